What follows belongs to an exercise in optimizing a design on an open flow for a short achievable clock period and few clock cycles per item; a production flow would make more cautious choices.
Where RTL was checked, it was by simulation tests only, not by an equivalence proof against the original.
Runs are listed by start time; runs that overlapped did not see each other's results, and the first one shown may already differ from the original design.
The series may have gaps, and a smaller design here may also do less where the tests do not look.
No functional check of the RTL was part of runs 1 to 5 and 7.
No driver is modelled on the clock port, so clocking that relies on it looks cheaper here than on a real chip.
Power figures rest on the tool's default switching activity, not on a simulated workload.

==> config.mk <==
export PLATFORM = sky130hd
export DESIGN_NAME = hart
export DESIGN_NICKNAME = hart
export VERILOG_FILES = /design/flow/design.v
export SDC_FILE = /design/flow/constraint.sdc
export NUM_CORES = 8
export LEC_CHECK = 0
export CAP_MARGIN = 20
export CORE_MARGIN = 2
export CORE_UTILIZATION = 40
export SETUP_SLACK_MARGIN = 5
export SLEW_MARGIN = 20
==> constraint.sdc <==
create_clock -name core_clock -period 11.5 [get_ports {i_clk}]
set_input_delay 2.3000 -clock core_clock [delete_from_list [all_inputs] [get_ports {i_clk}]]
set_output_delay 2.3000 -clock core_clock [all_outputs]
set_load 0.01 [all_outputs]
==> design.v <==
module hart #(
    parameter RESET_ADDR = 32'h00000000
) (
    input  wire        i_clk,
    input  wire        i_rst,
    output wire [31:0] o_imem_raddr,
    input  wire [31:0] i_imem_rdata,
    output wire [31:0] o_dmem_addr,
    output wire        o_dmem_ren,
    output wire        o_dmem_wen,
    output wire [31:0] o_dmem_wdata,
    output wire [ 3:0] o_dmem_mask,
    input  wire [31:0] i_dmem_rdata,
    output wire        o_retire_valid,
    output wire [31:0] o_retire_inst,
    output wire        o_retire_trap,
    output wire        o_retire_halt,
    output wire [ 4:0] o_retire_rs1_raddr,
    output wire [ 4:0] o_retire_rs2_raddr,
    output wire [31:0] o_retire_rs1_rdata,
    output wire [31:0] o_retire_rs2_rdata,
    output wire [ 4:0] o_retire_rd_waddr,
    output wire [31:0] o_retire_rd_wdata,
    output wire [31:0] o_retire_pc,
    output wire [31:0] o_retire_next_pc
);
    localparam [6:0] OP_LUI    = 7'b0110111;
    localparam [6:0] OP_AUIPC  = 7'b0010111;
    localparam [6:0] OP_JAL    = 7'b1101111;
    localparam [6:0] OP_JALR   = 7'b1100111;
    localparam [6:0] OP_BRANCH = 7'b1100011;
    localparam [6:0] OP_LOAD   = 7'b0000011;
    localparam [6:0] OP_STORE  = 7'b0100011;
    localparam [6:0] OP_IMM    = 7'b0010011;
    localparam [6:0] OP_REG    = 7'b0110011;
    reg  [31:2] pc_f;
    reg         v_d;
    reg  [31:0] ir_d;
    reg  [31:2] pc_d;
    reg         ptk_d;         
    reg         v_x;
    reg  [31:0] ir_x;
    reg  [31:2] pc_x;
    reg  [31:2] pcp4_x;
    reg  [31:1] tgt_x;         
    reg         ptk_x;         
    reg  [31:0] a_x, b_x, s_x;
    reg         fm_a_x, fw_a_x, fm_b_x, fw_b_x, fm_s_x, fw_s_x;
    reg  [31:0] dres_x;        
    reg         sel_d_x, sel_add_x, sel_and_x, sel_or_x, sel_xor_x;
    reg         sel_sll_x, sel_srl_x, sel_slt_x;
    reg         sub_x, uns_x, arith_x;
    reg         br_x, jal_x, jalr_x, ld_x, st_x, wr_x, ill_x, halt_x;
    reg  [2:0]  f3_x;
    reg  [4:0]  rd_x, rs1a_x, rs2a_x;
    reg         v_m;
    reg         ld_m, wr_m, trap_m, halt_m;
    reg  [2:0]  f3_m;
    reg  [1:0]  off_m;
    reg  [4:0]  rd_m;
    reg  [31:0] res_m;
    reg  [31:2] addr_m;
    reg  [31:0] wdata_m;
    reg  [3:0]  mask_m;
    reg         ren_m, wen_m;
    reg  [31:0] ir_m, rs1d_m, rs2d_m;
    reg  [31:2] pc_m, npc_m;
    reg  [4:0]  rs1a_m, rs2a_m;
    reg         v_w;
    reg         wr_w, trap_w, halt_w;
    reg  [4:0]  rd_w;
    reg  [31:0] res_w;
    reg  [31:0] ir_w, rs1d_w, rs2d_w;
    reg  [31:2] pc_w, npc_w;
    reg  [4:0]  rs1a_w, rs2a_w, rdwa_w;
    reg         dead;
    reg         btb_v   [0:15];
    reg  [31:6] btb_tag [0:15];
    reg  [31:2] btb_tgt [0:15];
    wire [3:0]  f_idx  = pc_f[5:2];
    wire        f_hit  = btb_v[f_idx] && (btb_tag[f_idx] == pc_f[31:6]);
    wire [31:2] f_ptgt = btb_tgt[f_idx];
    assign o_imem_raddr = {pc_f, 2'b00};
    wire [6:0] d_op  = ir_d[6:0];
    wire [2:0] d_f3  = ir_d[14:12];
    wire [6:0] d_f7  = ir_d[31:25];
    wire [4:0] d_rs1 = ir_d[19:15];
    wire [4:0] d_rs2 = ir_d[24:20];
    wire [4:0] d_rd  = ir_d[11:7];
    wire d_lui   = d_op == OP_LUI;
    wire d_auipc = d_op == OP_AUIPC;
    wire d_jal   = d_op == OP_JAL;
    wire d_jalr  = d_op == OP_JALR;
    wire d_br    = d_op == OP_BRANCH;
    wire d_ld    = d_op == OP_LOAD;
    wire d_st    = d_op == OP_STORE;
    wire d_opi   = d_op == OP_IMM;
    wire d_opr   = d_op == OP_REG;
    wire d_halt  = ir_d == 32'h00100073;
    wire d_f7z   = d_f7 == 7'b0000000;
    wire d_f7s   = d_f7 == 7'b0100000;
    wire d_ill =
        d_opr   ? !(d_f7z || (d_f7s && (d_f3 == 3'b000 || d_f3 == 3'b101))) :
        d_opi   ? ((d_f3 == 3'b001) && !d_f7z) ||
                  ((d_f3 == 3'b101) && !d_f7z && !d_f7s) :
        d_ld    ? (d_f3 == 3'b011) || (d_f3 == 3'b110) || (d_f3 == 3'b111) :
        d_st    ? (d_f3[2] || d_f3[1:0] == 2'b11) :
        d_br    ? (d_f3[2:1] == 2'b01) :
        d_jalr  ? (d_f3 != 3'b000) :
        (d_jal || d_lui || d_auipc) ? 1'b0 :
        !d_halt;
    wire d_use1 = d_opr | d_opi | d_ld | d_st | d_br | d_jalr;
    wire d_use2 = d_opr | d_st | d_br;
    wire d_wr   = d_opr | d_opi | d_ld | d_jal | d_jalr | d_lui | d_auipc;
    wire [31:0] imm_i = {{20{ir_d[31]}}, ir_d[31:20]};
    wire [31:0] imm_s = {{20{ir_d[31]}}, ir_d[31:25], ir_d[11:7]};
    wire [31:0] imm_b = {{20{ir_d[31]}}, ir_d[7], ir_d[30:25], ir_d[11:8], 1'b0};
    wire [31:0] imm_j = {{12{ir_d[31]}}, ir_d[19:12], ir_d[20], ir_d[30:21], 1'b0};
    wire [31:0] imm_u = {ir_d[31:12], 12'd0};
    wire [31:0] d_boff = d_jal ? imm_j : imm_b;
    wire [31:1] d_tgt  = {pc_d + d_boff[31:2], d_boff[1]};
    wire [31:2] d_pcp4 = pc_d + 30'd1;
    wire [31:0] d_res  = d_lui   ? imm_u :
                         d_auipc ? {pc_d[31:12] + imm_u[31:12], pc_d[11:2], 2'b00} :
                                   {d_pcp4, 2'b00};
    wire        rf_we;
    wire [31:0] rf_r1, rf_r2;
    rf u_rf (
        .clk    (i_clk),
        .rst    (i_rst),
        .wen    (rf_we),
        .waddr  (rd_w),
        .wdata  (res_w),
        .raddr1 (d_rs1),
        .raddr2 (d_rs2),
        .rdata1 (rf_r1),
        .rdata2 (rf_r2)
    );
    wire x_w1 = v_x & wr_x & (rd_x == d_rs1);
    wire x_w2 = v_x & wr_x & (rd_x == d_rs2);
    wire m_w1 = v_m & wr_m & (rd_m == d_rs1);
    wire m_w2 = v_m & wr_m & (rd_m == d_rs2);
    wire w_w1 = v_w & wr_w & (rd_w == d_rs1);
    wire w_w2 = v_w & wr_w & (rd_w == d_rs2);
    wire nz1  = d_rs1 != 5'd0;
    wire nz2  = d_rs2 != 5'd0;
    wire [31:0] d_r1 = m_w1 ? res_m : w_w1 ? res_w : rf_r1;
    wire [31:0] d_r2 = m_w2 ? res_m : w_w2 ? res_w : rf_r2;
    wire d_fm1 = d_use1 & nz1 & x_w1;
    wire d_fw1 = d_use1 & nz1 & !x_w1 & m_w1 & ld_m;
    wire d_fm2 = d_use2 & nz2 & x_w2;
    wire d_fw2 = d_use2 & nz2 & !x_w2 & m_w2 & ld_m;
    wire stall = v_d & v_x & ld_x & ((d_fm1) | (d_fm2));
    wire d_redir_raw = !ptk_d & (d_jal | (d_br & ir_d[31]));
    wire [31:0] xa = fm_a_x ? res_m : fw_a_x ? res_w : a_x;
    wire [31:0] xb = fm_b_x ? res_m : fw_b_x ? res_w : b_x;
    wire [31:0] xs = fm_s_x ? res_m : fw_s_x ? res_w : s_x;
    wire [31:0] x_sum, x_alu;
    wire        x_eq, x_lt;
    alu u_alu (
        .i_a        (xa),
        .i_b        (xb),
        .i_sub      (sub_x),
        .i_unsigned (uns_x),
        .i_arith    (arith_x),
        .i_sel_add  (sel_add_x),
        .i_sel_and  (sel_and_x),
        .i_sel_or   (sel_or_x),
        .i_sel_xor  (sel_xor_x),
        .i_sel_sll  (sel_sll_x),
        .i_sel_srl  (sel_srl_x),
        .i_sel_slt  (sel_slt_x),
        .o_sum      (x_sum),
        .o_result   (x_alu),
        .o_eq       (x_eq),
        .o_lt       (x_lt)
    );
    wire [31:0] x_res = x_alu | ({32{sel_d_x}} & dres_x);
    reg x_cond;
    always @(*) begin
        case (f3_x)
            3'b000:  x_cond = x_eq;
            3'b001:  x_cond = !x_eq;
            3'b100:  x_cond = x_lt;
            3'b101:  x_cond = !x_lt;
            3'b110:  x_cond = x_lt;
            default: x_cond = !x_lt;
        endcase
    end
    wire x_taken = br_x & x_cond;
    wire x_mem = ld_x | st_x;
    wire x_misal = x_mem & ((f3_x[1:0] == 2'b01 && x_sum[0]) ||
                            (f3_x[1:0] == 2'b10 && x_sum[1:0] != 2'b00));
    wire x_trap = ill_x | x_misal | ((x_taken | jal_x) & tgt_x[1]) | (jalr_x & x_sum[1]);
    wire x_redir = v_x & ((br_x & (x_taken != ptk_x)) | jalr_x);
    wire [31:2] x_rtgt = jalr_x ? x_sum[31:2] : x_taken ? tgt_x[31:2] : pcp4_x;
    wire x_flush = v_x & (x_redir | x_trap | halt_x);
    wire [31:2] x_npc = (x_taken | jal_x) ? tgt_x[31:2] : jalr_x ? x_sum[31:2] : pcp4_x;
    reg [3:0] x_mask;
    always @(*) begin
        case (f3_x[1:0])
            2'b00:   x_mask = 4'b0001 << x_sum[1:0];
            2'b01:   x_mask = x_sum[1] ? 4'b1100 : 4'b0011;
            default: x_mask = 4'b1111;
        endcase
    end
    wire [31:0] x_wdata = (f3_x[1:0] == 2'b00) ? {4{xs[7:0]}} :
                          (f3_x[1:0] == 2'b01) ? {2{xs[15:0]}} : xs;
    wire        btb_we = v_x & !x_trap & (x_taken | jal_x);
    wire        btb_clr = v_x & br_x & ptk_x & !x_taken;
    wire [3:0]  x_idx = pc_x[5:2];
    assign o_dmem_addr  = {addr_m, 2'b00};
    assign o_dmem_ren   = ren_m;
    assign o_dmem_wen   = wen_m;
    assign o_dmem_wdata = wdata_m;
    assign o_dmem_mask  = mask_m;
    wire [31:0] m_sh = i_dmem_rdata >> {off_m, 3'b000};
    wire [31:0] m_ld =
        (f3_m[1:0] == 2'b00) ? {{24{~f3_m[2] & m_sh[7]}},  m_sh[7:0]}  :
        (f3_m[1:0] == 2'b01) ? {{16{~f3_m[2] & m_sh[15]}}, m_sh[15:0]} :
                               i_dmem_rdata;
    wire [31:0] m_res = ld_m ? m_ld : res_m;
    assign rf_we = v_w & wr_w;
    assign o_retire_valid     = v_w;
    assign o_retire_inst      = ir_w;
    assign o_retire_trap      = trap_w;
    assign o_retire_halt      = halt_w;
    assign o_retire_rs1_raddr = rs1a_w;
    assign o_retire_rs2_raddr = rs2a_w;
    assign o_retire_rs1_rdata = rs1d_w;
    assign o_retire_rs2_rdata = rs2d_w;
    assign o_retire_rd_waddr  = rdwa_w;
    assign o_retire_rd_wdata  = res_w;
    assign o_retire_pc        = {pc_w, 2'b00};
    assign o_retire_next_pc   = {npc_w, 2'b00};
    integer k;
    always @(posedge i_clk) begin
        if (i_rst) begin
            for (k = 0; k < 16; k = k + 1)
                btb_v[k] <= 1'b0;
        end else if (btb_we) begin
            btb_v[x_idx] <= 1'b1;
        end else if (btb_clr) begin
            btb_v[x_idx] <= 1'b0;
        end
    end
    always @(posedge i_clk) begin
        if (btb_we) begin
            btb_tag[x_idx] <= pc_x[31:6];
            btb_tgt[x_idx] <= x_rtgt;
        end
    end
    wire d_redir = v_d & !stall & d_redir_raw;
    always @(posedge i_clk) begin
        if (i_rst) begin
            pc_f <= RESET_ADDR[31:2];
            v_d  <= 1'b0;
        end else if (x_flush) begin
            pc_f <= x_rtgt;
            v_d  <= 1'b0;
        end else if (stall) begin
            pc_f <= pc_f;
        end else if (d_redir) begin
            pc_f <= d_tgt[31:2];
            v_d  <= 1'b0;
        end else begin
            pc_f  <= f_hit ? f_ptgt : pc_f + 30'd1;
            v_d   <= 1'b1;
        end
    end
    always @(posedge i_clk) begin
        if (!stall) begin
            ir_d  <= i_imem_rdata;
            pc_d  <= pc_f;
            ptk_d <= f_hit;
        end
    end
    always @(posedge i_clk) begin
        if (i_rst)
            v_x <= 1'b0;
        else
            v_x <= v_d & !stall & !x_flush & !dead;
        if (i_rst)
            dead <= 1'b0;
        else if (v_x & (x_trap | halt_x))
            dead <= 1'b1;
    end
    always @(posedge i_clk) begin
        ir_x    <= ir_d;
        pc_x    <= pc_d;
        pcp4_x  <= d_pcp4;
        tgt_x   <= d_tgt;
        ptk_x   <= ptk_d | d_redir_raw;
        a_x     <= d_use1 ? d_r1 : 32'd0;
        b_x     <= d_use2 & !d_st ? d_r2 :
                   d_st ? imm_s : imm_i;
        s_x     <= d_use2 ? d_r2 : 32'd0;
        fm_a_x  <= d_fm1;
        fw_a_x  <= d_fw1;
        fm_b_x  <= d_fm2 & !d_st;
        fw_b_x  <= d_fw2 & !d_st;
        fm_s_x  <= d_fm2;
        fw_s_x  <= d_fw2;
        dres_x  <= d_res;
        sel_d_x   <= d_lui | d_auipc | d_jal | d_jalr;
        sel_add_x <= d_ld | d_st | (d_opr & d_f3 == 3'b000) | (d_opi & d_f3 == 3'b000);
        sel_and_x <= (d_opr | d_opi) & d_f3 == 3'b111;
        sel_or_x  <= (d_opr | d_opi) & d_f3 == 3'b110;
        sel_xor_x <= (d_opr | d_opi) & d_f3 == 3'b100;
        sel_sll_x <= (d_opr | d_opi) & d_f3 == 3'b001;
        sel_srl_x <= (d_opr | d_opi) & d_f3 == 3'b101;
        sel_slt_x <= (d_opr | d_opi) & d_f3[2:1] == 2'b01;
        sub_x     <= d_opr & d_f7[5] & d_f3 == 3'b000;
        uns_x     <= d_br ? d_f3[1] : d_f3[0];
        arith_x   <= d_f7[5];
        br_x    <= d_br;
        jal_x   <= d_jal;
        jalr_x  <= d_jalr;
        ld_x    <= d_ld;
        st_x    <= d_st;
        wr_x    <= d_wr & (d_rd != 5'd0);
        ill_x   <= d_ill;
        halt_x  <= d_halt;
        f3_x    <= d_f3;
        rd_x    <= d_rd;
        rs1a_x  <= d_use1 ? d_rs1 : 5'd0;
        rs2a_x  <= d_use2 ? d_rs2 : 5'd0;
    end
    always @(posedge i_clk) begin
        if (i_rst) begin
            v_m   <= 1'b0;
            ren_m <= 1'b0;
            wen_m <= 1'b0;
        end else begin
            v_m   <= v_x;
            ren_m <= v_x & ld_x & !x_trap;
            wen_m <= v_x & st_x & !x_trap;
        end
        ld_m    <= ld_x;
        wr_m    <= wr_x & !x_trap;
        trap_m  <= x_trap;
        halt_m  <= halt_x;
        f3_m    <= f3_x;
        off_m   <= x_sum[1:0];
        rd_m    <= rd_x;
        res_m   <= x_res;
        addr_m  <= x_sum[31:2];
        wdata_m <= x_wdata;
        mask_m  <= x_mask;
        ir_m    <= ir_x;
        rs1d_m  <= xa;
        rs2d_m  <= xs;
        rs1a_m  <= rs1a_x;
        rs2a_m  <= rs2a_x;
        pc_m    <= pc_x;
        npc_m   <= x_npc;
    end
    always @(posedge i_clk) begin
        if (i_rst)
            v_w <= 1'b0;
        else
            v_w <= v_m;
        wr_w   <= wr_m;
        trap_w <= trap_m;
        halt_w <= halt_m;
        rd_w   <= rd_m;
        rdwa_w <= wr_m ? rd_m : 5'd0;
        res_w  <= m_res;
        ir_w   <= ir_m;
        rs1d_w <= rs1d_m;
        rs2d_w <= rs2d_m;
        rs1a_w <= rs1a_m;
        rs2a_w <= rs2a_m;
        pc_w   <= pc_m;
        npc_w  <= npc_m;
    end
endmodule
`default_nettype wire
`default_nettype none
module alu (
    input  wire [31:0] i_a,
    input  wire [31:0] i_b,
    input  wire        i_sub,       
    input  wire        i_unsigned,  
    input  wire        i_arith,     
    input  wire        i_sel_add,
    input  wire        i_sel_and,
    input  wire        i_sel_or,
    input  wire        i_sel_xor,
    input  wire        i_sel_sll,
    input  wire        i_sel_srl,
    input  wire        i_sel_slt,
    output wire [31:0] o_sum,       
    output wire [31:0] o_result,
    output wire        o_eq,
    output wire        o_lt
);
    assign o_sum = i_sub ? (i_a - i_b) : (i_a + i_b);
    wire [32:0] ax = {~i_unsigned & i_a[31], i_a};
    wire [32:0] bx = {~i_unsigned & i_b[31], i_b};
    assign o_lt = $signed(ax) < $signed(bx);
    assign o_eq = (i_a == i_b);
    wire [31:0] sll = i_a << i_b[4:0];
    wire [31:0] srl = $signed({i_arith & i_a[31], i_a}) >>> i_b[4:0];
    assign o_result = ({32{i_sel_add}} & o_sum) |
                      ({32{i_sel_and}} & (i_a & i_b)) |
                      ({32{i_sel_or}}  & (i_a | i_b)) |
                      ({32{i_sel_xor}} & (i_a ^ i_b)) |
                      ({32{i_sel_sll}} & sll) |
                      ({32{i_sel_srl}} & srl) |
                      {31'd0, i_sel_slt & o_lt};
endmodule
`default_nettype wire
`default_nettype none
module rf (
    input  wire        clk,
    input  wire        rst,
    input  wire        wen,
    input  wire [4:0]  waddr,
    input  wire [31:0] wdata,
    input  wire [4:0]  raddr1,
    input  wire [4:0]  raddr2,
    output wire [31:0] rdata1,
    output wire [31:0] rdata2
);
    reg [31:0] mem [1:31];
    integer i;
    always @(posedge clk) begin
        if (rst) begin
            for (i = 1; i < 32; i = i + 1)
                mem[i] <= 32'd0;
        end else if (wen && (waddr != 5'd0)) begin
            mem[waddr] <= wdata;
        end
    end
    assign rdata1 = (raddr1 == 5'd0) ? 32'd0 : mem[raddr1];
    assign rdata2 = (raddr2 == 5'd0) ? 32'd0 : mem[raddr2];
endmodule
`default_nettype wire
==> run.sh <==
#!/bin/bash
# synth_recipe.tcl (not shown) runs the flow's synth.tcl, then flattens the netlist and writes it again
# the make line also repeats each setting of config.mk as NAME=value (left out here)
make -C /OpenROAD-flow-scripts/flow DESIGN_CONFIG=/design/flow/config.mk WORK_HOME=/design/flow/orfs CLKGATE_MAP_FILE= SYNTH_SCRIPT=/design/flow/synth_recipe.tcl finish
==> results of run 1 <==
[final timing paths]
kind / slack (ps) / depth (start not counted) / to / startpoint
worst max-delay path: 5140 / 15 / btb_tgt[12][14] / fw_a_x
worst max register to register: 5140 / 15 / btb_tgt[12][14] / fw_a_x
worst min-delay path: 320 / 0 / pc_w[15] / pc_m[15]
worst min register to register: 320 / 0 / pc_w[15] / pc_m[15]
[power groups by stage]
| stage | Combinational, µW | Clock [µW] | Sequential, µW |
|---|---|---|---|
| global placement | 2090 | 0 | 11400 |
| finish | 2130 | 9910 | 11200 |
| global route | 2210 | 10400 | 11200 |
| detailed placement | 2090 | 0 | 11400 |
| CTS | 2110 | 10000 | 11200 |
| floorplan | 1320 | 0 | 11300 |
[sequential cells by signal, summed over array words and instances (netlist names), 31 cells and up, named ones only]
register	count
rs1d_m	32
rs2d_m	32
ir_w	32
ir_m	32
u_rf.mem	1024
rs2d_w	32
btb_tgt	480
res_w	32
res_m	32
rs1d_w	32
btb_tag	416
tgt_x	31
b_x	32
a_x	32
s_x	32
ir_d	32
[logic make-up (layout without fill, tap and decap cells)]
| family | after synthesis | count (layout) |
|---|---|---|
| muxes | 1253 | 1253 |
| and+or+nand+nor | 2432 | 2442 |
| DFF | 2802 | 2802 |
| adders and majority gates | 152 | 152 |
| buffers and inverters | 903 | 1359 |
| other | 1 | 62 |
| AOI/OAI and AO/OA | 1251 | 1251 |
| xor gates and xnor gates | 192 | 192 |
[cell usage in the layout (no fill, tap or decap), types with 47 or more instances in the layout]
| cell type | instances |
|---|---|
| o211ai_1 | 76 |
| mux4_2 | 897 |
| nor2_1 | 414 |
| inv_1 | 149 |
| or2_2 | 47 |
| nand3_1 | 71 |
| clkdlybuf4s50_1 | 368 |
| buf_4 | 246 |
| dfxtp_1 | 773 |
| clkbuf_16 | 314 |
| ha_1 | 146 |
| a21o_1 | 58 |
| nor3_1 | 57 |
| clkbuf_1 | 50 |
| edfxtp_1 | 1999 |
| a21oi_1 | 260 |
| xor2_1 | 58 |
| and2_1 | 1021 |
| clkinv_2 | 49 |
| nand2_1 | 543 |
| mux2_2 | 105 |
| o21ai_0 | 326 |
| a211oi_1 | 68 |
| a22oi_1 | 88 |
| mux2i_1 | 247 |
| xnor2_1 | 129 |
| o21a_1 | 75 |
[cell usage after synthesis, drive strengths merged, types with 154 or more instances]
library cell	number
mux4	897
mux2i	251
and2	1022
a21oi	266
dfxtp	803
buf	172
nor2	464
nand2	548
o21ai	354
edfxtp	1999
inv	154
clkbuf	576
[layer usage]
metal | up-vias | global-route usage, % | part of all wire (%)
met5 | - | 0 | 0.0064
met4 | 6 | 15.4 | 6.3
met2 | 4518 | 44.4 | 46
met3 | 909 | 4.70 | 8.8
li1 | 34406 | - | -
met1 | 42910 | 37.3 | 39
[final cells by class]
cell class              count  area, µm²  share of cell area, %
well taps                4180       5230                   3.56
multi-input cells        5330      48900                   33.3
clock inverters           173       1740                   1.19
flip-flops and latches   2802      76200                   51.8
repair buffers            650       6080                   4.13
diodes                     22       55.1                 0.0374
inverters                 155        592                  0.402
clock buffers             381       8280                   5.63
[stage by stage]
step                util [%]  instance area (µm²)  hold slack, ps  std cells  worst slack, ps
finish                  46.2               147000             320      13693             5140
global route            46.2               147000             322      13675             4990
CTS                     46.1               147000             323      13665             4890
detailed placement      42.9               136000             312      13085             3840
global placement        42.9               136000             310      13080             3890
floorplan                  -               128000             310       9025             4740
[what timing repair did]
| item | 4_1_cts | 5_1_grt |
|---|---|---|
| setup buffers | 16 | 6 |
| setup endpoints to repair | 1168 | 920 |
| gates resized for setup | 34 | 51 |
| hold endpoints to repair | 0 | 0 |
| cloned | 10 | 0 |
| pin swaps | 15 | 0 |
==> reports/metrics.csv, run 1 <==
stage,metric,value,unit
cts,clk-insertion-delay-late,950,ps
yosys,ys_types,87,
yosys,synth_async_sr_flop_share,0,%
setup_path,slowest_delay,670,ps
drt,wl,466000,µm
pwr,p_clk_share,42.6,%
yosys,synthCells,8986,
outcome,outcome,timing/DRC/antenna clean,
cts,root_buffer,clkbuf_16,
yosys,synth_edf_count,1999,
sta,fmax,0.157,GHz
sta,fin_crit,6360,ps
floorplanning,die_w,569,µm
drt,first_iter_violations,10597,
pwr,internal_power,17600,µW
setup_path,start_kind,flop,
yosys,synth_top_area_cell,edfxtp_1,
yosys,netlist_area,128000,µm²
pwr,p_per_area,158,nW/µm²
cts,cts_tree,done,
sta,hold_violations,0,
placed_design,hpwlAfterDp,308000,µm
cts,clockBufferDepth,4,
setup_path,worst-path-buf-inv,2,
yosys,yosys.area_share.adder,1.51,%
drt,ant_nets,0,
yosys,synth-seq-area-share,59.5,%
setup_path,path_class,flop to flop,
drt,wl_per_cell,34.1,µm
sta,rsz0062_at_grt,yes,
pwr,combPwrFrac,9.2,%
drt,num_vias,82749,
pwr,finalPower,23300,µW
final_layout,area_growth,15.0,%
placed_design,place.gp.congestion,0.980,
min_path,worstHoldPathType,flop to flop,
cts,cts.sinks,2802,
yosys,ys_top_cells_by_area,"edfxtp_1, mux4_2, dfxtp_1",
setup_path,crit_family,simple AND/OR/NAND/NOR gates,
yosys,synth_area_per_cell,14.2,µm²
drt,drc,0,
cts,postCtsHoldBufs,0,
yosys,dominantRegCellSynth,edfxtp_1,
sta,finalSetupViolations,0,
yosys,ys_ff_latch,2802,
floorplanning,initial_core_util,40.2,%
setup_path,cp_max_fo,34,
floorplanning,num_rows,207,
final_layout,drive_gt1_share,20.5,%
sta,min_period_over_period,55.3,%
yosys,yosys_warnings,2,
cts,cts_buffers,305,
pwr,p_leak,0.0519,µW
pwr,p_seq_share,48.2,%
pwr,vdd_drop_max,0.124,mV
yosys,yosysTopAreaCellShare,46.9,%
global_routing,grt_pass1_wl,643000,µm
setup_path,worstPathArrival,6840,ps
yosys,synth.area.mux_share,18.7,%
sta,slew_violations,0,
job,cap_violations,0,
setup_path,worstPathRequired,11990,ps
floorplanning,die-area,324000,µm²
setup_path,path_cells,buf_8 -> mux2_2 -> mux2i_1 -> ha_1 -> nor2_1 -> nand3_1 -> or4_1 -> o311ai_2 -> mux2i_1 -> or3_1 -> a31oi_1 -> and2_2 -> nand2_2 -> nor2_4 -> buf_6,
pwr,power.switching,5710,µW
drt,drtPass1Iterations,6,
final_layout,fillCellCount,27626,
setup_path,critPathMostFrequentCell,mux2i_1,
cts,clkTransAtPathRegs,60,ps
setup_path,cpMaxStageDelayCell,or4_1,
sta,worstMarginPinSlew,1290,ps
drt,vias_per_cell,6.04,
final_layout,finalNetCount,9462,
setup_path,critPathCaptureType,flop,
global_routing,antenna_found_initial,34,
cts,htreeDepth,5,
floorplanning,die_h,569,µm
global_routing,grt_max_degree,128,
sta,tns,0,ps
sta,skew,107,ps
pwr,swShare,24.6,%
global_routing,grt_pass1_vias,81779,
global_routing,grt.total_usage,28.2,%
yosys,synthSimpleGateAreaFrac,9.89,%
floorplanning,fp.coreArea,318000,µm²
yosys,synth-xor-area-share,1.31,%
placed_design,portBuffers,369,
sta,slew_headroom,14.2,%
yosys,synth_top_family_by_area,multiplexers,
floorplanning,io_pins,378,
global_routing,grt_overflow,0,
yosys,synth_compound_area_share,6.27,%
==> run 2: changes to the inputs <==
--- a/design.v
+++ b/design.v
@@ -34,22 +34,18 @@
     localparam [6:0] OP_IMM    = 7'b0010011;
     localparam [6:0] OP_REG    = 7'b0110011;
     reg  [31:2] pc_f;
-    reg         v_d;
-    reg  [31:0] ir_d;
-    reg  [31:2] pc_d;
-    reg         ptk_d;         
     reg         v_x;
     reg  [31:0] ir_x;
     reg  [31:2] pc_x;
     reg  [31:2] pcp4_x;
-    reg  [31:1] tgt_x;         
+    reg  [31:0] imm_x;         
     reg         ptk_x;         
     reg  [31:0] a_x, b_x, s_x;
     reg         fm_a_x, fw_a_x, fm_b_x, fw_b_x, fm_s_x, fw_s_x;
-    reg  [31:0] dres_x;        
-    reg         sel_d_x, sel_add_x, sel_and_x, sel_or_x, sel_xor_x;
+    reg         sel_pc4_x, sel_add_x, sel_and_x, sel_or_x, sel_xor_x;
     reg         sel_sll_x, sel_srl_x, sel_slt_x;
     reg         sub_x, uns_x, arith_x;
+    reg         use1_x;
     reg         br_x, jal_x, jalr_x, ld_x, st_x, wr_x, ill_x, halt_x;
     reg  [2:0]  f3_x;
     reg  [4:0]  rd_x, rs1a_x, rs2a_x;
@@ -81,12 +77,13 @@
     wire        f_hit  = btb_v[f_idx] && (btb_tag[f_idx] == pc_f[31:6]);
     wire [31:2] f_ptgt = btb_tgt[f_idx];
     assign o_imem_raddr = {pc_f, 2'b00};
-    wire [6:0] d_op  = ir_d[6:0];
-    wire [2:0] d_f3  = ir_d[14:12];
-    wire [6:0] d_f7  = ir_d[31:25];
-    wire [4:0] d_rs1 = ir_d[19:15];
-    wire [4:0] d_rs2 = ir_d[24:20];
-    wire [4:0] d_rd  = ir_d[11:7];
+    wire [31:0] ir  = i_imem_rdata;
+    wire [6:0] d_op  = ir[6:0];
+    wire [2:0] d_f3  = ir[14:12];
+    wire [6:0] d_f7  = ir[31:25];
+    wire [4:0] d_rs1 = ir[19:15];
+    wire [4:0] d_rs2 = ir[24:20];
+    wire [4:0] d_rd  = ir[11:7];
     wire d_lui   = d_op == OP_LUI;
     wire d_auipc = d_op == OP_AUIPC;
     wire d_jal   = d_op == OP_JAL;
@@ -96,7 +93,7 @@
     wire d_st    = d_op == OP_STORE;
     wire d_opi   = d_op == OP_IMM;
     wire d_opr   = d_op == OP_REG;
-    wire d_halt  = ir_d == 32'h00100073;
+    wire d_halt  = ir == 32'h00100073;
     wire d_f7z   = d_f7 == 7'b0000000;
     wire d_f7s   = d_f7 == 7'b0100000;
     wire d_ill =
@@ -112,17 +109,11 @@
     wire d_use1 = d_opr | d_opi | d_ld | d_st | d_br | d_jalr;
     wire d_use2 = d_opr | d_st | d_br;
     wire d_wr   = d_opr | d_opi | d_ld | d_jal | d_jalr | d_lui | d_auipc;
-    wire [31:0] imm_i = {{20{ir_d[31]}}, ir_d[31:20]};
-    wire [31:0] imm_s = {{20{ir_d[31]}}, ir_d[31:25], ir_d[11:7]};
-    wire [31:0] imm_b = {{20{ir_d[31]}}, ir_d[7], ir_d[30:25], ir_d[11:8], 1'b0};
-    wire [31:0] imm_j = {{12{ir_d[31]}}, ir_d[19:12], ir_d[20], ir_d[30:21], 1'b0};
-    wire [31:0] imm_u = {ir_d[31:12], 12'd0};
-    wire [31:0] d_boff = d_jal ? imm_j : imm_b;
-    wire [31:1] d_tgt  = {pc_d + d_boff[31:2], d_boff[1]};
-    wire [31:2] d_pcp4 = pc_d + 30'd1;
-    wire [31:0] d_res  = d_lui   ? imm_u :
-                         d_auipc ? {pc_d[31:12] + imm_u[31:12], pc_d[11:2], 2'b00} :
-                                   {d_pcp4, 2'b00};
+    wire [31:0] imm_i = {{20{ir[31]}}, ir[31:20]};
+    wire [31:0] imm_s = {{20{ir[31]}}, ir[31:25], ir[11:7]};
+    wire [31:0] imm_b = {{20{ir[31]}}, ir[7], ir[30:25], ir[11:8], 1'b0};
+    wire [31:0] imm_j = {{12{ir[31]}}, ir[19:12], ir[20], ir[30:21], 1'b0};
+    wire [31:0] imm_u = {ir[31:12], 12'd0};
     wire        rf_we;
     wire [31:0] rf_r1, rf_r2;
     rf u_rf (
@@ -136,22 +127,21 @@
         .rdata1 (rf_r1),
         .rdata2 (rf_r2)
     );
+    wire nz1  = d_rs1 != 5'd0;
+    wire nz2  = d_rs2 != 5'd0;
     wire x_w1 = v_x & wr_x & (rd_x == d_rs1);
     wire x_w2 = v_x & wr_x & (rd_x == d_rs2);
     wire m_w1 = v_m & wr_m & (rd_m == d_rs1);
     wire m_w2 = v_m & wr_m & (rd_m == d_rs2);
     wire w_w1 = v_w & wr_w & (rd_w == d_rs1);
     wire w_w2 = v_w & wr_w & (rd_w == d_rs2);
-    wire nz1  = d_rs1 != 5'd0;
-    wire nz2  = d_rs2 != 5'd0;
-    wire [31:0] d_r1 = m_w1 ? res_m : w_w1 ? res_w : rf_r1;
-    wire [31:0] d_r2 = m_w2 ? res_m : w_w2 ? res_w : rf_r2;
+    wire [31:0] d_r1 = w_w1 ? res_w : rf_r1;
+    wire [31:0] d_r2 = w_w2 ? res_w : rf_r2;
     wire d_fm1 = d_use1 & nz1 & x_w1;
-    wire d_fw1 = d_use1 & nz1 & !x_w1 & m_w1 & ld_m;
+    wire d_fw1 = d_use1 & nz1 & !x_w1 & m_w1;
     wire d_fm2 = d_use2 & nz2 & x_w2;
-    wire d_fw2 = d_use2 & nz2 & !x_w2 & m_w2 & ld_m;
-    wire stall = v_d & v_x & ld_x & ((d_fm1) | (d_fm2));
-    wire d_redir_raw = !ptk_d & (d_jal | (d_br & ir_d[31]));
+    wire d_fw2 = d_use2 & nz2 & !x_w2 & m_w2;
+    wire stall = ld_x & (d_fm1 | d_fm2);
     wire [31:0] xa = fm_a_x ? res_m : fw_a_x ? res_w : a_x;
     wire [31:0] xb = fm_b_x ? res_m : fw_b_x ? res_w : b_x;
     wire [31:0] xs = fm_s_x ? res_m : fw_s_x ? res_w : s_x;
@@ -175,7 +165,8 @@
         .o_eq       (x_eq),
         .o_lt       (x_lt)
     );
-    wire [31:0] x_res = x_alu | ({32{sel_d_x}} & dres_x);
+    wire [31:0] x_res = x_alu | ({32{sel_pc4_x}} & {pcp4_x, 2'b00});
+    wire [31:1] x_tgt = {pc_x + imm_x[31:2], imm_x[1]};
     reg x_cond;
     always @(*) begin
         case (f3_x)
@@ -188,14 +179,14 @@
         endcase
     end
     wire x_taken = br_x & x_cond;
+    wire x_jump  = x_taken | jal_x;
     wire x_mem = ld_x | st_x;
     wire x_misal = x_mem & ((f3_x[1:0] == 2'b01 && x_sum[0]) ||
                             (f3_x[1:0] == 2'b10 && x_sum[1:0] != 2'b00));
-    wire x_trap = ill_x | x_misal | ((x_taken | jal_x) & tgt_x[1]) | (jalr_x & x_sum[1]);
-    wire x_redir = v_x & ((br_x & (x_taken != ptk_x)) | jalr_x);
-    wire [31:2] x_rtgt = jalr_x ? x_sum[31:2] : x_taken ? tgt_x[31:2] : pcp4_x;
-    wire x_flush = v_x & (x_redir | x_trap | halt_x);
-    wire [31:2] x_npc = (x_taken | jal_x) ? tgt_x[31:2] : jalr_x ? x_sum[31:2] : pcp4_x;
+    wire x_trap = ill_x | x_misal | (x_jump & x_tgt[1]) | (jalr_x & x_sum[1]);
+    wire x_redir = v_x & ((x_jump != ptk_x) | jalr_x);
+    wire [31:2] x_npc = jalr_x ? x_sum[31:2] : x_jump ? x_tgt[31:2] : pcp4_x;
+    wire x_flush = x_redir | (v_x & (x_trap | halt_x));
     reg [3:0] x_mask;
     always @(*) begin
         case (f3_x[1:0])
@@ -206,9 +197,9 @@
     end
     wire [31:0] x_wdata = (f3_x[1:0] == 2'b00) ? {4{xs[7:0]}} :
                           (f3_x[1:0] == 2'b01) ? {2{xs[15:0]}} : xs;
-    wire        btb_we = v_x & !x_trap & (x_taken | jal_x);
+    wire        btb_we  = v_x & x_jump;
     wire        btb_clr = v_x & br_x & ptk_x & !x_taken;
-    wire [3:0]  x_idx = pc_x[5:2];
+    wire [3:0]  x_idx   = pc_x[5:2];
     assign o_dmem_addr  = {addr_m, 2'b00};
     assign o_dmem_ren   = ren_m;
     assign o_dmem_wen   = wen_m;
@@ -247,53 +238,36 @@
     always @(posedge i_clk) begin
         if (btb_we) begin
             btb_tag[x_idx] <= pc_x[31:6];
-            btb_tgt[x_idx] <= x_rtgt;
+            btb_tgt[x_idx] <= x_tgt[31:2];
         end
     end
-    wire d_redir = v_d & !stall & d_redir_raw;
     always @(posedge i_clk) begin
-        if (i_rst) begin
+        if (i_rst)
             pc_f <= RESET_ADDR[31:2];
-            v_d  <= 1'b0;
-        end else if (x_flush) begin
-            pc_f <= x_rtgt;
-            v_d  <= 1'b0;
-        end else if (stall) begin
-            pc_f <= pc_f;
-        end else if (d_redir) begin
-            pc_f <= d_tgt[31:2];
-            v_d  <= 1'b0;
-        end else begin
-            pc_f  <= f_hit ? f_ptgt : pc_f + 30'd1;
-            v_d   <= 1'b1;
-        end
-    end
-    always @(posedge i_clk) begin
-        if (!stall) begin
-            ir_d  <= i_imem_rdata;
-            pc_d  <= pc_f;
-            ptk_d <= f_hit;
-        end
+        else if (x_flush)
+            pc_f <= x_npc;
+        else if (!stall)
+            pc_f <= f_hit ? f_ptgt : pc_f + 30'd1;
     end
     always @(posedge i_clk) begin
         if (i_rst)
             v_x <= 1'b0;
         else
-            v_x <= v_d & !stall & !x_flush & !dead;
+            v_x <= !stall & !x_flush & !dead;
         if (i_rst)
             dead <= 1'b0;
         else if (v_x & (x_trap | halt_x))
             dead <= 1'b1;
     end
     always @(posedge i_clk) begin
-        ir_x    <= ir_d;
-        pc_x    <= pc_d;
-        pcp4_x  <= d_pcp4;
-        tgt_x   <= d_tgt;
-        ptk_x   <= ptk_d | d_redir_raw;
-        a_x     <= d_use1 ? d_r1 : 32'd0;
+        ir_x    <= ir;
+        pc_x    <= pc_f;
+        pcp4_x  <= pc_f + 30'd1;
+        imm_x   <= d_jal ? imm_j : imm_b;
+        ptk_x   <= f_hit;
+        a_x     <= d_use1 ? d_r1 : d_auipc ? {pc_f, 2'b00} : 32'd0;
         b_x     <= d_use2 & !d_st ? d_r2 :
-                   d_st ? imm_s : imm_i;
+                   d_st ? imm_s : (d_lui | d_auipc) ? imm_u : imm_i;
         s_x     <= d_use2 ? d_r2 : 32'd0;
         fm_a_x  <= d_fm1;
         fw_a_x  <= d_fw1;
@@ -301,9 +275,9 @@
         fw_b_x  <= d_fw2 & !d_st;
         fm_s_x  <= d_fm2;
         fw_s_x  <= d_fw2;
-        dres_x  <= d_res;
-        sel_d_x   <= d_lui | d_auipc | d_jal | d_jalr;
-        sel_add_x <= d_ld | d_st | (d_opr & d_f3 == 3'b000) | (d_opi & d_f3 == 3'b000);
+        sel_pc4_x <= d_jal | d_jalr;
+        sel_add_x <= d_ld | d_st | d_lui | d_auipc |
+                     (d_opr & d_f3 == 3'b000) | (d_opi & d_f3 == 3'b000);
         sel_and_x <= (d_opr | d_opi) & d_f3 == 3'b111;
         sel_or_x  <= (d_opr | d_opi) & d_f3 == 3'b110;
         sel_xor_x <= (d_opr | d_opi) & d_f3 == 3'b100;
@@ -313,6 +287,7 @@
         sub_x     <= d_opr & d_f7[5] & d_f3 == 3'b000;
         uns_x     <= d_br ? d_f3[1] : d_f3[0];
         arith_x   <= d_f7[5];
+        use1_x  <= d_use1;
         br_x    <= d_br;
         jal_x   <= d_jal;
         jalr_x  <= d_jalr;
@@ -348,7 +323,7 @@
         wdata_m <= x_wdata;
         mask_m  <= x_mask;
         ir_m    <= ir_x;
-        rs1d_m  <= xa;
+        rs1d_m  <= use1_x ? xa : 32'd0;
         rs2d_m  <= xs;
         rs1a_m  <= rs1a_x;
         rs2a_m  <= rs2a_x;
==> flow/run.sh (new file) <==
#!/bin/bash
set -euo pipefail
bash standard.sh SETUP_SLACK_MARGIN=8 finish > standard_flow.log 2>&1
==> standard.sh (new file) <==
#!/bin/bash
# synth_recipe.tcl (not shown) runs the flow's synth.tcl, then flattens the netlist and writes it again
# the make line also repeats each setting of config.mk as NAME=value (left out here)
make -C /OpenROAD-flow-scripts/flow DESIGN_CONFIG=/design/flow/config.mk WORK_HOME=/design/flow/orfs CLKGATE_MAP_FILE= SYNTH_SCRIPT=/design/flow/synth_recipe.tcl "${@:-finish}"
--- a/config.mk
+++ b/config.mk
@@ -7,6 +7,5 @@
 export LEC_CHECK = 0
 export CAP_MARGIN = 20
 export CORE_MARGIN = 2
-export CORE_UTILIZATION = 40
-export SETUP_SLACK_MARGIN = 5
+export CORE_UTILIZATION = 50
 export SLEW_MARGIN = 20
removed: run.sh
==> run 2 against run 1 <==
Non-clock buffer count up 939. Worst setup slack better by 1700 ps. Sequential power down 4%. Power up 2.0%. First-iteration DRC count up 40%. Largest power group unchanged.
==> reports/metrics.csv, run 2 <==
stage,metric,value,unit,change
outcome,outcome,timing/DRC/antenna clean,,
global_routing,grt.total_usage,43.3,%,+15 points
final_layout,final_common_cell,edfxtp_1,,
setup_path,r2r_start,fw_a_x,,
placed_design,hpwlAfterDp,289000,µm,-6.0%
final_layout,fillCellCount,16837,,-39%
drt,ant_nets,0,,unchanged
global_routing,antenna_found_initial,73,,+110%
yosys,synth-seq-area-share,59.8,%,+0.32 points
floorplanning,die_h,498,µm,-13%
yosys,ys_ff_latch,2681,,-4.3%
cts,postCtsHoldBufs,0,,unchanged
pwr,power.switching,6120,µW,+7.1%
global_routing,grt_overflow,0,,unchanged
sta,rsz0062_at_grt,yes,,
setup_path,path_class,flop to flop,,
setup_path,critPathMostFrequentCell,buf_12,,
job,cap_violations,0,,unchanged
floorplanning,fp.coreArea,243000,µm²,-24%
cts,root_buffer,clkbuf_16,,
yosys,synth_async_sr_flop_share,0,%,unchanged
yosys,netlist_area,122000,µm²,-4.5%
yosys,synth_edf_count,1936,,-3.2%
setup_path,cp_max_fo,8,,-76%
floorplanning,die-area,248000,µm²,-23%
setup_path,path_cells,buf_12 -> buf_16 -> mux2i_1 -> o21a_1 -> inv_2 -> ha_2 -> nor2b_1 -> o21ai_1 -> a21oi_1 -> o31a_1 -> or4_1 -> o211ai_1 -> o41ai_4 -> buf_6 -> buf_12 -> or2_4 -> buf_6 -> nor2_4 -> buf_12 -> buf_12 -> buf_16,,
drt,drtPass1Iterations,6,,unchanged
final_layout,largest_reg_flops,1024,,unchanged
cts,clkTransAtPathRegs,60,ps,about the same
final_layout,area_growth,32.0,%,
setup_path,rr_worst_depth,21,,+6
pwr,p_seq_share,45.3,%,-2.9 points
yosys,synth_area_per_cell,14.4,µm²,+1.2%
yosys,yosysMostFrequentCell,edfxtp_1,,
yosys,synth_top_area_cell,edfxtp_1,,
cts,clockBufferDepth,4,,unchanged
sta,slew_violations,0,,unchanged
pwr,combPwrFrac,13.7,%,+4.5 points
floorplanning,initial_core_util,50.2,%,+10 points
yosys,ys_top_cells_by_count,"edfxtp_1, and2_1, mux4_2",,
pwr,finalPower,23700,µW,+2.0%
cts,htreeDepth,5,,unchanged
final_layout,design_area,161000,µm²,+9.6%
yosys,synthCells,8481,,-5.6%
placed_design,postPlaceCellArea,130000,µm²,-4.9%
global_routing,grt_pass1_vias,84609,,+3.5%
sta,fin_crit,4650,ps,-1700 ps
final_layout,reg_top3,"u_rf.mem (1024), btb_tgt (480), btb_tag (416)",,
drt,num_vias,89953,,+8.7%
yosys,yosys_warnings,2,,unchanged
sta,tns,0,ps,unchanged
drt,first_iter_violations,14795,,+40%
sta,finalSetupViolations,0,,unchanged
setup_path,critPathCaptureType,flop,,
cts,clk-insertion-delay-late,1000,ps,+50 ps
setup_path,start_kind,flop,,
sta,fmax,0.215,GHz,+37%
drt,drc,0,,unchanged
setup_path,slowest_delay,420,ps,-250 ps
pwr,internal_power,17600,µW,+0.35%
sta,worstMarginPinSlew,1140,ps,-146 ps
drt,wl,554000,µm,+19%
min_path,hold-path-endpoint,pc_w[23],,
drt,wl_per_cell,42.0,µm,+23%
sta,min_period_over_period,40.5,%,-15 points
setup_path,worst-path-buf-inv,9,,+7
global_routing,grt_max_degree,86,,-33%
yosys,yosysTopAreaCellShare,47.6,%,+0.68 points
sta,skew,96.8,ps,-10.5 ps
setup_path,r2r-end,btb_tag[5][18],,
floorplanning,die_w,498,µm,-13%
sta,fin_hold_ws,289,ps,-31.8 ps
cts,cts.sinks,2681,,-4.3%
sta,hold_violations,0,,unchanged
final_layout,finalNetCount,9914,,+4.8%
min_path,worstHoldPathType,flop to flop,,
pwr,p_per_area,147,nW/µm²,-6.9%
min_path,worstHoldStart,pc_m[23],,
final_layout,final_cell_mix,"edfxtp_1, and2_1, mux4_2",,
global_routing,grt_pass1_wl,730000,µm,+14%
setup_path,cpMaxStageDelayCell,or4_1,,
yosys,ys_top_cells_by_area,"edfxtp_1, mux4_2, dfxtp_1",,
setup_path,worstPathRequired,12160,ps,+170 ps
sta,slew_headroom,23.2,%,+8.9 points
pwr,swShare,25.8,%,+1.2 points
cts,cts_buffers,304,,-0.33%
setup_path,worst-r2r-setup-slack,6850,ps,+1700 ps
pwr,p_leak,0.0592,µW,+14%
placed_design,place.gp.congestion,0.999,,+1.9%
placed_design,portBuffers,369,,unchanged
yosys,dominantRegCellSynth,edfxtp_1,,
setup_path,worstPathArrival,5320,ps,-1520 ps
pwr,vdd_drop_max,0.120,mV,-2.7%
drt,vias_per_cell,6.82,,+13%
min_path,hold_depth,0,,unchanged
cts,cts_tree,done,,
setup_path,crit_family,compound AO/OA/AOI/OAI gates,,
final_layout,largest_register,u_rf.mem,,
yosys,ys_types,84,,-3.4%
floorplanning,num_rows,181,,-13%
final_layout,drive_gt1_share,39.7,%,+19 points
floorplanning,io_pins,378,,unchanged
pwr,p_clk_share,41.0,%,-1.6 points
==> run 2: how the worst max path moves through the flow <==
stage           start        endpoint  slack (ps)  depth (start not counted)
6_report       fw_a_x  btb_tag[5][18]        6850                         21
5_1_grt        fw_a_x  btb_tgt[0][27]        6820                         20
4_1_cts        fw_b_x   btb_tgt[8][4]        6990                         19
3_5_place_dp   fw_a_x  btb_tgt[13][1]        4650                         14
3_3_place_gp   fw_a_x   btb_tgt[1][1]        4760                         15
2_1_floorplan  fw_b_x   btb_tag[0][0]        6790                         18
==> run 2: worst reg2reg max path: stages (launching register included) <==
cell	delay (ps)
dfxtp_4	410
buf_12	150
buf_16	160
mux2i_1	200
o21a_1	240
inv_2	90
ha_2	210
nor2b_1	130
o21ai_1	180
a21oi_1	100
o31a_1	320
or4_1	420
o211ai_1	320
o41ai_4	120
buf_6	140
buf_12	140
or2_4	320
buf_6	150
nor2_4	130
buf_12	170
buf_12	130
buf_16	160
==> run 2: what timing repair did <==
action	4_1_cts	5_1_grt
pin swaps	224	178
endpoints found under the setup margin	2762	1669
gates resized for setup	2964	431
setup buffers	607	176
gates cloned	221	45
==> run 2: logic make-up (layout without fill, tap and decap cells) <==
kind of cell,count (synthesis),in the layout,share of synthesized area [%]
xor+xnor,139,139,0.997
buf+inv,878,2260,2.92
mux,1213,1213,19.0
compound gates,1147,1148,6.05
other cells,1,89,0.00307
fa+ha+maj,131,131,1.36
simple gates,2291,2322,9.80
flops,2681,2681,59.8
==> run 2: per-stage QoR <==
stage,utilization (%),std cells,setup slack (ps)
3_5_place_dp,53.4,11562,4650
5_1_grt,66.3,13149,6820
3_3_place_gp,53.4,11562,4760
2_1_floorplan,-,8520,6790
6_report,66.3,13185,6850
4_1_cts,64.5,12913,6990
==> run 2: routing by layer <==
metal / wire length, µm / global-route usage [%]
met5: 241 / 0
met1: 191000 / 55.6
met4: 50900 / 30.7
met3: 75800 / 13.2
met2: 236000 / 62.8
==> run 2: area by class of cell <==
| type | count | area, µm² | area share (%) |
|---|---|---|---|
| clock buffer | 387 | 8310 | 5.16 |
| sequential | 2681 | 73600 | 45.6 |
| inverter | 144 | 608 | 0.377 |
| multi-input combinational | 4993 | 50400 | 31.3 |
| timing repair buffer | 1589 | 22700 | 14.1 |
| antenna | 49 | 123 | 0.0761 |
| clock inverter | 136 | 1420 | 0.879 |
| timing repair inverter | 4 | 42.5 | 0.0264 |
| tap | 3202 | 4010 | 2.49 |
==> run 2: power groups by stage <==
stage               sequential [µW]  combinational, µW  clock [µW]
finish                        10800               3240        9730
floorplan                     10900               1520           0
CTS                           10700               3000        9710
global placement              11000               2380           0
global route                  10800               3270       10100
detailed placement            11000               2390           0
==> run 3: changes to the inputs <==
--- a/design.v
+++ b/design.v
@@ -197,9 +197,17 @@
     end
     wire [31:0] x_wdata = (f3_x[1:0] == 2'b00) ? {4{xs[7:0]}} :
                           (f3_x[1:0] == 2'b01) ? {2{xs[15:0]}} : xs;
-    wire        btb_we  = v_x & x_jump;
-    wire        btb_clr = v_x & br_x & ptk_x & !x_taken;
-    wire [3:0]  x_idx   = pc_x[5:2];
+    reg         btb_we, btb_clr;
+    reg  [3:0]  btb_idx;
+    reg  [31:6] btb_wtag;
+    reg  [31:2] btb_wtgt;
+    always @(posedge i_clk) begin
+        btb_we   <= v_x & x_jump;
+        btb_clr  <= v_x & br_x & ptk_x & !x_taken;
+        btb_idx  <= pc_x[5:2];
+        btb_wtag <= pc_x[31:6];
+        btb_wtgt <= x_tgt[31:2];
+    end
     assign o_dmem_addr  = {addr_m, 2'b00};
     assign o_dmem_ren   = ren_m;
     assign o_dmem_wen   = wen_m;
@@ -230,15 +238,15 @@
             for (k = 0; k < 16; k = k + 1)
                 btb_v[k] <= 1'b0;
         end else if (btb_we) begin
-            btb_v[x_idx] <= 1'b1;
+            btb_v[btb_idx] <= 1'b1;
         end else if (btb_clr) begin
-            btb_v[x_idx] <= 1'b0;
+            btb_v[btb_idx] <= 1'b0;
         end
     end
     always @(posedge i_clk) begin
         if (btb_we) begin
-            btb_tag[x_idx] <= pc_x[31:6];
-            btb_tgt[x_idx] <= x_tgt[31:2];
+            btb_tag[btb_idx] <= btb_wtag;
+            btb_tgt[btb_idx] <= btb_wtgt;
         end
     end
     always @(posedge i_clk) begin
==> run 3 against run 2 <==
Power rose by 0.74%. Sequential power about the same. Cell area is 2.3% lower. Critical path type unchanged. Largest power group unchanged.
==> reports/metrics.csv, run 3 <==
stage,metric,value,unit,change
min_path,worstHoldPathType,flop to flop,,
global_routing,antenna_found_initial,102,,+40%
yosys,synth_area_per_cell,14.5,µm²,+0.41%
drt,vias_per_cell,6.84,,+0.23%
sta,rsz0062_at_grt,yes,,
placed_design,portBuffers,369,,unchanged
drt,wl_per_cell,41.3,µm,-1.9%
sta,skew,85.9,ps,-10.9 ps
drt,wl,540000,µm,-2.6%
outcome,outcome,timing/DRC/antenna clean,,
cts,root_buffer,clkbuf_16,,
sta,worstMarginPinSlew,1200,ps,+59.4 ps
sta,hold_violations,0,,unchanged
yosys,synthCells,8585,,+1.2%
job,cap_violations,0,,unchanged
pwr,vdd_drop_max,0.168,mV,+40%
yosys,synth_async_sr_flop_share,0,%,unchanged
global_routing,grt_max_degree,66,,-23%
yosys,netlist_area,124000,µm²,+1.6%
floorplanning,initial_core_util,50.4,%,+0.12 points
drt,ant_nets,0,,unchanged
sta,slew_headroom,20.0,%,-3.2 points
pwr,p_leak,0.0574,µW,-3.1%
sta,fin_hold_ws,282,ps,-6.33 ps
placed_design,hpwlAfterDp,311000,µm,+7.5%
final_layout,final_common_cell,edfxtp_1,,
yosys,ys_top_cells_by_area,"edfxtp_1, mux4_2, dfxtp_1",,
cts,clk-insertion-delay-late,1000,ps,about the same
sta,fmax,0.216,GHz,+0.52%
sta,fin_crit,4630,ps,-24.1 ps
final_layout,multiInputGateArea,51900,µm²,+2.8%
yosys,synth_top_area_cell,edfxtp_1,,
setup_path,critPathCaptureType,flop,,
final_layout,fillCellCount,17908,,+6.4%
global_routing,grt_pass1_wl,719000,µm,-1.6%
sta,tns,0,ps,unchanged
yosys,yosysMostFrequentCell,edfxtp_1,,
yosys,synth-seq-area-share,59.4,%,-0.45 points
cts,postCtsHoldBufs,0,,unchanged
floorplanning,die_h,502,µm,+0.81%
setup_path,path_class,flop to flop,,
sta,finalSetupViolations,0,,unchanged
drt,drtPass1Iterations,9,,+3
drt,num_vias,89481,,-0.52%
yosys,ys_types,97,,+15%
sta,slew_violations,0,,unchanged
global_routing,grt_pass1_vias,83951,,-0.78%
setup_path,cp_max_fo,7,,-1
drt,drc,0,,unchanged
yosys,dominantRegCellSynth,edfxtp_1,,
final_layout,reg_top3,"u_rf.mem (1024), btb_tgt (480), btb_tag (416)",,
floorplanning,num_rows,182,,+0.55%
floorplanning,die-area,252000,µm²,+1.6%
final_layout,largest_reg_flops,1024,,unchanged
setup_path,start_kind,flop,,
cts,clkTransAtPathRegs,60,ps,about the same
global_routing,grt.total_usage,42.2,%,-1.2 points
drt,first_iter_violations,15494,,+4.7%
pwr,p_per_area,152,nW/µm²,+3.1%
yosys,yosysTopAreaCellShare,46.8,%,-0.77 points
cts,htreeDepth,5,,unchanged
floorplanning,fp.coreArea,246000,µm²,+1.4%
sta,min_period_over_period,40.3,%,-0.21 points
final_layout,regArea,74100,µm²,+0.80%
floorplanning,io_pins,378,,unchanged
final_layout,finalNetCount,9708,,-2.1%
cts,cts_tree,done,,
global_routing,grt_overflow,0,,unchanged
placed_design,place.gp.congestion,1.06,,+6.4%
final_layout,drive_gt1_share,37.1,%,-2.6 points
cts,cts_buffers,303,,-0.33%
yosys,ys_ff_latch,2713,,+1.2%
floorplanning,die_w,502,µm,+0.81%
final_layout,largest_register,u_rf.mem,,
yosys,synth_edf_count,1936,,unchanged
setup_path,worstPathRequired,12310,ps,+150 ps
yosys,yosys_warnings,2,,unchanged
cts,clockBufferDepth,4,,unchanged
final_layout,area_growth,26.9,%,
yosys,ys_top_cells_by_count,"edfxtp_1, and2_1, mux4_2",,
cts,cts.sinks,2713,,+1.2%
setup_path,worstPathArrival,5440,ps,+120 ps
final_layout,final_cell_mix,"edfxtp_1, and2_1, mux4_2",,
-- run 3: final cells by class --
class                   instances  area share (%)
well taps                    3312            2.63
diodes                         40          0.0636
inverters                     189           0.526
multi-input cells            4975            32.9
flip-flops and latches       2713            47.1
repair buffers               1327            10.6
clock inverters               109           0.752
clock buffers                 419            5.40
repair inverters                2          0.0207
-- run 3: stage by stage --
| stage | power (µW) | instances | utilization, % | worst slack, ps | instance area (µm²) |
|---|---|---|---|---|---|
| after CTS | 23700 | 12905 | 62.7 | 6810 | 154000 |
| after global placement | 13600 | 11801 | 53.9 | 4050 | 133000 |
| after floorplan | 12600 | 8624 | - | 7060 | 127000 |
| after global routing | 24400 | 13059 | 63.9 | 6760 | 157000 |
| after detailed placement | 13600 | 11805 | 53.9 | 4750 | 133000 |
| final | 23900 | 13086 | 63.9 | 6870 | 157000 |
-- run 3: report_power, final --
| group | switching, µW | total [µW] | leakage [µW] | internal [µW] |
|---|---|---|---|---|
| Combinational | 1850 | 3270 | 0.0272 | 1420 |
| Clock | 4010 | 9650 | 0.00476 | 5640 |
| Sequential | 254 | 11000 | 0.0254 | 10700 |
| Total | 6120 | 23900 | 0.0574 | 17800 |
-- run 3: layer usage --
metal	routed length, µm	track usage, %	part of all wire (%)	up-vias
li1	-	-	-	34632
met4	35700	22.5	6.6	46
met5	316	0.984	0.059	-
met1	199000	56.9	37	45705
met3	85000	17.6	16	1609
met2	220000	57.7	41	7489
-- run 3: path summary, 6_finish.rpt --
check	start	end	slack, ps	cells after the start
setup / recovery	fw_b_x	pc_f[11]	6870	21
hold / removal	rs2d_m[11]	rs2d_w[11]	280	0
setup reg to reg	fw_b_x	pc_f[11]	6870	21
hold reg to reg	rs2d_m[11]	rs2d_w[11]	280	0
-- run 3: critical path: stages (launching register included) --
cell	delay, ps
dfxtp_4	360
buf_12	140
buf_6	130
mux2i_1	120
o21a_2	260
buf_12	140
ha_4	240
or4_4	540
nor3_4	320
nand4bb_4	150
buf_4	160
buf_6	110
nand3_2	80
o21ai_4	80
or3_4	450
o22ai_4	160
buf_12	150
buf_4	120
o221a_4	220
nor3_4	80
buf_12	210
a32o_1	260
-- run 3: kinds of logic after synthesis --
logic type               count (synthesis)  synth area share [%]
flip-flops                            2713                  59.4
AND/OR/NAND/NOR                       2224                  9.56
multiplexers                          1242                  19.2
AO/OA/AOI/OAI                         1209                  6.58
buffers and inverters                  938                  3.08
adder cells (fa/ha/maj)                131                  1.34
XOR/XNOR                               127                 0.896
other                                    1               0.00302
-- run 3: timing repair --
item / in CTS / in global routing
gates resized for setup: 2652 / 383
setup endpoints to repair: 2228 / 667
gates cloned: 124 / 10
buffers inserted: 448 / 131
pin swaps: 168 / 150
==> run 4: changes to the inputs <==
--- a/design.v
+++ b/design.v
@@ -34,6 +34,7 @@
     localparam [6:0] OP_IMM    = 7'b0010011;
     localparam [6:0] OP_REG    = 7'b0110011;
     reg  [31:2] pc_f;
+    reg  [31:2] pc_o;          
     reg         v_x;
     reg  [31:0] ir_x;
     reg  [31:2] pc_x;
@@ -41,7 +42,6 @@
     reg  [31:0] imm_x;         
     reg         ptk_x;         
     reg  [31:0] a_x, b_x, s_x;
-    reg         fm_a_x, fw_a_x, fm_b_x, fw_b_x, fm_s_x, fw_s_x;
     reg         sel_pc4_x, sel_add_x, sel_and_x, sel_or_x, sel_xor_x;
     reg         sel_sll_x, sel_srl_x, sel_slt_x;
     reg         sub_x, uns_x, arith_x;
@@ -63,20 +63,22 @@
     reg  [31:2] pc_m, npc_m;
     reg  [4:0]  rs1a_m, rs2a_m;
     reg         v_w;
-    reg         wr_w, trap_w, halt_w;
+    reg         trap_w, halt_w;
     reg  [4:0]  rd_w;
-    reg  [31:0] res_w;
+    reg  [31:0] res_w;         
+    reg  [31:0] res_o;         
+    reg         we_w;          
     reg  [31:0] ir_w, rs1d_w, rs2d_w;
     reg  [31:2] pc_w, npc_w;
     reg  [4:0]  rs1a_w, rs2a_w, rdwa_w;
     reg         dead;
     reg         btb_v   [0:15];
-    reg  [31:6] btb_tag [0:15];
-    reg  [31:2] btb_tgt [0:15];
+    reg  [11:6] btb_tag [0:15];    
+    reg  [15:2] btb_tgt [0:15];    
     wire [3:0]  f_idx  = pc_f[5:2];
-    wire        f_hit  = btb_v[f_idx] && (btb_tag[f_idx] == pc_f[31:6]);
-    wire [31:2] f_ptgt = btb_tgt[f_idx];
-    assign o_imem_raddr = {pc_f, 2'b00};
+    wire        f_hit  = btb_v[f_idx] && (btb_tag[f_idx] == pc_f[11:6]);
+    wire [31:2] f_ptgt = {pc_f[31:16], btb_tgt[f_idx]};
+    assign o_imem_raddr = {pc_o, 2'b00};
     wire [31:0] ir  = i_imem_rdata;
     wire [6:0] d_op  = ir[6:0];
     wire [2:0] d_f3  = ir[14:12];
@@ -133,18 +135,34 @@
     wire x_w2 = v_x & wr_x & (rd_x == d_rs2);
     wire m_w1 = v_m & wr_m & (rd_m == d_rs1);
     wire m_w2 = v_m & wr_m & (rd_m == d_rs2);
-    wire w_w1 = v_w & wr_w & (rd_w == d_rs1);
-    wire w_w2 = v_w & wr_w & (rd_w == d_rs2);
-    wire [31:0] d_r1 = w_w1 ? res_w : rf_r1;
-    wire [31:0] d_r2 = w_w2 ? res_w : rf_r2;
-    wire d_fm1 = d_use1 & nz1 & x_w1;
-    wire d_fw1 = d_use1 & nz1 & !x_w1 & m_w1;
-    wire d_fm2 = d_use2 & nz2 & x_w2;
-    wire d_fw2 = d_use2 & nz2 & !x_w2 & m_w2;
-    wire stall = ld_x & (d_fm1 | d_fm2);
-    wire [31:0] xa = fm_a_x ? res_m : fw_a_x ? res_w : a_x;
-    wire [31:0] xb = fm_b_x ? res_m : fw_b_x ? res_w : b_x;
-    wire [31:0] xs = fm_s_x ? res_m : fw_s_x ? res_w : s_x;
+    wire w_w1 = we_w & (rd_w == d_rs1);
+    wire w_w2 = we_w & (rd_w == d_rs2);
+    wire [31:0] x_res, m_res;
+    wire [31:0] d_r1 = (nz1 & x_w1) ? x_res : (nz1 & m_w1) ? m_res :
+                       (nz1 & w_w1) ? res_w : rf_r1;
+    wire [31:0] d_r2 = (nz2 & x_w2) ? x_res : (nz2 & m_w2) ? m_res :
+                       (nz2 & w_w2) ? res_w : rf_r2;
+    wire        f_static = d_jal | (d_br & ir[31]);
+    wire [11:0] fb_lo;
+    wire [19:0] fj_lo;
+    ks_add #(.W(11)) u_fb (.a(pc_f[12:2]), .b(imm_b[12:2]), .cin(1'b0),
+                           .sum(fb_lo[10:0]), .cout(fb_lo[11]));
+    ks_add #(.W(19)) u_fj (.a(pc_f[20:2]), .b(imm_j[20:2]), .cin(1'b0),
+                           .sum(fj_lo[18:0]), .cout(fj_lo[19]));
+    wire [31:13] pcb_p1 = pc_f[31:13] + 19'd1;
+    wire [31:13] pcb_m1 = pc_f[31:13] - 19'd1;
+    wire [31:21] pcj_p1 = pc_f[31:21] + 11'd1;
+    wire [31:21] pcj_m1 = pc_f[31:21] - 11'd1;
+    wire [31:13] fb_hi = (fb_lo[11] == ir[31]) ? pc_f[31:13] :
+                         fb_lo[11] ? pcb_p1 : pcb_m1;
+    wire [31:21] fj_hi = (fj_lo[19] == ir[31]) ? pc_f[31:21] :
+                         fj_lo[19] ? pcj_p1 : pcj_m1;
+    wire [31:2]  f_stgt = d_jal ? {fj_hi, fj_lo[18:0]} : {fb_hi, fb_lo[10:0]};
+    wire [31:2] f_next   = f_hit ? f_ptgt : f_static ? f_stgt : pc_f + 30'd1;
+    wire stall = ld_x & ((d_use1 & nz1 & x_w1) | (d_use2 & nz2 & x_w2));
+    wire [31:0] xa = a_x;
+    wire [31:0] xb = b_x;
+    wire [31:0] xs = s_x;
     wire [31:0] x_sum, x_alu;
     wire        x_eq, x_lt;
     alu u_alu (
@@ -165,8 +183,12 @@
         .o_eq       (x_eq),
         .o_lt       (x_lt)
     );
-    wire [31:0] x_res = x_alu | ({32{sel_pc4_x}} & {pcp4_x, 2'b00});
-    wire [31:1] x_tgt = {pc_x + imm_x[31:2], imm_x[1]};
+    assign x_res = x_alu | ({32{sel_pc4_x}} & {pcp4_x, 2'b00});
+    wire [31:1] x_tgt;
+    wire        x_tgt_c;
+    ks_add #(.W(30)) u_tgt (.a(pc_x), .b(imm_x[31:2]), .cin(1'b0),
+                            .sum(x_tgt[31:2]), .cout(x_tgt_c));
+    assign x_tgt[1] = imm_x[1];
     reg x_cond;
     always @(*) begin
         case (f3_x)
@@ -184,7 +206,10 @@
     wire x_misal = x_mem & ((f3_x[1:0] == 2'b01 && x_sum[0]) ||
                             (f3_x[1:0] == 2'b10 && x_sum[1:0] != 2'b00));
     wire x_trap = ill_x | x_misal | (x_jump & x_tgt[1]) | (jalr_x & x_sum[1]);
-    wire x_redir = v_x & ((x_jump != ptk_x) | jalr_x);
+    wire [31:2] tk_a = pc_x, tk_b = imm_x[31:2], tk_c = pc_f;
+    wire [31:2] tk_k = (tk_a & tk_b) | ((tk_a ^ tk_b) & ~tk_c);
+    wire x_tok   = (tk_a ^ tk_b ^ tk_c) == {tk_k[30:2], 1'b0};
+    wire x_redir = v_x & (jalr_x | (x_jump ? !(ptk_x & x_tok) : ptk_x));
     wire [31:2] x_npc = jalr_x ? x_sum[31:2] : x_jump ? x_tgt[31:2] : pcp4_x;
     wire x_flush = x_redir | (v_x & (x_trap | halt_x));
     reg [3:0] x_mask;
@@ -199,14 +224,14 @@
                           (f3_x[1:0] == 2'b01) ? {2{xs[15:0]}} : xs;
     reg         btb_we, btb_clr;
     reg  [3:0]  btb_idx;
-    reg  [31:6] btb_wtag;
-    reg  [31:2] btb_wtgt;
+    reg  [11:6] btb_wtag;
+    reg  [15:2] btb_wtgt;
     always @(posedge i_clk) begin
         btb_we   <= v_x & x_jump;
-        btb_clr  <= v_x & br_x & ptk_x & !x_taken;
+        btb_clr  <= v_x & ptk_x & !x_jump;
         btb_idx  <= pc_x[5:2];
-        btb_wtag <= pc_x[31:6];
-        btb_wtgt <= x_tgt[31:2];
+        btb_wtag <= pc_x[11:6];
+        btb_wtgt <= x_tgt[15:2];
     end
     assign o_dmem_addr  = {addr_m, 2'b00};
     assign o_dmem_ren   = ren_m;
@@ -218,8 +243,8 @@
         (f3_m[1:0] == 2'b00) ? {{24{~f3_m[2] & m_sh[7]}},  m_sh[7:0]}  :
         (f3_m[1:0] == 2'b01) ? {{16{~f3_m[2] & m_sh[15]}}, m_sh[15:0]} :
                                i_dmem_rdata;
-    wire [31:0] m_res = ld_m ? m_ld : res_m;
-    assign rf_we = v_w & wr_w;
+    assign m_res = ld_m ? m_ld : res_m;
+    assign rf_we = we_w;
     assign o_retire_valid     = v_w;
     assign o_retire_inst      = ir_w;
     assign o_retire_trap      = trap_w;
@@ -229,7 +254,7 @@
     assign o_retire_rs1_rdata = rs1d_w;
     assign o_retire_rs2_rdata = rs2d_w;
     assign o_retire_rd_waddr  = rdwa_w;
-    assign o_retire_rd_wdata  = res_w;
+    assign o_retire_rd_wdata  = res_o;
     assign o_retire_pc        = {pc_w, 2'b00};
     assign o_retire_next_pc   = {npc_w, 2'b00};
     integer k;
@@ -255,7 +280,17 @@
         else if (x_flush)
             pc_f <= x_npc;
         else if (!stall)
-            pc_f <= f_hit ? f_ptgt : pc_f + 30'd1;
+            pc_f <= f_next;
+    end
+    always @(posedge i_clk) begin
+        if (i_rst)
+            pc_o <= RESET_ADDR[31:2];
+        else if (x_flush)
+            pc_o <= x_npc;
+        else if (stall)
+            pc_o <= pc_f;
+        else
+            pc_o <= f_next;
     end
     always @(posedge i_clk) begin
         if (i_rst)
@@ -272,17 +307,11 @@
         pc_x    <= pc_f;
         pcp4_x  <= pc_f + 30'd1;
         imm_x   <= d_jal ? imm_j : imm_b;
-        ptk_x   <= f_hit;
+        ptk_x   <= f_hit | f_static;
         a_x     <= d_use1 ? d_r1 : d_auipc ? {pc_f, 2'b00} : 32'd0;
         b_x     <= d_use2 & !d_st ? d_r2 :
                    d_st ? imm_s : (d_lui | d_auipc) ? imm_u : imm_i;
         s_x     <= d_use2 ? d_r2 : 32'd0;
-        fm_a_x  <= d_fm1;
-        fw_a_x  <= d_fw1;
-        fm_b_x  <= d_fm2 & !d_st;
-        fw_b_x  <= d_fw2 & !d_st;
-        fm_s_x  <= d_fm2;
-        fw_s_x  <= d_fw2;
         sel_pc4_x <= d_jal | d_jalr;
         sel_add_x <= d_ld | d_st | d_lui | d_auipc |
                      (d_opr & d_f3 == 3'b000) | (d_opi & d_f3 == 3'b000);
@@ -339,16 +368,20 @@
         npc_m   <= x_npc;
     end
     always @(posedge i_clk) begin
-        if (i_rst)
-            v_w <= 1'b0;
-        else
-            v_w <= v_m;
-        wr_w   <= wr_m;
+        if (i_rst) begin
+            v_w  <= 1'b0;
+            we_w <= 1'b0;
+        end else begin
+            v_w  <= v_m;
+            we_w <= v_m & wr_m;
+        end
+        if (wr_m)
+            res_w <= m_res;
+        res_o  <= m_res;
         trap_w <= trap_m;
         halt_w <= halt_m;
         rd_w   <= rd_m;
         rdwa_w <= wr_m ? rd_m : 5'd0;
-        res_w  <= m_res;
         ir_w   <= ir_m;
         rs1d_w <= rs1d_m;
         rs2d_w <= rs2d_m;
@@ -360,6 +393,37 @@
 endmodule
 `default_nettype wire
 `default_nettype none
+module ks_add #(
+    parameter W = 32
+) (
+    input  wire [W-1:0] a,
+    input  wire [W-1:0] b,
+    input  wire         cin,
+    output wire [W-1:0] sum,
+    output wire         cout
+);
+    localparam L = $clog2(W);
+    wire [W-1:0] g [0:L];
+    wire [W-1:0] p [0:L];
+    assign g[0] = (a & b) | {{(W-1){1'b0}}, (a[0] ^ b[0]) & cin};
+    assign p[0] = a ^ b;
+    genvar l, i;
+    generate
+        for (l = 0; l < L; l = l + 1) begin : lvl
+            for (i = 0; i < W; i = i + 1) begin : bt
+                if (i >= (1 << l)) begin : comb
+                    assign g[l+1][i] = g[l][i] | (p[l][i] & g[l][i-(1<<l)]);
+                    assign p[l+1][i] = p[l][i] & p[l][i-(1<<l)];
+                end else begin : ps
+                    assign g[l+1][i] = g[l][i];
+                    assign p[l+1][i] = p[l][i];
+                end
+            end
+        end
+    endgenerate
+    assign sum  = p[0] ^ {g[L][W-2:0], cin};
+    assign cout = g[L][W-1];
+endmodule
 module alu (
     input  wire [31:0] i_a,
     input  wire [31:0] i_b,
@@ -378,10 +442,25 @@
     output wire        o_eq,
     output wire        o_lt
 );
-    assign o_sum = i_sub ? (i_a - i_b) : (i_a + i_b);
-    wire [32:0] ax = {~i_unsigned & i_a[31], i_a};
-    wire [32:0] bx = {~i_unsigned & i_b[31], i_b};
-    assign o_lt = $signed(ax) < $signed(bx);
+    wire unused_c;
+    ks_add #(.W(32)) u_add (
+        .a    (i_a),
+        .b    (i_sub ? ~i_b : i_b),
+        .cin  (i_sub),
+        .sum  (o_sum),
+        .cout (unused_c)
+    );
+    wire [31:0] nb = ~i_b;
+    wire        lt_c;
+    wire [31:0] lt_s;
+    ks_add #(.W(32)) u_cmp (
+        .a    ({i_a[31] ^ ~i_unsigned, i_a[30:0]}),
+        .b    ({nb[31] ^ ~i_unsigned, nb[30:0]}),
+        .cin  (1'b1),
+        .sum  (lt_s),
+        .cout (lt_c)
+    );
+    assign o_lt = !lt_c;
     assign o_eq = (i_a == i_b);
     wire [31:0] sll = i_a << i_b[4:0];
     wire [31:0] srl = $signed({i_arith & i_a[31], i_a}) >>> i_b[4:0];
@@ -416,7 +495,16 @@
             mem[waddr] <= wdata;
         end
     end
-    assign rdata1 = (raddr1 == 5'd0) ? 32'd0 : mem[raddr1];
-    assign rdata2 = (raddr2 == 5'd0) ? 32'd0 : mem[raddr2];
+    reg [31:0] r1, r2;
+    always @(*) begin
+        r1 = 32'd0;
+        r2 = 32'd0;
+        for (i = 1; i < 32; i = i + 1) begin
+            r1 = r1 | ({32{raddr1 == i[4:0]}} & mem[i]);
+            r2 = r2 | ({32{raddr2 == i[4:0]}} & mem[i]);
+        end
+    end
+    assign rdata1 = r1;
+    assign rdata2 = r2;
 endmodule
 `default_nettype wire
--- a/config.mk
+++ b/config.mk
@@ -7,5 +7,5 @@
 export LEC_CHECK = 0
 export CAP_MARGIN = 20
 export CORE_MARGIN = 2
-export CORE_UTILIZATION = 50
+export CORE_UTILIZATION = 60
 export SLEW_MARGIN = 20
==> run 4 against run 3 <==
The flow now stops in 5_1_grt. Synthesized area down 21%. Synthesized cell count decreased by 4.1%.
==> reports/metrics.csv, run 4 <==
stage,metric,value,unit,change
outcome,outcome,stopped before the end,,
outcome,stop_stage,5_1_grt,,
outcome,firstError,[ERROR GRT-0232] Routing congestion too high. Check the congestion heatmap in the GUI.,,
cts,cts_buffers,206,,-32%
yosys,synthCells,8229,,-4.1%
cts,clockBufferDepth,3,,-1
yosys,ys_types,89,,-8.2%
yosys,netlist_area,97500,µm²,-21%
floorplanning,initial_core_util,60.6,%,+10 points
yosys,yosys_warnings,6,,+4
placed_design,preCtsSetupSlack,3970,ps,-781 ps
yosys,synth_top_area_cell,edfxtp_1,,
floorplanning,num_rows,147,,-19%
placed_design,place.gp.congestion,1.08,,+1.4%
yosys,ys_top_cells_by_count,"edfxtp_1, and2_1, dfxtp_1",,
global_routing,grt_overflow,11,,
cts,htreeDepth,4,,-1
cts,postCtsHoldBufs,0,,unchanged
yosys,ys_top_cells_by_area,"edfxtp_1, dfxtp_1, and2_1",,
yosys,yosysTopAreaCellShare,41.9,%,-4.9 points
yosys,yosysMostFrequentCell,edfxtp_1,,
floorplanning,die_w,407,µm,-19%
yosys,synth-seq-area-share,57.4,%,-2.0 points
yosys,synth_async_sr_flop_share,0,%,unchanged
yosys,synth_edf_count,1360,,-30%
placed_design,portBuffers,369,,unchanged
global_routing,grt_max_degree,54,,
yosys,synth_area_per_cell,11.8,µm²,-18%
yosys,ys_ff_latch,2115,,-22%
cts,cts.sinks,2115,,-22%
floorplanning,die_h,407,µm,-19%
floorplanning,io_pins,378,,unchanged
cts,root_buffer,clkbuf_16,,
placed_design,hpwlAfterDp,279000,µm,-10%
yosys,dominantRegCellSynth,edfxtp_1,,
global_routing,grt.total_usage,71.1,%,
## run 4: changes by cell type after synthesis, moves of 82 or more
cell	change
a221oi_1	+114
a22o_1	+82
a22oi_1	+626
edfxtp_1	-576
mux2i_1	-182
mux4_2	-747
nand4_1	+140
## run 4: kinds of logic after synthesis
kind of cell | synth area share, %
and+or+nand+nor | 14.1
xor gates and xnor gates | 1.90
AOI/OAI and AO/OA | 14.8
other | 0.00385
buffers and inverters | 3.35
DFF | 57.4
adders and majority gates | 3.36
muxes | 5.13
## run 4: timing repair
action                     in CTS
cloned                         82
buffers inserted              638
resized for setup            3007
pin swaps                     363
hold endpoints to repair        0
setup endpoints to repair    1879
## run 4: power by group through the flow
| stage | clock, µW | sequential, µW | combinational [µW] |
|---|---|---|---|
| floorplan | 0 | 8670 | 1070 |
| global placement | 0 | 8790 | 1820 |
| detailed placement | 0 | 8800 | 1830 |
| CTS | 7020 | 8630 | 2290 |
## run 4: worst max-delay path by stage
stage	endpoint	startpoint	cells past startpoint
after CTS	pc_f[31]	i_imem_rdata[29]	22
after detailed placement	pc_f[31]	i_imem_rdata[28]	21
after global placement	pc_f[31]	i_imem_rdata[28]	21
after floorplan	pc_f[31]	i_imem_rdata[29]	20
## run 4: through the flow
stage                     util, %  std cells  cell area [µm²]
after CTS                    78.5      11482           126000
after detailed placement     65.7      10374           106000
after global placement       65.7      10374           106000
after floorplan                 -       8236           101000
## run 4: routing by layer
layer	GRT usage (%)	GRT overflow
met1	75.3	0
met2	82.4	2
met3	57.9	4
met4	63.1	5
met5	49.1	0
==> run 5: changes to the inputs <==
--- a/design.v
+++ b/design.v
@@ -34,8 +34,9 @@
     localparam [6:0] OP_IMM    = 7'b0010011;
     localparam [6:0] OP_REG    = 7'b0110011;
     reg  [31:2] pc_f;
-    reg  [31:2] pc_o;          
+    reg  [31:2] pc_on;         
     reg         v_x;
+    reg         rp_x;          
     reg  [31:0] ir_x;
     reg  [31:2] pc_x;
     reg  [31:2] pcp4_x;
@@ -60,7 +61,8 @@
     reg  [3:0]  mask_m;
     reg         ren_m, wen_m;
     reg  [31:0] ir_m, rs1d_m, rs2d_m;
-    reg  [31:2] pc_m, npc_m;
+    reg  [31:2] pc_m, tgt_m;
+    reg         jump_m, jalr_m;
     reg  [4:0]  rs1a_m, rs2a_m;
     reg         v_w;
     reg         trap_w, halt_w;
@@ -72,13 +74,14 @@
     reg  [31:2] pc_w, npc_w;
     reg  [4:0]  rs1a_w, rs2a_w, rdwa_w;
     reg         dead;
+    wire        m_stop;
     reg         btb_v   [0:15];
     reg  [11:6] btb_tag [0:15];    
     reg  [15:2] btb_tgt [0:15];    
     wire [3:0]  f_idx  = pc_f[5:2];
     wire        f_hit  = btb_v[f_idx] && (btb_tag[f_idx] == pc_f[11:6]);
     wire [31:2] f_ptgt = {pc_f[31:16], btb_tgt[f_idx]};
-    assign o_imem_raddr = {pc_o, 2'b00};
+    assign o_imem_raddr = {~pc_on, 2'b00};
     wire [31:0] ir  = i_imem_rdata;
     wire [6:0] d_op  = ir[6:0];
     wire [2:0] d_f3  = ir[14:12];
@@ -138,10 +141,16 @@
     wire w_w1 = we_w & (rd_w == d_rs1);
     wire w_w2 = we_w & (rd_w == d_rs2);
     wire [31:0] x_res, m_res;
-    wire [31:0] d_r1 = (nz1 & x_w1) ? x_res : (nz1 & m_w1) ? m_res :
-                       (nz1 & w_w1) ? res_w : rf_r1;
-    wire [31:0] d_r2 = (nz2 & x_w2) ? x_res : (nz2 & m_w2) ? m_res :
-                       (nz2 & w_w2) ? res_w : rf_r2;
+    wire rf1 = !(nz1 & (x_w1 | m_w1 | w_w1));
+    wire rf2 = !(nz2 & (x_w2 | m_w2 | w_w2));
+    wire [31:0] d_o1 = x_w1 ? x_res : m_w1 ? m_res : res_w;
+    wire [31:0] d_o2 = x_w2 ? x_res : m_w2 ? m_res : res_w;
+    wire [31:0] d_ra = !d_use1 ? (d_auipc ? {pc_f, 2'b00} : 32'd0) : d_o1;
+    wire [31:0] d_rb = !(d_use2 & !d_st) ? (d_st ? imm_s : (d_lui | d_auipc) ? imm_u : imm_i) : d_o2;
+    wire [31:0] d_rs = !d_use2 ? 32'd0 : d_o2;
+    wire d_sa = d_use1 & rf1;
+    wire d_sb = d_use2 & !d_st & rf2;
+    wire d_ss = d_use2 & rf2;
     wire        f_static = d_jal | (d_br & ir[31]);
     wire [11:0] fb_lo;
     wire [19:0] fj_lo;
@@ -158,8 +167,8 @@
     wire [31:21] fj_hi = (fj_lo[19] == ir[31]) ? pc_f[31:21] :
                          fj_lo[19] ? pcj_p1 : pcj_m1;
     wire [31:2]  f_stgt = d_jal ? {fj_hi, fj_lo[18:0]} : {fb_hi, fb_lo[10:0]};
-    wire [31:2] f_next   = f_hit ? f_ptgt : f_static ? f_stgt : pc_f + 30'd1;
-    wire stall = ld_x & ((d_use1 & nz1 & x_w1) | (d_use2 & nz2 & x_w2));
+    wire [31:2] f_next   = f_hit ? f_ptgt : pc_f + 30'd1;
+    wire f_wait = ld_x & ((d_use1 & nz1 & x_w1) | (d_use2 & nz2 & x_w2));
     wire [31:0] xa = a_x;
     wire [31:0] xb = b_x;
     wire [31:0] xs = s_x;
@@ -205,7 +214,8 @@
     wire x_mem = ld_x | st_x;
     wire x_misal = x_mem & ((f3_x[1:0] == 2'b01 && x_sum[0]) ||
                             (f3_x[1:0] == 2'b10 && x_sum[1:0] != 2'b00));
-    wire x_trap = ill_x | x_misal | (x_jump & x_tgt[1]) | (jalr_x & x_sum[1]);
+    wire x_strap = ill_x | x_misal | (jal_x & imm_x[1]) | (jalr_x & x_sum[1]);
+    wire x_trap  = x_strap | (x_taken & imm_x[1]);
     wire [31:2] tk_a = pc_x, tk_b = imm_x[31:2], tk_c = pc_f;
     wire [31:2] tk_k = (tk_a & tk_b) | ((tk_a ^ tk_b) & ~tk_c);
     wire x_tok   = (tk_a ^ tk_b ^ tk_c) == {tk_k[30:2], 1'b0};
@@ -244,6 +254,7 @@
         (f3_m[1:0] == 2'b01) ? {{16{~f3_m[2] & m_sh[15]}}, m_sh[15:0]} :
                                i_dmem_rdata;
     assign m_res = ld_m ? m_ld : res_m;
+    assign m_stop = dead | (v_m & (trap_m | halt_m));
     assign rf_we = we_w;
     assign o_retire_valid     = v_w;
     assign o_retire_inst      = ir_w;
@@ -279,27 +290,32 @@
             pc_f <= RESET_ADDR[31:2];
         else if (x_flush)
             pc_f <= x_npc;
-        else if (!stall)
+        else if (rp_x)
+            pc_f <= pc_x;
+        else
             pc_f <= f_next;
     end
     always @(posedge i_clk) begin
         if (i_rst)
-            pc_o <= RESET_ADDR[31:2];
+            pc_on <= ~RESET_ADDR[31:2];
         else if (x_flush)
-            pc_o <= x_npc;
-        else if (stall)
-            pc_o <= pc_f;
+            pc_on <= ~x_npc;
+        else if (rp_x)
+            pc_on <= ~pc_x;
         else
-            pc_o <= f_next;
+            pc_on <= ~f_next;
     end
     always @(posedge i_clk) begin
-        if (i_rst)
-            v_x <= 1'b0;
-        else
-            v_x <= !stall & !x_flush & !dead;
+        if (i_rst) begin
+            v_x  <= 1'b0;
+            rp_x <= 1'b0;
+        end else begin
+            v_x  <= !x_flush & !rp_x & !m_stop & !f_wait;
+            rp_x <= !x_flush & !rp_x & !m_stop & f_wait;
+        end
         if (i_rst)
             dead <= 1'b0;
-        else if (v_x & (x_trap | halt_x))
+        else if (m_stop)
             dead <= 1'b1;
     end
     always @(posedge i_clk) begin
@@ -307,11 +323,10 @@
         pc_x    <= pc_f;
         pcp4_x  <= pc_f + 30'd1;
         imm_x   <= d_jal ? imm_j : imm_b;
-        ptk_x   <= f_hit | f_static;
-        a_x     <= d_use1 ? d_r1 : d_auipc ? {pc_f, 2'b00} : 32'd0;
-        b_x     <= d_use2 & !d_st ? d_r2 :
-                   d_st ? imm_s : (d_lui | d_auipc) ? imm_u : imm_i;
-        s_x     <= d_use2 ? d_r2 : 32'd0;
+        ptk_x   <= f_hit;
+        a_x     <= d_sa ? rf_r1 : d_ra;
+        b_x     <= d_sb ? rf_r2 : d_rb;
+        s_x     <= d_ss ? rf_r2 : d_rs;
         sel_pc4_x <= d_jal | d_jalr;
         sel_add_x <= d_ld | d_st | d_lui | d_auipc |
                      (d_opr & d_f3 == 3'b000) | (d_opi & d_f3 == 3'b000);
@@ -345,11 +360,11 @@
             wen_m <= 1'b0;
         end else begin
             v_m   <= v_x;
-            ren_m <= v_x & ld_x & !x_trap;
-            wen_m <= v_x & st_x & !x_trap;
+            ren_m <= v_x & ld_x & !ill_x & !x_misal;
+            wen_m <= v_x & st_x & !ill_x & !x_misal;
         end
         ld_m    <= ld_x;
-        wr_m    <= wr_x & !x_trap;
+        wr_m    <= wr_x & !x_strap;    
         trap_m  <= x_trap;
         halt_m  <= halt_x;
         f3_m    <= f3_x;
@@ -365,7 +380,9 @@
         rs1a_m  <= rs1a_x;
         rs2a_m  <= rs2a_x;
         pc_m    <= pc_x;
-        npc_m   <= x_npc;
+        tgt_m   <= x_tgt[31:2];
+        jump_m  <= x_jump;
+        jalr_m  <= jalr_x;
     end
     always @(posedge i_clk) begin
         if (i_rst) begin
@@ -388,7 +405,7 @@
         rs1a_w <= rs1a_m;
         rs2a_w <= rs2a_m;
         pc_w   <= pc_m;
-        npc_w  <= npc_m;
+        npc_w  <= jalr_m ? addr_m : jump_m ? tgt_m : pc_m + 30'd1;
     end
 endmodule
 `default_nettype wire
@@ -495,16 +512,7 @@
             mem[waddr] <= wdata;
         end
     end
-    reg [31:0] r1, r2;
-    always @(*) begin
-        r1 = 32'd0;
-        r2 = 32'd0;
-        for (i = 1; i < 32; i = i + 1) begin
-            r1 = r1 | ({32{raddr1 == i[4:0]}} & mem[i]);
-            r2 = r2 | ({32{raddr2 == i[4:0]}} & mem[i]);
-        end
-    end
-    assign rdata1 = r1;
-    assign rdata2 = r2;
+    assign rdata1 = (raddr1 == 5'd0) ? 32'd0 : mem[raddr1];
+    assign rdata2 = (raddr2 == 5'd0) ? 32'd0 : mem[raddr2];
 endmodule
 `default_nettype wire
--- a/config.mk
+++ b/config.mk
@@ -7,5 +7,5 @@
 export LEC_CHECK = 0
 export CAP_MARGIN = 20
 export CORE_MARGIN = 2
-export CORE_UTILIZATION = 60
+export CORE_UTILIZATION = 45
 export SLEW_MARGIN = 20
==> run 5 against run 4 <==
The run now finishes clean. Synthesized cell count down 7.9%. Synthesized area is 6.0% higher.
==> reports/metrics.csv, run 5 <==
stage,metric,value,unit,change
cts,cts_buffers,226,,+9.7%
floorplanning,fp.coreArea,228000,µm²,
sta,fmax,0.230,GHz,
yosys,synth-seq-area-share,55.4,%,-2.0 points
setup_path,path_cells,inv_4 -> ha_4 -> or4_4 -> or4_4 -> buf_6 -> o41ai_4 -> a211oi_4 -> or4b_1 -> a21o_1 -> o21ai_4 -> buf_6 -> buf_6 -> nor2_4 -> buf_8 -> a32o_1,,
final_layout,design_area,133000,µm²,
drt,vias_per_cell,6.52,,
final_layout,final_cell_mix,"edfxtp_1, and2_1, mux4_2",,
global_routing,grt.total_usage,37.2,%,
global_routing,antenna_found_initial,38,,
floorplanning,num_rows,175,,+19%
job,cap_violations,0,,
setup_path,cp_max_fo,6,,
yosys,netlist_area,103000,µm²,+6.0%
sta,rsz0062_at_grt,yes,,
global_routing,grt_overflow,0,,
yosys,synth_top_area_cell,edfxtp_1,,
yosys,dominantRegCellSynth,edfxtp_1,,
setup_path,cpMaxStageDelayCell,or4_4,,
setup_path,cp.depth,15,,
placed_design,dp_cells,10541,,+1.6%
setup_path,slowest_delay,580,ps,
drt,wl_per_cell,38.2,µm,
floorplanning,die-area,233000,µm²,
final_layout,fillCellCount,17401,,
sta,tns,0,ps,
cts,clk-insertion-delay-late,900,ps,
cts,root_buffer,clkbuf_16,,
min_path,hold_depth,0,,
yosys,yosysMostFrequentCell,edfxtp_1,,
setup_path,worstPathArrival,5110,ps,
sta,slew_violations,0,,
pwr,p_leak,0.0506,µW,
cts,htreeDepth,4,,unchanged
drt,num_vias,76179,,
sta,min_period_over_period,37.9,%,
placed_design,hpwlAfterDp,252000,µm,-9.7%
final_layout,fin_cells,11676,,
global_routing,grt_pass1_vias,72914,,
placed_design,place.gp.congestion,1.00,,-7.1%
yosys,ys_top_cells_by_count,"edfxtp_1, and2_1, mux4_2",,
setup_path,critPathCaptureType,flop,,
yosys,yosysTopAreaCellShare,40.4,%,-1.5 points
setup_path,crit_family,simple AND/OR/NAND/NOR gates,,
min_path,worstHoldPathType,flop to flop,,
final_layout,drive_gt1_share,38.5,%,
drt,drc,0,,
cts,clkTransAtPathRegs,60,ps,
pwr,vdd_drop_max,0.123,mV,
sta,slew_headroom,18.9,%,
global_routing,grt_pass1_wl,603000,µm,
yosys,synth_async_sr_flop_share,0,%,unchanged
drt,ant_nets,0,,
setup_path,path_class,flop to flop,,
final_layout,multiInputGateArea,48000,µm²,
sta,hold_violations,0,,
yosys,ys_ff_latch,2162,,+2.2%
final_layout,largest_register,u_rf.mem,,
yosys,ys_top_cells_by_area,"edfxtp_1, mux4_2, dfxtp_1",,
cts,clockBufferDepth,3,,unchanged
final_layout,final_common_cell,edfxtp_1,,
cts,postCtsHoldBufs,0,,unchanged
sta,finalSetupViolations,0,,
floorplanning,io_pins,378,,unchanged
drt,drtPass1Iterations,8,,
yosys,ys_types,88,,-1.1%
setup_path,worst-path-buf-inv,5,,
setup_path,critPathMostFrequentCell,buf_6,,
final_layout,largest_reg_flops,1024,,
drt,wl,446000,µm,
final_layout,reg_top3,"u_rf.mem (1024), btb_tgt (224), btb_tag (96)",,
cts,cts_tree,done,,
sta,skew,73.4,ps,
yosys,synth_edf_count,1392,,+2.4%
yosys,yosys_warnings,6,,unchanged
floorplanning,die_h,483,µm,+19%
final_layout,finalNetCount,8703,,
setup_path,start_kind,flop,,
final_layout,area_growth,29.2,%,
setup_path,rr_worst_depth,15,,
sta,fin_crit,4360,ps,
placed_design,portBuffers,369,,unchanged
placed_design,postPlaceCellArea,111000,µm²,+4.8%
drt,first_iter_violations,11374,,
outcome,outcome,timing/DRC/antenna clean,,
yosys,synthCells,7578,,-7.9%
floorplanning,die_w,483,µm,+19%
cts,cts.sinks,2162,,+2.2%
global_routing,grt_max_degree,65,,
yosys,synth_area_per_cell,13.6,µm²,+15%
setup_path,worstPathRequired,12250,ps,
floorplanning,initial_core_util,45.3,%,-15 points
pwr,p_per_area,141,nW/µm²,
final_layout,regArea,57700,µm²,
final_layout,final_util,58.6,%,
sta,worstMarginPinSlew,1220,ps,
run 5: through the flow:
stage / hold WS [ps] / worst slack (ps) / total power, µW
3_5_place_dp: 312 / 4850 / 10900
3_3_place_gp: 310 / 4900 / 10900
6_report: 320 / 7140 / 18900
2_1_floorplan: 310 / 7150 / 10100
5_1_grt: 327 / 7140 / 19300
4_1_cts: 322 / 7220 / 18700
run 5: cells by family after synthesis:
family | Yosys count | share of synthesized area (%)
DFF | 2162 | 55.4
and+or+nand+nor | 2141 | 11.2
muxes | 1050 | 19.7
AOI/OAI and AO/OA | 994 | 6.26
buffers and inverters | 815 | 3.06
xor gates and xnor gates | 224 | 1.90
adders and majority gates | 191 | 2.54
other | 1 | 0.00363
run 5: layer usage:
| metal | track usage [%] | share of wire, % | up-vias | wire length [µm] |
|---|---|---|---|---|
| li1 | - | - | 30146 | - |
| met1 | 46.6 | 36 | 38682 | 159000 |
| met2 | 57.1 | 45 | 5795 | 199000 |
| met3 | 8.88 | 11 | 1548 | 49600 |
| met4 | 26.2 | 8.7 | 8 | 39000 |
| met5 | 0 | 0.012 | - | 53 |
run 5: what timing repair did:
action / in CTS / in global routing
resized for setup: 2684 / 494
pin swaps: 159 / 142
buffers inserted: 406 / 115
endpoints found under the setup margin: 2270 / 1329
gates cloned: 136 / 13
hold endpoints to repair: 0 / 0
run 5: area by class of cell:
class                      instances  area share, %
sequential                      2162           43.2
inverter                         206          0.622
tap                             3009           2.82
clock inverter                   112          0.812
antenna                           25         0.0469
timing repair inverter             1        0.00656
clock buffer                     312           4.79
timing repair buffer            1173           11.7
multi-input combinational       4676           36.0
run 5: path summary, 6_finish.rpt:
kind                  start         to  slack, ps
setup / recovery    a_x[30]   pc_f[15]       7140
hold / removal    rs1d_m[0]  rs1d_w[0]        320
setup reg to reg    a_x[30]   pc_f[15]       7140
hold reg to reg   rs1d_m[0]  rs1d_w[0]        320
run 5: worst reg2reg max path, stage by stage, from the launching register on:
cell and delay [ps]:
dfxtp_4 450, inv_4 70, ha_4 220, or4_4 560, or4_4 580, buf_6 150
o41ai_4 270, a211oi_4 150, or4b_1 510, a21o_1 220, o21ai_4 260, buf_6 170
buf_6 100, nor2_4 50, buf_8 190, a32o_1 270
run 5: power by group:
| part | total (µW) | internal (µW) | leakage (µW) | switching (µW) |
|---|---|---|---|---|
| clock | 7410 | 4130 | 0.00367 | 3270 |
| combinational | 2670 | 1230 | 0.0265 | 1440 |
| sequential | 8810 | 8520 | 0.0203 | 287 |
==> run 6: changes to the inputs <==
--- a/design.v
+++ b/design.v
@@ -34,9 +34,7 @@
     localparam [6:0] OP_IMM    = 7'b0010011;
     localparam [6:0] OP_REG    = 7'b0110011;
     reg  [31:2] pc_f;
-    reg  [31:2] pc_on;         
     reg         v_x;
-    reg         rp_x;          
     reg  [31:0] ir_x;
     reg  [31:2] pc_x;
     reg  [31:2] pcp4_x;
@@ -61,27 +59,23 @@
     reg  [3:0]  mask_m;
     reg         ren_m, wen_m;
     reg  [31:0] ir_m, rs1d_m, rs2d_m;
-    reg  [31:2] pc_m, tgt_m;
-    reg         jump_m, jalr_m;
+    reg  [31:2] pc_m, npc_m;
     reg  [4:0]  rs1a_m, rs2a_m;
     reg         v_w;
-    reg         trap_w, halt_w;
+    reg         wr_w, trap_w, halt_w;
     reg  [4:0]  rd_w;
-    reg  [31:0] res_w;         
-    reg  [31:0] res_o;         
-    reg         we_w;          
+    reg  [31:0] res_w;
     reg  [31:0] ir_w, rs1d_w, rs2d_w;
     reg  [31:2] pc_w, npc_w;
     reg  [4:0]  rs1a_w, rs2a_w, rdwa_w;
     reg         dead;
-    wire        m_stop;
     reg         btb_v   [0:15];
     reg  [11:6] btb_tag [0:15];    
     reg  [15:2] btb_tgt [0:15];    
     wire [3:0]  f_idx  = pc_f[5:2];
     wire        f_hit  = btb_v[f_idx] && (btb_tag[f_idx] == pc_f[11:6]);
     wire [31:2] f_ptgt = {pc_f[31:16], btb_tgt[f_idx]};
-    assign o_imem_raddr = {~pc_on, 2'b00};
+    assign o_imem_raddr = {pc_f, 2'b00};
     wire [31:0] ir  = i_imem_rdata;
     wire [6:0] d_op  = ir[6:0];
     wire [2:0] d_f3  = ir[14:12];
@@ -138,37 +132,14 @@
     wire x_w2 = v_x & wr_x & (rd_x == d_rs2);
     wire m_w1 = v_m & wr_m & (rd_m == d_rs1);
     wire m_w2 = v_m & wr_m & (rd_m == d_rs2);
-    wire w_w1 = we_w & (rd_w == d_rs1);
-    wire w_w2 = we_w & (rd_w == d_rs2);
+    wire w_w1 = v_w & wr_w & (rd_w == d_rs1);
+    wire w_w2 = v_w & wr_w & (rd_w == d_rs2);
     wire [31:0] x_res, m_res;
-    wire rf1 = !(nz1 & (x_w1 | m_w1 | w_w1));
-    wire rf2 = !(nz2 & (x_w2 | m_w2 | w_w2));
-    wire [31:0] d_o1 = x_w1 ? x_res : m_w1 ? m_res : res_w;
-    wire [31:0] d_o2 = x_w2 ? x_res : m_w2 ? m_res : res_w;
-    wire [31:0] d_ra = !d_use1 ? (d_auipc ? {pc_f, 2'b00} : 32'd0) : d_o1;
-    wire [31:0] d_rb = !(d_use2 & !d_st) ? (d_st ? imm_s : (d_lui | d_auipc) ? imm_u : imm_i) : d_o2;
-    wire [31:0] d_rs = !d_use2 ? 32'd0 : d_o2;
-    wire d_sa = d_use1 & rf1;
-    wire d_sb = d_use2 & !d_st & rf2;
-    wire d_ss = d_use2 & rf2;
-    wire        f_static = d_jal | (d_br & ir[31]);
-    wire [11:0] fb_lo;
-    wire [19:0] fj_lo;
-    ks_add #(.W(11)) u_fb (.a(pc_f[12:2]), .b(imm_b[12:2]), .cin(1'b0),
-                           .sum(fb_lo[10:0]), .cout(fb_lo[11]));
-    ks_add #(.W(19)) u_fj (.a(pc_f[20:2]), .b(imm_j[20:2]), .cin(1'b0),
-                           .sum(fj_lo[18:0]), .cout(fj_lo[19]));
-    wire [31:13] pcb_p1 = pc_f[31:13] + 19'd1;
-    wire [31:13] pcb_m1 = pc_f[31:13] - 19'd1;
-    wire [31:21] pcj_p1 = pc_f[31:21] + 11'd1;
-    wire [31:21] pcj_m1 = pc_f[31:21] - 11'd1;
-    wire [31:13] fb_hi = (fb_lo[11] == ir[31]) ? pc_f[31:13] :
-                         fb_lo[11] ? pcb_p1 : pcb_m1;
-    wire [31:21] fj_hi = (fj_lo[19] == ir[31]) ? pc_f[31:21] :
-                         fj_lo[19] ? pcj_p1 : pcj_m1;
-    wire [31:2]  f_stgt = d_jal ? {fj_hi, fj_lo[18:0]} : {fb_hi, fb_lo[10:0]};
-    wire [31:2] f_next   = f_hit ? f_ptgt : pc_f + 30'd1;
-    wire f_wait = ld_x & ((d_use1 & nz1 & x_w1) | (d_use2 & nz2 & x_w2));
+    wire [31:0] d_r1 = (nz1 & x_w1) ? x_res : (nz1 & m_w1) ? m_res :
+                       (nz1 & w_w1) ? res_w : rf_r1;
+    wire [31:0] d_r2 = (nz2 & x_w2) ? x_res : (nz2 & m_w2) ? m_res :
+                       (nz2 & w_w2) ? res_w : rf_r2;
+    wire stall = ld_x & ((d_use1 & nz1 & x_w1) | (d_use2 & nz2 & x_w2));
     wire [31:0] xa = a_x;
     wire [31:0] xb = b_x;
     wire [31:0] xs = s_x;
@@ -193,11 +164,7 @@
         .o_lt       (x_lt)
     );
     assign x_res = x_alu | ({32{sel_pc4_x}} & {pcp4_x, 2'b00});
-    wire [31:1] x_tgt;
-    wire        x_tgt_c;
-    ks_add #(.W(30)) u_tgt (.a(pc_x), .b(imm_x[31:2]), .cin(1'b0),
-                            .sum(x_tgt[31:2]), .cout(x_tgt_c));
-    assign x_tgt[1] = imm_x[1];
+    wire [31:1] x_tgt = {pc_x + imm_x[31:2], imm_x[1]};
     reg x_cond;
     always @(*) begin
         case (f3_x)
@@ -214,8 +181,7 @@
     wire x_mem = ld_x | st_x;
     wire x_misal = x_mem & ((f3_x[1:0] == 2'b01 && x_sum[0]) ||
                             (f3_x[1:0] == 2'b10 && x_sum[1:0] != 2'b00));
-    wire x_strap = ill_x | x_misal | (jal_x & imm_x[1]) | (jalr_x & x_sum[1]);
-    wire x_trap  = x_strap | (x_taken & imm_x[1]);
+    wire x_trap = ill_x | x_misal | (x_jump & x_tgt[1]) | (jalr_x & x_sum[1]);
     wire [31:2] tk_a = pc_x, tk_b = imm_x[31:2], tk_c = pc_f;
     wire [31:2] tk_k = (tk_a & tk_b) | ((tk_a ^ tk_b) & ~tk_c);
     wire x_tok   = (tk_a ^ tk_b ^ tk_c) == {tk_k[30:2], 1'b0};
@@ -254,8 +220,7 @@
         (f3_m[1:0] == 2'b01) ? {{16{~f3_m[2] & m_sh[15]}}, m_sh[15:0]} :
                                i_dmem_rdata;
     assign m_res = ld_m ? m_ld : res_m;
-    assign m_stop = dead | (v_m & (trap_m | halt_m));
-    assign rf_we = we_w;
+    assign rf_we = v_w & wr_w;
     assign o_retire_valid     = v_w;
     assign o_retire_inst      = ir_w;
     assign o_retire_trap      = trap_w;
@@ -265,7 +230,7 @@
     assign o_retire_rs1_rdata = rs1d_w;
     assign o_retire_rs2_rdata = rs2d_w;
     assign o_retire_rd_waddr  = rdwa_w;
-    assign o_retire_rd_wdata  = res_o;
+    assign o_retire_rd_wdata  = res_w;
     assign o_retire_pc        = {pc_w, 2'b00};
     assign o_retire_next_pc   = {npc_w, 2'b00};
     integer k;
@@ -290,32 +255,17 @@
             pc_f <= RESET_ADDR[31:2];
         else if (x_flush)
             pc_f <= x_npc;
-        else if (rp_x)
-            pc_f <= pc_x;
-        else
-            pc_f <= f_next;
+        else if (!stall)
+            pc_f <= f_hit ? f_ptgt : pc_f + 30'd1;
     end
     always @(posedge i_clk) begin
         if (i_rst)
-            pc_on <= ~RESET_ADDR[31:2];
-        else if (x_flush)
-            pc_on <= ~x_npc;
-        else if (rp_x)
-            pc_on <= ~pc_x;
+            v_x <= 1'b0;
         else
-            pc_on <= ~f_next;
-    end
-    always @(posedge i_clk) begin
-        if (i_rst) begin
-            v_x  <= 1'b0;
-            rp_x <= 1'b0;
-        end else begin
-            v_x  <= !x_flush & !rp_x & !m_stop & !f_wait;
-            rp_x <= !x_flush & !rp_x & !m_stop & f_wait;
-        end
+            v_x <= !stall & !x_flush & !dead;
         if (i_rst)
             dead <= 1'b0;
-        else if (m_stop)
+        else if (v_x & (x_trap | halt_x))
             dead <= 1'b1;
     end
     always @(posedge i_clk) begin
@@ -324,9 +274,10 @@
         pcp4_x  <= pc_f + 30'd1;
         imm_x   <= d_jal ? imm_j : imm_b;
         ptk_x   <= f_hit;
-        a_x     <= d_sa ? rf_r1 : d_ra;
-        b_x     <= d_sb ? rf_r2 : d_rb;
-        s_x     <= d_ss ? rf_r2 : d_rs;
+        a_x     <= d_use1 ? d_r1 : d_auipc ? {pc_f, 2'b00} : 32'd0;
+        b_x     <= d_use2 & !d_st ? d_r2 :
+                   d_st ? imm_s : (d_lui | d_auipc) ? imm_u : imm_i;
+        s_x     <= d_use2 ? d_r2 : 32'd0;
         sel_pc4_x <= d_jal | d_jalr;
         sel_add_x <= d_ld | d_st | d_lui | d_auipc |
                      (d_opr & d_f3 == 3'b000) | (d_opi & d_f3 == 3'b000);
@@ -360,11 +311,11 @@
             wen_m <= 1'b0;
         end else begin
             v_m   <= v_x;
-            ren_m <= v_x & ld_x & !ill_x & !x_misal;
-            wen_m <= v_x & st_x & !ill_x & !x_misal;
+            ren_m <= v_x & ld_x & !x_trap;
+            wen_m <= v_x & st_x & !x_trap;
         end
         ld_m    <= ld_x;
-        wr_m    <= wr_x & !x_strap;    
+        wr_m    <= wr_x & !x_trap;
         trap_m  <= x_trap;
         halt_m  <= halt_x;
         f3_m    <= f3_x;
@@ -380,67 +331,30 @@
         rs1a_m  <= rs1a_x;
         rs2a_m  <= rs2a_x;
         pc_m    <= pc_x;
-        tgt_m   <= x_tgt[31:2];
-        jump_m  <= x_jump;
-        jalr_m  <= jalr_x;
+        npc_m   <= x_npc;
     end
     always @(posedge i_clk) begin
-        if (i_rst) begin
-            v_w  <= 1'b0;
-            we_w <= 1'b0;
-        end else begin
-            v_w  <= v_m;
-            we_w <= v_m & wr_m;
-        end
-        if (wr_m)
-            res_w <= m_res;
-        res_o  <= m_res;
+        if (i_rst)
+            v_w <= 1'b0;
+        else
+            v_w <= v_m;
+        wr_w   <= wr_m;
         trap_w <= trap_m;
         halt_w <= halt_m;
         rd_w   <= rd_m;
         rdwa_w <= wr_m ? rd_m : 5'd0;
+        res_w  <= m_res;
         ir_w   <= ir_m;
         rs1d_w <= rs1d_m;
         rs2d_w <= rs2d_m;
         rs1a_w <= rs1a_m;
         rs2a_w <= rs2a_m;
         pc_w   <= pc_m;
-        npc_w  <= jalr_m ? addr_m : jump_m ? tgt_m : pc_m + 30'd1;
+        npc_w  <= npc_m;
     end
 endmodule
 `default_nettype wire
 `default_nettype none
-module ks_add #(
-    parameter W = 32
-) (
-    input  wire [W-1:0] a,
-    input  wire [W-1:0] b,
-    input  wire         cin,
-    output wire [W-1:0] sum,
-    output wire         cout
-);
-    localparam L = $clog2(W);
-    wire [W-1:0] g [0:L];
-    wire [W-1:0] p [0:L];
-    assign g[0] = (a & b) | {{(W-1){1'b0}}, (a[0] ^ b[0]) & cin};
-    assign p[0] = a ^ b;
-    genvar l, i;
-    generate
-        for (l = 0; l < L; l = l + 1) begin : lvl
-            for (i = 0; i < W; i = i + 1) begin : bt
-                if (i >= (1 << l)) begin : comb
-                    assign g[l+1][i] = g[l][i] | (p[l][i] & g[l][i-(1<<l)]);
-                    assign p[l+1][i] = p[l][i] & p[l][i-(1<<l)];
-                end else begin : ps
-                    assign g[l+1][i] = g[l][i];
-                    assign p[l+1][i] = p[l][i];
-                end
-            end
-        end
-    endgenerate
-    assign sum  = p[0] ^ {g[L][W-2:0], cin};
-    assign cout = g[L][W-1];
-endmodule
 module alu (
     input  wire [31:0] i_a,
     input  wire [31:0] i_b,
@@ -459,25 +373,10 @@
     output wire        o_eq,
     output wire        o_lt
 );
-    wire unused_c;
-    ks_add #(.W(32)) u_add (
-        .a    (i_a),
-        .b    (i_sub ? ~i_b : i_b),
-        .cin  (i_sub),
-        .sum  (o_sum),
-        .cout (unused_c)
-    );
-    wire [31:0] nb = ~i_b;
-    wire        lt_c;
-    wire [31:0] lt_s;
-    ks_add #(.W(32)) u_cmp (
-        .a    ({i_a[31] ^ ~i_unsigned, i_a[30:0]}),
-        .b    ({nb[31] ^ ~i_unsigned, nb[30:0]}),
-        .cin  (1'b1),
-        .sum  (lt_s),
-        .cout (lt_c)
-    );
-    assign o_lt = !lt_c;
+    assign o_sum = i_sub ? (i_a - i_b) : (i_a + i_b);
+    wire [32:0] ax = {~i_unsigned & i_a[31], i_a};
+    wire [32:0] bx = {~i_unsigned & i_b[31], i_b};
+    assign o_lt = $signed(ax) < $signed(bx);
     assign o_eq = (i_a == i_b);
     wire [31:0] sll = i_a << i_b[4:0];
     wire [31:0] srl = $signed({i_arith & i_a[31], i_a}) >>> i_b[4:0];
--- a/config.mk
+++ b/config.mk
@@ -7,5 +7,5 @@
 export LEC_CHECK = 0
 export CAP_MARGIN = 20
 export CORE_MARGIN = 2
-export CORE_UTILIZATION = 45
+export CORE_UTILIZATION = 60
 export SLEW_MARGIN = 20
==> run 6 against run 5 <==
Die area fell by 27%. Combinational power fell by 4%. First-iteration DRC count rose by 15%. Synthesized area fell by 2.5%. Largest power group unchanged.
==> reports/metrics.csv, run 6 <==
stage,metric,value,unit,change
outcome,outcome,timing/DRC/antenna clean,,
floorplanning,initial_core_util,60.4,%,+15 points
placed_design,preCtsSetupSlack,4790,ps,-55.8 ps
pwr,p_seq_share,47.1,%,+0.4 points
cts,cts.sinks,2115,,-2.2%
yosys,ys_top_cells_by_area,"edfxtp_1, mux4_2, dfxtp_1",,
cts,postCtsHoldBufs,0,,unchanged
cts,cts_tree,done,,
global_routing,grt.total_usage,49.2,%,+12 points
drt,wl_per_cell,40.4,µm,+5.7%
sta,tns,0,ps,unchanged
final_layout,finalNetCount,8402,,-3.5%
cts,htreeDepth,4,,unchanged
global_routing,antenna_found_initial,61,,+61%
final_layout,area_growth,28.1,%,
setup_path,start_kind,input port,,
cts,clk-insertion-delay-late,920,ps,+20 ps
drt,wl,429000,µm,-4.0%
drt,vias_per_cell,7.29,,+12%
pwr,p_leak,0.0482,µW,-4.7%
final_layout,fillCellCount,9454,,-46%
floorplanning,num_rows,150,,-14%
pwr,p_clk_share,38.9,%,-0.3 points
final_layout,regArea,56500,µm²,-2.0%
final_layout,largest_register,u_rf.mem,,
sta,hold_violations,0,,unchanged
sta,rsz0062_at_grt,yes,,
setup_path,cp_max_fo,5,,-1
placed_design,hpwlAfterDp,232000,µm,-7.8%
yosys,synth_area_per_cell,13.7,µm²,+0.77%
min_path,worstHoldPathType,flop to flop,,
yosys,synth-seq-area-share,55.6,%,+0.19 points
floorplanning,die-area,171000,µm²,-27%
yosys,dominantRegCellSynth,edfxtp_1,,
pwr,p_per_area,141,nW/µm²,-0.24%
pwr,swShare,26.5,%,about the same
yosys,netlist_area,101000,µm²,-2.5%
pwr,power.switching,4810,µW,-3.7%
drt,first_iter_violations,13114,,+15%
final_layout,reg_top3,"u_rf.mem (1024), btb_tgt (224), btb_tag (96)",,
final_layout,design_area,129000,µm²,-3.4%
final_layout,largest_reg_flops,1024,,unchanged
yosys,synthCells,7329,,-3.3%
placed_design,portBuffers,369,,unchanged
final_layout,final_common_cell,edfxtp_1,,
cts,root_buffer,clkbuf_16,,
sta,fin_hold_ws,321,ps,+1.18 ps
yosys,ys_ff_latch,2115,,-2.2%
setup_path,cpMaxStageDelayCell,mux4_2,,
pwr,combPwrFrac,14.0,%,about the same
yosys,yosys_warnings,2,,-4
floorplanning,die_h,414,µm,-14%
setup_path,critPathCaptureType,flop,,
drt,ant_nets,0,,unchanged
job,cap_violations,0,,unchanged
global_routing,grt_overflow,0,,unchanged
sta,fin_crit,4240,ps,-120 ps
floorplanning,die_w,414,µm,-14%
yosys,synth_edf_count,1360,,-2.3%
cts,clockBufferDepth,3,,unchanged
cts,clkTransAtPathRegs,60,ps,about the same
yosys,synth_async_sr_flop_share,0,%,unchanged
sta,worstMarginPinSlew,1430,ps,+212 ps
setup_path,worstPathArrival,4970,ps,-140 ps
final_layout,final_util,77.3,%,+19 points
drt,num_vias,77268,,+1.4%
floorplanning,io_pins,378,,unchanged
cts,cts_buffers,210,,-7.1%
placed_design,place.gp.congestion,1.04,,+4.2%
pwr,internal_power,13400,µW,-3.6%
floorplanning,fp.coreArea,167000,µm²,-27%
sta,timing.final.ws_setup,7260,ps,+120 ps
yosys,ys_types,100,,+14%
final_layout,drive_gt1_share,38.5,%,about the same
global_routing,grt_max_degree,69,,+6.2%
yosys,yosysMostFrequentCell,edfxtp_1,,
sta,finalSetupViolations,0,,unchanged
sta,slew_headroom,3.77,%,-15 points
yosys,synth_top_area_cell,edfxtp_1,,
setup_path,path_cells,buf_16 -> buf_12 -> buf_12 -> buf_16 -> mux4_2 -> mux4_2 -> mux2_4 -> a221oi_2 -> o21ai_1 -> o21ai_1 -> a21oi_1,,
global_routing,grt_pass1_vias,73883,,+1.3%
placed_design,postPlaceCellArea,107000,µm²,-3.0%
sta,fmax,0.236,GHz,+2.8%
yosys,ys_top_cells_by_count,"edfxtp_1, and2_1, mux4_2",,
final_layout,final_cell_mix,"edfxtp_1, and2_1, mux4_2",,
sta,min_period_over_period,36.8,%,-1.0 points
sta,slew_violations,0,,unchanged
drt,drtPass1Iterations,9,,+1
final_layout,multiInputGateArea,46300,µm²,-3.7%
setup_path,path_class,input port to flop,,
setup_path,worstPathRequired,12240,ps,about the same
drt,drc,0,,unchanged
setup_path,slowest_delay,590,ps,about the same
yosys,yosysTopAreaCellShare,40.6,%,+0.10 points
pwr,vdd_drop_max,0.177,mV,+43%
sta,skew,69.4,ps,-3.98 ps
global_routing,grt_pass1_wl,577000,µm,-4.3%
-- run 6: cell count changes after synthesis, sizes merged, moves of 28 or more --
cell,before,now
buf,147,176
nand2,351,307
mux2i,205,86
ha,160,127
a211oi,22,63
nor2,368,414
or2,46,8
edfxtp,1392,1360
mux4,778,806
xor2,113,40
-- run 6: final timing paths --
| path | startpoint | endpoint | slack (ps) | depth (start not counted) |
|---|---|---|---|---|
| max | i_imem_rdata[20] | b_x[23] | 7260 | 11 |
| min | ir_m[3] | ir_w[3] | 320 | 0 |
| max reg2reg | b_x[18] | a_x[29] | 7480 | 12 |
| min reg2reg | ir_m[3] | ir_w[3] | 320 | 0 |
-- run 6: logic make-up (layout without fill, tap and decap cells) --
logic type | after synthesis | count (layout) | synth area share (%)
muxes | 964 | 964 | 19.7
xor gates and xnor gates | 160 | 160 | 1.39
adders and majority gates | 159 | 159 | 2.21
other | 1 | 85 | 0.00372
DFF | 2115 | 2115 | 55.6
and+or+nand+nor | 2087 | 2094 | 11.1
AOI/OAI and AO/OA | 1031 | 1035 | 6.79
buffers and inverters | 812 | 1789 | 3.23
-- run 6: routing by layer --
metal  routed length [µm]  part of all wire, %  track usage (%)  vias up
met2               184000                   43             71.1     7523
li1                     -                    -                -    29350
met1               135000                   32             58.6    38194
met3                67400                   16             19.5     2165
met5                  346                0.081                0        -
met4                41600                  9.7             38.9       36
-- run 6: area by class of cell --
| class | instances | share of cell area [%] |
|---|---|---|
| sequential | 2115 | 43.8 |
| antenna | 45 | 0.0873 |
| clock buffer | 281 | 4.56 |
| timing repair inverter | 2 | 0.0252 |
| multi-input combinational | 4452 | 35.9 |
| clock inverter | 110 | 0.910 |
| timing repair buffer | 1211 | 12.0 |
| inverter | 185 | 0.580 |
| tap | 2204 | 2.14 |
-- run 6: what timing repair did --
action                                  in CTS  in global routing
pin swaps                                  171                151
cloned                                     134                 10
resized for setup                         2623                408
endpoints found under the setup margin    2196               1304
setup buffers                              373                141
-- run 6: power groups by stage --
stage               clock network [µW]  registers (µW)  logic, µW
floorplan                            0            8620       1220
global route                      7330            8570       2580
global placement                     0            8720       1820
finish                            7080            8570       2550
CTS                               7010            8540       2320
detailed placement                   0            8730       1830
-- run 6: through the flow --
step,cells,power [µW]
after detailed placement,9511,10600
after CTS,10409,17900
after global routing,10566,18500
final,10605,18200
after global placement,9510,10500
after floorplan,7368,9840
-- run 6: worst max-delay path, delay by kind of cell --
family / cells / cell delay (ps)
compound gates: 4 / 600
buf+inv: 4 / 560
mux: 3 / 1470
Testbench counts for the RTL of run 6, summed over its fixed seeds: cycles 67,756, instructions 60,455.
==> run 7: changes to the inputs <==
--- a/design.v
+++ b/design.v
@@ -34,6 +34,7 @@
     localparam [6:0] OP_IMM    = 7'b0010011;
     localparam [6:0] OP_REG    = 7'b0110011;
     reg  [31:2] pc_f;
+    reg  [31:2] pc_on;         
     reg         v_x;
     reg  [31:0] ir_x;
     reg  [31:2] pc_x;
@@ -59,23 +60,27 @@
     reg  [3:0]  mask_m;
     reg         ren_m, wen_m;
     reg  [31:0] ir_m, rs1d_m, rs2d_m;
-    reg  [31:2] pc_m, npc_m;
+    reg  [31:2] pc_m, tgt_m;
+    reg         jump_m, jalr_m;
     reg  [4:0]  rs1a_m, rs2a_m;
     reg         v_w;
-    reg         wr_w, trap_w, halt_w;
+    reg         trap_w, halt_w;
     reg  [4:0]  rd_w;
-    reg  [31:0] res_w;
+    reg  [31:0] res_w;         
+    reg  [31:0] res_o;         
+    reg         we_w;          
     reg  [31:0] ir_w, rs1d_w, rs2d_w;
     reg  [31:2] pc_w, npc_w;
     reg  [4:0]  rs1a_w, rs2a_w, rdwa_w;
     reg         dead;
+    wire        m_stop;
     reg         btb_v   [0:15];
     reg  [11:6] btb_tag [0:15];    
     reg  [15:2] btb_tgt [0:15];    
     wire [3:0]  f_idx  = pc_f[5:2];
     wire        f_hit  = btb_v[f_idx] && (btb_tag[f_idx] == pc_f[11:6]);
     wire [31:2] f_ptgt = {pc_f[31:16], btb_tgt[f_idx]};
-    assign o_imem_raddr = {pc_f, 2'b00};
+    assign o_imem_raddr = {~pc_on, 2'b00};
     wire [31:0] ir  = i_imem_rdata;
     wire [6:0] d_op  = ir[6:0];
     wire [2:0] d_f3  = ir[14:12];
@@ -114,7 +119,7 @@
     wire [31:0] imm_j = {{12{ir[31]}}, ir[19:12], ir[20], ir[30:21], 1'b0};
     wire [31:0] imm_u = {ir[31:12], 12'd0};
     wire        rf_we;
-    wire [31:0] rf_r1, rf_r2;
+    wire [31:0] rf_r1l, rf_r1h, rf_r2l, rf_r2h;
     rf u_rf (
         .clk    (i_clk),
         .rst    (i_rst),
@@ -123,8 +128,10 @@
         .wdata  (res_w),
         .raddr1 (d_rs1),
         .raddr2 (d_rs2),
-        .rdata1 (rf_r1),
-        .rdata2 (rf_r2)
+        .rdata1_lo (rf_r1l),
+        .rdata1_hi (rf_r1h),
+        .rdata2_lo (rf_r2l),
+        .rdata2_hi (rf_r2h)
     );
     wire nz1  = d_rs1 != 5'd0;
     wire nz2  = d_rs2 != 5'd0;
@@ -132,13 +139,36 @@
     wire x_w2 = v_x & wr_x & (rd_x == d_rs2);
     wire m_w1 = v_m & wr_m & (rd_m == d_rs1);
     wire m_w2 = v_m & wr_m & (rd_m == d_rs2);
-    wire w_w1 = v_w & wr_w & (rd_w == d_rs1);
-    wire w_w2 = v_w & wr_w & (rd_w == d_rs2);
+    wire w_w1 = we_w & (rd_w == d_rs1);
+    wire w_w2 = we_w & (rd_w == d_rs2);
     wire [31:0] x_res, m_res;
-    wire [31:0] d_r1 = (nz1 & x_w1) ? x_res : (nz1 & m_w1) ? m_res :
-                       (nz1 & w_w1) ? res_w : rf_r1;
-    wire [31:0] d_r2 = (nz2 & x_w2) ? x_res : (nz2 & m_w2) ? m_res :
-                       (nz2 & w_w2) ? res_w : rf_r2;
+    wire rf1 = !(nz1 & (x_w1 | m_w1 | w_w1));
+    wire rf2 = !(nz2 & (x_w2 | m_w2 | w_w2));
+    wire [31:0] d_o1 = x_w1 ? x_res : m_w1 ? m_res : res_w;
+    wire [31:0] d_o2 = x_w2 ? x_res : m_w2 ? m_res : res_w;
+    wire [31:0] d_ra = !d_use1 ? (d_auipc ? {pc_f, 2'b00} : 32'd0) : d_o1;
+    wire [31:0] d_rb = !(d_use2 & !d_st) ? (d_st ? imm_s : (d_lui | d_auipc) ? imm_u : imm_i) : d_o2;
+    wire [31:0] d_rs = !d_use2 ? 32'd0 : d_o2;
+    wire d_sa = d_use1 & rf1;
+    wire d_sb = d_use2 & !d_st & rf2;
+    wire d_ss = d_use2 & rf2;
+    wire        f_static = d_jal | (d_br & ir[31]);
+    wire [11:0] fb_lo;
+    wire [19:0] fj_lo;
+    ks_add #(.W(11)) u_fb (.a(pc_f[12:2]), .b(imm_b[12:2]), .cin(1'b0),
+                           .sum(fb_lo[10:0]), .cout(fb_lo[11]));
+    ks_add #(.W(19)) u_fj (.a(pc_f[20:2]), .b(imm_j[20:2]), .cin(1'b0),
+                           .sum(fj_lo[18:0]), .cout(fj_lo[19]));
+    wire [31:13] pcb_p1 = pc_f[31:13] + 19'd1;
+    wire [31:13] pcb_m1 = pc_f[31:13] - 19'd1;
+    wire [31:21] pcj_p1 = pc_f[31:21] + 11'd1;
+    wire [31:21] pcj_m1 = pc_f[31:21] - 11'd1;
+    wire [31:13] fb_hi = (fb_lo[11] == ir[31]) ? pc_f[31:13] :
+                         fb_lo[11] ? pcb_p1 : pcb_m1;
+    wire [31:21] fj_hi = (fj_lo[19] == ir[31]) ? pc_f[31:21] :
+                         fj_lo[19] ? pcj_p1 : pcj_m1;
+    wire [31:2]  f_stgt = d_jal ? {fj_hi, fj_lo[18:0]} : {fb_hi, fb_lo[10:0]};
+    wire [31:2] f_next   = f_hit ? f_ptgt : pc_f + 30'd1;
     wire stall = ld_x & ((d_use1 & nz1 & x_w1) | (d_use2 & nz2 & x_w2));
     wire [31:0] xa = a_x;
     wire [31:0] xb = b_x;
@@ -164,7 +194,11 @@
         .o_lt       (x_lt)
     );
     assign x_res = x_alu | ({32{sel_pc4_x}} & {pcp4_x, 2'b00});
-    wire [31:1] x_tgt = {pc_x + imm_x[31:2], imm_x[1]};
+    wire [31:1] x_tgt;
+    wire        x_tgt_c;
+    ks_add #(.W(30)) u_tgt (.a(pc_x), .b(imm_x[31:2]), .cin(1'b0),
+                            .sum(x_tgt[31:2]), .cout(x_tgt_c));
+    assign x_tgt[1] = imm_x[1];
     reg x_cond;
     always @(*) begin
         case (f3_x)
@@ -181,13 +215,26 @@
     wire x_mem = ld_x | st_x;
     wire x_misal = x_mem & ((f3_x[1:0] == 2'b01 && x_sum[0]) ||
                             (f3_x[1:0] == 2'b10 && x_sum[1:0] != 2'b00));
-    wire x_trap = ill_x | x_misal | (x_jump & x_tgt[1]) | (jalr_x & x_sum[1]);
+    wire x_strap = ill_x | x_misal | (jal_x & imm_x[1]) | (jalr_x & x_sum[1]);
+    wire x_trap  = x_strap | (x_taken & imm_x[1]);
     wire [31:2] tk_a = pc_x, tk_b = imm_x[31:2], tk_c = pc_f;
     wire [31:2] tk_k = (tk_a & tk_b) | ((tk_a ^ tk_b) & ~tk_c);
     wire x_tok   = (tk_a ^ tk_b ^ tk_c) == {tk_k[30:2], 1'b0};
-    wire x_redir = v_x & (jalr_x | (x_jump ? !(ptk_x & x_tok) : ptk_x));
-    wire [31:2] x_npc = jalr_x ? x_sum[31:2] : x_jump ? x_tgt[31:2] : pcp4_x;
-    wire x_flush = x_redir | (v_x & (x_trap | halt_x));
+    wire x_ok = ptk_x & x_tok;           
+    wire [31:2] f_keep  = stall ? ~pc_on : f_next;
+    wire [31:2] f_keepn = stall ? pc_f : f_next;
+    wire [31:2] n_t = x_ok ? f_next : x_tgt[31:2];    
+    wire [31:2] n_n = ptk_x ? pcp4_x : f_next;        
+    wire o_keep = !v_x | !(jalr_x | (jal_x & !x_ok) | (!jal_x & ptk_x));
+    wire [31:2] n_r = jalr_x ? x_sum[31:2] :          
+                      (jal_x & !x_ok) ? x_tgt[31:2] : pcp4_x;
+    wire x_br = v_x & br_x;
+    wire [31:2] pc_next  = x_br ? (x_cond ? n_t : n_n) : o_keep ? f_keep  : n_r;
+    wire [31:2] pc_nextn = x_br ? (x_cond ? n_t : n_n) : o_keep ? f_keepn : n_r;
+    wire fl_t = ill_x | !x_ok | imm_x[1];
+    wire fl_n = ill_x | ptk_x;
+    wire fl_o = v_x & (x_strap | halt_x | jalr_x | (jal_x ? !x_ok : ptk_x));
+    wire x_flush = x_br ? (x_cond ? fl_t : fl_n) : fl_o;
     reg [3:0] x_mask;
     always @(*) begin
         case (f3_x[1:0])
@@ -220,7 +267,8 @@
         (f3_m[1:0] == 2'b01) ? {{16{~f3_m[2] & m_sh[15]}}, m_sh[15:0]} :
                                i_dmem_rdata;
     assign m_res = ld_m ? m_ld : res_m;
-    assign rf_we = v_w & wr_w;
+    assign m_stop = dead | (v_m & (trap_m | halt_m));
+    assign rf_we = we_w;
     assign o_retire_valid     = v_w;
     assign o_retire_inst      = ir_w;
     assign o_retire_trap      = trap_w;
@@ -230,7 +278,7 @@
     assign o_retire_rs1_rdata = rs1d_w;
     assign o_retire_rs2_rdata = rs2d_w;
     assign o_retire_rd_waddr  = rdwa_w;
-    assign o_retire_rd_wdata  = res_w;
+    assign o_retire_rd_wdata  = res_o;
     assign o_retire_pc        = {pc_w, 2'b00};
     assign o_retire_next_pc   = {npc_w, 2'b00};
     integer k;
@@ -251,21 +299,22 @@
         end
     end
     always @(posedge i_clk) begin
-        if (i_rst)
-            pc_f <= RESET_ADDR[31:2];
-        else if (x_flush)
-            pc_f <= x_npc;
-        else if (!stall)
-            pc_f <= f_hit ? f_ptgt : pc_f + 30'd1;
+        if (i_rst) begin
+            pc_f  <= RESET_ADDR[31:2];
+            pc_on <= ~RESET_ADDR[31:2];
+        end else begin
+            pc_f  <= pc_next;
+            pc_on <= ~pc_nextn;
+        end
     end
     always @(posedge i_clk) begin
         if (i_rst)
             v_x <= 1'b0;
         else
-            v_x <= !stall & !x_flush & !dead;
+            v_x <= !x_flush & !m_stop & !stall;
         if (i_rst)
             dead <= 1'b0;
-        else if (v_x & (x_trap | halt_x))
+        else if (m_stop)
             dead <= 1'b1;
     end
     always @(posedge i_clk) begin
@@ -274,10 +323,12 @@
         pcp4_x  <= pc_f + 30'd1;
         imm_x   <= d_jal ? imm_j : imm_b;
         ptk_x   <= f_hit;
-        a_x     <= d_use1 ? d_r1 : d_auipc ? {pc_f, 2'b00} : 32'd0;
-        b_x     <= d_use2 & !d_st ? d_r2 :
-                   d_st ? imm_s : (d_lui | d_auipc) ? imm_u : imm_i;
-        s_x     <= d_use2 ? d_r2 : 32'd0;
+        a_x     <= ({32{d_sa & !d_rs1[4]}} & rf_r1l) | ({32{d_sa & d_rs1[4]}} & rf_r1h) |
+                   ({32{!d_sa}} & d_ra);
+        b_x     <= ({32{d_sb & !d_rs2[4]}} & rf_r2l) | ({32{d_sb & d_rs2[4]}} & rf_r2h) |
+                   ({32{!d_sb}} & d_rb);
+        s_x     <= ({32{d_ss & !d_rs2[4]}} & rf_r2l) | ({32{d_ss & d_rs2[4]}} & rf_r2h) |
+                   ({32{!d_ss}} & d_rs);
         sel_pc4_x <= d_jal | d_jalr;
         sel_add_x <= d_ld | d_st | d_lui | d_auipc |
                      (d_opr & d_f3 == 3'b000) | (d_opi & d_f3 == 3'b000);
@@ -311,11 +362,11 @@
             wen_m <= 1'b0;
         end else begin
             v_m   <= v_x;
-            ren_m <= v_x & ld_x & !x_trap;
-            wen_m <= v_x & st_x & !x_trap;
+            ren_m <= v_x & ld_x & !ill_x & !x_misal;
+            wen_m <= v_x & st_x & !ill_x & !x_misal;
         end
         ld_m    <= ld_x;
-        wr_m    <= wr_x & !x_trap;
+        wr_m    <= wr_x & !x_strap;    
         trap_m  <= x_trap;
         halt_m  <= halt_x;
         f3_m    <= f3_x;
@@ -331,30 +382,67 @@
         rs1a_m  <= rs1a_x;
         rs2a_m  <= rs2a_x;
         pc_m    <= pc_x;
-        npc_m   <= x_npc;
+        tgt_m   <= x_tgt[31:2];
+        jump_m  <= x_jump;
+        jalr_m  <= jalr_x;
     end
     always @(posedge i_clk) begin
-        if (i_rst)
-            v_w <= 1'b0;
-        else
-            v_w <= v_m;
-        wr_w   <= wr_m;
+        if (i_rst) begin
+            v_w  <= 1'b0;
+            we_w <= 1'b0;
+        end else begin
+            v_w  <= v_m;
+            we_w <= v_m & wr_m;
+        end
+        if (wr_m)
+            res_w <= m_res;
+        res_o  <= m_res;
         trap_w <= trap_m;
         halt_w <= halt_m;
         rd_w   <= rd_m;
         rdwa_w <= wr_m ? rd_m : 5'd0;
-        res_w  <= m_res;
         ir_w   <= ir_m;
         rs1d_w <= rs1d_m;
         rs2d_w <= rs2d_m;
         rs1a_w <= rs1a_m;
         rs2a_w <= rs2a_m;
         pc_w   <= pc_m;
-        npc_w  <= npc_m;
+        npc_w  <= jalr_m ? addr_m : jump_m ? tgt_m : pc_m + 30'd1;
     end
 endmodule
 `default_nettype wire
 `default_nettype none
+module ks_add #(
+    parameter W = 32
+) (
+    input  wire [W-1:0] a,
+    input  wire [W-1:0] b,
+    input  wire         cin,
+    output wire [W-1:0] sum,
+    output wire         cout
+);
+    localparam L = $clog2(W);
+    wire [W-1:0] g [0:L];
+    wire [W-1:0] p [0:L];
+    assign g[0] = (a & b) | {{(W-1){1'b0}}, (a[0] ^ b[0]) & cin};
+    assign p[0] = a ^ b;
+    genvar l, i;
+    generate
+        for (l = 0; l < L; l = l + 1) begin : lvl
+            for (i = 0; i < W; i = i + 1) begin : bt
+                if (i >= (1 << l)) begin : comb
+                    assign g[l+1][i] = g[l][i] | (p[l][i] & g[l][i-(1<<l)]);
+                    assign p[l+1][i] = p[l][i] & p[l][i-(1<<l)];
+                end else begin : ps
+                    assign g[l+1][i] = g[l][i];
+                    assign p[l+1][i] = p[l][i];
+                end
+            end
+        end
+    endgenerate
+    assign sum  = p[0] ^ {g[L][W-2:0], cin};
+    assign cout = g[L][W-1];
+endmodule
 module alu (
     input  wire [31:0] i_a,
     input  wire [31:0] i_b,
@@ -373,10 +461,25 @@
     output wire        o_eq,
     output wire        o_lt
 );
-    assign o_sum = i_sub ? (i_a - i_b) : (i_a + i_b);
-    wire [32:0] ax = {~i_unsigned & i_a[31], i_a};
-    wire [32:0] bx = {~i_unsigned & i_b[31], i_b};
-    assign o_lt = $signed(ax) < $signed(bx);
+    wire unused_c;
+    ks_add #(.W(32)) u_add (
+        .a    (i_a),
+        .b    (i_sub ? ~i_b : i_b),
+        .cin  (i_sub),
+        .sum  (o_sum),
+        .cout (unused_c)
+    );
+    wire [31:0] nb = ~i_b;
+    wire        lt_c;
+    wire [31:0] lt_s;
+    ks_add #(.W(32)) u_cmp (
+        .a    ({i_a[31] ^ ~i_unsigned, i_a[30:0]}),
+        .b    ({nb[31] ^ ~i_unsigned, nb[30:0]}),
+        .cin  (1'b1),
+        .sum  (lt_s),
+        .cout (lt_c)
+    );
+    assign o_lt = !lt_c;
     assign o_eq = (i_a == i_b);
     wire [31:0] sll = i_a << i_b[4:0];
     wire [31:0] srl = $signed({i_arith & i_a[31], i_a}) >>> i_b[4:0];
@@ -398,8 +501,10 @@
     input  wire [31:0] wdata,
     input  wire [4:0]  raddr1,
     input  wire [4:0]  raddr2,
-    output wire [31:0] rdata1,
-    output wire [31:0] rdata2
+    output wire [31:0] rdata1_lo,    
+    output wire [31:0] rdata1_hi,    
+    output wire [31:0] rdata2_lo,
+    output wire [31:0] rdata2_hi
 );
     reg [31:0] mem [1:31];
     integer i;
@@ -411,7 +516,22 @@
             mem[waddr] <= wdata;
         end
     end
-    assign rdata1 = (raddr1 == 5'd0) ? 32'd0 : mem[raddr1];
-    assign rdata2 = (raddr2 == 5'd0) ? 32'd0 : mem[raddr2];
+    reg [31:0] r1l, r1h, r2l, r2h;
+    always @(*) begin
+        r1l = 32'd0;
+        r1h = mem[16] & {32{raddr1[3:0] == 4'd0}};
+        r2l = 32'd0;
+        r2h = mem[16] & {32{raddr2[3:0] == 4'd0}};
+        for (i = 1; i < 16; i = i + 1) begin
+            r1l = r1l | ({32{raddr1[3:0] == i[3:0]}} & mem[i]);
+            r1h = r1h | ({32{raddr1[3:0] == i[3:0]}} & mem[i+16]);
+            r2l = r2l | ({32{raddr2[3:0] == i[3:0]}} & mem[i]);
+            r2h = r2h | ({32{raddr2[3:0] == i[3:0]}} & mem[i+16]);
+        end
+    end
+    assign rdata1_lo = r1l;
+    assign rdata1_hi = r1h;
+    assign rdata2_lo = r2l;
+    assign rdata2_hi = r2h;
 endmodule
 `default_nettype wire
--- a/config.mk
+++ b/config.mk
@@ -7,5 +7,5 @@
 export LEC_CHECK = 0
 export CAP_MARGIN = 20
 export CORE_MARGIN = 2
-export CORE_UTILIZATION = 60
+export CORE_UTILIZATION = 45
 export SLEW_MARGIN = 20
==> run 7 against run 6 <==
Still clean on timing, DRC and antenna. Utilization fell by 16 points. Fmax increased by 0.36%. Worst setup slack improved by 15 ps. First-iteration DRC count increased by 40%. Worst hold slack got worse by 21 ps. Register-to-register slack worse by 40 ps. Largest power group unchanged.
==> reports/metrics.csv, run 7 <==
stage,metric,value,unit,change
outcome,outcome,timing/DRC/antenna clean,,
drt,drc,0,,unchanged
setup_path,r2r-end,b_x[1],,
placed_design,hpwlAfterDp,300000,µm,+29%
sta,finalSetupViolations,0,,unchanged
placed_design,place.gp.congestion,0.997,,-4.4%
setup_path,rr_worst_depth,8,,-4
yosys,synth-xor-area-share,1.92,%,+0.53 points
drt,vias_per_cell,7.12,,-2.3%
yosys,synth_area_per_cell,11.4,µm²,-17%
cts,clk-insertion-delay-late,980,ps,+60 ps
sta,fin_crit,4220,ps,-15.3 ps
final_layout,final_util,61.1,%,-16 points
cts,cts_tree,done,,
drt,ant_nets,0,,unchanged
min_path,hold_depth,0,,unchanged
final_layout,multiInputGateArea,47100,µm²,+1.8%
floorplanning,initial_core_util,45.4,%,-15 points
yosys,yosys_warnings,6,,+4
final_layout,regArea,56700,µm²,+0.34%
sta,timing.final.ws_setup,7280,ps,+15.3 ps
setup_path,slowest_delay,850,ps,+260 ps
final_layout,final_common_cell,edfxtp_1,,
final_layout,reg_top3,"u_rf.mem (992), btb_tgt (224), btb_tag (96)",,
cts,clkTransAtPathRegs,60,ps,about the same
setup_path,crit_family,simple AND/OR/NAND/NOR gates,,
pwr,internal_power,13200,µW,-1.6%
cts,clockBufferDepth,3,,unchanged
floorplanning,die-area,225000,µm²,+32%
final_layout,largest_reg_flops,992,,-3.1%
min_path,worstHoldPathType,flop to flop,,
yosys,netlist_area,99800,µm²,-0.95%
yosys,yosysMostFrequentCell,edfxtp_1,,
yosys,synth_edf_count,1360,,unchanged
global_routing,grt_max_degree,66,,-4.3%
final_layout,finalNetCount,9989,,+19%
yosys,synth_top_area_cell,edfxtp_1,,
floorplanning,die_w,475,µm,+15%
global_routing,grt_pass1_wl,726000,µm,+26%
placed_design,preCtsSetupSlack,5040,ps,+250 ps
cts,cts_buffers,218,,+3.8%
sta,rsz0062_at_grt,yes,,
setup_path,worstPathArrival,5020,ps,+50 ps
sta,slew_violations,0,,unchanged
setup_path,cpMaxStageDelayCell,nand4_1,,
setup_path,path_cells,buf_8 -> buf_12 -> buf_12 -> nand2b_4 -> nor2_4 -> buf_12 -> buf_16 -> a221oi_2 -> nand4_1 -> a311o_1,,
pwr,vdd_drop_max,0.184,mV,+4.3%
setup_path,worstPathRequired,12300,ps,+60 ps
placed_design,portBuffers,369,,unchanged
global_routing,grt.total_usage,47.3,%,-1.9 points
setup_path,critPathCaptureType,flop,,
pwr,combPwrFrac,11.6,%,-2.4 points
yosys,ys_types,91,,-9.0%
floorplanning,num_rows,172,,+15%
drt,wl,551000,µm,+29%
pwr,p_clk_share,41.0,%,+2.1 points
final_layout,drive_gt1_share,32.6,%,-5.9 points
setup_path,cp_max_fo,17,,+12
yosys,synth_top_family_by_area,compound AO/OA/AOI/OAI gates,,
pwr,swShare,27.1,%,+0.62 points
yosys,yosys.area_share.adder,2.68,%,+0.47 points
floorplanning,fp.coreArea,220000,µm²,+32%
setup_path,worst-r2r-setup-slack,7440,ps,-40 ps
cts,htreeDepth,4,,unchanged
drt,first_iter_violations,18370,,+40%
sta,slew_headroom,17.7,%,+14 points
pwr,p_leak,0.0508,µW,+5.4%
min_path,worstHoldStart,rs1a_m[4],,
pwr,p_seq_share,47.4,%,+0.3 points
setup_path,worst-path-buf-inv,5,,+1
drt,num_vias,92029,,+19%
sta,min_period_over_period,36.7,%,-0.13 points
global_routing,grt_overflow,0,,unchanged
yosys,synthSimpleGateAreaFrac,14.0,%,+2.9 points
sta,tns,0,ps,unchanged
yosys,synth-seq-area-share,56.4,%,+0.81 points
final_layout,area_growth,34.7,%,
job,cap_violations,0,,unchanged
yosys,ys_top_cells_by_area,"edfxtp_1, dfxtp_1, and2_1",,
yosys,ys_top_cells_by_count,"edfxtp_1, and2_1, dfxtp_1",,
setup_path,critPathMostFrequentCell,buf_12,,
global_routing,antenna_found_initial,68,,+11%
sta,skew,74.8,ps,+5.44 ps
yosys,synthCells,8720,,+19%
drt,drtPass1Iterations,12,,+3
placed_design,dp_cells,11637,,+22%
setup_path,path_class,input port to flop,,
yosys,synth_async_sr_flop_share,0,%,unchanged
cts,postCtsHoldBufs,0,,unchanged
sta,hold_violations,0,,unchanged
yosys,dominantRegCellSynth,edfxtp_1,,
min_path,hold-path-endpoint,rs1a_w[4],,
drt,wl_per_cell,42.7,µm,+5.6%
yosys,synth_compound_area_share,16.5,%,+9.7 points
sta,worstMarginPinSlew,1230,ps,-194 ps
cts,root_buffer,clkbuf_16,,
final_layout,fillCellCount,17186,,+82%
floorplanning,die_h,475,µm,+15%
final_layout,fin_cells,12925,,+22%
final_layout,largest_register,u_rf.mem,,
sta,fmax,0.237,GHz,+0.36%
yosys,yosysTopAreaCellShare,40.9,%,+0.39 points
pwr,p_per_area,134,nW/µm²,-4.7%
global_routing,grt_pass1_vias,84886,,+15%
yosys,ys_ff_latch,2129,,+0.66%
setup_path,start_kind,input port,,
cts,cts.sinks,2129,,+0.66%
yosys,synth.area.mux_share,4.86,%,-15 points
floorplanning,io_pins,378,,unchanged
final_layout,final_cell_mix,"edfxtp_1, and2_1, buf_4",,
pwr,power.switching,4890,µW,+1.6%
setup_path,r2r_start,sel_sll_x,,
## run 7: changes by cell type after synthesis, sizes merged, moves of 53 or more
cell	change
a21oi	+86
a221oi	+221
a222oi	+69
a22o	+185
a22oi	+500
buf	-82
clkbuf	+161
mux2i	+69
mux4	-691
nand2	+72
nand3	+156
nand4	+63
o21ai	+85
xor2	+53
## run 7: layout make-up
cell class	instances	share of cell area (%)
Antenna cell	49	0.0913
Timing Repair inverter	4	0.0484
Tap cell	2958	2.75
Timing Repair Buffer	1470	13.6
Clock inverter	120	0.979
Inverter	235	0.748
Multi-Input combinational cell	5670	35.1
Clock buffer	290	4.49
Sequential cell	2129	42.2
## run 7: power by group through the flow
stage               logic, µW  clock network [µW]  registers, µW
floorplan                 758                   0           8610
detailed placement       1420                   0           8710
global route             2090                7680           8560
finish                   2100                7400           8560
global placement         1410                   0           8710
CTS                      1860                7360           8540
## run 7: kinds of logic after synthesis
family	after synthesis
AOI/OAI and AO/OA	2292
xor gates and xnor gates	219
adders and majority gates	195
buffers and inverters	941
DFF	2129
muxes	333
other	1
and+or+nand+nor	2610
## run 7: metrics by stage
stage                     power [µW]  area [µm²]  hold WS (ps)
final                          18100      134000           300
after global routing           18300      134000           300
after CTS                      17800      129000           295
after detailed placement       10100      109000           312
after global placement         10100      108000           310
after floorplan                 9370      102000           310
## run 7: worst max-delay path by stage
stage	startpoint	end	slack [ps]	cells past startpoint
CTS	i_imem_rdata[15]	pc_on[21]	7560	14
finish	i_imem_rdata[15]	a_x[26]	7280	10
detailed placement	i_imem_rdata[21]	b_x[8]	5040	13
global placement	i_imem_rdata[19]	a_x[27]	4610	10
floorplan	i_imem_rdata[21]	pc_on[8]	7210	11
global route	i_imem_rdata[15]	pc_on[25]	7460	14
## run 7: timing repair
| action | CTS | global route |
|---|---|---|
| buffers inserted | 517 | 167 |
| pin swaps | 339 | 242 |
| gates resized for setup | 3087 | 623 |
| gates cloned | 113 | 16 |
| endpoints found under the setup margin | 2584 | 1504 |
## run 7: routing by layer
metal	part of all wire, %	track usage, %	vias up	wire (µm)
met5	0.18	1.73	-	988
li1	-	-	34951	-
met3	16	22.2	3157	87300
met1	33	54.3	44336	180000
met4	11	41.2	40	61500
met2	40	65.6	9545	222000
## run 7: worst reg2reg max path, delay by kind of cell (launching register included)
kind,cells,cell delay [ps]
AO/OA/AOI/OAI,3,1780
buffers and inverters,2,520
flip-flops,1,320
multiplexers,1,360
AND/OR/NAND/NOR,2,1070
==> run 8: changes to the inputs <==
--- a/design.v
+++ b/design.v
@@ -34,13 +34,14 @@
     localparam [6:0] OP_IMM    = 7'b0010011;
     localparam [6:0] OP_REG    = 7'b0110011;
     reg  [31:2] pc_f;
-    reg  [31:2] pc_on;         
+    reg  [31:2] pc_o;          
     reg         v_x;
     reg  [31:0] ir_x;
     reg  [31:2] pc_x;
     reg  [31:2] pcp4_x;
     reg  [31:0] imm_x;         
     reg         ptk_x;         
+    reg         ptag_x;        
     reg  [31:0] a_x, b_x, s_x;
     reg         sel_pc4_x, sel_add_x, sel_and_x, sel_or_x, sel_xor_x;
     reg         sel_sll_x, sel_srl_x, sel_slt_x;
@@ -75,12 +76,13 @@
     reg         dead;
     wire        m_stop;
     reg         btb_v   [0:15];
-    reg  [11:6] btb_tag [0:15];    
+    reg  [31:6] btb_tag [0:15];
     reg  [15:2] btb_tgt [0:15];    
     wire [3:0]  f_idx  = pc_f[5:2];
-    wire        f_hit  = btb_v[f_idx] && (btb_tag[f_idx] == pc_f[11:6]);
+    wire        f_hit  = btb_v[f_idx] && (btb_tag[f_idx][11:6] == pc_f[11:6]);
+    wire        f_full = btb_tag[f_idx][31:12] == pc_f[31:12];
     wire [31:2] f_ptgt = {pc_f[31:16], btb_tgt[f_idx]};
-    assign o_imem_raddr = {~pc_on, 2'b00};
+    assign o_imem_raddr = {pc_o, 2'b00};
     wire [31:0] ir  = i_imem_rdata;
     wire [6:0] d_op  = ir[6:0];
     wire [2:0] d_f3  = ir[14:12];
@@ -178,7 +180,7 @@
     alu u_alu (
         .i_a        (xa),
         .i_b        (xb),
-        .i_sub      (sub_x),
+        .i_sel_sub  (sub_x),
         .i_unsigned (uns_x),
         .i_arith    (arith_x),
         .i_sel_add  (sel_add_x),
@@ -217,12 +219,9 @@
                             (f3_x[1:0] == 2'b10 && x_sum[1:0] != 2'b00));
     wire x_strap = ill_x | x_misal | (jal_x & imm_x[1]) | (jalr_x & x_sum[1]);
     wire x_trap  = x_strap | (x_taken & imm_x[1]);
-    wire [31:2] tk_a = pc_x, tk_b = imm_x[31:2], tk_c = pc_f;
-    wire [31:2] tk_k = (tk_a & tk_b) | ((tk_a ^ tk_b) & ~tk_c);
-    wire x_tok   = (tk_a ^ tk_b ^ tk_c) == {tk_k[30:2], 1'b0};
-    wire x_ok = ptk_x & x_tok;           
-    wire [31:2] f_keep  = stall ? ~pc_on : f_next;
-    wire [31:2] f_keepn = stall ? pc_f : f_next;
+    wire x_ok = ptk_x & ptag_x;
+    wire [31:2] f_keep  = stall ? pc_o : f_next;
+    wire [31:2] f_keepo = stall ? pc_f : f_next;
     wire [31:2] n_t = x_ok ? f_next : x_tgt[31:2];    
     wire [31:2] n_n = ptk_x ? pcp4_x : f_next;        
     wire o_keep = !v_x | !(jalr_x | (jal_x & !x_ok) | (!jal_x & ptk_x));
@@ -230,7 +229,7 @@
                       (jal_x & !x_ok) ? x_tgt[31:2] : pcp4_x;
     wire x_br = v_x & br_x;
     wire [31:2] pc_next  = x_br ? (x_cond ? n_t : n_n) : o_keep ? f_keep  : n_r;
-    wire [31:2] pc_nextn = x_br ? (x_cond ? n_t : n_n) : o_keep ? f_keepn : n_r;
+    wire [31:2] pc_nexto = x_br ? (x_cond ? n_t : n_n) : o_keep ? f_keepo : n_r;
     wire fl_t = ill_x | !x_ok | imm_x[1];
     wire fl_n = ill_x | ptk_x;
     wire fl_o = v_x & (x_strap | halt_x | jalr_x | (jal_x ? !x_ok : ptk_x));
@@ -245,17 +244,18 @@
     end
     wire [31:0] x_wdata = (f3_x[1:0] == 2'b00) ? {4{xs[7:0]}} :
                           (f3_x[1:0] == 2'b01) ? {2{xs[15:0]}} : xs;
-    reg         btb_we, btb_clr;
+    reg         btb_jmp, btb_clr;
     reg  [3:0]  btb_idx;
-    reg  [11:6] btb_wtag;
-    reg  [15:2] btb_wtgt;
+    reg  [31:6] btb_wtag;
+    reg  [31:2] btb_wtgt;
     always @(posedge i_clk) begin
-        btb_we   <= v_x & x_jump;
+        btb_jmp  <= v_x & x_jump;
         btb_clr  <= v_x & ptk_x & !x_jump;
         btb_idx  <= pc_x[5:2];
-        btb_wtag <= pc_x[11:6];
-        btb_wtgt <= x_tgt[15:2];
+        btb_wtag <= pc_x[31:6];
+        btb_wtgt <= x_tgt[31:2];
     end
+    wire btb_we = btb_jmp & (btb_wtgt[31:16] == btb_wtag[31:16]);
     assign o_dmem_addr  = {addr_m, 2'b00};
     assign o_dmem_ren   = ren_m;
     assign o_dmem_wen   = wen_m;
@@ -295,16 +295,16 @@
     always @(posedge i_clk) begin
         if (btb_we) begin
             btb_tag[btb_idx] <= btb_wtag;
-            btb_tgt[btb_idx] <= btb_wtgt;
+            btb_tgt[btb_idx] <= btb_wtgt[15:2];
         end
     end
     always @(posedge i_clk) begin
         if (i_rst) begin
             pc_f  <= RESET_ADDR[31:2];
-            pc_on <= ~RESET_ADDR[31:2];
+            pc_o  <= RESET_ADDR[31:2];
         end else begin
             pc_f  <= pc_next;
-            pc_on <= ~pc_nextn;
+            pc_o  <= pc_nexto;
         end
     end
     always @(posedge i_clk) begin
@@ -323,6 +323,7 @@
         pcp4_x  <= pc_f + 30'd1;
         imm_x   <= d_jal ? imm_j : imm_b;
         ptk_x   <= f_hit;
+        ptag_x  <= f_full;
         a_x     <= ({32{d_sa & !d_rs1[4]}} & rf_r1l) | ({32{d_sa & d_rs1[4]}} & rf_r1h) |
                    ({32{!d_sa}} & d_ra);
         b_x     <= ({32{d_sb & !d_rs2[4]}} & rf_r2l) | ({32{d_sb & d_rs2[4]}} & rf_r2h) |
@@ -331,7 +332,7 @@
                    ({32{!d_ss}} & d_rs);
         sel_pc4_x <= d_jal | d_jalr;
         sel_add_x <= d_ld | d_st | d_lui | d_auipc |
-                     (d_opr & d_f3 == 3'b000) | (d_opi & d_f3 == 3'b000);
+                     (d_opr & d_f3 == 3'b000 & !d_f7[5]) | (d_opi & d_f3 == 3'b000);
         sel_and_x <= (d_opr | d_opi) & d_f3 == 3'b111;
         sel_or_x  <= (d_opr | d_opi) & d_f3 == 3'b110;
         sel_xor_x <= (d_opr | d_opi) & d_f3 == 3'b100;
@@ -421,7 +422,7 @@
     output wire [W-1:0] sum,
     output wire         cout
 );
-    localparam L = $clog2(W);
+    localparam L = (W > 16) ? 5 : (W > 8) ? 4 : (W > 4) ? 3 : (W > 2) ? 2 : 1;   
     wire [W-1:0] g [0:L];
     wire [W-1:0] p [0:L];
     assign g[0] = (a & b) | {{(W-1){1'b0}}, (a[0] ^ b[0]) & cin};
@@ -446,7 +447,7 @@
 module alu (
     input  wire [31:0] i_a,
     input  wire [31:0] i_b,
-    input  wire        i_sub,       
+    input  wire        i_sel_sub,   
     input  wire        i_unsigned,  
     input  wire        i_arith,     
     input  wire        i_sel_add,
@@ -461,14 +462,22 @@
     output wire        o_eq,
     output wire        o_lt
 );
-    wire unused_c;
+    wire unused_c, unused_d;
+    wire [31:0] diff;
     ks_add #(.W(32)) u_add (
         .a    (i_a),
-        .b    (i_sub ? ~i_b : i_b),
-        .cin  (i_sub),
+        .b    (i_b),
+        .cin  (1'b0),
         .sum  (o_sum),
         .cout (unused_c)
     );
+    ks_add #(.W(32)) u_sub (
+        .a    (i_a),
+        .b    (~i_b),
+        .cin  (1'b1),
+        .sum  (diff),
+        .cout (unused_d)
+    );
     wire [31:0] nb = ~i_b;
     wire        lt_c;
     wire [31:0] lt_s;
@@ -484,6 +493,7 @@
     wire [31:0] sll = i_a << i_b[4:0];
     wire [31:0] srl = $signed({i_arith & i_a[31], i_a}) >>> i_b[4:0];
     assign o_result = ({32{i_sel_add}} & o_sum) |
+                      ({32{i_sel_sub}} & diff) |
                       ({32{i_sel_and}} & (i_a & i_b)) |
                       ({32{i_sel_or}}  & (i_a | i_b)) |
                       ({32{i_sel_xor}} & (i_a ^ i_b)) |
==> flow/run.sh (replaced) <==
#!/bin/bash
set -euo pipefail
bash standard.sh SETUP_SLACK_MARGIN=8 'BUFFER_PORTS_ARGS=-buffer_cell sky130_fd_sc_hd__buf_8' finish > standard_flow.log 2>&1
==> run 8 against run 7 <==
Clock-buffer cell count up 73. Sequential power increased by 16%. Power is 18% higher. Worst setup slack improved by 36 ps. Non-clock buffer count increased by 2. Clock power grew 19%. Global-route usage decreased by 3.2 points. Synthesized area up 12%. Synthesized cell count rose by 4.8%. Cell count is 6.3% higher. Combinational power up 26%. Critical path type unchanged. Largest cell class unchanged.
==> reports/metrics.csv, run 8 <==
stage,metric,value,unit,change
final_layout,final_util,60.7,%,-0.38 points
job,cap_violations,0,,unchanged
yosys,yosys_warnings,6,,unchanged
yosys,ys_top_cells_by_area,"edfxtp_1, dfxtp_1, and2_1",,
pwr,p_leak,0.0547,µW,+7.8%
final_layout,largest_register,u_rf.mem,,
min_path,hold_depth,0,,unchanged
cts,cts.sinks,2450,,+15%
drt,wl_per_cell,42.8,µm,+0.40%
cts,root_buffer,clkbuf_16,,
final_layout,finalNetCount,10360,,+3.7%
min_path,worstHoldPathType,flop to flop,,
cts,htreeDepth,5,,+1
final_layout,final_common_cell,edfxtp_1,,
sta,fin_crit,4180,ps,-35.9 ps
placed_design,portBuffers,369,,unchanged
pwr,p_clk_share,41.1,%,about the same
pwr,p_per_area,143,nW/µm²,+6.2%
yosys,yosysMostFrequentCell,edfxtp_1,,
pwr,power.switching,5610,µW,+15%
sta,rsz0062_at_grt,yes,,
setup_path,cpMaxStageDelayCell,nand4_1,,
final_layout,area_growth,33.9,%,
sta,fmax,0.239,GHz,+0.86%
setup_path,crit_family,compound AO/OA/AOI/OAI gates,,
yosys,synth_area_per_cell,12.2,µm²,+6.9%
yosys,ys_types,94,,+3.3%
drt,drc,0,,unchanged
setup_path,cp-startpoint,i_imem_rdata[15],,
outcome,outcome,timing/DRC/antenna clean,,
pwr,combPwrFrac,12.4,%,+0.8 points
floorplanning,fp.coreArea,246000,µm²,+12%
sta,skew,73.4,ps,-1.39 ps
setup_path,critPathCaptureType,flop,,
yosys,dominantRegCellSynth,edfxtp_1,,
global_routing,grt_pass1_vias,88424,,+4.2%
cts,cts_tree,done,,
global_routing,grt.total_usage,44.1,%,-3.2 points
final_layout,final_cell_mix,"edfxtp_1, and2_1, buf_4",,
final_layout,largest_reg_flops,992,,unchanged
sta,hold_violations,0,,unchanged
yosys,synthCells,9138,,+4.8%
floorplanning,die_h,502,µm,+5.8%
drt,wl,589000,µm,+6.8%
yosys,synth_edf_count,1680,,+24%
final_layout,reg_top3,"u_rf.mem (992), btb_tag (416), btb_tgt (224)",,
sta,slew_headroom,11.7,%,-6.0 points
setup_path,worstPathArrival,5010,ps,about the same
placed_design,hpwlAfterDp,319000,µm,+6.0%
setup_path,path_cells,buf_16 -> nand2b_4 -> buf_6 -> nor2_4 -> clkbuf_16 -> a22o_1 -> a221oi_2 -> nand4_1 -> a311o_1,,
global_routing,grt_max_degree,67,,+1.5%
final_layout,drive_gt1_share,34.1,%,+1.6 points
setup_path,worst-r2r-setup-slack,7570,ps,+130 ps
setup_path,r2r_start,b_x[1],,
global_routing,antenna_found_initial,76,,+12%
yosys,ys_ff_latch,2450,,+15%
setup_path,crit_end,a_x[6],,
setup_path,slowest_delay,740,ps,-110 ps
floorplanning,die-area,252000,µm²,+12%
cts,clockBufferDepth,4,,+1
floorplanning,num_rows,182,,+5.8%
global_routing,grt_pass1_wl,759000,µm,+4.6%
pwr,vdd_drop_max,0.126,mV,-32%
drt,num_vias,99029,,+7.6%
drt,drtPass1Iterations,15,,+3
sta,worstMarginPinSlew,1320,ps,+89.3 ps
min_path,worstHoldStart,ir_x[1],,
setup_path,cp.depth,9,,-1
cts,clkTransAtPathRegs,60,ps,about the same
setup_path,r2r-end,b_x[2],,
placed_design,place.gp.congestion,1.02,,+2.1%
sta,tns,0,ps,unchanged
setup_path,start_kind,input port,,
floorplanning,io_pins,378,,unchanged
yosys,ys_top_cells_by_count,"edfxtp_1, and2_1, dfxtp_1",,
setup_path,path_class,input port to flop,,
pwr,p_seq_share,46.5,%,-0.9 points
sta,slew_violations,0,,unchanged
final_layout,fin_cells,13743,,+6.3%
setup_path,rr_worst_depth,11,,+3
yosys,synth_async_sr_flop_share,0,%,unchanged
drt,ant_nets,0,,unchanged
drt,first_iter_violations,20746,,+13%
placed_design,dp_cells,12322,,+5.9%
floorplanning,initial_core_util,45.3,%,about the same
pwr,swShare,26.3,%,-0.78 points
yosys,synth-seq-area-share,59.0,%,+2.6 points
setup_path,worst-path-buf-inv,3,,-2
setup_path,worstPathRequired,12330,ps,+30 ps
drt,vias_per_cell,7.21,,+1.2%
sta,min_period_over_period,36.4,%,-0.31 points
yosys,yosysTopAreaCellShare,45.2,%,+4.2 points
cts,postCtsHoldBufs,0,,unchanged
setup_path,cp_max_fo,6,,-11
pwr,internal_power,15700,µW,+19%
yosys,netlist_area,112000,µm²,+12%
floorplanning,die_w,502,µm,+5.8%
sta,fin_hold_ws,302,ps,+1.77 ps
global_routing,grt_overflow,0,,unchanged
cts,cts_buffers,281,,+29%
cts,clk-insertion-delay-late,990,ps,about the same
sta,finalSetupViolations,0,,unchanged
yosys,synth_top_area_cell,edfxtp_1,,
## run 8: power by group through the flow
stage	sequential [µW]	clock [µW]	combinational, µW
after CTS	9900	8750	2280
after global routing	9930	9100	2620
after floorplan	9960	0	964
final	9920	8780	2640
after global placement	10100	0	1790
after detailed placement	10100	0	1800
## run 8: how the worst min path moves through the flow
stage / to / slack [ps]
floorplan: ir_m[0] / 310
global placement: ir_m[20] / 310
detailed placement: rs1d_w[30] / 310
CTS: ir_m[1] / 300
global route: ir_m[19] / 310
finish: ir_m[1] / 300
## run 8: cell families after synthesis
| group | count (synthesis) | share of synthesized area [%] |
|---|---|---|
| simple gates | 2630 | 12.6 |
| flops | 2450 | 59.0 |
| fa+ha+maj | 133 | 1.50 |
| other cells | 1 | 0.00336 |
| buf+inv | 960 | 3.37 |
| mux | 474 | 7.15 |
| xor+xnor | 199 | 1.56 |
| compound gates | 2291 | 14.8 |
## run 8: final cells by class
class	count	area, µm²
diodes	79	198
clock buffers	363	7670
clock inverters	111	1070
fillers	18771	96800
inverters	209	873
multi-input cells	5745	49100
flip-flops and latches	2450	66600
well taps	3312	4140
repair buffers	1472	19900
repair inverters	2	32.5
## run 8: worst register-to-register path, stage by stage (launching register included)
cell and delay [ps]:
dfxtp_4 380, buf_4 140, buf_12 110, buf_16 170
mux4_2 530, o21ai_0 470, mux2i_1 260, mux2i_1 240
o21ai_0 360, a21oi_4 540, a221o_2 450, o21ai_2 150
## run 8: what timing repair did
item / CTS / global route
pin swaps: 254 / 390
endpoints found under the hold margin: 0 / 0
setup endpoints to repair: 2166 / 737
setup buffers: 465 / 250
gates resized for setup: 1458 / 644
gates cloned: 104 / 30
## run 8: per-stage QoR
stage	worst slack, ps	area (µm²)	power (µW)
2_1_floorplan	7230	114000	10900
3_3_place_gp	5260	122000	11900
3_5_place_dp	5240	122000	11900
4_1_cts	7670	143000	20900
5_1_grt	7510	149000	21600
6_report	7320	150000	21300
## run 8: metal layers
layer  track usage (%)  share of wire, %
met1              54.0                34
met2              59.2                39
met3              20.6                17
met4              34.3                11
met5              3.14              0.36
Testbench counts for the RTL of run 8, summed over its fixed seeds: cycles 67,756, instructions 60,455.
==> run 9: changes to the inputs <==
==> flow/run.sh (replaced) <==
#!/bin/bash
set -euo pipefail
K=(SETUP_SLACK_MARGIN=8 MATCH_CELL_FOOTPRINT=0
   'BUFFER_PORTS_ARGS=-buffer_cell sky130_fd_sc_hd__buf_8')
R=orfs/results/sky130hd/hart/base
L=orfs/logs/sky130hd/hart/base
bash standard.sh "${K[@]}" grt > standard_flow_grt1.log 2>&1
cp $L/5_1_grt.log grt_round1.log
# the repaired, globally routed design becomes the input of a second round
cp $R/5_1_grt.odb $R/4_cts.odb
cp $R/5_1_grt.sdc $R/4_cts.sdc
bash standard.sh "${K[@]}" do-5_1_grt > standard_flow_grt2.log 2>&1
bash standard.sh "${K[@]}" finish > standard_flow_finish.log 2>&1
==> run 9 against run 8 <==
Power is 0.42% lower. Largest cell class unchanged. Still clean on timing, DRC and antenna. Via count is 1.3% lower. Critical path depth is 1 higher. Highest routed layer unchanged. Largest power group unchanged.
==> reports/metrics.csv, run 9 <==
stage,metric,value,unit,change
outcome,outcome,timing/DRC/antenna clean,,
yosys,synth_async_sr_flop_share,0,%,unchanged
final_layout,drive_gt1_share,33.7,%,-0.47 points
setup_path,r2r-end,s_x[24],,
yosys,ys_top_cells_by_count,"edfxtp_1, and2_1, dfxtp_1",,
sta,tns,0,ps,unchanged
cts,clkTransAtPathRegs,70,ps,about the same
yosys,ys_types,94,,unchanged
drt,first_iter_violations,20059,,-3.3%
drt,drc,0,,unchanged
min_path,worstHoldStart,rs2d_m[16],,
floorplanning,die_w,502,µm,unchanged
final_layout,fillCellCount,18889,,+0.63%
final_layout,multiInputGateArea,48800,µm²,-0.63%
drt,vias_per_cell,7.10,,-1.5%
cts,clk-insertion-delay-late,1010,ps,+20 ps
sta,min_period_over_period,35.6,%,-0.74 points
sta,finalSetupViolations,0,,unchanged
final_layout,largest_reg_flops,992,,unchanged
sta,slew_headroom,9.86,%,-1.9 points
yosys,synth_top_area_cell,edfxtp_1,,
yosys,synth_area_per_cell,12.2,µm²,unchanged
sta,worstMarginPinSlew,1350,ps,+28.1 ps
pwr,p_seq_share,46.7,%,+0.2 points
setup_path,slowest_delay,840,ps,+100 ps
sta,fin_crit,4100,ps,-85.1 ps
cts,cts.sinks,2450,,unchanged
yosys,yosys_warnings,6,,unchanged
global_routing,antenna_found_initial,70,,-7.9%
global_routing,grt_overflow,0,,unchanged
cts,htreeDepth,5,,unchanged
yosys,ys_ff_latch,2450,,unchanged
pwr,vdd_drop_max,0.147,mV,+16%
sta,hold_violations,0,,unchanged
yosys,yosysTopAreaCellShare,45.2,%,unchanged
placed_design,hpwlAfterDp,310000,µm,-2.7%
drt,drtPass1Iterations,14,,-1
placed_design,place.gp.congestion,1.03,,+1.3%
global_routing,grt_pass1_wl,760000,µm,+0.17%
setup_path,r2r_start,b_x[3],,
min_path,worstHoldPathType,flop to flop,,
sta,fmax,0.244,GHz,+2.1%
drt,ant_nets,0,,unchanged
pwr,power.switching,5540,µW,-1.2%
setup_path,cp_max_fo,6,,unchanged
floorplanning,die_h,502,µm,unchanged
setup_path,worstPathArrival,4920,ps,-90 ps
final_layout,largest_register,u_rf.mem,,
drt,wl_per_cell,41.6,µm,-2.9%
pwr,p_clk_share,41.3,%,+0.2 points
sta,rsz0062_at_grt,yes,,
floorplanning,num_rows,182,,unchanged
global_routing,grt_pass1_vias,90668,,+2.5%
cts,root_buffer,clkbuf_16,,
sta,skew,84.2,ps,+10.8 ps
min_path,hold-path-endpoint,rs2d_w[16],,
job,cap_violations,0,,unchanged
floorplanning,io_pins,378,,unchanged
yosys,dominantRegCellSynth,edfxtp_1,,
floorplanning,initial_core_util,45.3,%,unchanged
yosys,ys_top_cells_by_area,"edfxtp_1, dfxtp_1, and2_1",,
final_layout,finalNetCount,10391,,+0.30%
setup_path,worstPathRequired,12320,ps,about the same
setup_path,worst-r2r-setup-slack,7680,ps,+110 ps
setup_path,path_class,input port to flop,,
pwr,swShare,26.1,%,-0.20 points
final_layout,area_growth,33.2,%,
cts,postCtsHoldBufs,0,,unchanged
sta,slew_violations,0,,unchanged
sta,fin_hold_ws,297,ps,-4.62 ps
setup_path,start_kind,input port,,
min_path,hold_depth,0,,unchanged
pwr,p_per_area,143,nW/µm²,+0.12%
cts,clockBufferDepth,4,,unchanged
yosys,netlist_area,112000,µm²,unchanged
setup_path,critPathCaptureType,flop,,
pwr,internal_power,15700,µW,-0.15%
floorplanning,fp.coreArea,246000,µm²,unchanged
final_layout,final_common_cell,edfxtp_1,,
global_routing,grt_max_degree,65,,-3.0%
setup_path,rr_worst_depth,14,,+3
floorplanning,die-area,252000,µm²,unchanged
drt,num_vias,97787,,-1.3%
cts,cts_buffers,280,,-0.36%
final_layout,final_cell_mix,"edfxtp_1, and2_1, buf_4",,
placed_design,portBuffers,369,,unchanged
final_layout,regArea,66600,µm²,about the same
pwr,p_leak,0.0542,µW,-0.92%
drt,wl,573000,µm,-2.7%
setup_path,path_cells,buf_16 -> nand2b_4 -> buf_6 -> nor2_4 -> clkbuf_16 -> buf_4 -> a221oi_2 -> nand4_1 -> a32oi_4 -> nand3_2,,
yosys,synth_edf_count,1680,,unchanged
yosys,yosysMostFrequentCell,edfxtp_1,,
final_layout,final_util,60.4,%,-0.33 points
setup_path,cpMaxStageDelayCell,nand4_1,,
global_routing,grt.total_usage,43.9,%,-0.15 points
pwr,combPwrFrac,12.0,%,-0.4 points
yosys,synth-seq-area-share,59.0,%,unchanged
final_layout,reg_top3,"u_rf.mem (992), btb_tag (416), btb_tgt (224)",,
yosys,synthCells,9138,,unchanged
cts,cts_tree,done,,
run 9: kinds of logic after synthesis:
kind of cell	count (synthesis)	synth area share (%)
flops	2450	59.0
other cells	1	0.00336
buf+inv	960	3.37
xor+xnor	199	1.56
simple gates	2630	12.6
compound gates	2291	14.8
mux	474	7.15
fa+ha+maj	133	1.50
run 9: worst max-delay path: cells and delay by family:
kind	cells	cell delay [ps]
buffers and inverters	4	560
and+or+nand+nor	4	1150
AOI/OAI and AO/OA	2	860
run 9: power by group through the flow:
stage | Sequential [µW] | Clock [µW] | Combinational (µW)
2_1_floorplan | 9950 | 0 | 963
3_3_place_gp | 10100 | 0 | 1730
3_5_place_dp | 10100 | 0 | 1740
4_1_cts | 9910 | 8740 | 2140
5_1_grt | 9940 | 9120 | 2530
6_report | 9930 | 8780 | 2540
run 9: stage by stage:
| stage | cell area, µm² | cells | setup slack [ps] | power (µW) |
|---|---|---|---|---|
| 2_1_floorplan | 113000 | 9145 | 7250 | 10900 |
| 3_3_place_gp | 122000 | 12310 | 5600 | 11900 |
| 3_5_place_dp | 122000 | 12310 | 5600 | 11900 |
| 4_1_cts | 141000 | 13311 | 7680 | 20800 |
| 5_1_grt | 149000 | 13717 | 7590 | 21600 |
| 6_report | 149000 | 13775 | 7400 | 21300 |
run 9: what timing repair did:
item,CTS,global route
hold endpoints to repair,0,0
gates resized for setup,1424,208
cloned,92,10
setup buffers,430,113
pin swaps,206,218
setup endpoints to repair,2122,469
run 9: worst max path at each step:
stage	start	to	cells past startpoint
6_report	i_imem_rdata[15]	a_x[9]	10
5_1_grt	i_imem_rdata[16]	a_x[22]	14
4_1_cts	pc_o[3]	o_imem_raddr[3]	1
3_5_place_dp	i_imem_rdata[15]	a_x[22]	11
3_3_place_gp	i_imem_rdata[15]	a_x[29]	10
2_1_floorplan	i_imem_rdata[22]	pc_f[25]	11
run 9: per-layer routing:
metal | wire (µm) | vias to the layer above | GRT usage (%)
li1 | - | 37071 | -
met1 | 193000 | 47547 | 52.6
met2 | 227000 | 9883 | 59.9
met3 | 93200 | 3232 | 21.6
met4 | 56800 | 54 | 33.1
met5 | 2310 | - | 4.48
run 9: cell type report:
class | instances | area share (%)
multi-input combinational | 5750 | 32.8
timing repair buffer | 1499 | 13.1
sequential | 2450 | 44.8
clock buffer | 365 | 5.10
timing repair inverter | 2 | 0.0185
inverter | 209 | 0.569
tap | 3312 | 2.79
antenna | 74 | 0.124
clock inverter | 114 | 0.763
==> run 10: changes to the inputs <==
==> flow/run.sh (replaced) <==
#!/bin/bash
set -euo pipefail
K=(SETUP_SLACK_MARGIN=8 MATCH_CELL_FOOTPRINT=0
   'BUFFER_PORTS_ARGS=-buffer_cell sky130_fd_sc_hd__buf_8')
R=orfs/results/sky130hd/hart/base
L=orfs/logs/sky130hd/hart/base
bash standard.sh "${K[@]}" grt > standard_flow_grt1.log 2>&1
cp $L/5_1_grt.log grt_round1.log
for n in 2 3; do
  # the repaired, globally routed design becomes the input of another round
  cp $R/5_1_grt.odb $R/4_cts.odb
  cp $R/5_1_grt.sdc $R/4_cts.sdc
  bash standard.sh "${K[@]}" do-5_1_grt > standard_flow_grt$n.log 2>&1
  cp $L/5_1_grt.log grt_round$n.log
done
bash standard.sh "${K[@]}" finish > standard_flow_finish.log 2>&1
==> run 10 against run 9 <==
Sequential share of layout area decreased by 0.30 points. Sequential power about the same. Global-route usage increased by 0.53 points. Die area unchanged. Still clean on timing, DRC and antenna. First-iteration DRC count increased by 3.2%. Critical endpoint is now a_x[7]. Flip-flop and latch count unchanged. Synthesized area unchanged. Clock skew increased by 3.3 ps. Non-clock buffer count increased by 49. Utilization increased by 0.40 points.
==> reports/metrics.csv, run 10 <==
stage,metric,value,unit,change
drt,vias_per_cell,7.11,,+0.22%
global_routing,grt_overflow,0,,unchanged
sta,finalSetupViolations,0,,unchanged
sta,timing.final.ws_setup,7460,ps,+54.6 ps
cts,htreeDepth,5,,unchanged
global_routing,grt_pass1_wl,769000,µm,+1.2%
global_routing,antenna_found_initial,70,,unchanged
final_layout,largest_reg_flops,992,,unchanged
outcome,outcome,timing/DRC/antenna clean,,
cts,root_buffer,clkbuf_16,,
sta,tns,0,ps,unchanged
sta,slew_headroom,13.6,%,+3.7 points
cts,cts_tree,done,,
final_layout,largest_register,u_rf.mem,,
floorplanning,io_pins,378,,unchanged
global_routing,grt_util_met1,53.2,%,+0.61 points
setup_path,path_class,input port to flop,,
yosys,synth_top_area_cell,edfxtp_1,,
floorplanning,fp.coreArea,246000,µm²,unchanged
final_layout,final_cell_mix,"edfxtp_1, and2_1, buf_4",,
setup_path,critPathCaptureType,flop,,
placed_design,postPlaceCellArea,122000,µm²,unchanged
final_layout,fillCellCount,18743,,-0.77%
cts,cts.sinks,2450,,unchanged
sta,min_period_over_period,35.2,%,-0.47 points
drt,num_vias,98368,,+0.59%
global_routing,busiest_layer,met2,,
final_layout,finalNetCount,10440,,+0.47%
placed_design,hpwlAfterDp,310000,µm,unchanged
sta,worstMarginPinSlew,1300,ps,-55.6 ps
setup_path,worstPathArrival,4840,ps,-80 ps
yosys,synth-seq-area-share,59.0,%,unchanged
pwr,vdd_drop_max,0.146,mV,-0.37%
drt,wl_per_cell,41.7,µm,+0.24%
cts,cts_buffers,280,,unchanged
sta,rsz0062_at_grt,yes,,
sta,hold_violations,0,,unchanged
yosys,ys_types,94,,unchanged
global_routing,grtUsageMet2,60.1,%,+0.21 points
pwr,p_per_area,142,nW/µm²,-0.50%
drt,drtPass1Iterations,17,,+3
global_routing,grt_util_met3,21.7,%,+0.072 points
floorplanning,num_rows,182,,unchanged
yosys,ys_ff_latch,2450,,unchanged
yosys,dominantRegCellSynth,edfxtp_1,,
pwr,p_leak,0.0546,µW,+0.74%
final_layout,drive_gt1_share,34.3,%,+0.62 points
sta,slew_violations,0,,unchanged
final_layout,final_common_cell,edfxtp_1,,
yosys,synth_edf_count,1680,,unchanged
yosys,netlist_area,112000,µm²,unchanged
yosys,synth_async_sr_flop_share,0,%,unchanged
setup_path,start_kind,input port,,
floorplanning,initial_core_util,45.3,%,unchanged
drt,first_iter_violations,20701,,+3.2%
yosys,ys_top_cells_by_area,"edfxtp_1, dfxtp_1, and2_1",,
min_path,worstHoldPathType,flop to flop,,
cts,clk-insertion-delay-late,1010,ps,about the same
drt,wl,576000,µm,+0.62%
global_routing,grt_pass1_vias,91500,,+0.92%
cts,postCtsHoldBufs,0,,unchanged
floorplanning,die_h,502,µm,unchanged
pwr,finalPower,21300,µW,+0.16%
cts,clkTransAtPathRegs,60,ps,about the same
yosys,yosysMostFrequentCell,edfxtp_1,,
yosys,ys_top_cells_by_count,"edfxtp_1, and2_1, dfxtp_1",,
cts,clockBufferDepth,4,,unchanged
drt,ant_nets,0,,unchanged
setup_path,worstPathRequired,12290,ps,-30 ps
placed_design,preCtsSetupSlack,5600,ps,unchanged
job,cap_violations,0,,unchanged
yosys,yosysTopAreaCellShare,45.2,%,unchanged
setup_path,cp_max_fo,4,,-2
placed_design,portBuffers,369,,unchanged
drt,drc,0,,unchanged
floorplanning,die-area,252000,µm²,unchanged
yosys,synth_area_per_cell,12.2,µm²,unchanged
floorplanning,die_w,502,µm,unchanged
yosys,yosys_warnings,6,,unchanged
final_layout,area_growth,34.1,%,
sta,fmax,0.247,GHz,+1.3%
sta,skew,87.6,ps,+3.33 ps
global_routing,grt_max_degree,65,,unchanged
global_routing,grt.total_usage,44.5,%,+0.53 points
placed_design,place.gp.congestion,1.03,,unchanged
final_layout,reg_top3,"u_rf.mem (992), btb_tag (416), btb_tgt (224)",,
final_layout,design_area,150000,µm²,+0.67%
sta,fin_crit,4040,ps,-54.6 ps
setup_path,rr_worst_depth,17,,+3
yosys,synthCells,9138,,unchanged
min_path,hold_depth,0,,unchanged
-- run 10: where the power goes --
part	switching, µW	internal (µW)	total (µW)	leakage, µW
Combinational	1570	1020	2590	0.0276
Sequential	295	9640	9930	0.0228
Clock	3680	5080	8770	0.00426
Total	5550	15700	21300	0.0546
-- run 10: final cells by class --
class                      count  area [µm²]  share of cell area [%]
sequential                  2450       66600                    44.5
multi-input combinational   5750       49100                    32.8
timing repair buffer        1548       20100                    13.4
clock buffer                 365        7580                    5.06
tap                         3312        4140                    2.77
clock inverter               114        1130                   0.758
inverter                     209         855                   0.571
antenna                       77         193                   0.129
timing repair inverter         2        32.5                  0.0217
-- run 10: worst paths after layout --
check / end / slack, ps / startpoint
max: a_x[7] / 7460 / i_imem_rdata[17]
min: ir_m[17] / 300 / ir_x[17]
min reg2reg: ir_m[17] / 300 / ir_x[17]
max reg2reg: b_x[0] / 7630 / b_x[0]
-- run 10: cells by family (layout without fill, tap and decap cells) --
kind of cell / count (synthesis) / count (layout) / synth area share [%]
xor+xnor: 199 / 199 / 1.56
flops: 2450 / 2450 / 59.0
mux: 474 / 474 / 7.15
other cells: 1 / 85 / 0.00336
simple gates: 2630 / 2645 / 12.6
fa+ha+maj: 133 / 133 / 1.50
buf+inv: 960 / 2238 / 3.37
compound gates: 2291 / 2291 / 14.8
-- run 10: per-stage QoR --
stage	utilization, %	cells	hold slack [ps]
6_report	60.8	13827	298
5_1_grt	60.7	13779	292
4_1_cts	57.4	13311	298
3_5_place_dp	49.5	12310	312
3_3_place_gp	49.5	12310	310
2_1_floorplan	-	9145	310
-- run 10: what timing repair did --
item,CTS,global route
endpoints found under the setup margin,2122,467
setup buffers,430,43
pin swaps,206,108
cloned,92,5
resized for setup,1424,92
-- run 10: routing by layer --
metal  vias to the layer above  wire [µm]  share of wire, %
met1                     47818     193000                34
li1                      37147          -                 -
met3                      3251      94400                16
met4                        67      58500                10
met5                         -       2580              0.45
met2                     10085     227000                39
-- run 10: worst max-delay path: stages --
cell       delay (ps)
clkbuf_16         160
nand2_8            90
nor3_4             50
buf_4             130
clkbuf_16         180
a22o_1            260
a221oi_2          210
nand4_1           730
a32oi_2           550
nand3_2           150
==> run 11: changes to the inputs <==
==> flow/run.sh (replaced) <==
#!/bin/bash
set -euo pipefail
K=(SETUP_SLACK_MARGIN=8 MATCH_CELL_FOOTPRINT=0
   'BUFFER_PORTS_ARGS=-buffer_cell sky130_fd_sc_hd__buf_8')
R=orfs/results/sky130hd/hart/base
L=orfs/logs/sky130hd/hart/base
bash standard.sh "${K[@]}" grt > standard_flow_grt1.log 2>&1
cp $L/5_1_grt.log grt_round1.log
# the repaired, globally routed design becomes the input of a second round
cp $R/5_1_grt.odb $R/4_cts.odb
cp $R/5_1_grt.sdc $R/4_cts.sdc
bash standard.sh "${K[@]}" do-5_1_grt > standard_flow_grt2.log 2>&1
bash standard.sh "${K[@]}" finish > standard_flow_finish.log 2>&1
--- a/config.mk
+++ b/config.mk
@@ -7,5 +7,5 @@
 export LEC_CHECK = 0
 export CAP_MARGIN = 20
 export CORE_MARGIN = 2
-export CORE_UTILIZATION = 45
+export CORE_UTILIZATION = 50
 export SLEW_MARGIN = 20
==> run 11 against run 10 <==
Critical endpoint is now a_x[5]. Fmax is 2.2% lower. Flip-flop and latch count stayed put. Largest cell class unchanged. Worst setup slack worse by 91 ps. Still clean. Via count is 1.3% lower. Critical path type unchanged.
==> reports/metrics.csv, run 11 <==
stage,metric,value,unit,change
outcome,outcome,timing/DRC/antenna clean,,
yosys,netlist_area,112000,µm²,unchanged
drt,vias_per_cell,7.29,,+2.5%
final_layout,fillCellCount,16179,,-14%
yosys,synth-xor-area-share,1.56,%,unchanged
sta,slew_headroom,13.7,%,+0.18 points
yosys,synth_area_per_cell,12.2,µm²,unchanged
drt,wl,572000,µm,-0.67%
global_routing,grt_pass1_wl,763000,µm,-0.75%
placed_design,portBuffers,369,,unchanged
final_layout,largest_reg_flops,992,,unchanged
global_routing,antenna_found_initial,55,,-21%
setup_path,worst-r2r-setup-slack,7620,ps,about the same
setup_path,start_kind,input port,,
placed_design,dp_cells,11995,,-2.6%
yosys,synth_top_area_cell,edfxtp_1,,
drt,drc,0,,unchanged
final_layout,fin_cells,13318,,-3.7%
pwr,p_seq_share,46.6,%,about the same
setup_path,critPathCaptureType,flop,,
yosys,dominantRegCellSynth,edfxtp_1,,
cts,clkTransAtPathRegs,60,ps,about the same
yosys,ys_types,94,,unchanged
global_routing,busiest_layer,met2,,
yosys,synthSimpleGateAreaFrac,12.6,%,unchanged
setup_path,path_class,input port to flop,,
floorplanning,fp.coreArea,222000,µm²,-9.9%
drt,wl_per_cell,43.0,µm,+3.1%
yosys,ys_ff_latch,2450,,unchanged
yosys,ys_top_cells_by_area,"edfxtp_1, dfxtp_1, and2_1",,
setup_path,path_cells,buf_16 -> nand2b_4 -> buf_12 -> nor2_4 -> buf_12 -> a22o_1 -> a221oi_2 -> nand4_1 -> a32oi_4 -> o211ai_1,,
sta,min_period_over_period,36.0,%,+0.79 points
sta,fmax,0.242,GHz,-2.2%
yosys,synth-seq-area-share,59.0,%,unchanged
floorplanning,die_h,477,µm,-5.1%
pwr,p_leak,0.0537,µW,-1.6%
final_layout,area_growth,32.1,%,
sta,finalSetupViolations,0,,unchanged
yosys,synth_compound_area_share,14.8,%,unchanged
pwr,internal_power,15700,µW,about the same
setup_path,cpMaxStageDelayCell,nand4_1,,
setup_path,cp_max_fo,19,,+15
yosys,yosysTopAreaCellShare,45.2,%,unchanged
min_path,worstHoldPathType,flop to flop,,
drt,num_vias,97123,,-1.3%
yosys,yosys_warnings,6,,unchanged
final_layout,largest_register,u_rf.mem,,
yosys,synthCells,9138,,unchanged
setup_path,slowest_delay,640,ps,-90 ps
final_layout,final_util,66.5,%,+5.7 points
final_layout,reg_top3,"u_rf.mem (992), btb_tag (416), btb_tgt (224)",,
pwr,p_per_area,144,nW/µm²,+1.5%
yosys,synth_edf_count,1680,,unchanged
final_layout,final_common_cell,edfxtp_1,,
setup_path,worstPathArrival,4940,ps,+100 ps
final_layout,drive_gt1_share,33.7,%,-0.63 points
yosys,yosys.area_share.adder,1.50,%,unchanged
pwr,power.switching,5560,µW,+0.12%
floorplanning,die-area,227000,µm²,-9.9%
sta,fin_crit,4140,ps,+91.0 ps
cts,htreeDepth,5,,unchanged
cts,cts_tree,done,,
sta,slew_violations,0,,unchanged
yosys,synth_async_sr_flop_share,0,%,unchanged
yosys,synth.area.mux_share,7.15,%,unchanged
sta,worstMarginPinSlew,1280,ps,-16.2 ps
setup_path,critPathMostFrequentCell,buf_12,,
yosys,synth_top_family_by_area,compound AO/OA/AOI/OAI gates,,
pwr,p_clk_share,41.4,%,+0.2 points
job,cap_violations,0,,unchanged
yosys,yosysMostFrequentCell,edfxtp_1,,
global_routing,grt_overflow,0,,unchanged
pwr,vdd_drop_max,0.141,mV,-3.6%
global_routing,grt_pass1_vias,91300,,-0.22%
drt,ant_nets,0,,unchanged
pwr,combPwrFrac,12.0,%,-0.2 points
drt,first_iter_violations,19363,,-6.5%
floorplanning,initial_core_util,50.3,%,+5.0 points
global_routing,grtUsageMet2,67.8,%,+7.7 points
sta,skew,80.8,ps,-6.77 ps
sta,tns,0,ps,unchanged
floorplanning,die_w,477,µm,-5.1%
global_routing,grt_util_met1,57.9,%,+4.6 points
floorplanning,io_pins,378,,unchanged
cts,cts.sinks,2450,,unchanged
cts,postCtsHoldBufs,0,,unchanged
sta,hold_violations,0,,unchanged
cts,clockBufferDepth,4,,unchanged
drt,drtPass1Iterations,12,,-5
global_routing,grt_max_degree,65,,unchanged
final_layout,final_cell_mix,"edfxtp_1, and2_1, a22oi_1",,
cts,cts_buffers,278,,-0.71%
sta,rsz0062_at_grt,yes,,
floorplanning,num_rows,173,,-4.9%
global_routing,grt_util_met3,22.0,%,+0.31 points
cts,root_buffer,clkbuf_16,,
placed_design,place.gp.congestion,1.03,,-0.23%
setup_path,worstPathRequired,12300,ps,about the same
final_layout,finalNetCount,10296,,-1.4%
placed_design,hpwlAfterDp,330000,µm,+6.6%
global_routing,grt.total_usage,48.7,%,+4.2 points
yosys,ys_top_cells_by_count,"edfxtp_1, and2_1, dfxtp_1",,
cts,clk-insertion-delay-late,980,ps,-30 ps
pwr,swShare,26.1,%,about the same
## run 11: layout make-up
| type | instances | area [µm²] | area share (%) |
|---|---|---|---|
| multi-input combinational | 5750 | 49200 | 33.4 |
| clock inverter | 119 | 1110 | 0.749 |
| timing repair buffer | 1406 | 18300 | 12.4 |
| antenna | 46 | 115 | 0.0780 |
| clock buffer | 361 | 7700 | 5.22 |
| tap | 2975 | 3720 | 2.52 |
| inverter | 209 | 855 | 0.579 |
| sequential | 2450 | 66600 | 45.1 |
| timing repair inverter | 2 | 22.5 | 0.0153 |
## run 11: layer usage
metal,vias to the layer above,part of all wire [%]
li1,36835,-
met1,47132,33
met2,9808,40
met3,3304,16
met4,44,11
met5,-,0.10
## run 11: kinds of logic (layout without fill, tap and decap cells)
group,after synthesis,in the layout
xor gates and xnor gates,199,199
DFF,2450,2450
adders and majority gates,133,133
AOI/OAI and AO/OA,2291,2291
buffers and inverters,960,2097
muxes,474,474
and+or+nand+nor,2630,2645
other,1,54
## run 11: worst paths after layout
path                    startpoint   endpoint  cells past startpoint
setup reg to reg            b_x[2]    a_x[24]                     15
setup / recovery  i_imem_rdata[17]     a_x[5]                     10
hold reg to reg          rs1d_m[0]  rs1d_w[0]                      0
hold / removal           rs1d_m[0]  rs1d_w[0]                      0
## run 11: metrics by stage
step	hold WS (ps)	worst slack [ps]	instance area [µm²]	power, µW
after floorplan	310	7250	113000	10900
after global placement	310	5420	121000	11900
after detailed placement	312	5340	122000	11900
after CTS	307	7630	142000	20900
after global routing	318	7490	147000	21600
final	316	7360	148000	21300
## run 11: power by group through the flow
stage	registers (µW)	logic, µW	clock network (µW)
after floorplan	9950	963	0
after global placement	10100	1760	0
after detailed placement	10100	1760	0
after CTS	9910	2200	8770
after global routing	9940	2540	9160
final	9940	2550	8820
## run 11: worst max-delay path: cells and delay by family
| family | cells | cell delay, ps |
|---|---|---|
| AOI/OAI and AO/OA | 4 | 1210 |
| buffers and inverters | 3 | 430 |
| and+or+nand+nor | 3 | 910 |
## run 11: timing repair
action / 4_1_cts / 5_1_grt
resized for setup: 1601 / 187
endpoints found under the setup margin: 2145 / 476
setup buffers: 458 / 88
pin swaps: 265 / 205
endpoints found under the hold margin: 0 / 0
cloned: 82 / 13
==> run 12: changes to the inputs <==
==> flow/run.sh (replaced) <==
#!/bin/bash
set -euo pipefail
K=(SETUP_SLACK_MARGIN=8 MATCH_CELL_FOOTPRINT=0
   'BUFFER_PORTS_ARGS=-buffer_cell sky130_fd_sc_hd__buf_8')
R=orfs/results/sky130hd/hart/base
L=orfs/logs/sky130hd/hart/base
bash standard.sh "${K[@]}" grt > standard_flow_grt1.log 2>&1
cp $L/5_1_grt.log grt_round1.log
for n in 2 3; do
  # the repaired, globally routed design becomes the input of another round
  cp $R/5_1_grt.odb $R/4_cts.odb
  cp $R/5_1_grt.sdc $R/4_cts.sdc
  bash standard.sh "${K[@]}" do-5_1_grt > standard_flow_grt$n.log 2>&1
  cp $L/5_1_grt.log grt_round$n.log
done
bash standard.sh "${K[@]}" finish > standard_flow_finish.log 2>&1
--- a/config.mk
+++ b/config.mk
@@ -7,5 +7,5 @@
 export LEC_CHECK = 0
 export CAP_MARGIN = 20
 export CORE_MARGIN = 2
-export CORE_UTILIZATION = 50
+export CORE_UTILIZATION = 40
 export SLEW_MARGIN = 20
==> run 12 against run 11 <==
Non-clock buffer count is 94 higher. Clock skew is 13 ps higher. Sequential share of layout area is 0.70 points lower. Wire length is 1.8% higher. Still clean. Flip-flop and latch count stayed put. Cell count is 6.6% higher. Clock-buffer cell count is 11 higher. Global-route usage is 9.3 points lower. Via count is 0.46% higher. Combinational power hardly changed. Worst hold slack worse by 11 ps.
==> reports/metrics.csv, run 12 <==
stage,metric,value,unit,change
pwr,p_clk_share,41.9,%,+0.5 points
setup_path,critPathCaptureType,flop,,
final_layout,reg_top3,"u_rf.mem (992), btb_tag (416), btb_tgt (224)",,
drt,drc,0,,unchanged
cts,htreeDepth,5,,unchanged
min_path,worstHoldPathType,flop to flop,,
global_routing,grt_overflow,0,,unchanged
sta,skew,94.2,ps,+13.4 ps
sta,fmax,0.242,GHz,+0.23%
setup_path,worstPathArrival,4880,ps,-60 ps
floorplanning,die_w,532,µm,+12%
setup_path,worst-r2r-setup-slack,7680,ps,+60 ps
sta,hold_violations,0,,unchanged
final_layout,area_growth,34.3,%,
floorplanning,initial_core_util,40.1,%,-10 points
floorplanning,fp.coreArea,279000,µm²,+25%
yosys,ys_types,94,,unchanged
yosys,synth_async_sr_flop_share,0,%,unchanged
yosys,netlist_area,112000,µm²,unchanged
drt,first_iter_violations,20949,,+8.2%
global_routing,grt_pass1_wl,773000,µm,+1.2%
setup_path,path_cells,buf_16 -> nand2b_4 -> nor3_4 -> clkbuf_16 -> buf_16 -> a221oi_2 -> nand4_1 -> a32oi_2 -> nand3_4,,
placed_design,hpwlAfterDp,318000,µm,-3.6%
global_routing,antenna_found_initial,67,,+22%
job,cap_violations,0,,unchanged
yosys,ys_top_cells_by_count,"edfxtp_1, and2_1, dfxtp_1",,
cts,clk-insertion-delay-late,980,ps,about the same
cts,clockBufferDepth,4,,unchanged
final_layout,final_cell_mix,"edfxtp_1, and2_1, buf_4",,
yosys,yosysMostFrequentCell,edfxtp_1,,
global_routing,grt_max_degree,65,,unchanged
yosys,dominantRegCellSynth,edfxtp_1,,
cts,root_buffer,clkbuf_16,,
floorplanning,die-area,283000,µm²,+25%
placed_design,place.gp.congestion,1.01,,-1.9%
yosys,synth_edf_count,1680,,unchanged
yosys,yosysTopAreaCellShare,45.2,%,unchanged
outcome,outcome,timing/DRC/antenna clean,,
sta,worstMarginPinSlew,1280,ps,+4.55 ps
cts,cts_tree,done,,
sta,fin_crit,4130,ps,-9.37 ps
drt,ant_nets,0,,unchanged
placed_design,portBuffers,369,,unchanged
sta,slew_headroom,13.9,%,+0.18 points
setup_path,rr_worst_depth,11,,-4
setup_path,start_kind,input port,,
final_layout,largest_register,u_rf.mem,,
setup_path,cpMaxStageDelayCell,nand4_1,,
setup_path,worstPathRequired,12250,ps,-50 ps
floorplanning,num_rows,194,,+12%
setup_path,slowest_delay,700,ps,+60 ps
sta,finalSetupViolations,0,,unchanged
cts,cts.sinks,2450,,unchanged
yosys,yosys_warnings,6,,unchanged
yosys,synth-seq-area-share,59.0,%,unchanged
min_path,worstHoldStart,rs1d_m[26],,
yosys,ys_top_cells_by_area,"edfxtp_1, dfxtp_1, and2_1",,
yosys,ys_ff_latch,2450,,unchanged
global_routing,grt_pass1_vias,90661,,-0.70%
final_layout,finalNetCount,10379,,+0.81%
setup_path,cp-startpoint,i_imem_rdata[18],,
drt,drtPass1Iterations,13,,+1
setup_path,r2r_start,b_x[2],,
setup_path,critPathMostFrequentCell,buf_16,,
sta,fin_hold_ws,304,ps,-11.5 ps
setup_path,worst-path-buf-inv,3,,unchanged
global_routing,grt.total_usage,39.4,%,-9.3 points
sta,tns,0,ps,unchanged
cts,cts_buffers,274,,-1.4%
setup_path,cp_max_fo,8,,-11
pwr,internal_power,15700,µW,about the same
pwr,p_seq_share,46.4,%,-0.2 points
pwr,power.switching,5690,µW,+2.4%
floorplanning,die_h,532,µm,+12%
pwr,vdd_drop_max,0.155,mV,+10%
setup_path,crit_end,a_x[7],,
sta,min_period_over_period,35.9,%,-0.081 points
cts,clkTransAtPathRegs,60,ps,about the same
drt,wl,583000,µm,+1.8%
yosys,synthCells,9138,,unchanged
pwr,combPwrFrac,11.7,%,-0.3 points
drt,num_vias,97573,,+0.46%
pwr,p_per_area,143,nW/µm²,-1.1%
setup_path,r2r-end,a_x[27],,
pwr,p_leak,0.0547,µW,+1.7%
sta,slew_violations,0,,unchanged
final_layout,largest_reg_flops,992,,unchanged
final_layout,final_common_cell,edfxtp_1,,
floorplanning,io_pins,378,,unchanged
drt,wl_per_cell,41.0,µm,-4.5%
setup_path,cp.depth,9,,-1
final_layout,drive_gt1_share,34.2,%,+0.54 points
setup_path,path_class,input port to flop,,
drt,vias_per_cell,6.87,,-5.8%
yosys,synth_top_area_cell,edfxtp_1,,
sta,rsz0062_at_grt,yes,,
setup_path,crit_family,simple AND/OR/NAND/NOR gates,,
yosys,synth_area_per_cell,12.2,µm²,unchanged
pwr,swShare,26.6,%,+0.47 points
## run 12: cell types whose count changed in the layout (fill, tap and decap cells not counted), sizes merged
cell / delta
clkinv: +11
nor2: -2
buf: +77
clkinvlp: -3
diode: +24
nand2: -5
clkbuf: +28
inv: +2
nand2b: +1
bufinv: -4
## run 12: cell type report
class,instances,area [µm²]
timing repair buffer,1500,19600
clock inverter,126,1250
timing repair inverter,1,8.76
antenna,70,175
multi-input combinational,5744,49000
tap,3724,4660
sequential,2450,66600
fill,22843,129000
inverter,209,845
clock buffer,372,7790
## run 12: worst min-delay path by stage
stage | end | slack [ps] | cells past startpoint
global route | rs1d_w[26] | 310 | 0
finish | rs1d_w[26] | 300 | 0
global placement | ir_m[18] | 310 | 0
floorplan | ir_m[0] | 310 | 0
detailed placement | ir_w[27] | 310 | 0
CTS | rs1d_w[26] | 310 | 0
## run 12: layer usage
metal,vias up,wire [µm],track usage (%)
li1,37066,-,-
met1,47709,199000,47.6
met2,9759,232000,54.4
met4,46,57500,29.1
met5,-,2180,4.35
met3,2993,91600,17.8
## run 12: repair_timing
action                                  in CTS  in global routing
resized for setup                         1478                133
buffers inserted                           445                 61
hold buffers                                 0                  0
hold endpoints to repair                     0                  0
endpoints found under the setup margin    1946                468
cloned                                      92                  6
pin swaps                                  201                144
## run 12: power by group through the flow
stage / registers (µW) / logic, µW / clock network [µW]
6_report: 9930 / 2520 / 8970
3_5_place_dp: 10100 / 1750 / 0
3_3_place_gp: 10100 / 1740 / 0
2_1_floorplan: 9950 / 963 / 0
4_1_cts: 9910 / 2150 / 8960
5_1_grt: 9930 / 2510 / 9310
## run 12: kinds of logic after synthesis
family	synth area share, %
AND/OR/NAND/NOR	12.6
flip-flops	59.0
AO/OA/AOI/OAI	14.8
buffers and inverters	3.37
multiplexers	7.15
XOR/XNOR	1.56
adder cells (fa/ha/maj)	1.50
other	0.00336
## run 12: metrics by stage
step | cell area [µm²] | util [%] | setup slack [ps] | total power, µW | instances
final | 150000 | 53.8 | 7370 | 21400 | 14196
after global routing | 150000 | 53.8 | 7490 | 21800 | 14142
after CTS | 143000 | 51.2 | 7600 | 21000 | 13774
after detailed placement | 123000 | 44.0 | 5210 | 11900 | 12739
after global placement | 123000 | 44.0 | 5270 | 11900 | 12738
after floorplan | 113000 | - | 7250 | 10900 | 9145
==> run 13: changes to the inputs <==
--- a/flow/run.sh
+++ b/flow/run.sh
@@ -1,6 +1,6 @@
 #!/bin/bash
 set -euo pipefail
-K=(SETUP_SLACK_MARGIN=8 MATCH_CELL_FOOTPRINT=0
+K=(SETUP_SLACK_MARGIN=8.4 MATCH_CELL_FOOTPRINT=0
    'BUFFER_PORTS_ARGS=-buffer_cell sky130_fd_sc_hd__buf_8')
 R=orfs/results/sky130hd/hart/base
 L=orfs/logs/sky130hd/hart/base
--- a/config.mk
+++ b/config.mk
@@ -7,5 +7,5 @@
 export LEC_CHECK = 0
 export CAP_MARGIN = 20
 export CORE_MARGIN = 2
-export CORE_UTILIZATION = 40
+export CORE_UTILIZATION = 45
 export SLEW_MARGIN = 20
==> run 13 against run 12 <==
The run now fails in 5_1_grt. Synthesized area stayed put. Synthesized cell count stayed put.
==> reports/metrics.csv, run 13 <==
stage,metric,value,unit,change
outcome,outcome,stopped before the end,,
outcome,stop_stage,5_1_grt,,
outcome,firstError,[ERROR GRT-0232] Routing congestion too high. Check the congestion heatmap in the GUI.,,
floorplanning,io_pins,378,,unchanged
yosys,synth_top_family_by_area,compound AO/OA/AOI/OAI gates,,
cts,cts_buffers,280,,+2.2%
cts,clockBufferDepth,4,,unchanged
yosys,dominantRegCellSynth,edfxtp_1,,
global_routing,grt_overflow,1,,
cts,root_buffer,clkbuf_16,,
yosys,synth_async_sr_flop_share,0,%,unchanged
yosys,synth_edf_count,1680,,unchanged
yosys,synthCells,9138,,unchanged
yosys,ys_top_cells_by_count,"edfxtp_1, and2_1, dfxtp_1",,
yosys,yosysMostFrequentCell,edfxtp_1,,
global_routing,grt_max_degree,65,,
yosys,ys_top_cells_by_area,"edfxtp_1, dfxtp_1, and2_1",,
yosys,netlist_area,112000,µm²,unchanged
cts,cts.sinks,2450,,unchanged
yosys,synthSimpleGateAreaFrac,12.6,%,unchanged
floorplanning,die_h,502,µm,-5.7%
placed_design,place.gp.congestion,1.01,,+0.50%
global_routing,grt.total_usage,50.4,%,
placed_design,hpwlAfterDp,320000,µm,+0.62%
cts,htreeDepth,5,,unchanged
yosys,synth-xor-area-share,1.56,%,unchanged
yosys,synth_top_area_cell,edfxtp_1,,
yosys,ys_types,94,,unchanged
yosys,yosys.area_share.adder,1.50,%,unchanged
placed_design,dp_cells,12322,,-3.3%
yosys,synth-seq-area-share,59.0,%,unchanged
yosys,synth_compound_area_share,14.8,%,unchanged
yosys,synth.area.mux_share,7.15,%,unchanged
cts,postCtsHoldBufs,0,,unchanged
yosys,yosysTopAreaCellShare,45.2,%,unchanged
yosys,synth_area_per_cell,12.2,µm²,unchanged
placed_design,postPlaceCellArea,122000,µm²,-0.27%
placed_design,portBuffers,369,,unchanged
floorplanning,num_rows,182,,-6.2%
floorplanning,initial_core_util,45.3,%,+5.2 points
yosys,ys_ff_latch,2450,,unchanged
yosys,yosys_warnings,6,,unchanged
floorplanning,die_w,502,µm,-5.7%
[run 13: cell counts after synthesis]
Identical to the previous run, type by type.
[run 13: per-layer routing]
metal	overflow	global-route usage, %
met1	0	57.1
met2	1	66.2
met3	0	29.2
met4	0	42.4
met5	0	14.5
[run 13: how the worst max path moves through the flow]
stage | from | to | slack [ps]
after detailed placement | i_imem_rdata[24] | s_x[11] | 5320
after floorplan | i_imem_rdata[22] | pc_f[25] | 7250
after global placement | i_imem_rdata[24] | s_x[11] | 5300
after CTS | pc_o[3] | o_imem_raddr[3] | 7660
[run 13: cell families after synthesis]
logic type | after synthesis
other | 1
xor gates and xnor gates | 199
muxes | 474
and+or+nand+nor | 2630
DFF | 2450
buffers and inverters | 960
adders and majority gates | 133
AOI/OAI and AO/OA | 2291
[run 13: through the flow]
step	hold slack (ps)	total power, µW	utilization (%)	setup slack [ps]
after CTS	282	21100	59.4	7660
after detailed placement	312	11900	49.6	5320
after global placement	310	11900	49.6	5300
after floorplan	310	10900	-	7250
[run 13: what timing repair did]
action                                   CTS
gates resized for setup                 1932
cloned                                   130
hold endpoints to repair                   0
endpoints found under the setup margin  3201
buffers inserted                         653
pin swaps                                343
[run 13: power groups by stage]
stage               clock network [µW]  logic [µW]  registers (µW)
floorplan                            0         978            9960
global placement                     0        1760           10100
detailed placement                   0        1770           10100
CTS                               8810        2350            9900
==> run 14: changes to the inputs <==
--- a/flow/run.sh
+++ b/flow/run.sh
@@ -1,6 +1,6 @@
 #!/bin/bash
 set -euo pipefail
-K=(SETUP_SLACK_MARGIN=8.4 MATCH_CELL_FOOTPRINT=0
+K=(SETUP_SLACK_MARGIN=7.8 MATCH_CELL_FOOTPRINT=0
    'BUFFER_PORTS_ARGS=-buffer_cell sky130_fd_sc_hd__buf_8')
 R=orfs/results/sky130hd/hart/base
 L=orfs/logs/sky130hd/hart/base
==> run 14 against run 13 <==
Now clean on timing, DRC and antenna. Synthesized area did not move. Synthesized cell count did not move.
==> reports/metrics.csv, run 14 <==
stage,metric,value,unit,change
placed_design,hpwlAfterDp,315000,µm,-1.8%
min_path,hold-path-endpoint,ir_w[16],,
global_routing,grt_pass1_vias,90182,,
yosys,netlist_area,112000,µm²,unchanged
drt,num_vias,96787,,
drt,first_iter_violations,20163,,
sta,fmax,0.246,GHz,
setup_path,worstPathArrival,4860,ps,
placed_design,portBuffers,369,,unchanged
final_layout,finalNetCount,10313,,
yosys,ys_top_cells_by_count,"edfxtp_1, and2_1, dfxtp_1",,
setup_path,start_kind,input port,,
yosys,synth_top_area_cell,edfxtp_1,,
sta,worstMarginPinSlew,1210,ps,
setup_path,critPathCaptureType,flop,,
yosys,synth_area_per_cell,12.2,µm²,unchanged
final_layout,drive_gt1_share,32.8,%,
cts,clockBufferDepth,4,,unchanged
cts,cts_tree,done,,
yosys,ys_ff_latch,2450,,unchanged
drt,wl_per_cell,41.4,µm,
job,cap_violations,0,,
min_path,hold_depth,0,,
final_layout,fin_cells,13688,,
final_layout,final_cell_mix,"edfxtp_1, and2_1, buf_4",,
final_layout,reg_top3,"u_rf.mem (992), btb_tag (416), btb_tgt (224)",,
sta,rsz0062_at_grt,yes,,
global_routing,grt_overflow,0,,
final_layout,largest_register,u_rf.mem,,
drt,wl,567000,µm,
placed_design,place.gp.congestion,1.04,,+3.1%
sta,slew_violations,0,,
floorplanning,die_w,502,µm,unchanged
setup_path,r2r-end,pc_f[24],,
setup_path,worstPathRequired,12300,ps,
yosys,yosysMostFrequentCell,edfxtp_1,,
final_layout,largest_reg_flops,992,,
yosys,synth-seq-area-share,59.0,%,unchanged
setup_path,cp_max_fo,29,,
final_layout,area_growth,32.0,%,
global_routing,grt_pass1_wl,755000,µm,
final_layout,final_common_cell,edfxtp_1,,
pwr,vdd_drop_max,0.129,mV,
min_path,worstHoldStart,ir_m[16],,
floorplanning,io_pins,378,,unchanged
yosys,synth_async_sr_flop_share,0,%,unchanged
yosys,synth_edf_count,1680,,unchanged
yosys,ys_types,94,,unchanged
cts,htreeDepth,5,,unchanged
pwr,p_leak,0.0536,µW,
floorplanning,die_h,502,µm,unchanged
cts,cts.sinks,2450,,unchanged
drt,drc,0,,
sta,min_period_over_period,35.3,%,
min_path,worstHoldPathType,flop to flop,,
setup_path,rr_worst_depth,16,,
cts,cts_buffers,282,,+0.71%
sta,hold_violations,0,,
pwr,p_per_area,145,nW/µm²,
sta,fin_crit,4060,ps,
outcome,outcome,timing/DRC/antenna clean,,
yosys,synthCells,9138,,unchanged
floorplanning,num_rows,182,,unchanged
drt,drtPass1Iterations,14,,
floorplanning,fp.coreArea,246000,µm²,
cts,clkTransAtPathRegs,60,ps,
global_routing,antenna_found_initial,57,,
global_routing,grt.total_usage,43.6,%,
floorplanning,die-area,252000,µm²,
yosys,yosys_warnings,6,,unchanged
cts,root_buffer,clkbuf_16,,
sta,slew_headroom,19.2,%,
setup_path,r2r_start,b_x[3],,
yosys,yosysTopAreaCellShare,45.2,%,unchanged
setup_path,worst-r2r-setup-slack,7670,ps,
placed_design,dp_cells,12316,,-0.049%
global_routing,grt_max_degree,65,,
yosys,ys_top_cells_by_area,"edfxtp_1, dfxtp_1, and2_1",,
sta,finalSetupViolations,0,,
yosys,dominantRegCellSynth,edfxtp_1,,
sta,tns,0,ps,
drt,vias_per_cell,7.07,,
floorplanning,initial_core_util,45.3,%,unchanged
drt,ant_nets,0,,
sta,skew,95.0,ps,
setup_path,path_class,input port to flop,,
cts,clk-insertion-delay-late,990,ps,
## run 14: cell counts after synthesis
No cell type changed its count.
## run 14: layout make-up
| class | count | area [µm²] |
|---|---|---|
| sequential | 2450 | 66600 |
| inverter | 209 | 852 |
| timing repair inverter | 2 | 27.5 |
| tap | 3312 | 4140 |
| clock inverter | 110 | 1110 |
| fill | 19184 | 99000 |
| antenna | 67 | 168 |
| timing repair buffer | 1419 | 18200 |
| clock buffer | 369 | 7770 |
| multi-input combinational | 5750 | 48600 |
## run 14: per-stage QoR
step,hold WS [ps],cell area (µm²),util [%],power [µW],setup WS (ps)
CTS,291,139000,56.4,20900,7650
detailed placement,312,122000,49.4,11900,5310
finish,293,147000,59.8,21300,7440
floorplan,310,113000,-,10900,7250
global placement,310,122000,49.4,11900,5400
global route,290,147000,59.8,21700,7580
## run 14: how the worst max path moves through the flow
stage                     start        to  slack [ps]  depth (start not counted)
2_1_floorplan  i_imem_rdata[22]  pc_f[25]        7250                         11
3_3_place_gp    i_imem_rdata[6]  pc_f[25]        5400                         13
3_5_place_dp    i_imem_rdata[4]  pc_f[25]        5310                         13
4_1_cts                 pc_f[2]   pc_f[3]        7650                         13
5_1_grt        i_imem_rdata[16]   a_x[19]        7580                         11
6_report       i_imem_rdata[15]    a_x[9]        7440                         10
## run 14: cell families (layout without fill, tap and decap cells)
group           after synthesis  in the layout  synth area share (%)
fa+ha+maj                   133            133                  1.50
compound gates             2291           2293                  14.8
other cells                   1             75               0.00336
buf+inv                     960           2109                  3.37
simple gates               2630           2643                  12.6
mux                         474            474                  7.15
xor+xnor                    199            199                  1.56
flops                      2450           2450                  59.0
## run 14: power by group
group / internal (µW) / switching [µW] / total (µW)
Sequential: 9640 / 289 / 9930
Clock: 5160 / 3720 / 8880
Combinational: 976 / 1540 / 2520
Total: 15800 / 5550 / 21300
## run 14: metal layers
| metal | up-vias | share of wire (%) | global-route usage, % |
|---|---|---|---|
| met5 | - | 0.25 | 1.76 |
| met4 | 41 | 9.8 | 33.0 |
| met3 | 3039 | 16 | 19.9 |
| met2 | 9664 | 40 | 59.6 |
| met1 | 47121 | 34 | 53.1 |
| li1 | 36922 | - | - |
## run 14: critical path: stages
cell,delay (ps)
buf_16,140
buf_12,130
nand2_8,100
nor3_4,100
buf_8,260
a22o_1,240
a221oi_2,180
nand4_1,760
a32oi_1,500
nand3_1,110
## run 14: timing repair
item                       4_1_cts  5_1_grt
gates cloned                    69        6
hold buffers                     0        0
pin swaps                      143       95
buffers inserted               315       47
setup endpoints to repair     2008      370
resized for setup             1217       71
==> run 15: changes to the inputs <==
--- a/flow/run.sh
+++ b/flow/run.sh
@@ -1,6 +1,6 @@
 #!/bin/bash
 set -euo pipefail
-K=(SETUP_SLACK_MARGIN=7.8 MATCH_CELL_FOOTPRINT=0
+K=(SETUP_SLACK_MARGIN=7.6 MATCH_CELL_FOOTPRINT=0
    'BUFFER_PORTS_ARGS=-buffer_cell sky130_fd_sc_hd__buf_8')
 R=orfs/results/sky130hd/hart/base
 L=orfs/logs/sky130hd/hart/base
==> run 15 against run 14 <==
Worst setup slack got worse by 16 ps. Synthesized cell count did not move. Non-clock buffer count fell by 430. Sequential power barely moved. First-iteration DRC count fell by 13%. Global-route usage fell by 2.1 points. Wire length fell by 5.4%. Via count fell by 4.7%. Die area did not move. Power fell by 1.1%. Largest cell class unchanged.
==> reports/metrics.csv, run 15 <==
stage,metric,value,unit,change
drt,drtPass1Iterations,11,,-3
setup_path,crit_end,a_x[9],,
yosys,synth_async_sr_flop_share,0,%,unchanged
sta,worstMarginPinSlew,1270,ps,+61.9 ps
sta,fmax,0.245,GHz,-0.40%
setup_path,r2r-end,s_x[31],,
floorplanning,num_rows,182,,unchanged
setup_path,worstPathRequired,12320,ps,+20 ps
yosys,yosysMostFrequentCell,edfxtp_1,,
setup_path,cp-startpoint,i_imem_rdata[18],,
sta,rsz0062_at_grt,yes,,
yosys,synthCells,9138,,unchanged
floorplanning,fp.coreArea,246000,µm²,unchanged
drt,wl,537000,µm,-5.4%
final_layout,final_cell_mix,"edfxtp_1, and2_1, dfxtp_1",,
floorplanning,io_pins,378,,unchanged
floorplanning,die_w,502,µm,unchanged
yosys,ys_types,94,,unchanged
yosys,ys_top_cells_by_count,"edfxtp_1, and2_1, dfxtp_1",,
setup_path,worst-r2r-setup-slack,7540,ps,-130 ps
drt,num_vias,92269,,-4.7%
sta,fin_hold_ws,311,ps,+18.1 ps
final_layout,final_util,56.2,%,-3.6 points
yosys,dominantRegCellSynth,edfxtp_1,,
sta,hold_violations,0,,unchanged
final_layout,largest_reg_flops,992,,unchanged
setup_path,cp_max_fo,6,,-79%
pwr,finalPower,21100,µW,-1.1%
final_layout,area_growth,24.0,%,
final_layout,design_area,139000,µm²,-6.0%
floorplanning,initial_core_util,45.3,%,unchanged
setup_path,worstPathArrival,4900,ps,+40 ps
sta,fin_crit,4080,ps,+16.4 ps
job,cap_violations,0,,unchanged
floorplanning,die_h,502,µm,unchanged
final_layout,final_common_cell,edfxtp_1,,
sta,skew,79.4,ps,-15.6 ps
outcome,outcome,timing/DRC/antenna clean,,
drt,vias_per_cell,6.97,,-1.4%
sta,finalSetupViolations,0,,unchanged
placed_design,portBuffers,369,,unchanged
cts,cts.sinks,2450,,unchanged
yosys,synth_top_area_cell,edfxtp_1,,
setup_path,start_kind,input port,,
placed_design,place.gp.congestion,1.03,,-1.1%
global_routing,grt.total_usage,41.5,%,-2.1 points
sta,tns,0,ps,unchanged
cts,cts_tree,done,,
cts,cts_buffers,283,,+0.35%
global_routing,grt_max_degree,65,,unchanged
yosys,ys_ff_latch,2450,,unchanged
sta,min_period_over_period,35.5,%,+0.14 points
final_layout,fillCellCount,20049,,+4.5%
final_layout,largest_register,u_rf.mem,,
final_layout,reg_top3,"u_rf.mem (992), btb_tag (416), btb_tgt (224)",,
cts,clockBufferDepth,4,,unchanged
yosys,synth_edf_count,1680,,unchanged
setup_path,critPathCaptureType,flop,,
placed_design,postPlaceCellArea,122000,µm²,about the same
drt,drc,0,,unchanged
cts,postCtsHoldBufs,0,,unchanged
setup_path,path_class,input port to flop,,
pwr,p_per_area,152,nW/µm²,+5.2%
yosys,synth_area_per_cell,12.2,µm²,unchanged
pwr,p_leak,0.0500,µW,-6.7%
sta,slew_violations,0,,unchanged
sta,slew_headroom,14.2,%,-5.0 points
drt,wl_per_cell,40.5,µm,-2.1%
placed_design,hpwlAfterDp,317000,µm,+0.95%
cts,htreeDepth,5,,unchanged
global_routing,grt_overflow,0,,unchanged
global_routing,grt_pass1_vias,86701,,-3.9%
final_layout,finalNetCount,9875,,-4.2%
drt,first_iter_violations,17618,,-13%
cts,root_buffer,clkbuf_16,,
pwr,vdd_drop_max,0.142,mV,+10%
cts,clkTransAtPathRegs,60,ps,about the same
yosys,ys_top_cells_by_area,"edfxtp_1, dfxtp_1, and2_1",,
yosys,netlist_area,112000,µm²,unchanged
setup_path,r2r_start,b_x[1],,
floorplanning,die-area,252000,µm²,unchanged
global_routing,antenna_found_initial,48,,-16%
yosys,synth-seq-area-share,59.0,%,unchanged
global_routing,grt_pass1_wl,722000,µm,-4.4%
yosys,yosys_warnings,6,,unchanged
yosys,yosysTopAreaCellShare,45.2,%,unchanged
final_layout,drive_gt1_share,23.9,%,-8.9 points
setup_path,rr_worst_depth,13,,-3
min_path,worstHoldPathType,flop to flop,,
cts,clk-insertion-delay-late,1000,ps,about the same
drt,ant_nets,0,,unchanged
==> run 15: cell counts after synthesis <==
No cell type changed its count.
==> run 15: per-layer routing <==
| metal | track usage, % | part of all wire [%] |
|---|---|---|
| met5 | 0.810 | 0.086 |
| met4 | 27.0 | 8.2 |
| met3 | 16.2 | 15 |
| met2 | 58.7 | 41 |
| met1 | 52.6 | 35 |
==> run 15: layout make-up <==
type | instances | area, µm² | share of cell area, %
Antenna cell | 45 | 113 | 0.0813
Clock buffer | 367 | 7880 | 5.69
Clock inverter | 122 | 1120 | 0.805
Inverter | 209 | 826 | 0.596
Multi-Input combinational cell | 5741 | 45800 | 33.1
Sequential cell | 2450 | 66100 | 47.7
Tap cell | 3312 | 4140 | 2.99
Timing Repair Buffer | 989 | 12600 | 9.10
Timing Repair inverter | 2 | 13.8 | 0.00993
==> run 15: where the power goes <==
part           leakage (µW)  switching [µW]  internal (µW)
Clock               0.00443            3730           5210
Sequential           0.0226             288           9640
Combinational        0.0229            1410            807
==> run 15: timing repair <==
action,CTS,global route
pin swaps,52,11
endpoints found under the setup margin,693,17
gates cloned,28,0
resized for setup,509,6
buffers inserted,125,4
==> run 15: critical path: stages <==
cell and delay, ps:
buf_16 110, nand2b_4 160, buf_12 100, nor2_4 30, buf_12 160, buf_16 150, a22o_1 250, a221oi_2 190
nand4_1 810, a32oi_2 490, nand3_1 90
==> run 15: worst min path at each step <==
stage / from / slack [ps] / to / depth (start not counted)
after floorplan: ir_x[0] / 310 / ir_m[0] / 0
after global placement: ir_m[21] / 310 / ir_w[21] / 0
after detailed placement: ir_m[6] / 310 / ir_w[6] / 0
after CTS: ir_m[4] / 300 / ir_w[4] / 0
after global routing: ir_m[4] / 320 / ir_w[4] / 0
final: ir_m[4] / 310 / ir_w[4] / 0
==> run 15: kinds of logic after synthesis <==
group                    Yosys count  synth area share (%)
AND/OR/NAND/NOR                 2630                  12.6
flip-flops                      2450                  59.0
AO/OA/AOI/OAI                   2291                  14.8
buffers and inverters            960                  3.37
multiplexers                     474                  7.15
XOR/XNOR                         199                  1.56
adder cells (fa/ha/maj)          133                  1.50
other                              1               0.00336
==> run 15: metrics by stage <==
step	cells	worst slack, ps
6_report	13237	7420
5_1_grt	13194	7580
3_3_place_gp	12320	5350
2_1_floorplan	9145	7250
4_1_cts	12967	7560
3_5_place_dp	12325	5370

==> afterwards: timing with drivers on the ports <==
Ports are ideal in the flow. The routed layouts listed here were re-timed in OpenROAD.
Step 1 sets driving cells, clkbuf_16 on the clock port and buf_2 on the other inputs (assumed; they add their load-dependent delay and slew).
Step 2 adds t to the input delays and takes it off the output delays; t is the mean of the earliest and latest rising clock arrival at the registers after step 1. Input paths then give back, and output paths get back, about the clock's delay inside the block.
a / b / c = no drivers / after step 1 / after step 2; a / b = the first two.
run	shift t [ns]	setup WS [ns]	hold slack, ns
run 1	1.002	5.143 / 5.143 / 5.143	0.320 / 0.320 / 0.320
run 2	1.054	6.845 / 6.845 / 5.995	0.289 / 0.289 / 0.289
run 3	1.058	6.869 / 6.869 / 5.848	0.282 / 0.282 / 0.282
run 5	0.965	7.145 / 7.145 / 6.311	0.320 / 0.320 / 0.320
run 6	0.980	7.265 / 6.929 / 5.948	0.321 / 0.321 / 0.321
run 7	1.056	7.280 / 7.354 / 6.298	0.300 / 0.300 / 0.300
run 8	1.063	7.316 / 7.197 / 6.133	0.302 / 0.302 / 0.302
run 9	1.064	7.401 / 7.284 / 6.220	0.297 / 0.297 / 0.297
run 10	1.063	7.456 / 7.355 / 6.292	0.298 / 0.298 / 0.298
run 11	1.054	7.365 / 7.265 / 6.210	0.316 / 0.316 / 0.316
run 12	1.032	7.374 / 7.253 / 6.221	0.304 / 0.304 / 0.304
run 14	1.041	7.436 / 7.376 / 6.335	0.293 / 0.293 / 0.293
run 15	1.061	7.420 / 7.305 / 6.244	0.311 / 0.311 / 0.311
After both steps every run listed still meets setup and hold. The setup slack of run 6, which loses most, moves by -0.336 ns with the drivers and by -1.317 ns with both steps.
